Source: an optimization exercise on an open RTL-to-GDS flow (aim: a short achievable clock period and few clock cycles). Production flows keep margins and buffers that such runs may drop. At most, simulation tests tie the RTL to the original design; equivalence was not proved. Runs are listed by start time; runs that overlapped did not see each other's results, and the first one shown may already differ from the original design. Some runs may be left out. An edit can pass the tests and still lose a function that they never use. The RTL of runs 2 and 3 was laid out without a check of its function. No activity file was given, so power comes from the tool's default toggle rates.

[flow/run.sh]
#!/bin/bash
# synth_recipe.tcl (not shown) runs the flow's synth.tcl, then flattens the netlist and writes it again
# the make line also repeats each setting of config.mk as NAME=value (left out here)
make -C /OpenROAD-flow-scripts/flow DESIGN_CONFIG=/design/flow/config.mk WORK_HOME=/design/flow/orfs CLKGATE_MAP_FILE= SYNTH_SCRIPT=/design/flow/synth_recipe.tcl finish
[flow/config.mk]
export PLATFORM = sky130hd
export DESIGN_NAME = rv32i_mc
export DESIGN_NICKNAME = rv32i_mc
export VERILOG_FILES = /design/flow/design.v
export SDC_FILE = /design/flow/constraint.sdc
export NUM_CORES = 4
export LEC_CHECK = 0
export CAP_MARGIN = 20
export CORE_MARGIN = 2
export CORE_UTILIZATION = 40
export SLEW_MARGIN = 20
[flow/constraint.sdc]
create_clock -name core_clock -period 11.0 [get_ports {clk}]
set_input_delay 2.2000 -clock core_clock [delete_from_list [all_inputs] [get_ports {clk}]]
set_output_delay 2.2000 -clock core_clock [all_outputs]
set_load 0.01 [all_outputs]
[flow/design.v]
module mux2(
    input      [31:0] d0, d1,
    input              sel,
    output [31:0] op
);
assign op=sel?d1:d0;
endmodule
module mux4(
    input     [31:0] d0, d1, d2,d3,
    input      [1:0]  sel,
    output reg [31:0] op
);
    always @(*) begin
        case (sel)
            2'b00: op = d0;
            2'b01: op = d1;
            2'b10: op = d2;
            2'b11: op = d3; 
            default: op = 32'h00000000;  
        endcase
    end
	 endmodule
module ff(
    input clk, reset,
    input [31:0] d,
    output reg [31:0] q
);
    always @(posedge clk) begin
        if (reset == 1)
            q <= 0;
        else
            q <= d;
    end
endmodule
module ff_en(
        input clk,en,reset,
        input [31:0] d,
        output reg [31:0] q
    );
    always @(posedge clk) begin
        if (reset)
            q <= 0;
        else if (en) 
            q <= d;
        else 
            q <= q;    
    end
endmodule
module Extend(
    input [31:7] instr,
    input [2:0]ImmSrc,
    output reg  [31:0]immext
);
    always@(*)
    begin
        case(ImmSrc)
        3'b000:   immext = {{20{instr[31]}}, instr[31:20]};
        3'b001:   immext = {{20{instr[31]}}, instr[31:25], instr[11:7]};
        3'b010:   immext = {{20{instr[31]}}, instr[7], instr[30:25], instr[11:8], 1'b0};
        3'b011:   immext = {{12{instr[31]}}, instr[19:12], instr[20], instr[30:21], 1'b0};
        3'b100: immext = {instr[31:12], 12'b0};
        default: immext = 32'bx;  
        endcase
    end
endmodule
module alu(
    input [31:0] SrcA,
    input [31:0] SrcB,
    input [3:0]  ALUControl,  
    output reg [31:0] ALUResult,
    output Zero,
    output Negative,
    output Carry,
    output Overflow
);
    reg carry_temp;   
    always @(*) begin
        carry_temp = 1'b0;
        case (ALUControl)
            4'b0000: begin   
                {carry_temp, ALUResult} = SrcA + SrcB;
            end
            4'b0001: begin   
                {carry_temp, ALUResult} = SrcA + {1'b0, ~SrcB} + 33'd1;
            end
            4'b0010: begin   
                ALUResult = SrcA & SrcB;
                carry_temp = 1'b0;
            end
            4'b0011: begin   
                ALUResult = SrcA | SrcB;
                carry_temp = 1'b0;
            end
            4'b0100: begin   
                ALUResult = SrcA ^ SrcB;
                carry_temp = 1'b0;
            end
            4'b0101: begin   
                {carry_temp, ALUResult} = SrcA + {1'b0, ~SrcB} + 33'd1;   
                if ((SrcA[31] ^ SrcB[31]) == 1'b1) 
                    ALUResult = SrcA[31] ? 32'b1 : 32'b0;   
                else 
                    ALUResult = ALUResult[31] ? 32'b1 : 32'b0;   
            end
            4'b0110: begin   
                if (SrcA < SrcB) 
                    ALUResult = 32'b1;   
                else 
                    ALUResult = 32'b0;   
                carry_temp = 1'b0;
            end
            4'b0111: begin   
                ALUResult = SrcA >> SrcB[4:0];   
                carry_temp = SrcA[0];   
            end
            4'b1000: begin   
                ALUResult = $signed(SrcA) >>> SrcB[4:0];   
                carry_temp = SrcA[0];                     
            end
            4'b1001: begin   
                ALUResult = SrcA << SrcB[4:0];   
                carry_temp = SrcA[31];   
            end
            default: begin
                ALUResult = 32'b0;
                carry_temp = 1'b0;
            end
        endcase
    end
    assign Zero = (ALUResult == 32'b0);
    assign Negative = ALUResult[31];
    assign Carry = carry_temp;
    assign Overflow = (ALUControl == 4'b0000) ? 
                    ((SrcA[31] == SrcB[31]) && (SrcA[31] != ALUResult[31])) :   
                    (ALUControl == 4'b0001) ? 
                    ((SrcA[31] != SrcB[31]) && (SrcA[31] != ALUResult[31])) :   
                    1'b0; 
endmodule
module alu_decoder (
    input            opb5,        
    input [2:0]      funct3,      
    input            funct7b5,    
    input [1:0]      ALUOp,       
    output reg [3:0] ALUControl   
);
always @(*) begin
    case (ALUOp)
        2'b00: begin  
            ALUControl = 4'b0000;  
        end
        2'b01: begin  
            ALUControl = 4'b0001;  
        end
        default: begin  
            case (funct3)
                3'b000: begin  
                    if (funct7b5 & opb5) begin
                        ALUControl = 4'b0001;  
                    end else begin
                        ALUControl = 4'b0000;  
                    end
                end
                3'b001: begin  
                        ALUControl = 4'b1001;  
                end
                3'b010: begin  
                    ALUControl = 4'b0101;  
                end
                3'b011: begin  
                    ALUControl = 4'b0110;  
                end
                3'b100: begin  
                    ALUControl = 4'b0100;  
                end
                3'b101: begin  
                    case ({opb5, funct7b5})
                        2'b00: ALUControl = 4'b0111;  
                        2'b01: ALUControl = 4'b1000;  
                        2'b10: ALUControl = 4'b0111;  
                        2'b11: ALUControl = 4'b1000;  
                        default: ALUControl = 4'bxxxx;  
                    endcase
                end
                3'b110: begin  
                    ALUControl = 4'b0011;  
                end
                3'b111: begin  
                    ALUControl = 4'b0010;  
                end
                default: begin  
                    ALUControl = 4'bxxxx;  
                end
            endcase
        end
    endcase
end
endmodule
module Main_FSM (
    input        clk,
    input        reset,
    input [6:0]  op,
    output reg        MemWrite,
    output reg        RegWrite,
    output reg        IRWrite,
    output reg        AdrSrc,
    output reg        PCUpdate,
    output reg [1:0]  ResultSrc,
    output reg [1:0]  ALUSrcA,
    output reg [1:0]  ALUSrcB,
    output reg        Branch,
    output reg [1:0]  ALUOp,
    output reg [2:0]  ImmSrc    
);
parameter [3:0] 
    S0_fetch     = 4'b0000,
    S1_decode    = 4'b0001,
    S2_MemAdr    = 4'b0010,
    S3_MemRead   = 4'b0011,
    S4_MemWB     = 4'b0100,
    S5_MemWrite  = 4'b0101,
    S6_ExecuteR  = 4'b0110,
    S7_ALUWB     = 4'b0111,
    S8_ExecuteI  = 4'b1000,
    S9_JAL       = 4'b1001,
    S10_BRANCH   = 4'b1010,
    S11_LUI      = 4'b1011,  
    S12_AUIPC    = 4'b1100;  
reg [3:0] present_state, next_state;
always @(*) begin
    case (present_state)
        S0_fetch: begin
            IRWrite    = 1'b1;
            AdrSrc     = 1'b0;
            PCUpdate   = 1'b1;
            ResultSrc  = 2'b10;
            ALUSrcA    = 2'b00;
            ALUSrcB    = 2'b10;
            ALUOp      = 2'b00;
            MemWrite   = 1'b0;
            RegWrite   = 1'b0;
            Branch     = 1'b0;
            ImmSrc     = 3'b010;          
        end
        S1_decode: begin
            ALUSrcA    = 2'b01;
            ALUSrcB    = 2'b01;
            ALUOp      = 2'b00;
            MemWrite   = 1'b0;
            RegWrite   = 1'b0;
            IRWrite    = 1'b0;
            AdrSrc     = 1'b0;
            PCUpdate   = 1'b0;
            Branch     = 1'b0;
            case(op)
                7'b0000011 : ImmSrc = 3'b000;     
                7'b1100011 : ImmSrc = 3'b010;     
                7'b1101111 : ImmSrc = 3'b011;     
                7'b0110111 : ImmSrc = 3'b100;     
                7'b0010111 : ImmSrc = 3'b100;     
                default : ImmSrc = 3'b000;
            endcase
            ResultSrc  = 2'b00;
        end
        S2_MemAdr: begin
            ALUSrcA    = 2'b10;
            ALUSrcB    = 2'b01;
            case(op)
                7'b0000011 : ImmSrc = 3'b000;     
                7'b0100011 : ImmSrc = 3'b001;     
                7'b1100111 : ImmSrc = 3'b000;
                default : ImmSrc = 3'b000;
            endcase
            ALUOp      = 2'b00;
            MemWrite   = 1'b0;
            RegWrite   = 1'b0;
            IRWrite    = 1'b0;
            AdrSrc     = 1'b0;
            PCUpdate   = 1'b0;
            Branch     = 1'b0;
            ResultSrc  = 2'b00;
        end
        S3_MemRead: begin
            AdrSrc     = 1'b1;
            ResultSrc  = 2'b00;
            MemWrite   = 1'b0;
            RegWrite   = 1'b0;
            IRWrite    = 1'b0;
            PCUpdate   = 1'b0;
            ALUOp      = 2'b00;
            ALUSrcA    = 2'b10;
            Branch     = 1'b0;
            ImmSrc     = 3'b000;
            ALUSrcB    = 2'b01;
        end
        S4_MemWB: begin
            ResultSrc  = 2'b01;
            RegWrite   = 1'b1;
            MemWrite   = 1'b0;
            IRWrite    = 1'b0;
            AdrSrc     = 1'b0;
            PCUpdate   = 1'b0;
            ALUOp      = 2'b00;
            ALUSrcA    = 2'b10;
            Branch     = 1'b0;
            ImmSrc     = 3'b000;
            ALUSrcB    = 2'b01;
        end
        S5_MemWrite: begin
            ResultSrc  = 2'b00;
            AdrSrc     = 1'b1;
            MemWrite   = 1'b1;
            RegWrite   = 1'b0;
            IRWrite    = 1'b0;
            PCUpdate   = 1'b0;
            ALUOp      = 2'b00;
            ALUSrcA    = 2'b00;
            Branch     = 1'b0;
            ImmSrc     = 3'b001;
            ALUSrcB    = 2'b00;
        end
        S6_ExecuteR: begin
            ALUSrcA    = 2'b10;
            ALUSrcB    = 2'b00;
            ALUOp      = 2'b10;
            MemWrite   = 1'b0;
            RegWrite   = 1'b0;
            IRWrite    = 1'b0;
            AdrSrc     = 1'b0;
            PCUpdate   = 1'b0;
            Branch     = 1'b0;
            ImmSrc     = 3'b000;
            ResultSrc  = 2'b00;
        end
        S7_ALUWB: begin
            ResultSrc  = 2'b00;
            RegWrite   = 1'b1;
            MemWrite   = 1'b0;
            IRWrite    = 1'b0;
            AdrSrc     = 1'b0;
            PCUpdate   = 1'b0;
            ALUOp      = 2'b00;
            ALUSrcA    = 2'b00;
            Branch     = 1'b0;
            ImmSrc     = 3'b000;
            ALUSrcB    = 2'b00;
        end
        S8_ExecuteI: begin
            ALUSrcA    = 2'b10;
            ALUSrcB    = 2'b01;
            ALUOp      = 2'b10;
            MemWrite   = 1'b0;
            RegWrite   = 1'b0;
            IRWrite    = 1'b0;
            AdrSrc     = 1'b0;
            PCUpdate   = 1'b0;
            Branch     = 1'b0;
            ImmSrc     = 3'b000;
            ResultSrc  = 2'b00;
        end
        S9_JAL: begin
            ALUSrcA    = 2'b01;
            ALUSrcB    = 2'b10;
            ALUOp      = 2'b00;
            ResultSrc  = 2'b00;
            PCUpdate   = 1'b1;
            MemWrite   = 1'b0;
            RegWrite   = 1'b0;
            IRWrite    = 1'b0;
            AdrSrc     = 1'b0;
            Branch     = 1'b0;
            ImmSrc     = 3'b011;
        end
        S10_BRANCH: begin
            ALUSrcA    = 2'b10;
            ALUSrcB    = 2'b00;
            ALUOp      = 2'b01;
            Branch     = 1'b1;
            ResultSrc  = 2'b00;
            MemWrite   = 1'b0;
            RegWrite   = 1'b0;
            IRWrite    = 1'b0;
            AdrSrc     = 1'b0;
            PCUpdate   = 1'b0;
            ImmSrc     = 3'b010;
        end
    S11_LUI: begin
        ALUSrcA    = 2'b11;     
        ALUSrcB    = 2'b01;     
        ALUOp      = 2'b00;     
        MemWrite   = 1'b0;      
        RegWrite   = 1'b1;      
        IRWrite    = 1'b0;      
        AdrSrc     = 1'b0;      
        PCUpdate   = 1'b0;      
        ResultSrc  = 2'b00;     
        Branch     = 1'b0;      
        ImmSrc     = 3'b100;    
    end
    S12_AUIPC: begin
        ALUSrcA=2'b01;
        ALUSrcB=2'b01;  
        ALUOp=2'b00;  
        MemWrite=1'b0;  
        RegWrite=1'b1;  
        IRWrite=1'b0;  
        AdrSrc=1'b0;  
        PCUpdate=1'b0;  
        ResultSrc=2'b00;  
        Branch=1'b0;  
        ImmSrc=3'b100;  
    end
        default: begin
            MemWrite   = 1'b0;
            RegWrite   = 1'b0;
            IRWrite    = 1'b0;
            AdrSrc     = 1'b0;
            PCUpdate   = 1'b0;
            ResultSrc  = 2'b00;
            ALUSrcA    = 2'b00;
            ALUSrcB    = 2'b00;
            ImmSrc     = 3'b000;
            Branch     = 1'b0;
            ALUOp      = 2'b00;
        end
    endcase
end
always @(*) begin
    case (present_state)
        S0_fetch: 
            next_state = S1_decode;
        S1_decode: begin
            case (op)
                7'b0000011, 7'b0100011, 7'b1100111: next_state = S2_MemAdr;     
                7'b0110011: next_state = S6_ExecuteR;   
                7'b1100011: next_state = S10_BRANCH;       
                7'b0010011: next_state = S8_ExecuteI;   
                7'b1101111: next_state = S9_JAL;        
                7'b0110111: next_state = S11_LUI;  
                7'b0010111: next_state = S12_AUIPC;  
                default:    next_state = S1_decode;     
            endcase
        end
        S2_MemAdr: begin
            case (op)
                7'b0000011: next_state = S3_MemRead;    
                7'b0100011: next_state = S5_MemWrite;   
                7'b1100111: next_state = S9_JAL;  
                default:    next_state = S1_decode;     
            endcase
        end
        S3_MemRead:    next_state = S4_MemWB;
        S4_MemWB:      next_state = S0_fetch;
        S5_MemWrite:   next_state = S0_fetch;
        S6_ExecuteR:   next_state = S7_ALUWB;
        S7_ALUWB:      next_state = S0_fetch;
        S8_ExecuteI:   next_state = S7_ALUWB;
        S9_JAL:        next_state = S7_ALUWB;
        S10_BRANCH:    next_state = S0_fetch;
        S11_LUI:       next_state = S7_ALUWB;  
        S12_AUIPC:     next_state = S7_ALUWB;  
        default:       next_state = S0_fetch;    
    endcase
end
always @(posedge clk) begin
    if (reset) begin
        present_state <= S0_fetch;   
    end else begin
        present_state <= next_state;
    end
end
endmodule
module Controller(
    input  [6:0] op,
    input        Zero, clk, reset,
    input        Negative, Carry, Overflow,
    input  [2:0] funct3,
    input        funct7b5,
    output       MemWrite, RegWrite, IRWrite, AdrSrc, PCUpdate,
    output [1:0] ResultSrc, ALUSrcA, ALUSrcB,  
    output [3:0] ALUControl,
    output [2:0] ImmSrc,
    output reg   PCWrite
);
wire [1:0] ALUOp ;
Main_FSM Control_signals_gen(
   .op(op),
   .clk(clk),
   .reset(reset),
   .MemWrite(MemWrite),
   .RegWrite(RegWrite),
   .IRWrite(IRWrite),
   .AdrSrc(AdrSrc),
   .PCUpdate(PCUpdate),
   .ResultSrc(ResultSrc),
   .ALUSrcA(ALUSrcA),
   .ALUSrcB(ALUSrcB),
   .Branch(Branch),
   .ALUOp(ALUOp),
   .ImmSrc(ImmSrc)
);
always @(*) begin
    case(funct3)
        3'b000: PCWrite = (Zero && Branch) || PCUpdate;                      
        3'b001: PCWrite = (!Zero && Branch) || PCUpdate;                     
        3'b100: PCWrite = ((Negative ^ Overflow) && Branch) || PCUpdate;     
        3'b101: PCWrite = (!(Negative ^ Overflow) && Branch) || PCUpdate;    
        3'b110: PCWrite = (!Carry && Branch) || PCUpdate;                    
        3'b111: PCWrite = (Carry && Branch) || PCUpdate;                     
        default: PCWrite = PCUpdate;
    endcase
end
alu_decoder alu_decoder(
   .opb5(op[5]),
   .funct3(funct3),
   .funct7b5(funct7b5),
   .ALUOp(ALUOp),
   .ALUControl(ALUControl)
);
endmodule
module Register(
    input clk,WE3,
    input [4:0] A1,A2,A3,
    input [31:0] WD3,
    output [31:0] RD1,RD2
);
reg [31:0] reg_arr [0:31];
always@(posedge clk)
begin 
    if(WE3)
    reg_arr[A3]<=WD3;
end
assign RD1 = ( A1 != 0 ) ? reg_arr[A1] : 0;
assign RD2 = ( A2 != 0 ) ? reg_arr[A2] : 0;
endmodule
module Datapath (
    input         clk, reset,
    input         RegWrite, IRWrite, AdrSrc, PCWrite,
    input  [1:0]  ResultSrc, ALUSrcA, ALUSrcB, 
    input  [2:0]  ImmSrc,
    input  [3:0]  ALUControl,
    input  [31:0] Mem_RdData,
    output [31:0] PC,
    output        Zero,
    output        Negative,
    output        Carry,
    output        Overflow,
    output        func7b5,
    output [2:0]  func3,
    output [6:0]  op,
    output [31:0] Mem_WrAddr, Mem_WrData, Result
);
wire [31:0] OldPC, Adr;
wire [31:0] InstrReg, Data;  
wire [31:0] RD1, RD2, A, WriteData;
wire [31:0] ImmExt;
wire [31:0] SrcA, SrcB;
wire [31:0] ALUResult, ALUOut;
ff_en pcreg       (.clk(clk), .en(PCWrite), .reset(reset), .d(Result), .q(PC));
ff_en pcnextreg   (.clk(clk), .en(IRWrite), .reset(reset), .d(PC),     .q(OldPC));
mux2 pc_mux       (.d0(PC), .d1(Result), .sel(AdrSrc), .op(Adr));
ff_en instreg     (.clk(clk), .en(IRWrite), .reset(reset), .d(Mem_RdData), .q(InstrReg));
ff    readData    (.clk(clk), .reset(reset), .d(Mem_RdData), .q(Data));
Register regfile (
    .clk(clk), .WE3(RegWrite),
    .A1(InstrReg[19:15]), .A2(InstrReg[24:20]), .A3(InstrReg[11:7]),
    .WD3(Result), .RD1(RD1), .RD2(RD2)
);
Extend ext (
    .instr(InstrReg[31:7]), .ImmSrc(ImmSrc), .immext(ImmExt)
);
ff regfile_A            (.clk(clk), .reset(reset), .d(RD1),      .q(A));
ff regfile_Write_data   (.clk(clk), .reset(reset), .d(RD2),      .q(WriteData));
mux4 ALUSrcA_mux_3      (.d0(PC), .d1(OldPC), .d2(A),         .d3(32'b0), .sel(ALUSrcA), .op(SrcA)); 
mux4 ALUSrcB_mux        (.d0(WriteData), .d1(ImmExt), .d2(32'd4), .d3(32'b11), .sel(ALUSrcB), .op(SrcB));
alu ALU (
    .SrcA(SrcA), .SrcB(SrcB),
    .ALUControl(ALUControl),
    .Zero(Zero), .Negative(Negative),
    .Carry(Carry), .Overflow(Overflow), 
    .ALUResult(ALUResult)
);
ff alu_result           (.clk(clk), .reset(reset), .d(ALUResult), .q(ALUOut));
mux4 ResultSrc_mux      (.d0(ALUOut), .d1(Data), .d2(ALUResult), .d3(32'b0),
                        .sel(ResultSrc), .op(Result));
assign Mem_WrAddr = Adr;
assign Mem_WrData = WriteData;
assign func7b5 = InstrReg[30];
assign func3 = InstrReg[14:12];
assign op = InstrReg[6:0];
endmodule
module CPU_rv32i (
    input         clk, reset,
    input  [31:0] Mem_RdData,
    output [31:0] Result,
    output [31:0] PC,
    output        MemWrite,
    output [31:0] Mem_WrAddr, Mem_WrData
);
wire MW, Zero;
wire Negative, Carry;
wire Overflow;
wire RegWrite, IRWrite, AdrSrc, PCWrite, func7b5;
wire [1:0] ResultSrc, ALUSrcA, ALUSrcB;
wire [2:0] ImmSrc, func3;
wire [3:0] ALUControl;
wire [6:0] op;
Controller Control_unit (
    .op(op),
    .funct3(func3),
    .funct7b5(func7b5),
    .Zero(Zero),
    .Negative(Negative),
    .Carry(Carry), 
    .Overflow(Overflow), 
    .clk(clk),
    .reset(reset),
    .MemWrite(MW),
    .RegWrite(RegWrite),
    .IRWrite(IRWrite),
    .AdrSrc(AdrSrc),
    .PCWrite(PCWrite),
    .ResultSrc(ResultSrc),
    .ALUSrcA(ALUSrcA),
    .ALUSrcB(ALUSrcB),
    .ALUControl(ALUControl),
    .ImmSrc(ImmSrc)
);
Datapath datapath (
    .clk(clk),
    .reset(reset),
    .RegWrite(RegWrite),
    .IRWrite(IRWrite),
    .AdrSrc(AdrSrc),
    .PCWrite(PCWrite),
    .ResultSrc(ResultSrc),
    .ALUSrcA(ALUSrcA),
    .ALUSrcB(ALUSrcB),
    .ImmSrc(ImmSrc),
    .ALUControl(ALUControl),
    .Mem_RdData(Mem_RdData),
    .PC(PC),
    .Zero(Zero),
    .Negative(Negative),
    .Carry(Carry), 
    .Overflow(Overflow), 
    .func7b5(func7b5),
    .func3(func3),
    .op(op),
    .Mem_WrAddr(Mem_WrAddr),
    .Mem_WrData(Mem_WrData),
    .Result(Result)
);
assign MemWrite = MW;
endmodule
module rv32i_mc (
    input         clk,
    input         reset,        
    input  [31:0] mem_rdata,    
    output [31:0] mem_addr,     
    output [31:0] mem_wdata,    
    output        mem_we        
);
    wire [31:0] Result_unused, PC_unused;
    CPU_rv32i core (
        .clk(clk),
        .reset(reset),
        .Mem_RdData(mem_rdata),
        .Result(Result_unused),
        .PC(PC_unused),
        .MemWrite(mem_we),
        .Mem_WrAddr(mem_addr),
        .Mem_WrData(mem_wdata)
    );
endmodule
==> metrics.md, run 1 <==
| Metric | Value |
|---|---|
| Status | `no timing/DRC/antenna violations` |
| Critical Path Most Common Cell | `buf_4` |
| Fin Clk Skew | `81.06 ps` |
| Root Driver | `clkbuf_16` |
| Antenna-violating nets left | `0` |
| Area occupied by multi-input gates | `28980 um^2` |
| Syn_area_per_cell | `13.75 um^2` |
| Synth top area share | `46.64%` |
| Adder-Cell Fraction of Synth Area | `between 1.5 and 2%` |
| Setup CP Type | `flip-flop to output port` |
| Int Power | `8.641 mW` |
| Worst Path Required | `a little under 9000 ps` |
| CTS tree | `built` |
| Yosys cell types | `around 120` |
| Nets | `roughly 5000` |
| Post-Syn Nets | `4931` |
| Ys async rst share | `0%` |
| CTS sink cnt | `1252` |
| Count leader, synth | `edfxtp_1` |
| Setup crit end kind | `output port` |
| Number of synthesized flops with an enable pin | `1024` |
| Hold Vio Cnt, Final | `0` |
| Comb pwr share | `15.6%` |
| Pleak | `~24 nW` |
| Net Sw Frac | `28.14%` |
| Worst-Margin Slew | `around 1200 ps` |
| Slew headroom | `~16%` |
| Commonest cells post-synth | `edfxtp_1, mux4_2, nand2_1` |
| Reg clk slew, reported paths | `approximately 70 ps` |
| Fin crit share | `97.78%` |
| H-Tree Depth | `4` |
| Post-CTS Hold Buffers | `0` |
| Post-Route Setup TNS | `0 ps` |
| Core Region | `about 160000 um^2` |
| Vias in the first global route | `about 47000` |
| Fmax | `between 0.09 and 0.1 GHz` |
| Crit-path slowest cell | `fa_1` |
| Share of cells above drive strength 1 | `approximately a quarter` |
| Ranking of synthesized cells by area | `edfxtp_1, mux4_2, dfxtp_1` |
| GRT Util Overall | `32.25%` |
| Cells after Synth | `roughly 4800` |
| Yosys warns | `10` |
| Register Area | `between 30000 and 40000 um^2` |
| Crit path arrival time | `8560 ps` |
| Hold WS | `around 400 ps` |
| Sw Pwr | `around 3.4 mW` |
| Synth Area in XOR/XNOR | `0.4232%` |
| Initial DRT Pass Iterations | `8` |
| Simple-gate share of the synthesized area | `slightly above 6%` |
| Peak VDD IR | `between 150 and 200 uV` |
| Gr ovfl total | `0` |
| # setup viols final | `0` |
| Dpl hpwl | `178800 um` |
| Mux share of post-synthesis cell area | `22.01%` |
| Fin crit period | `10760 ps` |
| Number of port buffers | `98` |
| Clk pwr share | `between 30 and 40%` |
| Vias/cell | `~6.7` |
| Placed Cells incl. Taps | `6911` |
| Die area | `~170000 um^2` |
| Seq/Total Area, Yosys | `around 54%` |
| WL final | `between 200000 and 300000 um` |
| Vias | `around 48000` |
| Startpoint types | `flip-flop` |
| Crit path buffers/inverters | `6` |
| Mapped Area | `approximately 66000 um^2` |
| Non-Filler Instances | `7169` |
| P&R area growth vs syn | `13.91%` |
| DRT iter0 DRCs | `around 6000` |
| CP peak stage delay | `between 500 and 600 ps` |
| Clk latency of the worst-skew pair | `820 ps` |
| First-pass GRT wire length | `roughly 380000 um` |
| # rows | `approximately 150` |
| Largest family of logic cells by synthesized area | `multiplexers` |
| Synth Area in Compound Gates | `between 10% and 20%` |
| Starting Density | `roughly 40%` |
| PD cells | `~160 nW/um^2` |
| Post-synthesis register bit count | `approximately 1300` |
| Die H | `about 410 um` |
| Crit-path leading delay family | `compound AO/OA/AOI/OAI gates` |
| Hold crit path type | `flip-flop to flip-flop` |
| Placer's final routability congestion estimate | `approximately 1.1` |
| Ports | `around 100` |
| CTS buffer count | `about 140` |
| Critical path fanouts, max | `35` |
| Die Span X | `between 400 and 500 um` |
| DRC | `0` |
| Max Transition Viols Final | `0` |
| Reg power frac | `45.1%` |
| Largest net degree at the start of global routing | `104` |
| FILL cells | `~14000` |
| Post_cts resized | `0` |
| Routed WL per cell | `roughly 38 um` |
| Postcts setup bufs | `0` |
| Synth area leader | `edfxtp_1` |
| Main synth FF type | `edfxtp_1` |
| Max Cap Viol | `0` |
| Initial antenna violation count | `14` |
| Longest Clk Path Bufs | `3` |
==> cell families (layout without fill, tap and decap cells) <==
group / count (synthesis) / after routing
xor+xnor: 31 / 31
flops: 1252 / 1252
compound gates: 1188 / 1188
other cells: 0 / 4
fa+ha+maj: 101 / 101
buf+inv: 541 / 735
simple gates: 891 / 891
mux: 792 / 792
==> layer usage <==
metal	up-vias	GRT usage (%)	share of wire [%]	wire, um
li1	19437	-	-	-
met1	24968	41.90	38	103900
met2	2977	48.99	45	123000
met3	738	7.444	10	28010
met4	14	20.03	7.1	19470
met5	-	0	0.032	88
==> worst reg2reg max path, delay by kind of cell (launching register included) <==
family,cells,cell delay (ps)
buffers and inverters,3,970
multiplexers,1,580
flip-flops,1,530
adder cells (fa/ha/maj),2,830
AND/OR/NAND/NOR,11,3170
AO/OA/AOI/OAI,14,3040
==> power by group through the flow <==
stage	Combinational, mW	Clock [mW]	Sequential, mW
after floorplan	1.08	0	5.44
after global placement	1.82	0	5.51
after detailed placement	1.82	0	5.51
after CTS	1.83	4.78	5.41
after global routing	1.96	4.97	5.42
final	1.88	4.72	5.42
==> area by class of cell <==
type	instances	share of cell area, %
flip-flops and latches	1252	47.07
multi-input cells	3003	38.58
clock buffers	188	4.981
repair buffers	337	3.793
well taps	2175	3.623
clock inverters	66	1.214
inverters	144	0.7214
diodes	4	0.01333
==> cells in the final DEF (no fill, tap or decap), drive strengths merged, types with 24 or more instances in the layout <==
cell type | synthesis | routed
clkdlybuf4s50 | 0 | 97
inv | 142 | 151
nor2 | 287 | 287
mux2 | 79 | 79
a221oi | 59 | 59
nor2b | 45 | 45
buf | 134 | 240
dfxtp | 228 | 228
nand3 | 41 | 41
o21ai | 184 | 184
xnor2 | 24 | 24
a22oi | 68 | 68
a31oi | 40 | 40
a21o | 45 | 45
nand2 | 329 | 329
clkinv | 2 | 46
nor3 | 47 | 47
mux2i | 196 | 196
a22o | 39 | 39
mux4 | 517 | 517
o221ai | 43 | 43
a211oi | 83 | 83
edfxtp | 1024 | 1024
o22ai | 85 | 85
a21oi | 277 | 277
o211ai | 48 | 48
clkbuf | 263 | 188
ha | 99 | 99
==> through the flow <==
stage	power [mW]	util [%]	instance area [um^2]	worst slack, ps
after floorplan	6.510	-	65930	1446
final	12.02	46.04	75100	244.5
after global placement	7.335	43.12	70350	1002
after global routing	12.34	46.03	75090	-19.47
after detailed placement	7.332	43.13	70360	1092
after CTS	12.02	45.98	75020	219.9
==> path summary, 6_finish.rpt <==
kind	from	to	slack, ps	depth (start not counted)
worst max register to register	flip-flop	core.datapath.pcreg.q[16]	1680	31
worst min register to register	core.datapath.pcreg.q[19]	core.datapath.pcnextreg.q[19]	400	2
worst min-delay path	core.datapath.pcreg.q[19]	core.datapath.pcnextreg.q[19]	400	2
worst max-delay path	flip-flop	mem_addr[0]	240	32
==> sequential cells by signal, summed over array words and instances (netlist names) <==
name / flops
core.datapath.regfile_Write_data.q: 32
core.Control_unit.Control_signals_gen.present_state: 4
core.datapath.pcnextreg.q: 32
core.datapath.instreg.q: 32
core.datapath.regfile_A.q: 32
core.datapath.regfile.reg_arr: 1024
core.datapath.pcreg.q: 32
core.datapath.alu_result.q: 32
core.datapath.readData.q: 32
Testbench counts, summed over its fixed seeds: cycles 145,946.
==> run 2: changes to the inputs <==
==> flow/design.v (replaced) <==
module rv32i_mc (
    input         clk,
    input         reset,        
    input  [31:0] mem_rdata,    
    output [31:0] mem_addr,     
    output [31:0] mem_wdata,    
    output        mem_we        
);
    localparam [6:0] OP_LUI = 7'b0110111, OP_AUIPC = 7'b0010111, OP_JAL = 7'b1101111,
                     OP_JALR = 7'b1100111, OP_BR = 7'b1100011, OP_LD = 7'b0000011,
                     OP_ST = 7'b0100011, OP_IMM = 7'b0010011, OP_OP = 7'b0110011;
    reg [31:0] ma;           
    reg [31:0] wd;           
    reg        we;           
    reg        m_active;     
    reg        m_ld;         
    reg [4:0]  m_rd;
    reg [31:0] resume;       
    assign mem_addr  = ma;
    assign mem_wdata = wd;
    assign mem_we    = we;
    reg [31:0] rf [1:31];
    reg        d_valid;
    reg [31:0] d_ir;
    reg [31:0] d_pc;
    wire [6:0] d_op  = d_ir[6:0];
    wire [4:0] d_rd  = d_ir[11:7];
    wire [2:0] d_f3  = d_ir[14:12];
    wire [4:0] d_rs1 = d_ir[19:15];
    wire [4:0] d_rs2 = d_ir[24:20];
    wire d_lui   = d_op == OP_LUI;
    wire d_auipc = d_op == OP_AUIPC;
    wire d_jal   = d_op == OP_JAL;
    wire d_jalr  = d_op == OP_JALR;
    wire d_br    = d_op == OP_BR;
    wire d_ld    = d_op == OP_LD;
    wire d_st    = d_op == OP_ST;
    wire d_opimm = d_op == OP_IMM;
    wire d_opr   = d_op == OP_OP;
    wire [31:0] imm_i = {{20{d_ir[31]}}, d_ir[31:20]};
    wire [31:0] imm_s = {{20{d_ir[31]}}, d_ir[31:25], d_ir[11:7]};
    wire [31:0] imm_b = {{20{d_ir[31]}}, d_ir[7], d_ir[30:25], d_ir[11:8], 1'b0};
    wire [31:0] imm_j = {{12{d_ir[31]}}, d_ir[19:12], d_ir[20], d_ir[30:21], 1'b0};
    wire [31:0] imm_u = {d_ir[31:12], 12'b0};
    wire [31:0] d_off    = d_jal ? imm_j : (d_auipc ? imm_u : imm_b);
    wire [31:0] d_target = d_pc + d_off;
    wire [31:0] d_pc4    = d_pc + 32'd4;
    wire        d_pred   = d_jal | (d_br & d_ir[31]);    
    reg        x_valid;
    reg [31:0] x_a, x_b, x_imm, x_link, x_alt;
    reg [4:0]  x_rd, x_rs1, x_rs2;
    reg        x_b_rs2;      
    reg        x_wen;        
    reg        x_ldw;        
    reg        x_ld, x_st, x_br, x_jalr, x_pred;
    reg [2:0]  x_f3;
    reg        x_sub, x_sra;
    reg        s_add, s_slt, s_sltu, s_xor, s_or, s_and, s_sll, s_srl, s_link;
    wire x_exec = x_valid & ~m_active;
    wire [31:0] x_bb   = x_sub ? ~x_b : x_b;
    wire [31:0] x_sum  = x_a + x_bb + {31'b0, x_sub};
    wire        x_eq   = x_a == x_b;
    wire        x_lt   = $signed(x_a) < $signed(x_b);
    wire        x_ltu  = x_a < x_b;
    wire [31:0] x_sll  = x_a << x_b[4:0];
    wire [31:0] x_srl  = $signed({x_sra & x_a[31], x_a}) >>> x_b[4:0];
    wire [31:0] x_res  = ({32{s_add}}  & x_sum)
                       | ({32{s_slt}}  & {31'b0, x_lt})
                       | ({32{s_sltu}} & {31'b0, x_ltu})
                       | ({32{s_xor}}  & (x_a ^ x_b))
                       | ({32{s_or}}   & (x_a | x_b))
                       | ({32{s_and}}  & (x_a & x_b))
                       | ({32{s_sll}}  & x_sll)
                       | ({32{s_srl}}  & x_srl)
                       | ({32{s_link}} & x_link);
    reg x_taken;
    always @(*) begin
        case (x_f3)
            3'b000:  x_taken = x_eq;
            3'b001:  x_taken = ~x_eq;
            3'b100:  x_taken = x_lt;
            3'b101:  x_taken = ~x_lt;
            3'b110:  x_taken = x_ltu;
            3'b111:  x_taken = ~x_ltu;
            default: x_taken = 1'b0;
        endcase
    end
    wire [31:0] x_addr    = x_a + x_imm;
    wire        x_mem     = x_exec & (x_ld | x_st);
    wire        x_mispred = x_exec & ((x_br & (x_taken ^ x_pred)) | x_jalr);
    wire [31:0] x_target  = x_jalr ? {x_addr[31:1], 1'b0} : x_alt;
    wire        x_wb      = x_exec & x_wen;
    wire d_redirect = d_valid & d_pred & ~m_active & ~x_mispred;
    wire [31:0] rf_a = (d_rs1 == 5'd0) ? 32'b0 : rf[d_rs1];
    wire [31:0] rf_b = (d_rs2 == 5'd0) ? 32'b0 : rf[d_rs2];
    wire [31:0] d_a  = (x_wb && x_rd == d_rs1) ? x_res : rf_a;
    wire [31:0] d_b  = (x_wb && x_rd == d_rs2) ? x_res : rf_b;
    always @(posedge clk) begin
        if (m_active) begin
            if (m_ld) rf[m_rd] <= mem_rdata;
        end else if (x_wb) begin
            rf[x_rd] <= x_res;
        end
    end
    always @(posedge clk) begin
        if (reset) begin
            ma       <= 32'b0;
            we       <= 1'b0;
            m_active <= 1'b0;
            m_ld     <= 1'b0;
            d_valid  <= 1'b0;
            x_valid  <= 1'b0;
        end else begin
            if (x_mem) begin
                ma       <= x_addr;
                we       <= x_st;
                wd       <= x_b;
                m_active <= 1'b1;
                m_ld     <= x_ldw;
                m_rd     <= x_rd;
                resume   <= d_redirect ? d_target : ma + 32'd4;
            end else if (m_active) begin
                ma       <= resume;
                we       <= 1'b0;
                m_active <= 1'b0;
                m_ld     <= 1'b0;
            end else if (x_mispred) begin
                ma <= x_target;
            end else if (d_redirect) begin
                ma <= d_target;
            end else begin
                ma <= ma + 32'd4;
            end
            if (!m_active) begin
                d_valid <= ~x_mispred & ~d_redirect;
                d_ir    <= mem_rdata;
                d_pc    <= ma;
            end
            if (!m_active) begin
                x_valid <= d_valid & ~x_mispred;
                x_a     <= d_a;
                x_b     <= d_opimm ? imm_i : d_b;
                x_b_rs2 <= ~d_opimm;
                x_imm   <= d_st ? imm_s : imm_i;
                x_link  <= d_lui ? imm_u : (d_auipc ? d_target : d_pc4);
                x_alt   <= d_pred ? d_pc4 : d_target;
                x_rd    <= d_rd;
                x_rs1   <= d_rs1;
                x_rs2   <= d_rs2;
                x_wen   <= (d_rd != 5'd0) & (d_lui | d_auipc | d_jal | d_jalr | d_opimm | d_opr);
                x_ldw   <= (d_rd != 5'd0) & d_ld;
                x_ld    <= d_ld;
                x_st    <= d_st;
                x_br    <= d_br;
                x_jalr  <= d_jalr;
                x_pred  <= d_pred;
                x_f3    <= d_f3;
                x_sub   <= d_opr & (d_f3 == 3'b000) & d_ir[30];
                x_sra   <= d_ir[30];
                s_add   <= (d_opimm | d_opr) & (d_f3 == 3'b000);
                s_sll   <= (d_opimm | d_opr) & (d_f3 == 3'b001);
                s_slt   <= (d_opimm | d_opr) & (d_f3 == 3'b010);
                s_sltu  <= (d_opimm | d_opr) & (d_f3 == 3'b011);
                s_xor   <= (d_opimm | d_opr) & (d_f3 == 3'b100);
                s_srl   <= (d_opimm | d_opr) & (d_f3 == 3'b101);
                s_or    <= (d_opimm | d_opr) & (d_f3 == 3'b110);
                s_and   <= (d_opimm | d_opr) & (d_f3 == 3'b111);
                s_link  <= d_lui | d_auipc | d_jal | d_jalr;
            end else if (m_ld) begin
                if (m_rd == x_rs1) x_a <= mem_rdata;
                if (x_b_rs2 && m_rd == x_rs2) x_b <= mem_rdata;
            end
        end
    end
endmodule
==> run 2 against run 1 <==
Net effect:
- still clean
- critical path depth decreased by 15
- flip-flop and latch count increased by 96
- sequential share of layout area increased by 1.3 points
- first-iteration DRC count increased by 2.2%
- final cell count is 7.7% higher
- synthesized area rose by 12%
- critical endpoint is now ma[29]
- highest routed layer unchanged
==> metrics.md, run 2 <==
| Metric | Value |
|---|---|
| Main synth FF type | `edfxtp_1` |
| Post_cts resized | `0` |
| Initial antenna violation count | `19` |
| Setup CP Type | `flip-flop to flip-flop` |
| Final Power | `14.15 mW` |
| Setup crit end kind | `flip-flop` |
| Post-Route Setup TNS | `0 ps` |
| Postcts setup bufs | `0` |
| Pre-CTS setup slack | `about 5200 ps` |
| Met1 track demand over resource | `35.33%` |
| Startpoint types | `flip-flop` |
| FILL cells | `between 15000 and 20000` |
| Yosys cell types | `98` |
| GRT Util Overall | `a little over a quarter` |
| Die Span X | `roughly 430 um` |
| Net Sw Frac | `a little under a third` |
| Fin crit period | `roughly 5800 ps` |
| Fin Clk Skew | `approximately 75 ps` |
| Hold Vio Cnt, Final | `0` |
| Gr ovfl total | `0` |
| Hold crit path type | `flip-flop to flip-flop` |
| Seq/Total Area, Yosys | `a little over half` |
| Critical path fanouts, max | `19` |
| Syn_area_per_cell | `~15 um^2` |
| Vias | `49514` |
| Vias/cell | `around 6.4` |
| Fmax | `~0.17 GHz` |
| Max FFs per register | `roughly 1000` |
| CTS buffer count | `approximately 150` |
| Peak VDD IR | `118.6 uV` |
| Yosys warns | `1` |
| Met2 usage in global routing | `42.49%` |
| Die H | `~430 um` |
| PnR worst setup slack | `roughly 5200 ps` |
| Number of port buffers | `98` |
| Sw Pwr | `roughly 4.3 mW` |
| Vias in the first global route | `48201` |
| Clk pwr share | `34.9%` |
| PD cells | `~170 nW/um^2` |
| Pleak | `~28 nW` |
| H-Tree Depth | `4` |
| GRT Max-Usage Layer | `met2` |
| Nets | `5359` |
| Synth area leader | `edfxtp_1` |
| Max Cap Viol | `0` |
| Root Driver | `clkbuf_16` |
| RSZ-0062 raised after global routing | `false` |
| Cells after Synth | `between 5000 and 6000` |
| Commonest cells post-synth | `edfxtp_1, mux4_2, nor2_1` |
| Most frequent cells in the layout | `edfxtp_1, mux4_2, nor2_1` |
| Biggest register | `rf` |
| # setup viols final | `0` |
| Ports | `just under 100` |
| Initial DRT Pass Iterations | `6` |
| Synth top area share | `between 50% and 60%` |
| Mapped Area | `73620 um^2` |
| Starting Density | `between 40% and 50%` |
| Dpl hpwl | `~160000 um` |
| Final instance area | `slightly above 80000 um^2` |
| Comb pwr share | `a little over a fifth` |
| Fin crit share | `a little over half` |
| P&R area growth vs syn | `12.45%` |
| Largest net degree at the start of global routing | `130` |
| First-pass GRT wire length | `about 360000 um` |
| Placer's final routability congestion estimate | `roughly 1` |
| Worst Path Required | `11660 ps` |
| Crit path arrival time | `~6500 ps` |
| Count leader, synth | `edfxtp_1` |
| Longest Clk Path Bufs | `3` |
| Commonest non-fill, non-tap cell in the layout | `edfxtp_1` |
| Reg power frac | `a little over two fifths` |
| Post-Syn Nets | `roughly 5300` |
| Post-synthesis register bit count | `1348` |
| DP Area | `77960 um^2` |
| CTS tree | `built` |
| WL final | `about 250000 um` |
| Post-CTS Hold Buffers | `0` |
| Antenna-violating nets left | `0` |
| Ranking of synthesized cells by area | `edfxtp_1, mux4_2, ha_1` |
| CTS sink cnt | `~1300` |
| Slew headroom | `between 20% and 30%` |
| DRT iter0 DRCs | `~6300` |
| Worst-Margin Slew | `around 1200 ps` |
| Max Transition Viols Final | `0` |
| Number of synthesized flops with an enable pin | `around 1300` |
| Die area | `187500 um^2` |
| Reg clk slew, reported paths | `60 ps` |
| Core Region | `between 150000 and 200000 um^2` |
| Clk latency of the worst-skew pair | `~800 ps` |
| Int Power | `approximately 9.9 mW` |
| Ys async rst share | `0%` |
| DRC | `0` |
| Share of cells above drive strength 1 | `21.92%` |
| # rows | `157` |
| Routed WL per cell | `roughly 33 um` |
| Final core utilization | `a little under half` |
| Met3 usage in global routing | `4.884%` |
| Status | `no timing/DRC/antenna violations` |
## run 2: cell count changes after synthesis, moves of 35 or more
cell / previous run / this run
clkbuf_1: 262 / 227
dfxtp_1: 228 / 47
a22o_1: 39 / 2
xor2_1: 7 / 106
edfxtp_1: 1024 / 1301
o21ai_0: 175 / 235
mux4_2: 517 / 624
xnor2_1: 23 / 80
o22ai_1: 84 / 33
nor2_1: 285 / 356
ha_1: 99 / 190
## run 2: worst paths after layout
path	end	start	slack, ps	cells past startpoint
max	ma[29]	d_ir[3]	5180	17
min	m_ld	x_ldw	490	2
max reg2reg	ma[29]	d_ir[3]	5180	17
min reg2reg	m_ld	x_ldw	490	2
## run 2: routing by layer
layer  wire length, um  share of wire [%]
met1             97880                 38
met2            118800                 47
met3             22820                9.0
met4             15290                6.0
met5                13             0.0051
## run 2: critical path, stage by stage (launching register included)
cell and delay, ps:
edfxtp_1 460, nor3_1 320, and3_1 700, nand2b_1 620, nand2_1 200, o21ai_0 110, ha_1 270, fa_1 460
a211oi_1 320, o21bai_1 130, a21o_1 260, a211o_2 370, a2111o_1 470, and4_2 250, nor3_2 250, or3_4 180
o211ai_2 80, a31o_1 250
## run 2: power groups by stage
stage	registers, mW	logic (mW)	clock network [mW]
final	6.14	3.07	4.93
after global routing	6.14	3.27	5.20
after CTS	6.14	3.02	4.99
after detailed placement	6.24	3.00	0
after global placement	6.24	2.99	0
after floorplan	6.09	2.02	0
## run 2: kinds of logic (layout without fill, tap and decap cells)
logic type / count (synthesis) / count (layout) / synth area share (%)
mux: 870 / 870 / 22.51
flops: 1348 / 1348 / 54.35
buf+inv: 464 / 647 / 2.507
other cells: 0 / 9 / 0
xor+xnor: 186 / 186 / 2.213
simple gates: 973 / 973 / 6.008
fa+ha+maj: 193 / 193 / 3.311
compound gates: 1034 / 1034 / 9.108
## run 2: stage by stage
stage | std cells | hold WS (ps)
floorplan | 5068 | 424.4
global placement | 7442 | 468.1
detailed placement | 7444 | 467.6
CTS | 7714 | 485.4
global route | 7718 | 517.4
finish | 7724 | 485.9
## run 2: cell type report
type                    count  area (um^2)  area share (%)
diodes                      9        22.52         0.02721
clock buffers             186         3909           4.722
clock inverters            84        843.3           1.019
inverters                 118        442.9          0.5350
multi-input cells        3256        32190           38.88
flip-flops and latches   1348        40050           48.38
well taps                2464         3083           3.724
repair buffers            259         2250           2.718
==> run 3: changes to the inputs <==
--- a/flow/config.mk
+++ b/flow/config.mk
@@ -5,7 +5,9 @@
 export SDC_FILE = /design/flow/constraint.sdc
 export NUM_CORES = 4
 export LEC_CHECK = 0
+export ABC_CLOCK_PERIOD_IN_PS = 2500
 export CAP_MARGIN = 20
 export CORE_MARGIN = 2
 export CORE_UTILIZATION = 40
+export SETUP_SLACK_MARGIN = 5
 export SLEW_MARGIN = 20
==> run 3 against run 2 <==
Net effect:
- synthesized area did not move
- critical path depth stayed put
- cell area barely moved
- core utilization is essentially flat
- routed wire length down 0.71%
- sequential share of layout area barely moved
- highest routed layer unchanged
==> metrics.md, run 3 <==
| Metric | Value |
|---|---|
| Antenna-violating nets left | `0` |
| Gr ovfl total | `0` |
| CP peak stage delay | `510 ps` |
| CTS buffer count | `roughly 150` |
| Number of port buffers | `98` |
| Comb pwr share | `21.4%` |
| Worst Path Required | `around 12000 ps` |
| Routed WL per cell | `approximately 33 um` |
| Critical Path Most Common Cell | `a211oi_1` |
| Crit-path leading delay family | `simple AND/OR/NAND/NOR gates` |
| Main synth FF type | `edfxtp_1` |
| Ports | `99` |
| RSZ-0062 raised after global routing | `false` |
| Yosys warns | `1` |
| Initial antenna violation count | `17` |
| Post-Route Setup TNS | `0 ps` |
| Commonest non-fill, non-tap cell in the layout | `edfxtp_1` |
| Int Power | `9.828 mW` |
| Slew headroom | `between 15 and 20%` |
| Post_cts resized | `0` |
| Most frequent cells in the layout | `edfxtp_1, mux4_2, nor2_1` |
| Ys async rst share | `0%` |
| Fin crit share | `just over 50%` |
| Net Sw Frac | `a little under a third` |
| Die Span X | `about 430 um` |
| Seq/Total Area, Yosys | `54.35%` |
| Status | `no timing/DRC/antenna violations` |
| Yosys cell types | `a little under 100` |
| Ranking of synthesized cells by area | `edfxtp_1, mux4_2, ha_1` |
| Setup CP Type | `flip-flop to flip-flop` |
| Fmax | `0.1809 GHz` |
| Postcts setup bufs | `0` |
| Placer's final routability congestion estimate | `around 1` |
| Startpoint types | `flip-flop` |
| PD cells | `171.3 nW/um^2` |
| First-pass GRT wire length | `approximately 360000 um` |
| Starting Density | `about two fifths` |
| Biggest register | `rf` |
| Fin Clk Skew | `66.96 ps` |
| # setup viols final | `0` |
| Core Region | `between 150000 and 200000 um^2` |
| Max FFs per register | `a little under 1000` |
| Initial DRT Pass Iterations | `6` |
| Reg power frac | `~44%` |
| Count leader, synth | `edfxtp_1` |
| Setup crit end kind | `flip-flop` |
| Max Cap Viol | `0` |
| Synth top area share | `between 50 and 60%` |
| Critical path fanouts, max | `19` |
| Synth area leader | `edfxtp_1` |
| Share of cells above drive strength 1 | `around 22%` |
| Pleak | `27.82 nW` |
| Max Transition Viols Final | `0` |
| Post-Syn Nets | `~5300` |
| Peak VDD IR | `185.3 uV` |
| Crit-path slowest cell | `nand2b_1` |
| DRT iter0 DRCs | `approximately 6600` |
| P&R area growth vs syn | `12.48%` |
| Largest net degree at the start of global routing | `140` |
| Cells after Synth | `~5000` |
| Syn_area_per_cell | `approximately 15 um^2` |
| Worst-Margin Slew | `1257 ps` |
| Die area | `around 190000 um^2` |
| Root Driver | `clkbuf_16` |
| Hold Vio Cnt, Final | `0` |
| DRC | `0` |
| WL final | `253000 um` |
| Longest Clk Path Bufs | `3` |
| Vias in the first global route | `47840` |
| Die H | `433.0 um` |
| Reg clk slew, reported paths | `approximately 60 ps` |
| Clk pwr share | `between 30% and 40%` |
| CP cell instances | `nor3_1 -> and3_2 -> nand2b_1 -> nand2_1 -> o21ai_0 -> ha_1 -> fa_1 -> a211oi_1 -> o21bai_1 -> a21o_1 -> a211o_2 -> a2111o_1 -> and4_2 -> nor3_2 -> nor2_1 -> a211oi_1 -> a21oi_1` |
| # rows | `157` |
| CTS sink cnt | `1348` |
| Post-CTS Hold Buffers | `0` |
| Number of synthesized flops with an enable pin | `between 1000 and 1500` |
| H-Tree Depth | `4` |
| Mapped Area | `73620 um^2` |
| Vias/cell | `between 6 and 7` |
| Nets | `~5300` |
| Fin crit period | `between 5000 and 6000 ps` |
| CTS tree | `built` |
| Dpl hpwl | `~160000 um` |
| Vias | `around 50000` |
| Crit path buffers/inverters | `0` |
| Clk latency of the worst-skew pair | `around 840 ps` |
| GRT Util Overall | `between 20% and 30%` |
| Crit path arrival time | `~6000 ps` |
| Sw Pwr | `around 4.4 mW` |
| Hold WS | `483.3 ps` |
| Commonest cells post-synth | `edfxtp_1, mux4_2, nor2_1` |
| Hold crit path type | `flip-flop to flip-flop` |
| Post-synthesis register bit count | `~1300` |
==> run 3: changes by cell type in the layout (fill, tap and decap cells not counted), sizes merged <==
cell,previous run,this run
clkinvlp,5,7
bufinv,11,10
inv,123,120
diode,9,8
clkinv,63,76
clkbuf,186,174
buf,162,149
==> run 3: layer usage <==
| metal | wire length, um | vias to the layer above | track usage [%] | part of all wire, % |
|---|---|---|---|---|
| met5 | 41 | - | 0 | 0.016 |
| met4 | 14540 | 6 | 14.05 | 5.7 |
| met3 | 23450 | 563 | 5.074 | 9.3 |
| met2 | 115700 | 2838 | 41.13 | 46 |
| met1 | 99300 | 25624 | 36.09 | 39 |
| li1 | - | 20536 | - | - |
==> run 3: cell type report <==
class / count / area [um^2]
Fill cell: 15972 / 100100
Sequential cell: 1348 / 40050
Multi-Input combinational cell: 3256 / 32220
Clock buffer: 174 / 3832
Tap cell: 2464 / 3083
Timing Repair Buffer: 246 / 2170
Clock inverter: 95 / 988.4
Inverter: 118 / 442.9
Antenna cell: 8 / 20.02
==> run 3: tightest hold or removal path, stage by stage (launching register included) <==
cell      delay (ps)
edfxtp_1         330
a21oi_1           60
nor2_1            60
==> run 3: power by group through the flow <==
stage	sequential [mW]	clock (mW)	combinational [mW]
2_1_floorplan	6.09	0	2.02
3_3_place_gp	6.26	0	2.97
3_5_place_dp	6.26	0	2.98
4_1_cts	6.16	5.03	2.99
5_1_grt	6.17	5.24	3.23
6_report	6.17	4.98	3.04
==> run 3: cells by family after synthesis <==
| group | Yosys count | synth area share, % |
|---|---|---|
| buf+inv | 464 | 2.507 |
| simple gates | 973 | 6.008 |
| fa+ha+maj | 193 | 3.311 |
| mux | 870 | 22.51 |
| compound gates | 1034 | 9.108 |
| xor+xnor | 186 | 2.213 |
| flops | 1348 | 54.35 |
==> run 3: final timing paths <==
kind           start         end  slack [ps]  depth (start not counted)
max          d_ir[3]  x_link[29]        5470                         17
min            x_ldw        m_ld         480                          2
max reg2reg  d_ir[3]  x_link[29]        5470                         17
min reg2reg    x_ldw        m_ld         480                          2
==> run 3: per-stage QoR <==
step	area [um^2]	utilization, %	power [mW]	worst slack (ps)	cells
2_1_floorplan	73620	-	8.106	5075	5068
3_3_place_gp	77870	42.58	9.229	5217	7431
3_5_place_dp	77910	42.60	9.241	5229	7431
4_1_cts	82730	45.23	14.18	5236	7700
5_1_grt	82810	45.28	14.64	5107	7709
6_report	82810	45.28	14.18	5471	7709
==> run 4: changes to the inputs <==
==> flow/design.v (replaced) <==
module rv32i_mc (
    input         clk,
    input         reset,        
    input  [31:0] mem_rdata,    
    output [31:0] mem_addr,     
    output [31:0] mem_wdata,    
    output        mem_we        
);
    localparam [6:0] OP_LUI = 7'b0110111, OP_AUIPC = 7'b0010111, OP_JAL = 7'b1101111,
                     OP_JALR = 7'b1100111, OP_BR = 7'b1100011, OP_LD = 7'b0000011,
                     OP_ST = 7'b0100011, OP_IMM = 7'b0010011, OP_OP = 7'b0110011;
    function [31:0] add32;
        input [31:0] a, b;
        input        cin;
        reg   [31:0] g, p, t;
        integer i, d;
        begin
            g = a & b;
            p = a ^ b;
            t = p;
            g[0] = g[0] | (p[0] & cin);
            for (d = 1; d < 32; d = d * 2)
                for (i = 31; i >= d; i = i - 1) begin
                    g[i] = g[i] | (p[i] & g[i-d]);
                    p[i] = p[i] & p[i-d];
                end
            add32 = t ^ {g[30:0], cin};
        end
    endfunction
    function [31:0] inc4;
        input [31:0] a;
        reg   [31:0] c;
        integer i, d;
        begin
            c = a;
            for (d = 1; d < 32; d = d * 2)
                for (i = 31; i >= d + 2; i = i - 1)
                    c[i] = c[i] & c[i-d];
            inc4 = {a[31:3] ^ c[30:2], ~a[2], a[1:0]};
        end
    endfunction
    function ltu32;
        input [31:0] a, b;
        reg   [31:0] l, e;
        integer i, d;
        begin
            l = ~a & b;
            e = ~(a ^ b);
            for (d = 1; d < 32; d = d * 2)
                for (i = 31; i >= d; i = i - 1) begin
                    l[i] = l[i] | (e[i] & l[i-d]);
                    e[i] = e[i] & e[i-d];
                end
            ltu32 = l[31];
        end
    endfunction
    function sum_eq;
        input [31:0] a, b, c;
        reg   [31:0] s, k;
        begin
            s = a ^ b ^ c;
            k = (a & b) | ((a | b) & ~c);
            sum_eq = (s[31:2] == k[30:1]) && (s[1] == (a[0] & b[0]));
        end
    endfunction
    reg [31:0] ma;           
    reg [31:0] wd;           
    reg        we;           
    reg [31:0] fpc;          
    reg        m_active;     
    reg        m_ld;         
    reg [4:0]  m_rd;
    reg        rst;          
    assign mem_addr  = ma;
    assign mem_wdata = wd;
    assign mem_we    = we;
    reg [31:0] rf [1:31];
    reg        bt_v   [0:31];
    reg [4:0]  bt_tag [0:31];
    reg [9:0]  bt_tgt [0:31];
    wire [4:0]  f_idx   = fpc[6:2];
    wire        f_low   = fpc[31:12] == 20'b0;
    wire        f_bhit  = f_low & bt_v[f_idx] & (bt_tag[f_idx] == fpc[11:7]);
    wire [31:0] f_btgt  = {20'b0, bt_tgt[f_idx], 2'b00};
    wire [31:0] f_pc4   = inc4(fpc);
    wire [31:0] f_next  = f_bhit ? f_btgt : f_pc4;
    wire [31:0] fi    = mem_rdata;
    wire [6:0]  f_op  = fi[6:0];
    wire [2:0]  f_f3  = fi[14:12];
    wire f_lui   = f_op == OP_LUI;
    wire f_auipc = f_op == OP_AUIPC;
    wire f_jal   = f_op == OP_JAL;
    wire f_jalr  = f_op == OP_JALR;
    wire f_br    = f_op == OP_BR;
    wire f_ld    = f_op == OP_LD;
    wire f_st    = f_op == OP_ST;
    wire f_opimm = f_op == OP_IMM;
    wire f_opr   = f_op == OP_OP;
    wire f_alu   = f_opimm | f_opr;
    wire f_rd0   = fi[11:7] == 5'd0;
    wire [31:0] f_imm_i = {{20{fi[31]}}, fi[31:20]};
    wire [31:0] f_imm_s = {{20{fi[31]}}, fi[31:25], fi[11:7]};
    wire [31:0] f_imm_b = {{20{fi[31]}}, fi[7], fi[30:25], fi[11:8], 1'b0};
    wire [31:0] f_imm_j = {{12{fi[31]}}, fi[19:12], fi[20], fi[30:21], 1'b0};
    wire [31:0] f_imm_u = {fi[31:12], 12'b0};
    reg        d_valid;
    reg [31:0] d_pc;
    reg        d_bp;         
    reg [31:0] d_btgt;       
    reg [4:0]  d_rd, d_rs1, d_rs2;
    reg [2:0]  d_f3;
    reg [31:0] d_immi;       
    reg [31:0] d_imma;       
    reg [31:0] d_off;        
    reg [31:0] d_immu;
    reg        d_lui, d_auipc, d_jal, d_jalr, d_br, d_ld, d_st, d_opimm;
    reg        d_spred;      
    reg        d_cti;        
    reg        d_wen, d_ldw, d_sub, d_sra;
    reg        d_sadd, d_sslt, d_ssltu, d_sxor, d_sor, d_sand, d_ssll, d_ssrl, d_slink;
    wire [31:0] d_target = add32(d_pc, d_off, 1'b0);
    wire [31:0] d_pc4    = inc4(d_pc);
    wire        d_stat   = d_spred & ~d_bp;
    wire        d_unbp   = d_bp & ~d_cti;
    wire [31:0] d_rtgt   = d_unbp ? d_pc4 : d_target;
    wire        d_pred   = d_bp ? d_cti : d_spred;
    reg        x_valid;
    reg [31:0] x_a, x_b, x_imm, x_link, x_pc, x_tgt, x_pc4, x_btgt;
    reg [4:0]  x_rd, x_rs1, x_rs2;
    reg        x_b_rs2;      
    reg        x_wen;        
    reg        x_ldw;        
    reg        x_ld, x_st, x_br, x_jal, x_jalr, x_pred, x_bp, x_tgt_ok;
    reg [2:0]  x_f3;
    reg        x_sub, x_sra;
    reg        s_add, s_slt, s_sltu, s_xor, s_or, s_and, s_sll, s_srl, s_link;
    reg        w_wen;
    reg [4:0]  w_rd;
    reg [31:0] w_res;
    wire x_exec = x_valid & ~m_active;
    wire [31:0] x_sum  = add32(x_a, x_sub ? ~x_b : x_b, x_sub);
    wire        x_eq   = x_a == x_b;
    wire        x_ltu  = ltu32(x_a, x_b);
    wire        x_lt   = (x_a[31] ^ x_b[31]) ? x_a[31] : x_ltu;
    wire [31:0] x_sll  = x_a << x_b[4:0];
    wire [31:0] x_srl  = $signed({x_sra & x_a[31], x_a}) >>> x_b[4:0];
    wire [31:0] x_res  = ({32{s_add}}  & x_sum)
                       | ({32{s_slt}}  & {31'b0, x_lt})
                       | ({32{s_sltu}} & {31'b0, x_ltu})
                       | ({32{s_xor}}  & (x_a ^ x_b))
                       | ({32{s_or}}   & (x_a | x_b))
                       | ({32{s_and}}  & (x_a & x_b))
                       | ({32{s_sll}}  & x_sll)
                       | ({32{s_srl}}  & x_srl)
                       | ({32{s_link}} & x_link);
    reg x_cond;
    always @(*) begin
        case (x_f3)
            3'b000:  x_cond = x_eq;
            3'b001:  x_cond = ~x_eq;
            3'b100:  x_cond = x_lt;
            3'b101:  x_cond = ~x_lt;
            3'b110:  x_cond = x_ltu;
            3'b111:  x_cond = ~x_ltu;
            default: x_cond = 1'b0;
        endcase
    end
    wire [31:0] x_addr    = add32(x_a, x_imm, 1'b0);
    wire [31:0] x_jtgt    = {x_addr[31:1], 1'b0};
    wire        x_jr_ok   = x_bp & sum_eq(x_a, x_imm, x_btgt);
    wire        x_taken   = x_jal | x_jalr | (x_br & x_cond);
    wire        x_mem     = x_exec & (x_ld | x_st);
    wire        x_bad     = x_jalr ? ~x_jr_ok
                          : x_jal  ? ~x_tgt_ok
                          : x_br & (x_pred ? (~x_cond | ~x_tgt_ok) : x_cond);
    wire        x_mispred = x_exec & x_bad;
    wire [31:0] x_target  = x_jalr ? x_jtgt : (x_taken ? x_tgt : x_pc4);
    wire        x_wb      = x_exec & x_wen;
    wire [31:0] x_ntgt    = x_jalr ? x_jtgt : x_tgt;
    wire        bt_set    = x_exec & x_taken & (x_pc[31:12] == 20'b0) & (x_ntgt[31:12] == 20'b0)
                          & (x_ntgt[1:0] == 2'b00);
    wire        bt_clr    = x_exec & x_br & ~x_cond & x_bp;
    wire d_redirect = d_valid & (d_stat | d_unbp) & ~m_active & ~x_mispred;
    wire [31:0] fetch_next = m_active   ? fpc
                           : x_mispred  ? x_target
                           : d_redirect ? d_rtgt
                           : f_next;
    wire [31:0] rf_a = (d_rs1 == 5'd0) ? 32'b0 : rf[d_rs1];
    wire [31:0] rf_b = (d_rs2 == 5'd0) ? 32'b0 : rf[d_rs2];
    wire [31:0] w_a  = (w_wen && w_rd == d_rs1) ? w_res : rf_a;
    wire [31:0] w_b  = (w_wen && w_rd == d_rs2) ? w_res : rf_b;
    wire [31:0] d_a  = (x_wb && x_rd == d_rs1) ? x_res : w_a;
    wire [31:0] d_b  = (x_wb && x_rd == d_rs2) ? x_res : w_b;
    always @(posedge clk) begin
        if (w_wen) rf[w_rd] <= w_res;
    end
    reg        bu_set, bu_clr;
    reg [4:0]  bu_idx, bu_tag;
    reg [9:0]  bu_tgt;
    integer bi;
    always @(posedge clk) begin
        bu_idx <= x_pc[6:2];
        bu_tag <= x_pc[11:7];
        bu_tgt <= x_ntgt[11:2];
        if (rst) begin
            bu_set <= 1'b0;
            bu_clr <= 1'b0;
            for (bi = 0; bi < 32; bi = bi + 1) bt_v[bi] <= 1'b0;
        end else begin
            bu_set <= bt_set;
            bu_clr <= bt_clr;
            if (bu_set) begin
                bt_v[bu_idx]   <= 1'b1;
                bt_tag[bu_idx] <= bu_tag;
                bt_tgt[bu_idx] <= bu_tgt;
            end else if (bu_clr) begin
                bt_v[bu_idx]   <= 1'b0;
            end
        end
    end
    always @(posedge clk) rst <= reset;
    always @(posedge clk) begin
        if (rst) begin
            ma       <= 32'b0;
            fpc      <= 32'b0;
            we       <= 1'b0;
            m_active <= 1'b0;
            m_ld     <= 1'b0;
            d_valid  <= 1'b0;
            x_valid  <= 1'b0;
            w_wen    <= 1'b0;
        end else begin
            fpc      <= fetch_next;
            ma       <= x_mem ? x_addr : fetch_next;
            we       <= x_mem & x_st;
            m_active <= x_mem;
            m_ld     <= x_mem & x_ldw;
            if (x_mem) begin
                wd       <= x_b;
                m_rd     <= x_rd;
            end
            if (m_active) begin
                w_wen <= m_ld;
                w_rd  <= m_rd;
                w_res <= mem_rdata;
            end else begin
                w_wen <= x_wb;
                w_rd  <= x_rd;
                w_res <= x_res;
            end
            if (!m_active) begin
                d_valid <= ~x_mispred & ~d_redirect;
                d_pc    <= fpc;
                d_bp    <= f_bhit;
                d_btgt  <= f_btgt;
                d_rd    <= fi[11:7];
                d_rs1   <= fi[19:15];
                d_rs2   <= fi[24:20];
                d_f3    <= f_f3;
                d_immi  <= f_imm_i;
                d_imma  <= f_st ? f_imm_s : f_imm_i;
                d_off   <= f_jal ? f_imm_j : (f_auipc ? f_imm_u : f_imm_b);
                d_immu  <= f_imm_u;
                d_lui   <= f_lui;
                d_auipc <= f_auipc;
                d_jal   <= f_jal;
                d_jalr  <= f_jalr;
                d_br    <= f_br;
                d_ld    <= f_ld;
                d_st    <= f_st;
                d_opimm <= f_opimm;
                d_spred <= f_jal | (f_br & fi[31]);
                d_cti   <= f_jal | f_jalr | f_br;
                d_wen   <= ~f_rd0 & (f_lui | f_auipc | f_jal | f_jalr | f_alu);
                d_ldw   <= ~f_rd0 & f_ld;
                d_sub   <= f_opr & (f_f3 == 3'b000) & fi[30];
                d_sra   <= fi[30];
                d_sadd  <= f_alu & (f_f3 == 3'b000);
                d_ssll  <= f_alu & (f_f3 == 3'b001);
                d_sslt  <= f_alu & (f_f3 == 3'b010);
                d_ssltu <= f_alu & (f_f3 == 3'b011);
                d_sxor  <= f_alu & (f_f3 == 3'b100);
                d_ssrl  <= f_alu & (f_f3 == 3'b101);
                d_sor   <= f_alu & (f_f3 == 3'b110);
                d_sand  <= f_alu & (f_f3 == 3'b111);
                d_slink <= f_lui | f_auipc | f_jal | f_jalr;
            end
            if (!m_active) begin
                x_valid  <= d_valid & ~x_mispred;
                x_a      <= d_a;
                x_b      <= d_opimm ? d_immi : d_b;
                x_b_rs2  <= ~d_opimm;
                x_imm    <= d_imma;
                x_link   <= d_lui ? d_immu : (d_auipc ? d_target : d_pc4);
                x_pc     <= d_pc;
                x_tgt    <= d_target;
                x_pc4    <= d_pc4;
                x_btgt   <= d_btgt;
                x_bp     <= d_bp;
                x_pred   <= d_pred;
                x_tgt_ok <= ~d_bp | (d_btgt == d_target);
                x_rd     <= d_rd;
                x_rs1    <= d_rs1;
                x_rs2    <= d_rs2;
                x_wen    <= d_wen;
                x_ldw    <= d_ldw;
                x_ld     <= d_ld;
                x_st     <= d_st;
                x_br     <= d_br;
                x_jal    <= d_jal;
                x_jalr   <= d_jalr;
                x_f3     <= d_f3;
                x_sub    <= d_sub;
                x_sra    <= d_sra;
                s_add    <= d_sadd;
                s_sll    <= d_ssll;
                s_slt    <= d_sslt;
                s_sltu   <= d_ssltu;
                s_xor    <= d_sxor;
                s_srl    <= d_ssrl;
                s_or     <= d_sor;
                s_and    <= d_sand;
                s_link   <= d_slink;
            end else if (m_ld) begin
                if (m_rd == x_rs1) x_a <= mem_rdata;
                if (x_b_rs2 && m_rd == x_rs2) x_b <= mem_rdata;
            end
        end
    end
endmodule
==> flow/flow/run.sh (new file) <==
#!/bin/bash
# The standard layout (standard.sh: the standard synthesis and ORFS
# steps), with a larger setup repair margin so that repair_timing keeps
# shortening paths below the 11 ns period. The SDC is the standard flow's, unchanged.
set -euo pipefail
sed -i '/^export SETUP_SLACK_MARGIN/d' config.mk
echo "export SETUP_SLACK_MARGIN = 7.5" >> config.mk
bash standard.sh > standard.log 2>&1
==> flow/standard.sh (new file) <==
#!/bin/bash
# synth_recipe.tcl (not shown) runs the flow's synth.tcl, then flattens the netlist and writes it again
# the make line also repeats each setting of config.mk as NAME=value (left out here)
make -C /OpenROAD-flow-scripts/flow DESIGN_CONFIG=/design/flow/config.mk WORK_HOME=/design/flow/orfs CLKGATE_MAP_FILE= SYNTH_SCRIPT=/design/flow/synth_recipe.tcl "${@:-finish}"
--- a/flow/config.mk
+++ b/flow/config.mk
@@ -9,5 +9,5 @@
 export CAP_MARGIN = 20
 export CORE_MARGIN = 2
 export CORE_UTILIZATION = 40
-export SETUP_SLACK_MARGIN = 5
 export SLEW_MARGIN = 20
+export SETUP_SLACK_MARGIN = 7.5
removed: flow/run.sh
==> run 4 against run 3 <==
Net effect:
- clock power is 42% higher
- cell area is 49% higher
- largest cell class unchanged
- first-iteration DRC count is 39% higher
- maximum frequency is 34% higher
==> metrics.md, run 4 <==
| Metric | Value |
|---|---|
| Status | `no timing/DRC/antenna violations` |
| Die H | `about 510 um` |
| Die Span X | `509.5 um` |
| Syn_area_per_cell | `15.12 um^2` |
| Seq/Total Area, Yosys | `between 50% and 60%` |
| Critical path fanouts, max | `7` |
| CTS sink cnt | `between 2000 and 2500` |
| P&R area growth vs syn | `20.61%` |
| Hold Vio Cnt, Final | `0` |
| Biggest register | `rf` |
| Synth Area in Compound Gates | `8.277%` |
| Hold WS | `343.0 ps` |
| Placer's final routability congestion estimate | `about 0.97` |
| Root Driver | `clkbuf_16` |
| Max FFs per register | `992` |
| Reg clk slew, reported paths | `around 70 ps` |
| Simple-gate share of the synthesized area | `about 6%` |
| Top Registers | `rf: 992 flops, bt_tgt: 320 flops, bt_tag: 160 flops` |
| Initial antenna violation count | `24` |
| Vias/cell | `roughly 6.4` |
| DRC | `0` |
| Fmax | `approximately 0.24 GHz` |
| Yosys warns | `1` |
| Most frequent cells in the layout | `edfxtp_1, mux4_2, nor2_1` |
| Routed WL per cell | `approximately 34 um` |
| Worst-Margin Slew | `between 1000 and 1500 ps` |
| PnR worst setup slack | `6888 ps` |
| Longest Clk Path Bufs | `3` |
| Peak VDD IR | `roughly 180 uV` |
| Worst Path Required | `roughly 12000 ps` |
| Setup crit end kind | `flip-flop` |
| CP peak stage delay | `approximately 460 ps` |
| Core Region | `around 250000 um^2` |
| Synth Area in XOR/XNOR | `slightly below 2%` |
| Largest net degree at the start of global routing | `roughly 120` |
| Uppermost layer routed | `met5` |
| Fin crit period | `slightly above 4000 ps` |
| Post-Syn Nets | `between 7000 and 8000` |
| Pre-CTS setup slack | `roughly 5700 ps` |
| Pleak | `around 41 nW` |
| Yosys cell types | `96` |
| Ports | `99` |
| CTS buffer count | `roughly 210` |
| Cells after Synth | `a little under 7000` |
| Largest family of logic cells by synthesized area | `multiplexers` |
| Gr ovfl total | `0` |
| Antenna-violating nets left | `0` |
| Fin crit share | `between 30% and 40%` |
| RSZ-0062 raised after global routing | `true` |
| Vias in the first global route | `~67000` |
| GRT Util Overall | `between 20% and 30%` |
| Final Power | `around 23 mW` |
| Commonest non-fill, non-tap cell in the layout | `edfxtp_1` |
| Number of synthesized flops with an enable pin | `just under 2000` |
| Setup CP Type | `flip-flop to flip-flop` |
| Critical Path Most Common Cell | `buf_6` |
| WL final | `~370000 um` |
| Ranking of synthesized cells by area | `edfxtp_1, mux4_2, ha_1` |
| Number of port buffers | `a little under 100` |
| Fin Clk Skew | `about 50 ps` |
| CTS tree | `built` |
| Hold crit path type | `flip-flop to flip-flop` |
| Met3 WL | `roughly 34000 um` |
| Crit path buffers/inverters | `5` |
| Main synth FF type | `edfxtp_1` |
| PD cells | `roughly 190 nW/um^2` |
| Initial DRT Pass Iterations | `6` |
| # setup viols final | `0` |
| Commonest cells post-synth | `edfxtp_1, mux4_2, nor2_1` |
| Vias | `between 60000 and 70000` |
| Post-synthesis register bit count | `~2000` |
| Nets | `7508` |
| Met2 wire len | `about 170000 um` |
| Die area | `~260000 um^2` |
| Max Cap Viol | `0` |
| Wl on met1 | `about 140000 um` |
| CP cell instances | `buf_6 -> buf_16 -> buf_12 -> xor2_2 -> ha_4 -> nand4_1 -> or2_4 -> a211o_4 -> a21oi_4 -> o41ai_4 -> buf_4 -> nor3b_2 -> o21ai_2 -> buf_6 -> nand2_4 -> o211ai_1 -> a21oi_2` |
| Non-Filler Instances | `between 10000 and 15000` |
| Crit-path leading delay family | `compound AO/OA/AOI/OAI gates` |
| H-Tree Depth | `4` |
| Mux share of post-synthesis cell area | `19.01%` |
| Synth area leader | `edfxtp_1` |
| Mapped Area | `between 100000 and 150000 um^2` |
| Post-CTS Hold Buffers | `0` |
| Max Transition Viols Final | `0` |
| Slew headroom | `around a fifth` |
| Synth top area share | `57.38%` |
| Starting Density | `about two fifths` |
| # rows | `185` |
| Share of cells above drive strength 1 | `roughly 33%` |
| Post-Route Setup TNS | `0 ps` |
| Ys async rst share | `0%` |
| Dpl hpwl | `224100 um` |
| Startpoint types | `flip-flop` |
| Crit path arrival time | `roughly 4700 ps` |
| Adder-Cell Fraction of Synth Area | `slightly below 3%` |
| Crit-path slowest cell | `edfxtp_1` |
| Count leader, synth | `edfxtp_1` |
| DRT iter0 DRCs | `~9100` |
| First-pass GRT wire length | `slightly above 500000 um` |
| Placed Cells incl. Taps | `9986` |
| Clk latency of the worst-skew pair | `roughly 900 ps` |
-- run 4: changes by cell type in the layout (fill, tap and decap cells not counted), moves of 39 or more --
cell and delta:
buf_4 +261, buf_6 +112, ha_4 +43, nor2_1 +142
mux4_2 +105, clkdlybuf4s50_1 -69, edfxtp_1 +652, buf_12 +42
a21oi_2 +50, buf_8 +39, clkbuf_16 +69
-- run 4: layout make-up --
cell class	instances	area, um^2
inverter	175	726.9
timing repair buffer	707	7347
tap	3366	4212
timing repair inverter	2	12.51
fill	21403	130900
antenna	15	37.54
multi-input combinational	4092	43420
sequential	2056	60850
clock buffer	271	5614
clock inverter	110	1049
-- run 4: logic make-up (layout without fill, tap and decap cells) --
kind of cell             Yosys count  count (layout)
flip-flops                      2056            2056
AND/OR/NAND/NOR                 1326            1333
AO/OA/AOI/OAI                   1277            1277
multiplexers                    1020            1021
buffers and inverters            619            1265
adder cells (fa/ha/maj)          233             233
XOR/XNOR                         228             228
other                              0              15
-- run 4: worst register-to-register path: cells and delay by family (launching register included) --
| family | cells | cell delay [ps] |
|---|---|---|
| XOR/XNOR | 1 | 180 |
| flip-flops | 1 | 460 |
| adder cells (fa/ha/maj) | 1 | 310 |
| buffers and inverters | 5 | 800 |
| AO/OA/AOI/OAI | 6 | 1270 |
| AND/OR/NAND/NOR | 4 | 840 |
-- run 4: final timing paths --
check | from | to | slack [ps] | depth (start not counted)
max | x_sub | x_b[27] | 6890 | 17
max reg2reg | x_sub | x_b[27] | 6890 | 17
min | x_pc[5] | bu_idx[3] | 340 | 0
min reg2reg | x_pc[5] | bu_idx[3] | 340 | 0
-- run 4: power by group --
group | total, mW | internal, mW | switching [mW] | leakage [nW]
logic | 6.14 | 2.60 | 3.53 | 19.2
clock network | 7.05 | 3.91 | 3.14 | 3.24
registers | 9.77 | 9.20 | 0.561 | 18.7
total | 22.9 | 15.7 | 7.23 | 41.1
-- run 4: metal layers --
layer	up-vias	GRT usage, %
li1	28032	-
met2	3968	43.54
met1	36017	37.36
met3	818	4.847
met5	-	0
met4	2	12.80
-- run 4: repair_timing --
action | CTS | global route
resized for setup | 1066 | 343
endpoints found under the setup margin | 423 | 278
setup buffers | 251 | 112
hold endpoints to repair | 0 | 0
gates cloned | 21 | 8
pin swaps | 234 | 219
-- run 4: per-stage QoR --
step | util (%) | area, um^2
after CTS | 47.28 | 120200
after global placement | 42.36 | 107700
after floorplan | - | 102500
after global routing | 48.50 | 123300
after detailed placement | 42.36 | 107700
final | 48.50 | 123300
Testbench counts for the RTL of run 4, summed over its fixed seeds: cycles 47,989.
==> run 5: changes to the inputs <==
==> flow/design.v (replaced) <==
module rv32i_mc (
    input         clk,
    input         reset,        
    input  [31:0] mem_rdata,    
    output [31:0] mem_addr,     
    output [31:0] mem_wdata,    
    output        mem_we        
);
    localparam [6:0] OP_LUI = 7'b0110111, OP_AUIPC = 7'b0010111, OP_JAL = 7'b1101111,
                     OP_JALR = 7'b1100111, OP_BR = 7'b1100011, OP_LD = 7'b0000011,
                     OP_ST = 7'b0100011, OP_IMM = 7'b0010011, OP_OP = 7'b0110011;
    function [31:0] add32;
        input [31:0] a, b;
        input        cin;
        reg   [31:0] g, p, t;
        integer i, d;
        begin
            g = a & b;
            p = a ^ b;
            t = p;
            g[0] = g[0] | (p[0] & cin);
            for (d = 1; d < 32; d = d * 2)
                for (i = 31; i >= d; i = i - 1) begin
                    g[i] = g[i] | (p[i] & g[i-d]);
                    p[i] = p[i] & p[i-d];
                end
            add32 = t ^ {g[30:0], cin};
        end
    endfunction
    function [31:0] inc4;
        input [31:0] a;
        reg   [31:0] c;
        integer i, d;
        begin
            c = a;
            for (d = 1; d < 32; d = d * 2)
                for (i = 31; i >= d + 2; i = i - 1)
                    c[i] = c[i] & c[i-d];
            inc4 = {a[31:3] ^ c[30:2], ~a[2], a[1:0]};
        end
    endfunction
    function ltu32;
        input [31:0] a, b;
        reg   [31:0] l, e;
        integer i, d;
        begin
            l = ~a & b;
            e = ~(a ^ b);
            for (d = 1; d < 32; d = d * 2)
                for (i = 31; i >= d; i = i - 1) begin
                    l[i] = l[i] | (e[i] & l[i-d]);
                    e[i] = e[i] & e[i-d];
                end
            ltu32 = l[31];
        end
    endfunction
    function sum_eq;
        input [31:0] a, b, c;
        reg   [31:0] s, k;
        begin
            s = a ^ b ^ c;
            k = (a & b) | ((a | b) & ~c);
            sum_eq = (s[31:2] == k[30:1]) && (s[1] == (a[0] & b[0]));
        end
    endfunction
    reg [31:0] ma;           
    reg [31:0] wd;           
    reg        we;           
    reg [31:0] fpc;          
    reg        m_active;     
    reg        m_ld;         
    reg [4:0]  m_rd;
    reg        rst;          
    reg        stall;        
    assign mem_addr  = ma;
    assign mem_wdata = wd;
    assign mem_we    = we;
    reg [31:0] rf [1:31];
    reg        bt_v   [0:31];
    reg [4:0]  bt_tag [0:31];
    reg [9:0]  bt_tgt [0:31];
    wire [4:0]  f_idx   = fpc[6:2];
    wire        f_low   = fpc[31:12] == 20'b0;
    wire        f_bhit  = f_low & bt_v[f_idx] & (bt_tag[f_idx] == fpc[11:7]);
    wire [31:0] f_btgt  = {20'b0, bt_tgt[f_idx], 2'b00};
    wire [31:0] f_pc4   = inc4(fpc);
    wire [31:0] f_next  = f_bhit ? f_btgt : f_pc4;
    reg        ic_v   [0:31];
    reg [4:0]  ic_tag [0:31];
    reg [31:0] ic_d   [0:31];
    wire        c_hit   = f_low & ic_v[f_idx] & (ic_tag[f_idx] == fpc[11:7]);
    wire        f_avail = ~m_active | c_hit;     
    wire [31:0] fi    = m_active ? ic_d[f_idx] : mem_rdata;
    wire [6:0]  f_op  = fi[6:0];
    wire [2:0]  f_f3  = fi[14:12];
    wire f_lui   = f_op == OP_LUI;
    wire f_auipc = f_op == OP_AUIPC;
    wire f_jal   = f_op == OP_JAL;
    wire f_jalr  = f_op == OP_JALR;
    wire f_br    = f_op == OP_BR;
    wire f_ld    = f_op == OP_LD;
    wire f_st    = f_op == OP_ST;
    wire f_opimm = f_op == OP_IMM;
    wire f_opr   = f_op == OP_OP;
    wire f_alu   = f_opimm | f_opr;
    wire f_rd0   = fi[11:7] == 5'd0;
    wire [31:0] f_imm_i = {{20{fi[31]}}, fi[31:20]};
    wire [31:0] f_imm_s = {{20{fi[31]}}, fi[31:25], fi[11:7]};
    wire [31:0] f_imm_b = {{20{fi[31]}}, fi[7], fi[30:25], fi[11:8], 1'b0};
    wire [31:0] f_imm_j = {{12{fi[31]}}, fi[19:12], fi[20], fi[30:21], 1'b0};
    wire [31:0] f_imm_u = {fi[31:12], 12'b0};
    localparam DW = 6*32 + 18 + 26;
    wire [DW-1:0] d_in = {
        fpc, f_btgt,
        f_imm_i, (f_st ? f_imm_s : f_imm_i),
        (f_jal ? f_imm_j : (f_auipc ? f_imm_u : f_imm_b)), f_imm_u,
        fi[11:7], fi[19:15], fi[24:20], f_f3,
        f_bhit, f_lui, f_auipc, f_jal, f_jalr, f_br, f_ld, f_st, f_opimm,
        f_jal | (f_br & fi[31]),                                   
        f_jal | f_jalr | f_br,                                     
        ~f_rd0 & (f_lui | f_auipc | f_jal | f_jalr | f_alu),       
        ~f_rd0 & f_ld,                                             
        f_opr & (f_f3 == 3'b000) & fi[30],                         
        fi[30],                                                    
        f_alu & (f_f3 == 3'b000), f_alu & (f_f3 == 3'b010), f_alu & (f_f3 == 3'b011),
        f_alu & (f_f3 == 3'b100), f_alu & (f_f3 == 3'b110), f_alu & (f_f3 == 3'b111),
        f_alu & (f_f3 == 3'b001), f_alu & (f_f3 == 3'b101),
        f_lui | f_auipc | f_jal | f_jalr,
        f_jalr | f_br | f_ld | f_st | f_alu,                       
        f_br | f_st | f_opr                                        
    };
    reg [DW-1:0] dq, dh;
    reg          d_valid;
    wire [31:0] d_pc, d_btgt, d_immi, d_imma, d_off, d_immu;
    wire [4:0]  d_rd, d_rs1, d_rs2;
    wire [2:0]  d_f3;
    wire        d_bp, d_lui, d_auipc, d_jal, d_jalr, d_br, d_ld, d_st, d_opimm;
    wire        d_spred, d_cti, d_wen, d_ldw, d_sub, d_sra;
    wire        d_sadd, d_sslt, d_ssltu, d_sxor, d_sor, d_sand, d_ssll, d_ssrl, d_slink;
    wire        d_use1, d_use2;
    assign {d_pc, d_btgt, d_immi, d_imma, d_off, d_immu,
            d_rd, d_rs1, d_rs2, d_f3,
            d_bp, d_lui, d_auipc, d_jal, d_jalr, d_br, d_ld, d_st, d_opimm,
            d_spred, d_cti, d_wen, d_ldw, d_sub, d_sra,
            d_sadd, d_sslt, d_ssltu, d_sxor, d_sor, d_sand, d_ssll, d_ssrl, d_slink,
            d_use1, d_use2} = dq;
    wire [31:0] d_target = add32(d_pc, d_off, 1'b0);
    wire [31:0] d_pc4    = inc4(d_pc);
    wire        d_stat   = d_spred & ~d_bp;
    wire        d_unbp   = d_bp & ~d_cti;
    wire [31:0] d_rtgt   = d_unbp ? d_pc4 : d_target;
    wire        d_pred   = d_bp ? d_cti : d_spred;
    localparam XW = 8*32 + 18 + 22;
    reg [XW-1:0] xq, xh;
    reg          x_valid;
    wire [31:0] x_a, x_b, x_imm, x_link, x_pc, x_tgt, x_pc4, x_btgt;
    wire [4:0]  x_rd, x_rs1, x_rs2;
    wire [2:0]  x_f3;
    wire        x_b_rs2, x_wen, x_ldw, x_ld, x_st, x_br, x_jal, x_jalr, x_pred, x_bp, x_tgt_ok;
    wire        x_sub, x_sra;
    wire        s_add, s_slt, s_sltu, s_xor, s_or, s_and, s_sll, s_srl, s_link;
    assign {x_a, x_b, x_imm, x_link, x_pc, x_tgt, x_pc4, x_btgt,
            x_rd, x_rs1, x_rs2, x_f3,
            x_b_rs2, x_wen, x_ldw, x_ld, x_st, x_br, x_jal, x_jalr, x_pred, x_bp, x_tgt_ok,
            x_sub, x_sra,
            s_add, s_slt, s_sltu, s_xor, s_or, s_and, s_sll, s_srl, s_link} = xq;
    reg        w_wen;
    reg [4:0]  w_rd;
    reg [31:0] w_res;
    reg        l_wen;
    reg [4:0]  l_rd;
    reg [31:0] l_res;
    wire adv    = ~stall;                
    wire x_exec = x_valid & adv;
    wire [31:0] x_sum  = add32(x_a, x_sub ? ~x_b : x_b, x_sub);
    wire        x_eq   = x_a == x_b;
    wire        x_ltu  = ltu32(x_a, x_b);
    wire        x_lt   = (x_a[31] ^ x_b[31]) ? x_a[31] : x_ltu;
    wire [31:0] x_sll  = x_a << x_b[4:0];
    wire [31:0] x_srl  = $signed({x_sra & x_a[31], x_a}) >>> x_b[4:0];
    wire [31:0] x_res  = ({32{s_add}}  & x_sum)
                       | ({32{s_slt}}  & {31'b0, x_lt})
                       | ({32{s_sltu}} & {31'b0, x_ltu})
                       | ({32{s_xor}}  & (x_a ^ x_b))
                       | ({32{s_or}}   & (x_a | x_b))
                       | ({32{s_and}}  & (x_a & x_b))
                       | ({32{s_sll}}  & x_sll)
                       | ({32{s_srl}}  & x_srl)
                       | ({32{s_link}} & x_link);
    reg x_cond;
    always @(*) begin
        case (x_f3)
            3'b000:  x_cond = x_eq;
            3'b001:  x_cond = ~x_eq;
            3'b100:  x_cond = x_lt;
            3'b101:  x_cond = ~x_lt;
            3'b110:  x_cond = x_ltu;
            3'b111:  x_cond = ~x_ltu;
            default: x_cond = 1'b0;
        endcase
    end
    wire [31:0] x_addr    = add32(x_a, x_imm, 1'b0);
    wire [31:0] x_jtgt    = {x_addr[31:1], 1'b0};
    wire        x_jr_ok   = x_bp & sum_eq(x_a, x_imm, x_btgt);
    wire        x_taken   = x_jal | x_jalr | (x_br & x_cond);
    wire        x_mem     = x_exec & (x_ld | x_st);
    wire        x_wb      = x_exec & x_wen;
    wire        mis_t = x_exec & ((x_br & x_cond & (~x_pred | ~x_tgt_ok)) | (x_jal & ~x_tgt_ok));
    wire        mis_4 = x_exec & x_br & ~x_cond & x_pred;
    wire        mis_j = x_exec & x_jalr & ~x_jr_ok;
    wire        x_mispred = mis_t | mis_4 | mis_j;
    wire [31:0] x_ntgt    = x_jalr ? x_jtgt : x_tgt;
    wire        bt_set    = x_exec & x_taken & (x_pc[31:12] == 20'b0) & (x_ntgt[31:12] == 20'b0)
                          & (x_ntgt[1:0] == 2'b00);
    wire        bt_clr    = x_exec & x_br & ~x_cond & x_bp;
    wire d_redirect = d_valid & (d_stat | d_unbp) & adv;
    wire [31:0] fetch_ok   = ~adv       ? fpc
                           : d_redirect ? d_rtgt
                           : f_avail    ? f_next
                           : fpc;
    wire [31:0] fetch_next = ({32{mis_t}} & x_tgt)
                           | ({32{mis_4}} & x_pc4)
                           | ({32{mis_j}} & x_jtgt)
                           | ({32{~x_mispred}} & fetch_ok);
    wire [31:0] rf_a = (d_rs1 == 5'd0) ? 32'b0 : rf[d_rs1];
    wire [31:0] rf_b = (d_rs2 == 5'd0) ? 32'b0 : rf[d_rs2];
    wire [31:0] l_a  = (l_wen && l_rd == d_rs1) ? l_res : rf_a;
    wire [31:0] l_b  = (l_wen && l_rd == d_rs2) ? l_res : rf_b;
    wire [31:0] ww_a = (w_wen && w_rd == d_rs1) ? w_res : l_a;
    wire [31:0] ww_b = (w_wen && w_rd == d_rs2) ? w_res : l_b;
    wire [31:0] w_a  = (m_ld && m_rd == d_rs1) ? mem_rdata : ww_a;
    wire [31:0] w_b  = (m_ld && m_rd == d_rs2) ? mem_rdata : ww_b;
    wire        xb_a = x_wb && x_rd == d_rs1;
    wire        xb_b = x_wb && x_rd == d_rs2;
    wire        fix_a = m_ld && m_rd == x_rs1;
    wire        fix_b = m_ld && x_b_rs2 && m_rd == x_rs2;
    wire [31:0] h_a   = fix_a ? mem_rdata : xh[XW-1 -: 32];
    wire [31:0] h_b   = fix_b ? mem_rdata : xh[XW-33 -: 32];
    wire [31:0] n_a_o = stall ? h_a : w_a;
    wire [31:0] n_b_o = stall ? h_b : (d_opimm ? d_immi : w_b);
    wire [31:0] n_a   = xb_a ? x_res : n_a_o;
    wire [31:0] n_b   = (xb_b && !d_opimm) ? x_res : n_b_o;
    wire [XW-65:0] x_in_rest = {
        d_imma, (d_lui ? d_immu : (d_auipc ? d_target : d_pc4)),
        d_pc, d_target, d_pc4, d_btgt,
        d_rd, d_rs1, d_rs2, d_f3,
        ~d_opimm, d_wen, d_ldw, d_ld, d_st, d_br, d_jal, d_jalr, d_pred, d_bp,
        (~d_bp | (d_btgt == d_target)),
        d_sub, d_sra,
        d_sadd, d_sslt, d_ssltu, d_sxor, d_sor, d_sand, d_ssll, d_ssrl, d_slink
    };
    always @(posedge clk) begin
        if (l_wen) rf[l_rd] <= l_res;
        if (w_wen) rf[w_rd] <= w_res;
    end
    reg        ic_inv;
    reg [4:0]  ic_inv_idx;
    integer ci;
    always @(posedge clk) begin
        ic_inv_idx <= ma[6:2];
        if (rst) begin
            ic_inv <= 1'b0;
            for (ci = 0; ci < 32; ci = ci + 1) ic_v[ci] <= 1'b0;
        end else begin
            ic_inv <= we && ma[31:12] == 20'b0 && ic_tag[ma[6:2]] == ma[11:7];
            if (ic_inv) ic_v[ic_inv_idx] <= 1'b0;
            if (!m_active) begin
                ic_v[f_idx]   <= f_low;
                ic_tag[f_idx] <= fpc[11:7];
                ic_d[f_idx]   <= mem_rdata;
            end
        end
    end
    reg        bu_set, bu_clr;
    reg [4:0]  bu_idx, bu_tag;
    reg [9:0]  bu_tgt;
    integer bi;
    always @(posedge clk) begin
        bu_idx <= x_pc[6:2];
        bu_tag <= x_pc[11:7];
        bu_tgt <= x_ntgt[11:2];
        if (rst) begin
            bu_set <= 1'b0;
            bu_clr <= 1'b0;
            for (bi = 0; bi < 32; bi = bi + 1) bt_v[bi] <= 1'b0;
        end else begin
            bu_set <= bt_set;
            bu_clr <= bt_clr;
            if (bu_set) begin
                bt_v[bu_idx]   <= 1'b1;
                bt_tag[bu_idx] <= bu_tag;
                bt_tgt[bu_idx] <= bu_tgt;
            end else if (bu_clr) begin
                bt_v[bu_idx]   <= 1'b0;
            end
        end
    end
    always @(posedge clk) rst <= reset;
    always @(posedge clk) begin
        ma <= rst ? 32'b0 : (x_mem ? x_addr : fetch_next);
        we <= ~rst & x_mem & x_st;
        wd <= x_b;
        if (adv) dh <= d_in;
        dq <= adv ? d_in : dh;
        if (adv) xh <= {n_a, n_b, x_in_rest};
        xq <= adv ? {n_a, n_b, x_in_rest} : {h_a, h_b, xh[XW-65:0]};
        w_rd  <= x_rd;
        w_res <= x_res;
        l_rd  <= m_rd;
        l_res <= mem_rdata;
        m_rd <= x_rd;
        if (rst) begin
            fpc      <= 32'b0;
            m_active <= 1'b0;
            m_ld     <= 1'b0;
            stall    <= 1'b0;
            d_valid  <= 1'b0;
            x_valid  <= 1'b0;
            w_wen    <= 1'b0;
            l_wen    <= 1'b0;
        end else begin
            fpc      <= fetch_next;
            m_active <= x_mem;
            m_ld     <= x_mem & x_ldw;
            stall    <= x_mem & x_ldw & d_valid & ~x_mispred
                        & ((d_use1 & (d_rs1 == x_rd)) | (d_use2 & (d_rs2 == x_rd)));
            w_wen    <= x_wb;
            l_wen    <= m_ld;
            if (adv) begin
                d_valid <= f_avail & ~x_mispred & ~d_redirect;
                x_valid <= d_valid & ~x_mispred;
            end
        end
    end
endmodule
==> run 5 against run 4 <==
Net effect:
- still clean on timing, DRC and antenna
- routed wire length rose by 76%
- non-clock buffer count up 399
- final cell count is 65% higher
- clock skew increased by 87 ps
- flip-flop and latch count grew 1508
- sequential power grew 69%
- largest power group unchanged
- highest routed layer unchanged
==> metrics.md, run 5 <==
| Metric | Value |
|---|---|
| Starting Density | `between 40% and 50%` |
| CTS tree | `built` |
| Cells after Synth | `~11000` |
| Fmax | `around 0.25 GHz` |
| Setup crit end kind | `flip-flop` |
| Seq/Total Area, Yosys | `~60%` |
| Slew headroom | `between 20% and 30%` |
| First-pass GRT wire length | `885600 um` |
| Mapped Area | `roughly 170000 um^2` |
| Final Power | `between 40 and 50 mW` |
| H-Tree Depth | `5` |
| CTS sink cnt | `about 3600` |
| Nets | `approximately 12000` |
| Share of cells above drive strength 1 | `40.11%` |
| Clk latency of the worst-skew pair | `1000 ps` |
| Biggest register | `ic_d` |
| Number of synthesized flops with an enable pin | `approximately 3100` |
| Fin crit share | `between 30% and 40%` |
| Most frequent cells in the layout | `edfxtp_1, mux2_2, mux4_2` |
| Synth area leader | `edfxtp_1` |
| Die Span X | `around 660 um` |
| Crit path arrival time | `between 4000 and 5000 ps` |
| CP peak stage delay | `450 ps` |
| Crit path buffers/inverters | `7` |
| CTS buffer count | `roughly 380` |
| PnR worst setup slack | `slightly below 7000 ps` |
| Ranking of synthesized cells by area | `edfxtp_1, mux4_2, mux2_2` |
| Hold Vio Cnt, Final | `0` |
| # setup viols final | `0` |
| Die H | `659.5 um` |
| Root Driver | `clkbuf_16` |
| Max Cap Viol | `0` |
| Critical path fanouts, max | `8` |
| Number of port buffers | `between 90 and 100` |
| Peak VDD IR | `~160 uV` |
| Count leader, synth | `edfxtp_1` |
| DRT iter0 DRCs | `around 17000` |
| Vias | `roughly 120k` |
| Startpoint types | `flip-flop` |
| Yosys warns | `1` |
| Gr ovfl total | `0` |
| Max FFs per register | `between 1000 and 1500` |
| Main synth FF type | `edfxtp_1` |
| Critical Path Most Common Cell | `buf_12` |
| Worst-Margin Slew | `1193 ps` |
| Longest Clk Path Bufs | `4` |
| Syn_area_per_cell | `approximately 15 um^2` |
| RSZ-0062 raised after global routing | `true` |
| P&R area growth vs syn | `19.95%` |
| Largest net degree at the start of global routing | `173` |
| Reg clk slew, reported paths | `60 ps` |
| # rows | `240` |
| Synth top area share | `54.11%` |
| Die area | `approximately 430000 um^2` |
| Vias/cell | `around 6.5` |
| Post-synthesis register bit count | `~3600` |
| Setup CP Type | `flip-flop to flip-flop` |
| Ys async rst share | `0%` |
| WL final | `roughly 650000 um` |
| Fin crit period | `4066 ps` |
| Initial DRT Pass Iterations | `8` |
| Commonest cells post-synth | `edfxtp_1, mux2_2, mux4_2` |
| Worst Path Required | `roughly 12000 ps` |
| Routed WL per cell | `between 30 and 40 um` |
| Initial antenna violation count | `36` |
| Max Transition Viols Final | `0` |
| Crit-path slowest cell | `a41oi_2` |
| Antenna-violating nets left | `0` |
| Crit-path leading delay family | `compound AO/OA/AOI/OAI gates` |
| Commonest non-fill, non-tap cell in the layout | `edfxtp_1` |
| Placer's final routability congestion estimate | `0.9495` |
| Vias in the first global route | `between 100k and 150k` |
| Yosys cell types | `95` |
| CP cell instances | `buf_12 -> buf_12 -> buf_4 -> buf_16 -> buf_8 -> mux2i_2 -> o22ai_1 -> nor4_1 -> nand2_1 -> xnor2_1 -> a41oi_2 -> buf_12 -> nor3_4 -> buf_4 -> a311o_1 -> a2111oi_4 -> o21ai_1 -> a21oi_1` |
| FILL cells | `approximately 36000` |
| PD cells | `around 200 nW/um^2` |
| Post-Route Setup TNS | `0 ps` |
| GRT Util Overall | `about 29%` |
| Top Registers | `ic_d: 1024 flops, rf: 992 flops, bt_tgt: 320 flops` |
| DRC | `0` |
| Post-CTS Hold Buffers | `0` |
| Core Region | `about 430000 um^2` |
| Pre-CTS setup slack | `~5300 ps` |
| Fin Clk Skew | `approximately 140 ps` |
| Pleak | `between 70 and 80 nW` |
| Post-Syn Nets | `about 12000` |
| Ports | `99` |
| Dpl hpwl | `roughly 370000 um` |
| Status | `no timing/DRC/antenna violations` |
| Hold crit path type | `flip-flop to flip-flop` |
==> run 5: through the flow <==
step	util [%]	cell area (um^2)	cells	hold WS (ps)
after floorplan	-	172100	11235	309.6
after global placement	42.07	179900	16439	315.6
after detailed placement	42.11	180000	16446	312.1
after CTS	47.19	201800	17566	326.3
after global routing	48.21	206100	17793	327.8
final	48.22	206200	17809	324.3
==> run 5: layer usage <==
metal  part of all wire (%)  GRT usage, %  vias up
li1                       -             -    45866
met1                     38         38.51    60000
met2                     45         44.17     7808
met3                     11         6.994     1624
met4                    5.6         13.08       18
met5                  0.021       0.05541        -
==> run 5: timing repair <==
action	in CTS	in global routing
gates resized for setup	1362	476
buffers inserted	347	212
endpoints found under the setup margin	1564	517
gates cloned	63	11
pin swaps	197	225
==> run 5: logic make-up (layout without fill, tap and decap cells) <==
kind of cell	Yosys count	in the layout	share of synthesized area [%]
buffers and inverters	1159	2017	2.716
and+or+nand+nor	1667	1677	4.488
other	0	19	0
DFF	3564	3564	59.54
adders and majority gates	236	236	1.775
muxes	2643	2643	23.48
xor gates and xnor gates	220	220	1.121
AOI/OAI and AO/OA	1746	1746	6.874
==> run 5: final timing paths <==
kind / from / endpoint / slack (ps) / cells after the start
worst max-delay path: fpc[2] / ma[28] / 6930 / 18
worst min-delay path: xq[142] / bu_idx[4] / 320 / 0
worst max register to register: fpc[2] / ma[28] / 6930 / 18
worst min register to register: xq[142] / bu_idx[4] / 320 / 0
==> run 5: cell type report <==
cell class                 count  area (um^2)  share of cell area [%]
antenna                       19        47.55                 0.02306
clock buffer                 501        10480                   5.082
clock inverter               209         2056                  0.9970
inverter                     200        840.8                  0.4078
multi-input combinational   6522        70650                   34.27
sequential                  3564       102700                   49.83
tap                         5687         7116                   3.451
timing repair buffer        1106        12260                   5.945
timing repair inverter         1        7.507                0.003641
==> run 5: power by group <==
group          switching, mW  total, mW  leakage, nW  internal [mW]
clock network           5.65       13.0         6.14           7.35
registers              0.764       16.5         32.8           15.7
logic                   6.33       11.3         31.2           4.94
Testbench counts for the RTL of run 5, summed over its fixed seeds: cycles 42,110.
==> run 6: changes to the inputs <==
--- a/flow/design.v
+++ b/flow/design.v
@@ -72,6 +72,10 @@
     reg [4:0]  m_rd;
     reg        rst;          
     reg        stall;        
+    reg        pf_q;         
+    reg [9:0]  pfw;          
+    reg [9:0]  pfa;          
+    reg [31:0] sa;           
     assign mem_addr  = ma;
     assign mem_wdata = wd;
     assign mem_we    = we;
@@ -81,16 +85,32 @@
     reg [9:0]  bt_tgt [0:31];
     wire [4:0]  f_idx   = fpc[6:2];
     wire        f_low   = fpc[31:12] == 20'b0;
-    wire        f_bhit  = f_low & bt_v[f_idx] & (bt_tag[f_idx] == fpc[11:7]);
+    reg  [31:0] bt_m;
+    integer bk;
+    always @(*)
+        for (bk = 0; bk < 32; bk = bk + 1)
+            bt_m[bk] = bt_v[bk] & (bt_tag[bk] == fpc[11:7]);
+    wire        f_bhit  = f_low & bt_m[f_idx];
     wire [31:0] f_btgt  = {20'b0, bt_tgt[f_idx], 2'b00};
     wire [31:0] f_pc4   = inc4(fpc);
     wire [31:0] f_next  = f_bhit ? f_btgt : f_pc4;
     reg        ic_v   [0:31];
     reg [4:0]  ic_tag [0:31];
     reg [31:0] ic_d   [0:31];
-    wire        c_hit   = f_low & ic_v[f_idx] & (ic_tag[f_idx] == fpc[11:7]);
-    wire        f_avail = ~m_active | c_hit;     
-    wire [31:0] fi    = m_active ? ic_d[f_idx] : mem_rdata;
+    reg  [31:0] ic_m;
+    integer ck;
+    always @(*)
+        for (ck = 0; ck < 32; ck = ck + 1)
+            ic_m[ck] = ic_v[ck] & (ic_tag[ck] == fpc[11:7]);
+    wire        c_hit   = f_low & ic_m[f_idx];
+    wire        from_c  = m_active | pf_q;       
+    wire        f_avail = ~from_c | c_hit;       
+    wire [31:0] ic_mn   = {1'b0, ic_m[31:1]};
+    wire        n_hit   = f_low & ic_mn[f_idx];
+    wire [9:0]  pf_dist = pfw - fpc[11:2];
+    wire        pf_near = f_low & (pf_dist != 10'd0) & (pf_dist <= 10'd16);
+    wire        pf_behind = ~f_low | (pf_dist == 10'd0) | pf_dist[9];
+    wire [31:0] fi    = from_c ? ic_d[f_idx] : mem_rdata;
     wire [6:0]  f_op  = fi[6:0];
     wire [2:0]  f_f3  = fi[14:12];
     wire f_lui   = f_op == OP_LUI;
@@ -210,8 +230,7 @@
     wire        mis_j = x_exec & x_jalr & ~x_jr_ok;
     wire        x_mispred = mis_t | mis_4 | mis_j;
     wire [31:0] x_ntgt    = x_jalr ? x_jtgt : x_tgt;
-    wire        bt_set    = x_exec & x_taken & (x_pc[31:12] == 20'b0) & (x_ntgt[31:12] == 20'b0)
-                          & (x_ntgt[1:0] == 2'b00);
+    wire        bt_set    = x_exec & x_taken;
     wire        bt_clr    = x_exec & x_br & ~x_cond & x_bp;
     wire d_redirect = d_valid & (d_stat | d_unbp) & adv;
     wire [31:0] fetch_ok   = ~adv       ? fpc
@@ -222,6 +241,9 @@
                            | ({32{mis_4}} & x_pc4)
                            | ({32{mis_j}} & x_jtgt)
                            | ({32{~x_mispred}} & fetch_ok);
+    wire        can_pf   = adv & ~d_redirect & f_avail & ~f_bhit & n_hit & pf_near;
+    wire        bus_own  = x_mem | can_pf;
+    wire [31:0] bus_own_a = x_mem ? x_addr : {20'b0, pfw, 2'b00};
     wire [31:0] rf_a = (d_rs1 == 5'd0) ? 32'b0 : rf[d_rs1];
     wire [31:0] rf_b = (d_rs2 == 5'd0) ? 32'b0 : rf[d_rs2];
     wire [31:0] l_a  = (l_wen && l_rd == d_rs1) ? l_res : rf_a;
@@ -257,14 +279,18 @@
     reg [4:0]  ic_inv_idx;
     integer ci;
     always @(posedge clk) begin
-        ic_inv_idx <= ma[6:2];
+        ic_inv_idx <= sa[6:2];
         if (rst) begin
             ic_inv <= 1'b0;
             for (ci = 0; ci < 32; ci = ci + 1) ic_v[ci] <= 1'b0;
         end else begin
-            ic_inv <= we && ma[31:12] == 20'b0 && ic_tag[ma[6:2]] == ma[11:7];
+            ic_inv <= we && sa[31:12] == 20'b0 && ic_tag[sa[6:2]] == sa[11:7];
             if (ic_inv) ic_v[ic_inv_idx] <= 1'b0;
-            if (!m_active) begin
+            if (pf_q) begin
+                ic_v[pfa[4:0]]   <= 1'b1;
+                ic_tag[pfa[4:0]] <= pfa[9:5];
+                ic_d[pfa[4:0]]   <= mem_rdata;
+            end else if (!m_active) begin
                 ic_v[f_idx]   <= f_low;
                 ic_tag[f_idx] <= fpc[11:7];
                 ic_d[f_idx]   <= mem_rdata;
@@ -272,13 +298,13 @@
         end
     end
     reg        bu_set, bu_clr;
-    reg [4:0]  bu_idx, bu_tag;
-    reg [9:0]  bu_tgt;
+    reg [31:0] bu_pc, bu_ntgt;
+    wire [4:0] bu_idx = bu_pc[6:2];
+    wire       bu_ok  = (bu_pc[31:12] == 20'b0) & (bu_ntgt[31:12] == 20'b0) & (bu_ntgt[1:0] == 2'b00);
     integer bi;
     always @(posedge clk) begin
-        bu_idx <= x_pc[6:2];
-        bu_tag <= x_pc[11:7];
-        bu_tgt <= x_ntgt[11:2];
+        bu_pc   <= x_pc;
+        bu_ntgt <= x_ntgt;
         if (rst) begin
             bu_set <= 1'b0;
             bu_clr <= 1'b0;
@@ -286,10 +312,10 @@
         end else begin
             bu_set <= bt_set;
             bu_clr <= bt_clr;
-            if (bu_set) begin
+            if (bu_set & bu_ok) begin
                 bt_v[bu_idx]   <= 1'b1;
-                bt_tag[bu_idx] <= bu_tag;
-                bt_tgt[bu_idx] <= bu_tgt;
+                bt_tag[bu_idx] <= bu_pc[11:7];
+                bt_tgt[bu_idx] <= bu_ntgt[11:2];
             end else if (bu_clr) begin
                 bt_v[bu_idx]   <= 1'b0;
             end
@@ -297,7 +323,9 @@
     end
     always @(posedge clk) rst <= reset;
     always @(posedge clk) begin
-        ma <= rst ? 32'b0 : (x_mem ? x_addr : fetch_next);
+        ma <= rst ? 32'b0 : (bus_own ? bus_own_a : fetch_next);
+        if (x_mem) sa <= x_addr;
+        pfa <= pfw;
         we <= ~rst & x_mem & x_st;
         wd <= x_b;
         if (adv) dh <= d_in;
@@ -314,6 +342,8 @@
             m_active <= 1'b0;
             m_ld     <= 1'b0;
             stall    <= 1'b0;
+            pf_q     <= 1'b0;
+            pfw      <= 10'd0;
             d_valid  <= 1'b0;
             x_valid  <= 1'b0;
             w_wen    <= 1'b0;
@@ -326,6 +356,11 @@
                         & ((d_use1 & (d_rs1 == x_rd)) | (d_use2 & (d_rs2 == x_rd)));
             w_wen    <= x_wb;
             l_wen    <= m_ld;
+            pf_q     <= ~x_mem & can_pf;
+            if (pf_behind)
+                pfw <= fpc[11:2] + 10'd1;
+            else if (~x_mem & can_pf)
+                pfw <= pfw + 10'd1;
             if (adv) begin
                 d_valid <= f_avail & ~x_mispred & ~d_redirect;
                 x_valid <= d_valid & ~x_mispred;
==> run 6 against run 5 <==
Net effect:
- register-to-register slack got worse by 190 ps
- setup slack got worse by 190 ps
- synthesized cell count grew 4.8%
- non-clock buffer count increased by 11
- power grew 7.4%
- clock skew is 39 ps lower
- flip-flop and latch count increased by 98
- clock-buffer cell count up 9
- via count is 2.8% higher
- clock power is essentially flat
- cell area increased by 3.1%
- critical path type unchanged
- highest routed layer unchanged
==> metrics.md, run 6 <==
| Metric | Value |
|---|---|
| CP peak stage delay | `610 ps` |
| First-pass GRT wire length | `between 900000 and 1000000 um` |
| Startpoint types | `flip-flop` |
| Placed Cells incl. Taps | `17172` |
| DRT iter0 DRCs | `roughly 18000` |
| Nets | `~13000` |
| Post-Route Setup TNS | `0 ps` |
| Ys async rst share | `0%` |
| Die H | `about 670 um` |
| Final instance area | `between 200000 and 250000 um^2` |
| Max Transition Viols Final | `0` |
| Crit-path slowest cell | `a2111o_1` |
| Post-Syn Nets | `roughly 12000` |
| Net Sw Frac | `32.19%` |
| Status | `no timing/DRC/antenna violations` |
| Comb pwr share | `between 30 and 40%` |
| Biggest register | `ic_d` |
| Setup crit end kind | `flip-flop` |
| Sw Pwr | `between 10 and 15 mW` |
| RSZ-0062 raised after global routing | `true` |
| Final core utilization | `48.17%` |
| Post-CTS Hold Buffers | `0` |
| Ports | `around 100` |
| Gr ovfl total | `0` |
| Main synth FF type | `edfxtp_1` |
| Vias in the first global route | `~110k` |
| Hold WS | `326.3 ps` |
| Number of synthesized flops with an enable pin | `about 3100` |
| PD cells | `approximately 210 nW/um^2` |
| # rows | `roughly 240` |
| Syn_area_per_cell | `~15 um^2` |
| Int Power | `slightly below 30 mW` |
| Initial DRT Pass Iterations | `9` |
| Crit-path leading delay family | `compound AO/OA/AOI/OAI gates` |
| Top Registers | `ic_d: 1024 flops, rf: 992 flops, bt_tgt: 320 flops` |
| Most frequent cells in the layout | `edfxtp_1, mux2_2, mux4_2` |
| Pleak | `72.40 nW` |
| CP cell instances | `buf_12 -> xor2_4 -> ha_4 -> inv_1 -> o21bai_1 -> a21o_1 -> a211oi_4 -> a2111o_1 -> a211o_4 -> a21o_1 -> a21bo_2 -> a2111o_1 -> nand3_2 -> o21ai_2 -> a22oi_2` |
| Crit path arrival time | `5090 ps` |
| Largest net degree at the start of global routing | `155` |
| Die area | `about 450000 um^2` |
| Reg power frac | `roughly two fifths` |
| CTS tree | `built` |
| Initial antenna violation count | `66` |
| Cells after Synth | `around 12000` |
| Max Cap Viol | `0` |
| Ranking of synthesized cells by area | `edfxtp_1, mux4_2, mux2_2` |
| Hold crit path type | `flip-flop to flip-flop` |
| Routed WL per cell | `around 36 um` |
| Pre-CTS setup slack | `~5200 ps` |
| Number of port buffers | `98` |
| R2R setup slack | `between 6000 and 7000 ps` |
| GRT Util Overall | `~29%` |
| Post-synthesis register bit count | `~3700` |
| Die Span X | `between 600 and 700 um` |
| Vias | `118506` |
| DP Area | `approximately 190000 um^2` |
| Yosys warns | `1` |
| PnR worst setup slack | `between 6000 and 7000 ps` |
| Mapped Area | `between 150000 and 200000 um^2` |
| Root Driver | `clkbuf_16` |
| Max FFs per register | `1024` |
| Reg clk slew, reported paths | `approximately 60 ps` |
| Yosys cell types | `just under 100` |
| Clk pwr share | `30.1%` |
| Slew headroom | `12.95%` |
| Fin Clk Skew | `~100 ps` |
| Commonest non-fill, non-tap cell in the layout | `edfxtp_1` |
| Hold Vio Cnt, Final | `0` |
| Dpl hpwl | `between 300000 and 400000 um` |
| Fmax | `between 0.2 and 0.25 GHz` |
| Critical path fanouts, max | `5` |
| Peak VDD IR | `between 200 and 250 uV` |
| Non-Filler Instances | `18592` |
| Clk latency of the worst-skew pair | `between 1000 and 1500 ps` |
| Starting Density | `between 40 and 50%` |
| # setup viols final | `0` |
| Final Power | `43.79 mW` |
| Setup CP Type | `flip-flop to flip-flop` |
| Core Region | `441100 um^2` |
| Vias/cell | `approximately 6.4` |
| Count leader, synth | `edfxtp_1` |
| Placer's final routability congestion estimate | `around 0.93` |
| Antenna-violating nets left | `0` |
| WL final | `approximately 670000 um` |
| Longest Clk Path Bufs | `4` |
| Worst-Margin Slew | `between 1000 and 1500 ps` |
| Commonest cells post-synth | `edfxtp_1, mux2_2, mux4_2` |
| Worst Path Required | `roughly 12000 ps` |
| Share of cells above drive strength 1 | `between 30% and 40%` |
| Seq/Total Area, Yosys | `slightly below 60%` |
| P&R area growth vs syn | `20.01%` |
| Fin crit period | `about 4300 ps` |
| Synth area leader | `edfxtp_1` |
| Fin crit share | `38.67%` |
| H-Tree Depth | `5` |
| CTS sink cnt | `~3700` |
| Synth top area share | `between 50% and 60%` |
| DRC | `0` |
| CTS buffer count | `between 300 and 400` |
| Crit path buffers/inverters | `2` |
-- run 6: changes by cell type after synthesis, moves of 38 or more --
cell / before / now
inv_1: 195 / 233
nand2_1: 440 / 677
a21o_1: 119 / 53
o21ai_0: 285 / 385
nand4_1: 50 / 88
o22ai_1: 118 / 29
xor2_1: 108 / 252
xnor2_1: 112 / 294
mux4_2: 992 / 1046
dfxtp_1: 467 / 535
a22oi_1: 112 / 29
mux2i_1: 456 / 269
nor2_1: 630 / 585
-- run 6: metal layers --
layer | GRT usage [%] | routed length (um)
met3 | 7.704 | 81050
met4 | 13.96 | 41810
met5 | 0.4358 | 449
met1 | 37.43 | 247100
met2 | 43.92 | 299700
-- run 6: logic make-up after synthesis --
logic type / after synthesis / synth area share (%)
compound gates: 1649 / 6.105
flops: 3662 / 59.08
mux: 2514 / 22.45
xor+xnor: 547 / 2.714
fa+ha+maj: 243 / 1.772
simple gates: 1949 / 5.048
buf+inv: 1205 / 2.831
-- run 6: power groups by stage --
stage / combinational [mW] / sequential (mW) / clock [mW]
floorplan: 6.81 / 17.0 / 0
global placement: 9.54 / 17.8 / 0
detailed placement: 9.62 / 17.9 / 0
CTS: 12.1 / 17.3 / 13.3
global route: 13.8 / 17.4 / 13.8
finish: 13.3 / 17.4 / 13.2
-- run 6: final cells by class --
cell class | instances | area (um^2)
Inverter | 237 | 1011
Tap cell | 5904 | 7387
Clock inverter | 213 | 2034
Sequential cell | 3662 | 105100
Antenna cell | 36 | 90.09
Clock buffer | 510 | 10660
Multi-Input combinational cell | 6910 | 73310
Timing Repair inverter | 3 | 25.02
Fill cell | 37091 | 228600
Timing Repair Buffer | 1117 | 12930
-- run 6: repair_timing --
action / 4_1_cts / 5_1_grt
setup buffers: 385 / 193
setup endpoints to repair: 2112 / 1070
pin swaps: 228 / 241
gates cloned: 62 / 19
hold endpoints to repair: 0 / 0
resized for setup: 1396 / 590
-- run 6: worst reg2reg max path, stage by stage, from the launching register on --
cell and delay [ps]:
dfxtp_4 380, buf_12 160, xor2_4 190, ha_4 270, inv_1 30, o21bai_1 130
a21o_1 190, a211oi_4 90, a2111o_1 430, a211o_4 400, a21o_1 230, a21bo_2 250
a2111o_1 610, nand3_2 190, o21ai_2 90, a22oi_2 460
-- run 6: final timing paths --
| check | start | end | depth (start not counted) |
|---|---|---|---|
| max | xq[10] | xq[261] | 15 |
| min | xq[145] | bu_pc[9] | 0 |
| max reg2reg | xq[10] | xq[261] | 15 |
| min reg2reg | xq[145] | bu_pc[9] | 0 |
Testbench counts for the RTL of run 6, summed over its fixed seeds: cycles 40,793.
==> run 7: changes to the inputs <==
--- a/flow/design.v
+++ b/flow/design.v
@@ -84,6 +84,8 @@
     reg [4:0]  bt_tag [0:31];
     reg [9:0]  bt_tgt [0:31];
     wire [4:0]  f_idx   = fpc[6:2];
+    reg  [4:0]  fidx_n;
+    wire [4:0]  c_idx   = ~fidx_n;
     wire        f_low   = fpc[31:12] == 20'b0;
     reg  [31:0] bt_m;
     integer bk;
@@ -110,7 +112,8 @@
     wire [9:0]  pf_dist = pfw - fpc[11:2];
     wire        pf_near = f_low & (pf_dist != 10'd0) & (pf_dist <= 10'd16);
     wire        pf_behind = ~f_low | (pf_dist == 10'd0) | pf_dist[9];
-    wire [31:0] fi    = from_c ? ic_d[f_idx] : mem_rdata;
+    reg         pfn_q;
+    wire [31:0] fi    = from_c ? ic_d[c_idx] : mem_rdata;
     wire [6:0]  f_op  = fi[6:0];
     wire [2:0]  f_f3  = fi[14:12];
     wire f_lui   = f_op == OP_LUI;
@@ -168,22 +171,25 @@
     wire [31:0] d_pc4    = inc4(d_pc);
     wire        d_stat   = d_spred & ~d_bp;
     wire        d_unbp   = d_bp & ~d_cti;
-    wire [31:0] d_rtgt   = d_unbp ? d_pc4 : d_target;
     wire        d_pred   = d_bp ? d_cti : d_spred;
-    localparam XW = 8*32 + 18 + 22;
+    localparam XW = 8*32 + 18 + 23;
     reg [XW-1:0] xq, xh;
     reg          x_valid;
     wire [31:0] x_a, x_b, x_imm, x_link, x_pc, x_tgt, x_pc4, x_btgt;
     wire [4:0]  x_rd, x_rs1, x_rs2;
     wire [2:0]  x_f3;
     wire        x_b_rs2, x_wen, x_ldw, x_ld, x_st, x_br, x_jal, x_jalr, x_pred, x_bp, x_tgt_ok;
-    wire        x_sub, x_sra;
+    wire        x_sub, x_sra, x_auipc;
     wire        s_add, s_slt, s_sltu, s_xor, s_or, s_and, s_sll, s_srl, s_link;
     assign {x_a, x_b, x_imm, x_link, x_pc, x_tgt, x_pc4, x_btgt,
             x_rd, x_rs1, x_rs2, x_f3,
             x_b_rs2, x_wen, x_ldw, x_ld, x_st, x_br, x_jal, x_jalr, x_pred, x_bp, x_tgt_ok,
             x_sub, x_sra,
-            s_add, s_slt, s_sltu, s_xor, s_or, s_and, s_sll, s_srl, s_link} = xq;
+            s_add, s_slt, s_sltu, s_xor, s_or, s_and, s_sll, s_srl, s_link, x_auipc} = xq;
+    wire        d_jr     = d_jalr & ~d_bp & x_valid & x_auipc & x_wen & (x_rd == d_rs1);
+    wire [31:0] d_jsum   = add32(x_link, d_immi, 1'b0);
+    wire [31:0] d_jtgt   = {d_jsum[31:1], 1'b0};
+    wire [31:0] d_rtgt   = d_jr ? d_jtgt : (d_unbp ? d_pc4 : d_target);
     reg        w_wen;
     reg [4:0]  w_rd;
     reg [31:0] w_res;
@@ -196,8 +202,10 @@
     wire        x_eq   = x_a == x_b;
     wire        x_ltu  = ltu32(x_a, x_b);
     wire        x_lt   = (x_a[31] ^ x_b[31]) ? x_a[31] : x_ltu;
-    wire [31:0] x_sll  = x_a << x_b[4:0];
-    wire [31:0] x_srl  = $signed({x_sra & x_a[31], x_a}) >>> x_b[4:0];
+    reg  [4:0]  x_shn;
+    wire [4:0]  x_sh   = ~x_shn;
+    wire [31:0] x_sll  = x_a << x_sh;
+    wire [31:0] x_srl  = $signed({x_sra & x_a[31], x_a}) >>> x_sh;
     wire [31:0] x_res  = ({32{s_add}}  & x_sum)
                        | ({32{s_slt}}  & {31'b0, x_lt})
                        | ({32{s_sltu}} & {31'b0, x_ltu})
@@ -228,20 +236,21 @@
     wire        mis_t = x_exec & ((x_br & x_cond & (~x_pred | ~x_tgt_ok)) | (x_jal & ~x_tgt_ok));
     wire        mis_4 = x_exec & x_br & ~x_cond & x_pred;
     wire        mis_j = x_exec & x_jalr & ~x_jr_ok;
-    wire        x_mispred = mis_t | mis_4 | mis_j;
+    wire        mis_br    = x_br & (x_cond ? (~x_pred | ~x_tgt_ok) : x_pred);
+    wire        x_mispred = x_exec & (mis_br | (x_jal & ~x_tgt_ok) | (x_jalr & ~x_jr_ok));
+    wire [31:0] x_red     = x_jalr ? x_jtgt : ((x_cond | x_jal) ? x_tgt : x_pc4);
     wire [31:0] x_ntgt    = x_jalr ? x_jtgt : x_tgt;
     wire        bt_set    = x_exec & x_taken;
     wire        bt_clr    = x_exec & x_br & ~x_cond & x_bp;
-    wire d_redirect = d_valid & (d_stat | d_unbp) & adv;
+    wire d_redirect = d_valid & (d_stat | d_unbp | d_jr) & adv;
     wire [31:0] fetch_ok   = ~adv       ? fpc
                            : d_redirect ? d_rtgt
                            : f_avail    ? f_next
                            : fpc;
-    wire [31:0] fetch_next = ({32{mis_t}} & x_tgt)
-                           | ({32{mis_4}} & x_pc4)
-                           | ({32{mis_j}} & x_jtgt)
-                           | ({32{~x_mispred}} & fetch_ok);
-    wire        can_pf   = adv & ~d_redirect & f_avail & ~f_bhit & n_hit & pf_near;
+    reg         mis_q;
+    reg  [31:0] red_q;
+    wire [31:0] fetch_next = mis_q ? red_q : fetch_ok;
+    wire        can_pf   = adv & ~d_redirect & f_avail & ~f_bhit & n_hit & pfn_q;
     wire        bus_own  = x_mem | can_pf;
     wire [31:0] bus_own_a = x_mem ? x_addr : {20'b0, pfw, 2'b00};
     wire [31:0] rf_a = (d_rs1 == 5'd0) ? 32'b0 : rf[d_rs1];
@@ -264,12 +273,12 @@
     wire [31:0] n_b   = (xb_b && !d_opimm) ? x_res : n_b_o;
     wire [XW-65:0] x_in_rest = {
         d_imma, (d_lui ? d_immu : (d_auipc ? d_target : d_pc4)),
-        d_pc, d_target, d_pc4, d_btgt,
+        d_pc, d_target, d_pc4, (d_jr ? d_jtgt : d_btgt),
         d_rd, d_rs1, d_rs2, d_f3,
-        ~d_opimm, d_wen, d_ldw, d_ld, d_st, d_br, d_jal, d_jalr, d_pred, d_bp,
-        (~d_bp | (d_btgt == d_target)),
+        ~d_opimm, d_wen, d_ldw, d_ld, d_st, d_br, d_jal, d_jalr, d_pred, d_bp | d_jr,
+        (~d_bp | sum_eq(d_pc, d_off, d_btgt)),
         d_sub, d_sra,
-        d_sadd, d_sslt, d_ssltu, d_sxor, d_sor, d_sand, d_ssll, d_ssrl, d_slink
+        d_sadd, d_sslt, d_ssltu, d_sxor, d_sor, d_sand, d_ssll, d_ssrl, d_slink, d_auipc
     };
     always @(posedge clk) begin
         if (l_wen) rf[l_rd] <= l_res;
@@ -291,9 +300,9 @@
                 ic_tag[pfa[4:0]] <= pfa[9:5];
                 ic_d[pfa[4:0]]   <= mem_rdata;
             end else if (!m_active) begin
-                ic_v[f_idx]   <= f_low;
-                ic_tag[f_idx] <= fpc[11:7];
-                ic_d[f_idx]   <= mem_rdata;
+                ic_v[c_idx]   <= f_low;
+                ic_tag[c_idx] <= fpc[11:7];
+                ic_d[c_idx]   <= mem_rdata;
             end
         end
     end
@@ -324,14 +333,16 @@
     always @(posedge clk) rst <= reset;
     always @(posedge clk) begin
         ma <= rst ? 32'b0 : (bus_own ? bus_own_a : fetch_next);
+        red_q <= x_red;
         if (x_mem) sa <= x_addr;
         pfa <= pfw;
         we <= ~rst & x_mem & x_st;
         wd <= x_b;
-        if (adv) dh <= d_in;
-        dq <= adv ? d_in : dh;
-        if (adv) xh <= {n_a, n_b, x_in_rest};
-        xq <= adv ? {n_a, n_b, x_in_rest} : {h_a, h_b, xh[XW-65:0]};
+        if (adv) dh <= ~d_in;
+        dq <= adv ? d_in : ~dh;
+        if (adv) xh <= {n_a, n_b, ~x_in_rest};
+        xq <= adv ? {n_a, n_b, x_in_rest} : {h_a, h_b, ~xh[XW-65:0]};
+        x_shn <= adv ? ~n_b[4:0] : ~h_b[4:0];
         w_rd  <= x_rd;
         w_res <= x_res;
         l_rd  <= m_rd;
@@ -339,17 +350,22 @@
         m_rd <= x_rd;
         if (rst) begin
             fpc      <= 32'b0;
+            fidx_n   <= 5'b11111;
             m_active <= 1'b0;
             m_ld     <= 1'b0;
             stall    <= 1'b0;
             pf_q     <= 1'b0;
             pfw      <= 10'd0;
+            pfn_q    <= 1'b0;
             d_valid  <= 1'b0;
             x_valid  <= 1'b0;
+            mis_q    <= 1'b0;
             w_wen    <= 1'b0;
             l_wen    <= 1'b0;
         end else begin
+            mis_q    <= x_mispred;
             fpc      <= fetch_next;
+            fidx_n   <= ~fetch_next[6:2];
             m_active <= x_mem;
             m_ld     <= x_mem & x_ldw;
             stall    <= x_mem & x_ldw & d_valid & ~x_mispred
@@ -357,12 +373,13 @@
             w_wen    <= x_wb;
             l_wen    <= m_ld;
             pf_q     <= ~x_mem & can_pf;
+            pfn_q    <= pf_near;
             if (pf_behind)
                 pfw <= fpc[11:2] + 10'd1;
             else if (~x_mem & can_pf)
                 pfw <= pfw + 10'd1;
             if (adv) begin
-                d_valid <= f_avail & ~x_mispred & ~d_redirect;
+                d_valid <= f_avail & ~x_mispred & ~mis_q & ~d_redirect;
                 x_valid <= d_valid & ~x_mispred;
             end
         end
==> run 7 against run 6 <==
Net effect:
- final cell count increased by 7.6%
- clock skew increased by 20 ps
- routed wire length decreased by 1.2%
- via count increased by 4.0%
- synthesized area increased by 5.0%
- highest routed layer unchanged
- cell area increased by 5.3%
- largest power group unchanged
- worst hold slack got worse by 33 ps
- sequential power increased by 4%
==> metrics.md, run 7 <==
| Metric | Value |
|---|---|
| Fin crit share | `around a third` |
| P&R area growth vs syn | `20.30%` |
| Commonest cells post-synth | `edfxtp_1, mux2_2, mux4_2` |
| Final Power | `44.07 mW` |
| Setup crit end kind | `output port` |
| Vias/cell | `6.159` |
| Clk latency of the worst-skew pair | `about 1100 ps` |
| Worst Path Required | `roughly 8800 ps` |
| First-pass GRT wire length | `907700 um` |
| Fin Clk Skew | `about 120 ps` |
| Starting Density | `between 40 and 50%` |
| Largest family of logic cells by synthesized area | `multiplexers` |
| Seq/Total Area, Yosys | `between 50% and 60%` |
| Core Region | `463300 um^2` |
| Gr ovfl total | `0` |
| Synth area leader | `edfxtp_1` |
| Yosys cell types | `98` |
| Setup CP Type | `flip-flop to output port` |
| Placer's final routability congestion estimate | `a little under 1` |
| Most frequent cells in the layout | `edfxtp_1, mux2_2, mux4_2` |
| Critical path fanouts, max | `1` |
| DP Area | `slightly below 200000 um^2` |
| Antenna-violating nets left | `0` |
| WL final | `roughly 660000 um` |
| Critical Path Start | `ma[2]` |
| Ys async rst share | `0%` |
| Worst Reg-to-Reg Cells | `16` |
| Status | `no timing/DRC/antenna violations` |
| FILL cells | `approximately 39000` |
| PnR worst setup slack | `a little over 7000 ps` |
| DRT iter0 DRCs | `16488` |
| Number of port buffers | `approximately 100` |
| Synth top area share | `between 50% and 60%` |
| Syn_area_per_cell | `approximately 15 um^2` |
| DRC | `0` |
| RR Startpoint | `dq[29]` |
| Crit-path slowest cell | `dfxtp_4` |
| Hold Crit Start | `xq[148]` |
| CP peak stage delay | `between 400 and 500 ps` |
| Routed WL per cell | `between 30 and 40 um` |
| Final core utilization | `between 40 and 50%` |
| Post-CTS Hold Buffers | `0` |
| Synth Area in XOR/XNOR | `roughly 2.8%` |
| Ports | `99` |
| GRT Util Overall | `approximately 27%` |
| Peak VDD IR | `183.2 uV` |
| Startpoint types | `flip-flop` |
| PD cells | `between 150 and 200 nW/um^2` |
| Initial antenna violation count | `31` |
| Mux share of post-synthesis cell area | `between 20 and 25%` |
| Longest Clk Path Bufs | `4` |
| Register Area | `between 100000 and 150000 um^2` |
| H-Tree Depth | `5` |
| Critical path depth | `1` |
| Largest net degree at the start of global routing | `roughly 150` |
| # rows | `between 200 and 300` |
| Crit path arrival time | `~1600 ps` |
| Biggest register | `ic_d` |
| Simple-gate share of the synthesized area | `under 10%` |
| Pleak | `a little under 80 nW` |
| Count leader, synth | `edfxtp_1` |
| Adder-Cell Fraction of Synth Area | `2.429%` |
| Die area | `approximately 470000 um^2` |
| Synth Area in Compound Gates | `6.546%` |
| Max Cap Viol | `0` |
| Fin crit period | `~3800 ps` |
| Hold Vio Cnt, Final | `0` |
| Main synth FF type | `edfxtp_1` |
| Die H | `roughly 690 um` |
| Post-synthesis register bit count | `approximately 3900` |
| # setup viols final | `0` |
| Crit path buffers/inverters | `1` |
| Die Span X | `roughly 690 um` |
| Root Driver | `clkbuf_16` |
| Mapped Area | `roughly 190000 um^2` |
| CTS sink cnt | `slightly below 4000` |
| Number of synthesized flops with an enable pin | `roughly 3100` |
| Commonest non-fill, non-tap cell in the layout | `edfxtp_1` |
| Max FFs per register | `roughly 1000` |
| CTS buffer count | `approximately 410` |
| Initial DRT Pass Iterations | `6` |
| RSZ-0062 raised after global routing | `true` |
| Cells after Synth | `12815` |
| Post-Syn Nets | `roughly 13000` |
| Max Transition Viols Final | `0` |
| Fmax | `between 0.2 and 0.3 GHz` |
| Nets | `~14000` |
| Crit-path leading delay family | `flip-flops` |
| Final instance area | `223700 um^2` |
| Worst-Margin Slew | `approximately 1200 ps` |
| Area occupied by multi-input gates | `a little under 80000 um^2` |
| Vias | `about 120k` |
| Slew headroom | `22.10%` |
| Hold crit path type | `flip-flop to flip-flop` |
| Post-Route Setup TNS | `0 ps` |
| Pre-CTS setup slack | `5315 ps` |
| Worst Hold Path Cells | `0` |
| Yosys warns | `1` |
| Vias in the first global route | `between 100k and 150k` |
| CTS tree | `built` |
| Reg clk slew, reported paths | `around 60 ps` |
| Share of cells above drive strength 1 | `a little over a third` |
| Dpl hpwl | `approximately 390000 um` |
| Ranking of synthesized cells by area | `edfxtp_1, mux4_2, dfxtp_1` |
| CP cell instances | `buf_6` |
| Top Registers | `ic_d: 1024 flops, rf: 992 flops, bt_tgt: 320 flops` |
## run 7: cell count changes in the layout (fill, tap and decap cells not counted), sizes merged, moves of 59 or more
cell,delta
a211oi,-109
o21ai,+100
ha,+59
mux2,-134
a21oi,+261
mux2i,+240
xor2,+85
o211ai,-72
inv,+201
dfxtp,+183
buf,+118
## run 7: path summary, 6_finish.rpt
kind	end	slack [ps]
setup / recovery	mem_addr[2]	7190
hold / removal	bu_pc[11]	290
setup reg to reg	xh[240]	7200
hold reg to reg	bu_pc[11]	290
## run 7: worst register-to-register path, stage by stage, from the launching register on
cell and delay, ps:
dfxtp_4 360, buf_8 120, buf_6 110, buf_12 140, buf_16 140, buf_12 120
buf_16 130, mux4_2 500, mux4_2 590, nand2_2 140, a21oi_4 70, a21oi_4 200
nand2_1 70, o21ai_1 100, o21ai_1 110, a222oi_1 410, a21oi_1 130
## run 7: per-layer routing
metal	global-route usage, %	vias to the layer above	part of all wire [%]	wire (um)
met5	0	-	0.0085	56
met4	11.98	8	5.3	35190
met3	5.309	1507	10	66900
met2	42.35	7319	46	303900
met1	36.17	63629	39	256200
li1	-	50799	-	-
## run 7: area by class of cell
| class | count | area share (%) |
|---|---|---|
| clock buffers | 550 | 5.064 |
| repair inverters | 3 | 0.01174 |
| repair buffers | 1238 | 6.327 |
| multi-input cells | 7511 | 34.51 |
| well taps | 6174 | 3.453 |
| inverters | 450 | 0.8506 |
| diodes | 12 | 0.01342 |
| flip-flops and latches | 3867 | 48.87 |
| clock inverters | 207 | 0.8920 |
## run 7: logic make-up after synthesis
| family | after synthesis |
|---|---|
| AND/OR/NAND/NOR | 2032 |
| XOR/XNOR | 605 |
| AO/OA/AOI/OAI | 1943 |
| flip-flops | 3867 |
| buffers and inverters | 1446 |
| adder cells (fa/ha/maj) | 334 |
| multiplexers | 2588 |
## run 7: repair_timing
action / in CTS / in global routing
pin swaps: 174 / 332
cloned: 54 / 37
setup endpoints to repair: 2147 / 1267
buffers inserted: 338 / 297
resized for setup: 1342 / 797
## run 7: per-stage QoR
step	hold slack (ps)	instances
2_1_floorplan	309.6	12815
3_3_place_gp	310.1	18515
3_5_place_dp	312.0	18517
4_1_cts	294.0	19666
5_1_grt	303.5	20002
6_report	292.9	20012
## run 7: report_power, final
part	internal [mW]	switching (mW)
Clock	7.93	5.95
Sequential	17.1	0.967
Combinational	5.36	6.75
Total	30.4	13.7
Testbench counts for the RTL of run 7, summed over its fixed seeds: cycles 41,246.
==> run 8: changes to the inputs <==
--- a/flow/design.v
+++ b/flow/design.v
@@ -341,8 +341,8 @@
         if (adv) dh <= ~d_in;
         dq <= adv ? d_in : ~dh;
         if (adv) xh <= {n_a, n_b, ~x_in_rest};
-        xq <= adv ? {n_a, n_b, x_in_rest} : {h_a, h_b, ~xh[XW-65:0]};
-        x_shn <= adv ? ~n_b[4:0] : ~h_b[4:0];
+        xq <= {n_a, n_b, (adv ? x_in_rest : ~xh[XW-65:0])};
+        x_shn <= ~n_b[4:0];
         w_rd  <= x_rd;
         w_res <= x_res;
         l_rd  <= m_rd;
==> run 8 against run 7 <==
Net effect:
- still clean on timing, DRC and antenna
- sequential power is essentially flat
- routed wire length up 1.6%
- highest routed layer unchanged
- core utilization up 0.39 points
- clock skew decreased by 33 ps
- largest power group unchanged
==> metrics.md, run 8 <==
| Metric | Value |
|---|---|
| Nets | `approximately 14000` |
| Final core utilization | `approximately half` |
| R2r endpoint | `ma[15]` |
| Gr ovfl total | `0` |
| Share of cells above drive strength 1 | `between 30 and 40%` |
| Number of port buffers | `approximately 100` |
| Longest Clk Path Bufs | `4` |
| Peak VDD IR | `approximately 150 uV` |
| CP cell instances | `buf_12 -> buf_16 -> xor2_1 -> nor4_2 -> a221oi_1 -> a31oi_1 -> o31a_2 -> a32oi_4 -> and3_4 -> buf_12 -> or4_4 -> mux2_4 -> a211o_1 -> a32o_1` |
| Yosys warns | `1` |
| Worst Hold Path Cells | `0` |
| Starting Density | `between 40% and 50%` |
| Die area | `~470000 um^2` |
| Fmax | `0.2585 GHz` |
| P&R area growth vs syn | `21.52%` |
| Max FFs per register | `1024` |
| Max Transition Viols Final | `0` |
| Final instance area | `between 200000 and 250000 um^2` |
| Sw Pwr | `13.90 mW` |
| Fin crit period | `3868 ps` |
| Biggest register | `ic_d` |
| Number of synthesized flops with an enable pin | `between 3000 and 4000` |
| Area occupied by multi-input gates | `between 70000 and 80000 um^2` |
| Main synth FF type | `edfxtp_1` |
| Count leader, synth | `edfxtp_1` |
| Crit path arrival time | `about 4700 ps` |
| Hold WS | `about 330 ps` |
| Vias | `124012` |
| FILL cells | `between 30000 and 40000` |
| Placer's final routability congestion estimate | `about 0.96` |
| Reg clk slew, reported paths | `around 60 ps` |
| Ports | `99` |
| Antenna-violating nets left | `0` |
| Top Registers | `ic_d: 1024 flops, rf: 992 flops, bt_tgt: 320 flops` |
| DP Area | `194300 um^2` |
| Synth top area share | `slightly above 50%` |
| Seq/Total Area, Yosys | `58.77%` |
| Cells after Synth | `around 13000` |
| Core Region | `between 400000 and 500000 um^2` |
| Initial DRT Pass Iterations | `9` |
| Critical path fanouts, max | `6` |
| CP peak stage delay | `between 400 and 500 ps` |
| Status | `no timing/DRC/antenna violations` |
| Die Span X | `roughly 680 um` |
| Crit path buffers/inverters | `3` |
| PD cells | `between 150 and 200 nW/um^2` |
| First-pass GRT wire length | `923500 um` |
| Final Power | `~45 mW` |
| Hold crit path type | `flip-flop to flip-flop` |
| Reg power frac | `~40%` |
| Syn_area_per_cell | `14.47 um^2` |
| Startpoint types | `flip-flop` |
| Initial antenna violation count | `25` |
| CTS sink cnt | `~3900` |
| Max Cap Viol | `0` |
| RR Startpoint | `fpc[7]` |
| CTS tree | `built` |
| CTS buffer count | `just over 400` |
| Post-synthesis register bit count | `approximately 3900` |
| Vias in the first global route | `between 100k and 150k` |
| Setup crit end kind | `flip-flop` |
| Worst-Margin Slew | `~1300 ps` |
| Clk latency of the worst-skew pair | `990 ps` |
| Setup CP Type | `flip-flop to flip-flop` |
| Synth area leader | `edfxtp_1` |
| Ranking of synthesized cells by area | `edfxtp_1, mux4_2, dfxtp_1` |
| WL final | `around 670000 um` |
| Clk pwr share | `roughly a third` |
| R2R setup slack | `approximately 7100 ps` |
| Vias/cell | `roughly 6.2` |
| Hold Vio Cnt, Final | `0` |
| H-Tree Depth | `5` |
| # setup viols final | `0` |
| Crit-path slowest cell | `or4_4` |
| Int Power | `approximately 30 mW` |
| # rows | `250` |
| Comb pwr share | `between 20% and 30%` |
| Root Driver | `clkbuf_16` |
| Commonest non-fill, non-tap cell in the layout | `edfxtp_1` |
| Largest net degree at the start of global routing | `approximately 150` |
| Critical Path Most Common Cell | `buf_12` |
| Register Area | `109300 um^2` |
| Slew headroom | `between 10% and 20%` |
| Worst Reg-to-Reg Cells | `14` |
| Dpl hpwl | `387500 um` |
| Routed WL per cell | `33.53 um` |
| Net Sw Frac | `31.13%` |
| Hold EP | `bu_pc[25]` |
| Pleak | `79.71 nW` |
| DRT iter0 DRCs | `16647` |
| Post-Route Setup TNS | `0 ps` |
| Fin crit share | `a little over a third` |
| Mapped Area | `185400 um^2` |
| Most frequent cells in the layout | `edfxtp_1, mux2_2, mux4_2` |
| GRT Util Overall | `27.52%` |
| Post-Syn Nets | `about 13000` |
| DRC | `0` |
| Die H | `between 600 and 700 um` |
| Fin Clk Skew | `85.38 ps` |
| Hold Crit Start | `xq[162]` |
| Yosys cell types | `99` |
| Ys async rst share | `0%` |
| RSZ-0062 raised after global routing | `true` |
| Crit-path leading delay family | `compound AO/OA/AOI/OAI gates` |
| Worst Path Required | `11860 ps` |
| Commonest cells post-synth | `edfxtp_1, mux2_2, mux4_2` |
==> run 8: cell types whose count changed after synthesis, sizes merged, moves of 21 or more <==
cell / before / now
a211oi: 75 / 125
a21oi: 655 / 618
mux2: 1065 / 1036
xor2: 337 / 288
nor3: 71 / 97
nand2: 713 / 746
a311oi: 3 / 38
a221o: 39 / 12
o21a: 76 / 50
mux4: 1014 / 993
xnor2: 268 / 317
==> run 8: timing repair <==
action	in CTS	in global routing
endpoints found under the setup margin	2023	1331
pin swaps	282	384
setup buffers	429	233
gates cloned	77	29
hold buffers	0	0
gates resized for setup	1562	733
==> run 8: logic make-up (layout without fill, tap and decap cells) <==
group / Yosys count / in the layout / share of synthesized area (%)
AO/OA/AOI/OAI: 1951 / 1951 / 6.649
XOR/XNOR: 605 / 605 / 2.858
adder cells (fa/ha/maj): 334 / 334 / 2.437
buffers and inverters: 1451 / 2525 / 3.120
flip-flops: 3867 / 3867 / 58.77
multiplexers: 2521 / 2521 / 21.02
other: 0 / 11 / 0
AND/OR/NAND/NOR: 2078 / 2081 / 5.153
==> run 8: worst max-delay path by stage <==
stage	from	slack, ps	endpoint	cells after the start
finish	fpc[7]	7130	ma[15]	14
global route	fpc[13]	7070	ma[31]	11
CTS	xq[265]	7130	ma[30]	13
detailed placement	fpc[2]	4630	ma[25]	13
global placement	fpc[2]	4650	ma[26]	13
floorplan	fpc[4]	7130	pfw[4]	23
==> run 8: power groups by stage <==
stage | sequential, mW | combinational (mW) | clock [mW]
after floorplan | 17.8 | 6.23 | 0
after global placement | 18.4 | 9.02 | 0
after detailed placement | 18.4 | 9.08 | 0
after CTS | 17.9 | 11.6 | 14.2
after global routing | 18.0 | 13.1 | 14.7
final | 18.0 | 12.6 | 14.1
==> run 8: cell type report <==
class | count | share of cell area, %
Inverter | 466 | 0.8576
Clock inverter | 207 | 0.8993
Multi-Input combinational cell | 7492 | 34.46
Tap cell | 6174 | 3.429
Antenna cell | 11 | 0.01222
Timing Repair Buffer | 1295 | 6.707
Clock buffer | 556 | 5.095
Sequential cell | 3867 | 48.53
Timing Repair inverter | 1 | 0.003333
==> run 8: metrics by stage <==
step / worst slack [ps] / cells
4_1_cts: 7127 / 19795
5_1_grt: 7067 / 20060
6_report: 7132 / 20069
2_1_floorplan: 7134 / 12807
3_3_place_gp: 4645 / 18525
3_5_place_dp: 4629 / 18526
==> run 8: metal layers <==
layer	GRT usage [%]	part of all wire, %	vias to the layer above
li1	-	-	50861
met1	37.19	39	64306
met2	43.17	45	7289
met3	5.600	10	1548
met4	11.97	5.4	8
met5	0	0.027	-
Testbench counts for the RTL of run 8, summed over its fixed seeds: cycles 41,246.
==> run 9: changes to the inputs <==
--- a/flow/config.mk
+++ b/flow/config.mk
@@ -8,6 +8,6 @@
 export ABC_CLOCK_PERIOD_IN_PS = 2500
 export CAP_MARGIN = 20
 export CORE_MARGIN = 2
-export CORE_UTILIZATION = 40
+export CORE_UTILIZATION = 55
 export SLEW_MARGIN = 20
 export SETUP_SLACK_MARGIN = 7.5
==> run 9 against run 8 <==
Net effect:
- setup slack worse by 230 ps
- synthesized area stayed put
- clock skew is 11 ps lower
- sequential power hardly changed
- critical endpoint is now pfw[4]
- still clean on timing, DRC and antenna
- via count is 2.9% higher
- critical path type unchanged
- critical path depth is 3 higher
- largest power group unchanged
- largest cell class unchanged
==> metrics.md, run 9 <==
| Metric | Value |
|---|---|
| RR Startpoint | `fpc[7]` |
| Max FFs per register | `1024` |
| Pre-CTS setup slack | `approximately 5300 ps` |
| RSZ-0062 raised after global routing | `true` |
| Startpoint types | `flip-flop` |
| First-pass GRT wire length | `~960000 um` |
| Cells after Synth | `12807` |
| Hold Vio Cnt, Final | `0` |
| Worst-Margin Slew | `roughly 1300 ps` |
| Number of synthesized flops with an enable pin | `between 3000 and 4000` |
| Fin crit share | `between 30% and 40%` |
| Starting Density | `between 50% and 60%` |
| Hold EP | `bu_pc[8]` |
| Reg clk slew, reported paths | `roughly 60 ps` |
| Share of cells above drive strength 1 | `between 30% and 40%` |
| Vias | `between 100k and 150k` |
| Pleak | `roughly 80 nW` |
| Longest Clk Path Bufs | `4` |
| Synth area leader | `edfxtp_1` |
| Antenna-violating nets left | `0` |
| Worst Path Required | `11830 ps` |
| Syn_area_per_cell | `14.47 um^2` |
| DRC | `0` |
| Status | `no timing/DRC/antenna violations` |
| Max Transition Viols Final | `0` |
| Hold Crit Start | `xq[145]` |
| Initial DRT Pass Iterations | `6` |
| Max Cap Viol | `0` |
| Crit path buffers/inverters | `4` |
| Core Region | `around 340000 um^2` |
| CTS buffer count | `slightly above 400` |
| Die Span X | `~600 um` |
| Worst Hold Path Cells | `0` |
| Vias in the first global route | `between 100k and 150k` |
| Clk latency of the worst-skew pair | `1000 ps` |
| CTS tree | `built` |
| R2R setup slack | `~6900 ps` |
| Hold WS | `323.5 ps` |
| Top Registers | `ic_d: 1024 flops, rf: 992 flops, bt_tgt: 320 flops` |
| Fin Clk Skew | `between 70 and 80 ps` |
| Dpl hpwl | `~400000 um` |
| Nets | `13977` |
| Die H | `~600 um` |
| Largest net degree at the start of global routing | `about 130` |
| Peak VDD IR | `about 160 uV` |
| Root Driver | `clkbuf_16` |
| Ys async rst share | `0%` |
| Post-Route Setup TNS | `0 ps` |
| H-Tree Depth | `5` |
| Ports | `99` |
| WL final | `706700 um` |
| # setup viols final | `0` |
| CP peak stage delay | `500 ps` |
| Seq/Total Area, Yosys | `approximately three fifths` |
| Vias/cell | `just under 7` |
| CP cell instances | `buf_16 -> clkinvlp_4 -> ha_1 -> o21ai_1 -> nor3b_4 -> nand3_1 -> nor3_2 -> o32ai_2 -> o311ai_2 -> buf_6 -> nand2_2 -> o21ai_4 -> ha_4 -> inv_2 -> nor3_4 -> xnor2_1 -> a211oi_2` |
| Yosys warns | `1` |
| Non-Filler Instances | `about 18000` |
| Placed Cells incl. Taps | `roughly 17000` |
| Fmax | `0.2438 GHz` |
| DRT iter0 DRCs | `19177` |
| Hold crit path type | `flip-flop to flip-flop` |
| Post-Syn Nets | `13175` |
| Synth top area share | `roughly 51%` |
| R2r endpoint | `pfw[4]` |
| Gr ovfl total | `0` |
| Worst Reg-to-Reg Cells | `17` |
| Crit-path leading delay family | `simple AND/OR/NAND/NOR gates` |
| Final instance area | `about 220000 um^2` |
| Initial antenna violation count | `34` |
| Biggest register | `ic_d` |
| Setup CP Type | `flip-flop to flip-flop` |
| CTS sink cnt | `roughly 3900` |
| Die area | `341700 um^2` |
| # rows | `roughly 210` |
| Number of port buffers | `between 90 and 100` |
| DP Area | `192200 um^2` |
| Main synth FF type | `edfxtp_1` |
| Crit-path slowest cell | `dfxtp_4` |
| Fin crit period | `around 4100 ps` |
| Crit path arrival time | `between 4000 and 5000 ps` |
| PD cells | `~200 nW/um^2` |
| Mapped Area | `approximately 190000 um^2` |
| Ranking of synthesized cells by area | `edfxtp_1, mux4_2, dfxtp_1` |
| FILL cells | `~23000` |
| Yosys cell types | `99` |
| Commonest cells post-synth | `edfxtp_1, mux2_2, mux4_2` |
| Slew headroom | `13.07%` |
| Placer's final routability congestion estimate | `0.9858` |
| Routed WL per cell | `38.24 um` |
| P&R area growth vs syn | `20.84%` |
| Count leader, synth | `edfxtp_1` |
| Post-synthesis register bit count | `between 3000 and 4000` |
| Critical path depth | `17` |
| Most frequent cells in the layout | `edfxtp_1, mux2_2, mux4_2` |
| Setup crit end kind | `flip-flop` |
| PnR worst setup slack | `between 6000 and 7000 ps` |
| Critical path fanouts, max | `12` |
| Commonest non-fill, non-tap cell in the layout | `edfxtp_1` |
| GRT Util Overall | `between 40% and 50%` |
[run 9: cell counts after synthesis]
Identical to the previous run, type by type.
[run 9: layout make-up]
class	instances	area (um^2)	share of cell area, %
sequential	3867	109300	48.80
multi-input combinational	7495	77690	34.68
timing repair buffer	1368	16170	7.217
clock buffer	586	11510	5.140
tap	4515	5649	2.522
inverter	466	1936	0.8641
clock inverter	169	1674	0.7474
antenna	13	32.53	0.01452
timing repair inverter	3	23.77	0.01061
[run 9: worst max-delay path by stage]
| stage | from | end | slack, ps |
|---|---|---|---|
| 6_report | fpc[7] | pfw[4] | 6900 |
| 3_3_place_gp | dq[35] | xh[292] | 4760 |
| 5_1_grt | fpc[2] | pfw[4] | 6780 |
| 3_5_place_dp | fpc[2] | ma[6] | 5350 |
| 2_1_floorplan | fpc[4] | pfw[4] | 7130 |
| 4_1_cts | fpc[8] | ma[15] | 7190 |
[run 9: layer usage]
layer	vias up	part of all wire, %	track usage [%]
li1	51006	-	-
met4	18	6.0	19.39
met2	8950	45	60.97
met5	-	0.017	0
met1	65737	37	54.30
met3	1889	12	9.897
[run 9: per-stage QoR]
step                utilization (%)  power, mW
CTS                           64.62      43.47
finish                        66.66      44.74
floorplan                         -      23.99
global route                  66.65      45.91
global placement              57.18      27.39
detailed placement            57.20      27.51
[run 9: what timing repair did]
item	4_1_cts	5_1_grt
gates resized for setup	1542	787
hold buffers	0	0
cloned	81	39
pin swaps	273	355
setup buffers	444	289
hold endpoints to repair	0	0
endpoints found under the setup margin	2321	1027
[run 9: worst register-to-register path, cell delays in order, from the launching register on]
cell and delay [ps]:
dfxtp_4 500, buf_16 260, clkinvlp_4 210, ha_1 430, o21ai_1 190, nor3b_4 340, nand3_1 170, nor3_2 250
o32ai_2 160, o311ai_2 380, buf_6 190, nand2_2 70, o21ai_4 80, ha_4 220, inv_2 80, nor3_4 160
xnor2_1 160, a211oi_2 90
[run 9: cells by family (layout without fill, tap and decap cells)]
logic type	Yosys count	count (layout)	synth area share [%]
other	0	13	0
flip-flops	3867	3867	58.77
AO/OA/AOI/OAI	1951	1951	6.649
adder cells (fa/ha/maj)	334	334	2.437
buffers and inverters	1451	2592	3.120
multiplexers	2521	2521	21.02
AND/OR/NAND/NOR	2078	2084	5.153
XOR/XNOR	605	605	2.858
[run 9: power by group]
part	internal [mW]	switching, mW
registers	17.1	0.899
clock network	7.92	5.91
logic	5.71	7.22
==> run 10: changes to the inputs <==
--- a/flow/design.v
+++ b/flow/design.v
@@ -306,6 +306,17 @@
             end
         end
     end
+    reg        pd_v;
+    reg [31:0] pd_w;
+    reg [9:0]  pd_a;
+    wire        pd_jal = pd_w[6:0] == OP_JAL;
+    wire        pd_bb  = (pd_w[6:0] == OP_BR) & pd_w[31];
+    wire [31:0] pd_off = pd_jal ? {{12{pd_w[31]}}, pd_w[19:12], pd_w[20], pd_w[30:21], 1'b0}
+                                : {{20{pd_w[31]}}, pd_w[7], pd_w[30:25], pd_w[11:8], 1'b0};
+    wire [31:0] pd_tgt = add32({20'b0, pd_a, 2'b00}, pd_off, 1'b0);
+    wire [4:0]  pd_idx = pd_a[4:0];
+    wire        pd_ins = pd_v & (pd_jal | pd_bb) & (pd_tgt[31:12] == 20'b0)
+                       & (~bt_v[pd_idx] | (bt_tag[pd_idx] == pd_a[9:5]));
     reg        bu_set, bu_clr;
     reg [31:0] bu_pc, bu_ntgt;
     wire [4:0] bu_idx = bu_pc[6:2];
@@ -314,11 +325,15 @@
     always @(posedge clk) begin
         bu_pc   <= x_pc;
         bu_ntgt <= x_ntgt;
+        pd_w    <= mem_rdata;
+        pd_a    <= pfa;
         if (rst) begin
+            pd_v   <= 1'b0;
             bu_set <= 1'b0;
             bu_clr <= 1'b0;
             for (bi = 0; bi < 32; bi = bi + 1) bt_v[bi] <= 1'b0;
         end else begin
+            pd_v   <= pf_q;
             bu_set <= bt_set;
             bu_clr <= bt_clr;
             if (bu_set & bu_ok) begin
@@ -327,6 +342,10 @@
                 bt_tgt[bu_idx] <= bu_ntgt[11:2];
             end else if (bu_clr) begin
                 bt_v[bu_idx]   <= 1'b0;
+            end else if (pd_ins) begin
+                bt_v[pd_idx]   <= 1'b1;
+                bt_tag[pd_idx] <= pd_a[9:5];
+                bt_tgt[pd_idx] <= pd_tgt[11:2];
             end
         end
     end
@@ -341,8 +360,8 @@
         if (adv) dh <= ~d_in;
         dq <= adv ? d_in : ~dh;
         if (adv) xh <= {n_a, n_b, ~x_in_rest};
-        xq <= {n_a, n_b, (adv ? x_in_rest : ~xh[XW-65:0])};
-        x_shn <= ~n_b[4:0];
+        xq <= adv ? {n_a, n_b, x_in_rest} : {h_a, h_b, ~xh[XW-65:0]};
+        x_shn <= adv ? ~n_b[4:0] : ~h_b[4:0];
         w_rd  <= x_rd;
         w_res <= x_res;
         l_rd  <= m_rd;
--- a/flow/config.mk
+++ b/flow/config.mk
@@ -8,6 +8,6 @@
 export ABC_CLOCK_PERIOD_IN_PS = 2500
 export CAP_MARGIN = 20
 export CORE_MARGIN = 2
-export CORE_UTILIZATION = 55
+export CORE_UTILIZATION = 40
 export SLEW_MARGIN = 20
 export SETUP_SLACK_MARGIN = 7.5
==> run 10 against run 9 <==
Net effect:
- now fails the layout checks on capacitance limit, slew limit
- via count up 1.5%
- register-to-register slack lost 690 ps
- clock-buffer cell count shrank 60
- setup slack worse by 690 ps
- non-clock buffer count increased by 107
- combinational power increased by 7%
- worst hold slack got worse by 21 ps
- routed wire length increased by 1.7%
- power rose by 1.5%
- maximum frequency down 14%
- largest power group unchanged
==> metrics.md, run 10 <==
| Metric | Value |
|---|---|
| CP cell instances | `buf_12 -> mux4_2 -> mux4_2 -> o22ai_1 -> xor2_1 -> a41oi_2 -> nor2_1 -> nand4_1 -> a2111oi_4 -> buf_6 -> buf_12 -> a32oi_4 -> clkbuf_16 -> nor2_4 -> buf_12` |
| Longest Clk Path Bufs | `4` |
| Number of synthesized flops with an enable pin | `between 3000 and 4000` |
| Vias/cell | `around 6.3` |
| Nets | `between 10000 and 15000` |
| Startpoint types | `flip-flop` |
| Fin crit share | `roughly 44%` |
| Post-Syn Nets | `roughly 14000` |
| Top Registers | `ic_d: 1024 flops, rf: 992 flops, bt_tgt: 320 flops` |
| Fin crit period | `between 4000 and 5000 ps` |
| Setup crit end kind | `flip-flop` |
| Synth area leader | `edfxtp_1` |
| Peak VDD IR | `about 150 uV` |
| FILL cells | `around 40000` |
| # setup viols final | `0` |
| Placer's final routability congestion estimate | `0.9727` |
| Count leader, synth | `edfxtp_1` |
| Initial antenna violation count | `42` |
| Worst Hold Path Cells | `0` |
| Commonest non-fill, non-tap cell in the layout | `edfxtp_1` |
| H-Tree Depth | `5` |
| Root Driver | `clkbuf_16` |
| Critical Path Most Common Cell | `buf_12` |
| Status | `complete, but fails checks` |
| Setup CP Type | `flip-flop to flip-flop` |
| P&R area growth vs syn | `23.40%` |
| Max Transition Viols Final | `5` |
| Number of port buffers | `98` |
| Crit-path slowest cell | `mux4_2` |
| GRT Util Overall | `about 29%` |
| DRT iter0 DRCs | `about 18000` |
| Final core utilization | `slightly below 50%` |
| Commonest cells post-synth | `edfxtp_1, mux4_2, mux2_2` |
| Ports | `a little under 100` |
| Ys async rst share | `0%` |
| Non-Filler Instances | `roughly 21000` |
| Placed Cells incl. Taps | `between 15000 and 20000` |
| Ranking of synthesized cells by area | `edfxtp_1, mux4_2, dfxtp_1` |
| CTS tree | `built` |
| Syn_area_per_cell | `roughly 14 um^2` |
| Synth top area share | `between 50% and 60%` |
| Final instance area | `233100 um^2` |
| First-pass GRT wire length | `974600 um` |
| WL final | `approximately 720000 um` |
| DRC | `0` |
| Largest net degree at the start of global routing | `168` |
| Die area | `477700 um^2` |
| Seq/Total Area, Yosys | `approximately 58%` |
| Vias | `between 100k and 150k` |
| Post-synthesis register bit count | `between 3000 and 4000` |
| Fmax | `approximately 0.21 GHz` |
| Hold crit path type | `flip-flop to flip-flop` |
| Share of cells above drive strength 1 | `38.46%` |
| RSZ-0062 raised after global routing | `true` |
| Core Region | `about 470000 um^2` |
| Biggest register | `ic_d` |
| Gr ovfl total | `0` |
| # rows | `between 200 and 300` |
| Most frequent cells in the layout | `edfxtp_1, mux4_2, mux2_2` |
| Yosys cell types | `95` |
| Slew headroom | `-18.34%` |
| Max FFs per register | `slightly above 1000` |
| Mapped Area | `188900 um^2` |
| Routed WL per cell | `about 35 um` |
| Reg clk slew, reported paths | `approximately 60 ps` |
| Antenna-violating nets left | `0` |
| Initial DRT Pass Iterations | `9` |
| Hold Vio Cnt, Final | `0` |
| Cells after Synth | `around 13000` |
| CTS sink cnt | `roughly 3900` |
| Worst-Margin Slew | `about 1800 ps` |
| Dpl hpwl | `a little over 400000 um` |
| DP Area | `between 150000 and 200000 um^2` |
| Max Cap Viol | `1` |
| Starting Density | `between 40% and 50%` |
| Worst Reg-to-Reg Cells | `15` |
| Yosys warns | `1` |
| Die Span X | `around 690 um` |
| CP peak stage delay | `a little over 600 ps` |
| Pleak | `just over 80 nW` |
| Final Power | `approximately 45 mW` |
| Main synth FF type | `edfxtp_1` |
| Critical path fanouts, max | `33` |
| Worst Path Required | `~12000 ps` |
| Vias in the first global route | `123377` |
| Post-Route Setup TNS | `0 ps` |
| PD cells | `194.9 nW/um^2` |
| CTS buffer count | `between 400 and 500` |
| Layout check faults | `capacitance limit, slew limit` |
| Crit path arrival time | `between 5000 and 6000 ps` |
| Die H | `approximately 690 um` |
| Fin Clk Skew | `about 110 ps` |
| Clk latency of the worst-skew pair | `roughly 1000 ps` |
| Post-CTS Hold Buffers | `0` |
-- run 10: cell count changes after synthesis, moves of 43 or more --
cell / previous run / this run
mux2i_1: 492 / 611
nor2_1: 618 / 704
nand2_1: 745 / 670
xor2_1: 288 / 363
xnor2_1: 317 / 251
mux4_2: 993 / 1050
nor3_1: 93 / 136
-- run 10: where the power goes --
| group | internal, mW | switching (mW) | leakage [nW] | total, mW |
|---|---|---|---|---|
| combinational | 6.00 | 7.85 | 41.4 | 13.8 |
| sequential | 17.1 | 0.823 | 34.7 | 17.9 |
| clock | 7.61 | 6.07 | 6.31 | 13.7 |
| total | 30.7 | 14.7 | 82.5 | 45.4 |
-- run 10: kinds of logic after synthesis --
family,synth area share (%)
fa+ha+maj,2.468
xor+xnor,2.847
compound gates,6.515
flops,57.80
simple gates,5.385
mux,21.93
buf+inv,3.056
-- run 10: per-layer routing --
metal	vias up	GRT usage (%)	wire [um]	share of wire, %
li1	52674	-	-	-
met1	66660	37.29	268600	37
met2	8166	44.19	321900	45
met3	1981	6.771	78380	11
met4	12	15.72	49510	6.9
met5	-	0	78	0.011
-- run 10: timing repair --
item,in CTS,in global routing
pin swaps,360,388
endpoints found under the setup margin,2763,1831
cloned,130,32
resized for setup,1868,892
buffers inserted,551,277
-- run 10: area by class of cell --
type                    instances  area, um^2  share of cell area [%]
diodes                         28       70.07                 0.03006
clock buffers                 526       11040                   4.737
clock inverters               220        1931                  0.8284
inverters                     440        1778                  0.7629
multi-input cells            7842       82760                   35.51
flip-flops and latches       3878      109600                   47.01
well taps                    6223        7786                   3.341
repair buffers               1475       18130                   7.778
repair inverters                2       13.76                0.005906
-- run 10: critical path: cells and delay by family, from the launching register on --
family / cells / cell delay, ps
compound gates: 4 / 1050
mux: 2 / 1150
simple gates: 3 / 460
buf+inv: 5 / 1050
flops: 1 / 430
xor+xnor: 1 / 270
-- run 10: path summary, 6_finish.rpt --
path	from	end	slack (ps)
hold / removal	xq[150]	bu_pc[13]	300
setup / recovery	pd_a[0]	bt_tgt[8][3]	6210
setup reg to reg	pd_a[0]	bt_tgt[8][3]	6210
hold reg to reg	xq[150]	bu_pc[13]	300
-- run 10: metrics by stage --
stage / hold slack, ps / worst slack [ps]
3_5_place_dp: 312.1 / 4084
2_1_floorplan: 309.6 / 6482
4_1_cts: 319.0 / 6251
6_report: 302.8 / 6213
3_3_place_gp: 310.1 / 2943
5_1_grt: 326.4 / 6112
Testbench counts for the RTL of run 10, summed over its fixed seeds: cycles 41,125.
==> run 11: changes to the inputs <==
--- a/flow/design.v
+++ b/flow/design.v
@@ -114,44 +114,52 @@
     wire        pf_behind = ~f_low | (pf_dist == 10'd0) | pf_dist[9];
     reg         pfn_q;
     wire [31:0] fi    = from_c ? ic_d[c_idx] : mem_rdata;
-    wire [6:0]  f_op  = fi[6:0];
-    wire [2:0]  f_f3  = fi[14:12];
-    wire f_lui   = f_op == OP_LUI;
-    wire f_auipc = f_op == OP_AUIPC;
-    wire f_jal   = f_op == OP_JAL;
-    wire f_jalr  = f_op == OP_JALR;
-    wire f_br    = f_op == OP_BR;
-    wire f_ld    = f_op == OP_LD;
-    wire f_st    = f_op == OP_ST;
-    wire f_opimm = f_op == OP_IMM;
-    wire f_opr   = f_op == OP_OP;
-    wire f_alu   = f_opimm | f_opr;
-    wire f_rd0   = fi[11:7] == 5'd0;
-    wire [31:0] f_imm_i = {{20{fi[31]}}, fi[31:20]};
-    wire [31:0] f_imm_s = {{20{fi[31]}}, fi[31:25], fi[11:7]};
-    wire [31:0] f_imm_b = {{20{fi[31]}}, fi[7], fi[30:25], fi[11:8], 1'b0};
-    wire [31:0] f_imm_j = {{12{fi[31]}}, fi[19:12], fi[20], fi[30:21], 1'b0};
-    wire [31:0] f_imm_u = {fi[31:12], 12'b0};
     localparam DW = 6*32 + 18 + 26;
-    wire [DW-1:0] d_in = {
-        fpc, f_btgt,
-        f_imm_i, (f_st ? f_imm_s : f_imm_i),
-        (f_jal ? f_imm_j : (f_auipc ? f_imm_u : f_imm_b)), f_imm_u,
-        fi[11:7], fi[19:15], fi[24:20], f_f3,
-        f_bhit, f_lui, f_auipc, f_jal, f_jalr, f_br, f_ld, f_st, f_opimm,
-        f_jal | (f_br & fi[31]),                                   
-        f_jal | f_jalr | f_br,                                     
-        ~f_rd0 & (f_lui | f_auipc | f_jal | f_jalr | f_alu),       
-        ~f_rd0 & f_ld,                                             
-        f_opr & (f_f3 == 3'b000) & fi[30],                         
-        fi[30],                                                    
-        f_alu & (f_f3 == 3'b000), f_alu & (f_f3 == 3'b010), f_alu & (f_f3 == 3'b011),
-        f_alu & (f_f3 == 3'b100), f_alu & (f_f3 == 3'b110), f_alu & (f_f3 == 3'b111),
-        f_alu & (f_f3 == 3'b001), f_alu & (f_f3 == 3'b101),
-        f_lui | f_auipc | f_jal | f_jalr,
-        f_jalr | f_br | f_ld | f_st | f_alu,                       
-        f_br | f_st | f_opr                                        
-    };
+    function [DW-65:0] predec;
+        input [31:0] w;
+        input        bhit;
+        reg   [2:0]  f3;
+        reg          lui, auipc, jal, jalr, br, ld, st, opimm, opr, alu, rd0;
+        reg   [31:0] ii, is, ib, ij, iu;
+        begin
+            f3    = w[14:12];
+            lui   = w[6:0] == OP_LUI;
+            auipc = w[6:0] == OP_AUIPC;
+            jal   = w[6:0] == OP_JAL;
+            jalr  = w[6:0] == OP_JALR;
+            br    = w[6:0] == OP_BR;
+            ld    = w[6:0] == OP_LD;
+            st    = w[6:0] == OP_ST;
+            opimm = w[6:0] == OP_IMM;
+            opr   = w[6:0] == OP_OP;
+            alu   = opimm | opr;
+            rd0   = w[11:7] == 5'd0;
+            ii = {{20{w[31]}}, w[31:20]};
+            is = {{20{w[31]}}, w[31:25], w[11:7]};
+            ib = {{20{w[31]}}, w[7], w[30:25], w[11:8], 1'b0};
+            ij = {{12{w[31]}}, w[19:12], w[20], w[30:21], 1'b0};
+            iu = {w[31:12], 12'b0};
+            predec = {
+                ii, (st ? is : ii),
+                (jal ? ij : (auipc ? iu : ib)), iu,
+                w[11:7], w[19:15], w[24:20], f3,
+                bhit, lui, auipc, jal, jalr, br, ld, st, opimm,
+                jal | (br & w[31]),                        
+                jal | jalr | br,                           
+                ~rd0 & (lui | auipc | jal | jalr | alu),   
+                ~rd0 & ld,                                 
+                opr & (f3 == 3'b000) & w[30],              
+                w[30],                                     
+                alu & (f3 == 3'b000), alu & (f3 == 3'b010), alu & (f3 == 3'b011),
+                alu & (f3 == 3'b100), alu & (f3 == 3'b110), alu & (f3 == 3'b111),
+                alu & (f3 == 3'b001), alu & (f3 == 3'b101),
+                lui | auipc | jal | jalr,
+                jalr | br | ld | st | alu,                  
+                br | st | opr                              
+            };
+        end
+    endfunction
+    wire [DW-1:0] d_in = {fpc, f_btgt, predec(fi, f_bhit)};
     reg [DW-1:0] dq, dh;
     reg          d_valid;
     wire [31:0] d_pc, d_btgt, d_immi, d_imma, d_off, d_immu;
@@ -239,6 +247,11 @@
     wire        mis_br    = x_br & (x_cond ? (~x_pred | ~x_tgt_ok) : x_pred);
     wire        x_mispred = x_exec & (mis_br | (x_jal & ~x_tgt_ok) | (x_jalr & ~x_jr_ok));
     wire [31:0] x_red     = x_jalr ? x_jtgt : ((x_cond | x_jal) ? x_tgt : x_pc4);
+    wire [31:0] x_alt     = x_pred ? x_pc4 : x_tgt;
+    wire [4:0]  alt_idx   = x_alt[6:2];
+    wire        alt_hit   = (x_alt[31:12] == 20'b0) & ic_v[alt_idx] & (ic_tag[alt_idx] == x_alt[11:7]);
+    wire        inject    = x_exec & x_br & (x_cond ^ x_pred) & alt_hit;
+    wire [DW-1:0] d_alt   = {x_alt, 32'b0, predec(ic_d[alt_idx], 1'b0)};
     wire [31:0] x_ntgt    = x_jalr ? x_jtgt : x_tgt;
     wire        bt_set    = x_exec & x_taken;
     wire        bt_clr    = x_exec & x_br & ~x_cond & x_bp;
@@ -249,7 +262,7 @@
                            : fpc;
     reg         mis_q;
     reg  [31:0] red_q;
-    wire [31:0] fetch_next = mis_q ? red_q : fetch_ok;
+    wire [31:0] fetch_next = (mis_q & ~d_redirect) ? red_q : fetch_ok;
     wire        can_pf   = adv & ~d_redirect & f_avail & ~f_bhit & n_hit & pfn_q;
     wire        bus_own  = x_mem | can_pf;
     wire [31:0] bus_own_a = x_mem ? x_addr : {20'b0, pfw, 2'b00};
@@ -306,17 +319,6 @@
             end
         end
     end
-    reg        pd_v;
-    reg [31:0] pd_w;
-    reg [9:0]  pd_a;
-    wire        pd_jal = pd_w[6:0] == OP_JAL;
-    wire        pd_bb  = (pd_w[6:0] == OP_BR) & pd_w[31];
-    wire [31:0] pd_off = pd_jal ? {{12{pd_w[31]}}, pd_w[19:12], pd_w[20], pd_w[30:21], 1'b0}
-                                : {{20{pd_w[31]}}, pd_w[7], pd_w[30:25], pd_w[11:8], 1'b0};
-    wire [31:0] pd_tgt = add32({20'b0, pd_a, 2'b00}, pd_off, 1'b0);
-    wire [4:0]  pd_idx = pd_a[4:0];
-    wire        pd_ins = pd_v & (pd_jal | pd_bb) & (pd_tgt[31:12] == 20'b0)
-                       & (~bt_v[pd_idx] | (bt_tag[pd_idx] == pd_a[9:5]));
     reg        bu_set, bu_clr;
     reg [31:0] bu_pc, bu_ntgt;
     wire [4:0] bu_idx = bu_pc[6:2];
@@ -325,15 +327,11 @@
     always @(posedge clk) begin
         bu_pc   <= x_pc;
         bu_ntgt <= x_ntgt;
-        pd_w    <= mem_rdata;
-        pd_a    <= pfa;
         if (rst) begin
-            pd_v   <= 1'b0;
             bu_set <= 1'b0;
             bu_clr <= 1'b0;
             for (bi = 0; bi < 32; bi = bi + 1) bt_v[bi] <= 1'b0;
         end else begin
-            pd_v   <= pf_q;
             bu_set <= bt_set;
             bu_clr <= bt_clr;
             if (bu_set & bu_ok) begin
@@ -342,23 +340,19 @@
                 bt_tgt[bu_idx] <= bu_ntgt[11:2];
             end else if (bu_clr) begin
                 bt_v[bu_idx]   <= 1'b0;
-            end else if (pd_ins) begin
-                bt_v[pd_idx]   <= 1'b1;
-                bt_tag[pd_idx] <= pd_a[9:5];
-                bt_tgt[pd_idx] <= pd_tgt[11:2];
             end
         end
     end
     always @(posedge clk) rst <= reset;
     always @(posedge clk) begin
         ma <= rst ? 32'b0 : (bus_own ? bus_own_a : fetch_next);
-        red_q <= x_red;
+        red_q <= inject ? inc4(x_alt) : x_red;
         if (x_mem) sa <= x_addr;
         pfa <= pfw;
         we <= ~rst & x_mem & x_st;
         wd <= x_b;
-        if (adv) dh <= ~d_in;
-        dq <= adv ? d_in : ~dh;
+        if (adv) dh <= ~(inject ? d_alt : d_in);
+        dq <= adv ? (inject ? d_alt : d_in) : ~dh;
         if (adv) xh <= {n_a, n_b, ~x_in_rest};
         xq <= adv ? {n_a, n_b, x_in_rest} : {h_a, h_b, ~xh[XW-65:0]};
         x_shn <= adv ? ~n_b[4:0] : ~h_b[4:0];
@@ -398,7 +392,7 @@
             else if (~x_mem & can_pf)
                 pfw <= pfw + 10'd1;
             if (adv) begin
-                d_valid <= f_avail & ~x_mispred & ~mis_q & ~d_redirect;
+                d_valid <= inject | (f_avail & ~x_mispred & ~mis_q & ~d_redirect);
                 x_valid <= d_valid & ~x_mispred;
             end
         end
==> run 11 against run 10 <==
Net effect:
- final cell count up 12%
- the run now finishes clean
- cell area is 5.3% higher
- first-iteration DRC count grew 22%
- critical path type unchanged
==> metrics.md, run 11 <==
| Metric | Value |
|---|---|
| Mux share of post-synthesis cell area | `about a fifth` |
| Mapped Area | `199300 um^2` |
| Longest Clk Path Bufs | `4` |
| Adder-Cell Fraction of Synth Area | `2.273%` |
| Max FFs per register | `between 1000 and 1500` |
| Fin crit share | `37.62%` |
| GRT Util Overall | `30.22%` |
| Synth top area share | `between 40% and 50%` |
| Worst-Margin Slew | `roughly 1300 ps` |
| Hold WS | `323.2 ps` |
| Crit-path slowest cell | `or4b_4` |
| Synth area leader | `edfxtp_1` |
| Cells after Synth | `15444` |
| Yosys cell types | `between 90 and 100` |
| Number of port buffers | `98` |
| Hold crit path type | `flip-flop to flip-flop` |
| Die area | `just over 500000 um^2` |
| Synth Area in Compound Gates | `about 8%` |
| Starting Density | `between 40% and 50%` |
| CP cell instances | `buf_8 -> buf_4 -> nor2b_4 -> a22o_4 -> buf_6 -> a221oi_1 -> a31oi_2 -> a31oi_2 -> o221ai_1 -> o22ai_2 -> or4b_4 -> buf_6 -> clkinvlp_4 -> buf_12 -> buf_12 -> o211ai_1 -> a21boi_4` |
| Antenna-violating nets left | `0` |
| Root Driver | `clkbuf_16` |
| Fmax | `~0.24 GHz` |
| CTS sink cnt | `between 3000 and 4000` |
| R2r endpoint | `dh[14]` |
| Post-synthesis register bit count | `between 3000 and 4000` |
| H-Tree Depth | `5` |
| DRT iter0 DRCs | `between 20000 and 25000` |
| Ranking of synthesized cells by area | `edfxtp_1, mux4_2, dfxtp_1` |
| Die Span X | `approximately 710 um` |
| CP peak stage delay | `600 ps` |
| Initial antenna violation count | `38` |
| R2R setup slack | `between 6000 and 7000 ps` |
| Setup CP Type | `flip-flop to flip-flop` |
| RR Startpoint | `xq[14]` |
| First-pass GRT wire length | `between 1000000 and 1500000 um` |
| PD cells | `between 200 and 250 nW/um^2` |
| Seq/Total Area, Yosys | `~55%` |
| Synth Area in XOR/XNOR | `2.760%` |
| Max Transition Viols Final | `0` |
| Post-Route Setup TNS | `0 ps` |
| Commonest cells post-synth | `edfxtp_1, nand2_1, mux2_2` |
| Critical path fanouts, max | `7` |
| Share of cells above drive strength 1 | `a little over a third` |
| Routed WL per cell | `34.30 um` |
| WL final | `794600 um` |
| Vias | `147674` |
| Worst Reg-to-Reg Cells | `17` |
| Reg clk slew, reported paths | `approximately 60 ps` |
| Main synth FF type | `edfxtp_1` |
| Peak VDD IR | `182.2 uV` |
| Worst Hold Path Cells | `0` |
| Post-Syn Nets | `around 16000` |
| Critical Path Start | `xq[14]` |
| Most frequent cells in the layout | `edfxtp_1, nand2_1, mux2_2` |
| Yosys warns | `1` |
| Crit path arrival time | `4900 ps` |
| Die H | `709.8 um` |
| Hold Vio Cnt, Final | `0` |
| Ports | `between 90 and 100` |
| Fin Clk Skew | `~80 ps` |
| # setup viols final | `0` |
| Fin crit period | `around 4100 ps` |
| RSZ-0062 raised after global routing | `true` |
| Nets | `around 17000` |
| Slew headroom | `roughly 16%` |
| Top Registers | `ic_d: 1024 flops, rf: 992 flops, bt_tgt: 320 flops` |
| Ys async rst share | `0%` |
| # rows | `about 260` |
| Startpoint types | `flip-flop` |
| CTS tree | `built` |
| Vias in the first global route | `~140k` |
| Largest family of logic cells by synthesized area | `multiplexers` |
| Status | `no timing/DRC/antenna violations` |
| Simple-gate share of the synthesized area | `under 10%` |
| Vias/cell | `around 6.4` |
| CTS buffer count | `420` |
| DP Area | `208300 um^2` |
| Count leader, synth | `edfxtp_1` |
| Initial DRT Pass Iterations | `9` |
| Biggest register | `ic_d` |
| CP Capture Point | `dh[14]` |
| P&R area growth vs syn | `23.19%` |
| Final instance area | `around 250000 um^2` |
| Syn_area_per_cell | `12.90 um^2` |
| Final core utilization | `between 40% and 50%` |
| Worst Path Required | `around 12000 ps` |
| Dpl hpwl | `~450000 um` |
| Core Region | `between 400000 and 500000 um^2` |
| DRC | `0` |
| Commonest non-fill, non-tap cell in the layout | `edfxtp_1` |
| Gr ovfl total | `0` |
| Max Cap Viol | `0` |
| Clk latency of the worst-skew pair | `roughly 1100 ps` |
| Setup crit end kind | `flip-flop` |
| Largest net degree at the start of global routing | `85` |
| Pleak | `between 80 and 90 nW` |
| Number of synthesized flops with an enable pin | `roughly 3100` |
| Placer's final routability congestion estimate | `roughly 0.97` |
run 11: cell count changes after synthesis, sizes merged, moves of 60 or more:
cell,before,now
clkbuf,702,785
o21ai,476,576
nand2,670,1684
nand3,144,455
a21oi,641,751
buf,319,480
and3,59,171
a31oi,56,132
nor2,705,765
nand2b,53,131
run 11: how the worst min path moves through the flow:
stage / start / to / slack, ps
6_report: xq[164] / bu_pc[27] / 320
5_1_grt: xq[152] / bu_pc[15] / 330
4_1_cts: xq[144] / bu_pc[7] / 320
3_5_place_dp: xq[147] / bu_pc[10] / 310
3_3_place_gp: xq[156] / bu_pc[19] / 310
2_1_floorplan: xq[147] / bu_pc[10] / 310
run 11: per-layer routing:
metal / track usage (%) / vias to the layer above / part of all wire (%)
met2: 45.93 / 10023 / 44
met3: 7.431 / 2331 / 12
met5: 0 / - / 0.014
li1: - / 60196 / -
met4: 17.27 / 16 / 7.0
met1: 39.51 / 75108 / 37
run 11: through the flow:
step	instances	setup WS [ps]	power [mW]
floorplan	15444	7178	27.20
global placement	21400	4920	32.63
detailed placement	21403	4806	32.72
CTS	22844	6999	50.98
global route	23150	6830	53.90
finish	23166	6862	52.70
run 11: cell type report:
cell class	instances	area (um^2)
clock inverters	230	2349
repair inverters	8	111.4
multi-input cells	9904	93040
repair buffers	1514	18840
flip-flops and latches	3867	109500
well taps	6655	8327
inverters	417	1802
clock buffers	552	11420
fillers	41963	251300
diodes	19	47.55
run 11: cells by family (layout without fill, tap and decap cells):
group	Yosys count	after routing
adders and majority gates	335	335
buffers and inverters	1682	2721
muxes	2700	2700
AOI/OAI and AO/OA	2463	2467
and+or+nand+nor	3769	3774
DFF	3867	3867
other	0	19
xor gates and xnor gates	628	628
run 11: worst max-delay path: cells and delay by family (launching register included):
| kind | cells | cell delay (ps) |
|---|---|---|
| buffers and inverters | 7 | 960 |
| AO/OA/AOI/OAI | 8 | 1770 |
| flip-flops | 1 | 460 |
| AND/OR/NAND/NOR | 2 | 640 |
run 11: timing repair:
item,in CTS,in global routing
setup buffers,521,280
hold buffers,0,0
endpoints found under the setup margin,1830,1461
gates cloned,138,23
pin swaps,350,410
resized for setup,2208,896
run 11: power breakdown:
part | internal, mW | switching (mW)
sequential | 17.1 | 1.06
clock | 8.25 | 6.23
combinational | 7.95 | 12.1
total | 33.3 | 19.4
Testbench counts for the RTL of run 11, summed over its fixed seeds: cycles 40,973.

==> static timing again, ports no longer ideal <==
How much do the figures lean on ideal ports? The routed layouts below were timed once more, with nothing changed but the port constraints. Step 1: set_driving_cell puts a clkbuf_16 on clk and a buf_2 on each other input, an assumption about the parent block. Step 2, shift: input delay + t, output delay - t, t = (earliest + latest rising clock arrival at the registers) / 2. This alone moves slack from input paths to output paths. a / b / c = no drivers / after step 1 / after step 2; a / b = the first two.
| run | t, ns | setup WS [ns] | hold slack, ns | worst data-port slew with drivers (ns) |
|---|---|---|---|---|
| run 1 | 0.865 | 0.245 / 0.158 / 1.024 | 0.404 / 0.404 / 0.404 | 0.07 |
| run 2 | 0.849 | 5.181 / 5.181 / 5.181 | 0.486 / 0.486 / 0.486 | 0.16 |
| run 3 | 0.893 | 5.471 / 5.471 / 5.471 | 0.483 / 0.483 / 0.483 | 0.17 |
| run 4 | 0.967 | 6.888 / 6.888 / 6.471 | 0.343 / 0.343 / 0.343 | 0.19 |
| run 5 | 1.051 | 6.934 / 6.934 / 6.168 | 0.324 / 0.324 / 0.324 | 0.27 |
| run 6 | 1.081 | 6.746 / 6.746 / 6.614 | 0.326 / 0.326 / 0.326 | 0.13 |
| run 7 | 1.099 | 7.193 / 7.073 / 6.477 | 0.293 / 0.293 / 0.293 | 0.22 |
| run 8 | 1.088 | 7.132 / 7.114 / 6.371 | 0.326 / 0.326 / 0.326 | 0.23 |
| run 9 | 1.070 | 6.899 / 6.899 / 6.473 | 0.323 / 0.323 / 0.323 | 0.10 |
| run 10 | 1.109 | 6.213 / 6.213 / 6.182 | 0.303 / 0.303 / 0.303 | 0.18 |
| run 11 | 1.169 | 6.862 / 6.862 / 6.083 | 0.323 / 0.323 / 0.323 | 0.17 |
The setup slack of run 11, which loses most, moves by 0.000 ns with the drivers and by -0.779 ns with both steps.
